Source: an optimization exercise on an open RTL-to-GDS flow (aim: small area, a short achievable clock period and few clock cycles). Production flows keep margins and buffers that such runs may drop. In this exercise RTL edits were held to simulation tests only and were not proved equivalent to the original. Order is by start time. A run may have started before the one above it ended, and the first run may already hold edits. Some runs may be left out. An edit can pass the tests and still lose a function that they never use. Power is estimated from default activity; no workload was simulated.

<file path="design.v">
module alu(
    input [15:0] a,         
    input [15:0] b,         
    input [2:0] alu_op,     
    output reg [15:0] result,   
    output reg zero,        
    output reg negative,    
    output reg carry,       
    output reg overflow     
);
wire [16:0] add_result;   
wire [16:0] sub_result;   
wire [15:0] b_invert;     
assign add_result = {1'b0, a} + {1'b0, b};
assign b_invert = ~b;
assign sub_result = {1'b0, a} + {1'b0, b_invert} + 17'b1;
always @(*) begin
    carry = 0;
    overflow = 0;
    case(alu_op)
        3'b000: begin  
            result = add_result[15:0];
            carry = add_result[16];   
            overflow = (a[15] & b[15] & ~result[15]) | (~a[15] & ~b[15] & result[15]);
        end
        3'b001: begin  
            result = sub_result[15:0];
            carry = sub_result[16];
            overflow = (a[15] & ~b[15] & ~result[15]) | (~a[15] & b[15] & result[15]);
        end
        3'b010: begin  
            result = a & b;
        end
        3'b011: begin  
            result = a | b;
        end
        3'b100: begin  
            result = a ^ b;
        end
        3'b101: begin  
            result = ~a;   
        end
        3'b110: begin  
            result = a << 1;
            carry = a[15];   
        end
        3'b111: begin  
            result = a >> 1;
            carry = a[0];    
        end
        default: begin
            result = 16'h0000;
        end
    endcase
    zero = (result == 16'h0000);
    negative = result[15];
end
endmodule
module register_file(
    input clk,                   
    input rst,                   
    input [3:0] rs_addr,         
    input [3:0] rt_addr,         
    output [15:0] rs_data,       
    output [15:0] rt_data,       
    input wr_en,                 
    input [3:0] rd_addr,         
    input [15:0] rd_data,        
    output [15:0] pc_out,        
    output [15:0] sp_out,        
    output [15:0] flags_out,     
    input pc_wr,                 
    input sp_wr,                 
    input flags_wr,              
    input [15:0] pc_in,          
    input [15:0] sp_in,          
    input [15:0] flags_in        
);
reg [15:0] registers [0:10];
parameter R0 = 4'd0;
parameter R1 = 4'd1;
parameter R2 = 4'd2;
parameter R3 = 4'd3;
parameter R4 = 4'd4;
parameter R5 = 4'd5;
parameter R6 = 4'd6;
parameter R7 = 4'd7;
parameter SP = 4'd8;
parameter PC = 4'd9;
parameter FLAGS = 4'd10;
assign rs_data = (rs_addr == R0 || rs_addr > FLAGS) ? 16'h0000 : registers[rs_addr];
assign rt_data = (rt_addr == R0 || rt_addr > FLAGS) ? 16'h0000 : registers[rt_addr];
assign pc_out = registers[PC];
assign sp_out = registers[SP];
assign flags_out = registers[FLAGS];
always @(posedge clk or posedge rst) begin
    if (rst) begin
        registers[0] <= 16'h0000;
        registers[1] <= 16'h0000;
        registers[2] <= 16'h0000;
        registers[3] <= 16'h0000;
        registers[4] <= 16'h0000;
        registers[5] <= 16'h0000;
        registers[6] <= 16'h0000;
        registers[7] <= 16'h0000;
        registers[8] <= 16'h0FFF;   
        registers[9] <= 16'h0000;   
        registers[10] <= 16'h0000;  
    end
    else begin
        if (wr_en && rd_addr != R0 && rd_addr <= 4'd7) begin
            registers[rd_addr] <= rd_data;
        end
        if (pc_wr) begin
            registers[PC] <= pc_in;
        end
        if (sp_wr) begin
            registers[SP] <= sp_in;
        end
        if (flags_wr) begin
            registers[FLAGS] <= flags_in;
        end
    end
end
endmodule
module solix16_cpu(
    input         clk,           
    input         rst,           
    output [11:0] imem_addr,     
    input  [15:0] imem_data,     
    output [11:0] dmem_addr,     
    output [15:0] dmem_wdata,    
    output        dmem_we,       
    input  [15:0] dmem_rdata,    
    output        halted         
);
localparam OP_MOV = 4'b1000;
localparam OP_JMP = 4'b1001;
localparam OP_JZ  = 4'b1010;
localparam OP_JNZ = 4'b1011;
localparam OP_LD  = 4'b1100;
localparam OP_ST  = 4'b1101;
localparam OP_HLT = 4'b1111;
wire [15:0] instr  = imem_data;
wire [3:0]  opcode = instr[15:12];
wire [3:0]  rd     = instr[11:8];
wire [3:0]  rs     = instr[7:4];
wire [3:0]  rt     = instr[3:0];
wire [7:0]  imm8   = instr[7:0];
wire [11:0] target = instr[11:0];
wire is_alu = (opcode[3] == 1'b0);      
wire is_mov = (opcode == OP_MOV);
wire is_ld  = (opcode == OP_LD);
wire is_st  = (opcode == OP_ST);
wire is_jmp = (opcode == OP_JMP);
wire is_jz  = (opcode == OP_JZ);
wire is_jnz = (opcode == OP_JNZ);
wire is_hlt = (opcode == OP_HLT);
wire       reg_write  = is_alu | is_mov | is_ld;
wire       flags_write = is_alu;
wire [2:0] alu_op     = is_alu ? opcode[2:0] : 3'b000;
wire [15:0] rs_data;
wire [15:0] rt_data;
wire [15:0] wb_data;
wire [15:0] pc;
wire [15:0] sp;
wire [15:0] flags;
wire [15:0] pc_next;
wire [15:0] flags_next;
register_file u_regs (
    .clk       (clk),
    .rst       (rst),
    .rs_addr   (rs),
    .rt_addr   (rt),
    .rs_data   (rs_data),
    .rt_data   (rt_data),
    .wr_en     (reg_write),
    .rd_addr   (rd),
    .rd_data   (wb_data),
    .pc_out    (pc),
    .sp_out    (sp),
    .flags_out (flags),
    .pc_wr     (~is_hlt),
    .sp_wr     (1'b0),
    .flags_wr  (flags_write),
    .pc_in     (pc_next),
    .sp_in     (16'h0000),
    .flags_in  (flags_next)
);
wire [15:0] alu_result;
wire        alu_zero;
wire        alu_negative;
wire        alu_carry;
wire        alu_overflow;
alu u_alu (
    .a        (rs_data),
    .b        (rt_data),
    .alu_op   (alu_op),
    .result   (alu_result),
    .zero     (alu_zero),
    .negative (alu_negative),
    .carry    (alu_carry),
    .overflow (alu_overflow)
);
assign flags_next = {12'h000, alu_overflow, alu_carry, alu_negative, alu_zero};
assign wb_data = is_ld  ? dmem_rdata :
                 is_mov ? {8'h00, imm8} :
                          alu_result;
wire branch = is_jmp | (is_jz & flags[0]) | (is_jnz & ~flags[0]);
assign pc_next = branch ? {4'h0, target} : pc + 16'd1;
assign imem_addr  = pc[11:0];
assign dmem_addr  = rs_data[11:0];
assign dmem_wdata = rt_data;
assign dmem_we    = is_st;
assign halted     = is_hlt;
endmodule
</file>
<file path="run.sh">
#!/bin/bash
# synth_recipe.tcl (not shown) runs the flow's synth.tcl, then flattens the netlist and writes it again
# the make line also repeats each setting of config.mk as NAME=value (left out here)
make -C /OpenROAD-flow-scripts/flow DESIGN_CONFIG=/design/flow/config.mk WORK_HOME=/design/flow/orfs CLKGATE_MAP_FILE= SYNTH_SCRIPT=/design/flow/synth_recipe.tcl finish
</file>
<file path="config.mk">
export PLATFORM = sky130hd
export DESIGN_NAME = solix16_cpu
export DESIGN_NICKNAME = solix16_cpu
export VERILOG_FILES = /design/flow/design.v
export SDC_FILE = /design/flow/constraint.sdc
export NUM_CORES = 4
export LEC_CHECK = 0
export CAP_MARGIN = 20
export CORE_MARGIN = 2
export CORE_UTILIZATION = 40
export SLEW_MARGIN = 20
</file>
<file path="constraint.sdc">
create_clock -name core_clock -period 5.3 [get_ports {clk}]
set_input_delay 1.0600 -clock core_clock [delete_from_list [all_inputs] [get_ports {clk}]]
set_output_delay 1.0600 -clock core_clock [all_outputs]
set_load 0.01 [all_outputs]
</file>
==> results.yml, run 1 <==
run_status:
  status: "timing/DRC/antenna clean"
yosys:
  synth_ff_type: "dfrtp_1"
  ys_seq_area_share_pct: 33.29
  synthArstFlopShare_pct: 100.0
  yosysMostFrequentCell: "a21oi_1"
  syn_avg_cell_area_um2: 8.837
  synth_cell_types: 94
  ys_top_cells_by_count: "a21oi_1, nor2_1, dfrtp_1, a22oi_1, clkbuf_1"
  ys_ff_latch: 160
  synth_area_leaders: "dfrtp_1, a21oi_1, mux2_2"
  synth_warnings: 3
  yosysTopAreaCell: "dfrtp_1"
  syn_inst: 1366
  synth.net_count: 1447
  yosysTopAreaCellShare_pct: 30.68
  synth_area_um2: 12070
  synth-edff-count: 0
global_routing:
  grt_max_degree: 161
  antenna_found_initial: 0
  track_usage_pct: 31.71
  grt.overflow.total: 0
  grt_pass1_vias: 12225
  grt_pass1_wl_um: 74950
timing:
  slew_viol_final: 0
  skew_ps: 10.54
  fmax_mhz: 194.0
  maxSlewHeadroom_pct: 35.93
  fin_crit_sh_pct: 97.24
  fin_setup_tns_ps: 0
  fin_crit_ps: 5154
  hold_viol: 0
  setup_viol: 0
  tightestPinTransition_ps: 952.3
  rsz0062_at_grt: "no"
  hold_ws_ps: 375.4
clock_tree:
  clk_latency_ps: 440
  path_clk_slew_ps: 70
  clock_path_buffers: 2
  clockRootBuffer: "clkbuf_16"
  cts_htree_levels: 4
  cts_buffers: 17
  cts_tree: "done"
  cts.sinks: 160
floorplanning:
  die-area_um2: 31580
  rows: 63
  die_w_um: 177.7
  pin_count: 76
  start_util_pct: 40.62
  core_um2: 29720
  die_h_um: 177.7
setup_path:
  worst-path-max-fanout: 8
  crit_path_cell_trace: "dlygate4sd2_1 -> buf_6 -> nand2b_4 -> nor2_2 -> a22o_1 -> a221o_1 -> and4b_2 -> buf_4 -> ha_1 -> buf_4 -> o21a_1 -> o21a_1 -> and3_1 -> a22o_1 -> a221oi_2 -> buf_4 -> mux2i_1 -> a21oi_1 -> o311a_1 -> o21ai_4 -> mux2_2"
  path_buf_inv: 5
  slowest_delay_ps: 420
  cp.depth: 21
  slowest_stage: "nor2_2"
  path_class: "in -> reg"
  worst_path_most_repeated_cell: "buf_4"
  worstPathRequired_ps: 5630
  crit_arrival_ps: 5480
  crit_family: "compound AO/OA/AOI/OAI gates"
  reg2reg_depth: 18
  start_kind: "input port"
  cp-end-kind: "flop"
pwr:
  cellLeakagePower_uw: 0.006880
  ir_worst_vdd_v: 0.0002206
  power_density_nw_per_um2: 379.4
routing:
  wl_um: 49490
  first_iter_violations: 1394
  route.detailed.drc: 0
  vias: 12605
  wl_per_cell_um: 24.36
  drtPass1Iterations: 6
  via_per_inst: 6.203
  antenna_left: 0
cells_and_area:
  largest_register_ff_count: 160
  fin_util_pct: 52.77
  drive_above_1_share_pct: 28.08
  top_register: "u_regs.registers"
  area_delta_synth_final_pct: 29.90
  fin_cells: 2032
  antenna_cells: 0
  reg_top3: "u_regs.registers (160)"
  final_nets: 1710
  nFillCells: 2816
worst_hold_path:
  hp-class: "reg -> reg"
  holdPathStages: 0
run:
  cap_violations: 0
place:
  place_congestion: 1.015
  dpl.cell_count: 1997
  port_buffers: 75
  place_hpwl_um: 38240
-- kinds of logic (layout without fill, tap and decap cells) --
| kind of cell | Yosys count | after routing | share of synthesized area, % |
|---|---|---|---|
| AND/OR/NAND/NOR | 405 | 405 | 18.21 |
| adder cells (fa/ha/maj) | 47 | 47 | 4.996 |
| buffers and inverters | 178 | 454 | 7.038 |
| multiplexers | 94 | 94 | 8.427 |
| AO/OA/AOI/OAI | 463 | 463 | 26.66 |
| XOR/XNOR | 19 | 19 | 1.379 |
| flip-flops | 160 | 160 | 33.29 |
-- stage by stage --
| stage | power [µW] | setup WS [ps] | area (µm²) |
|---|---|---|---|
| 6_report | 5949 | 146.2 | 15680 |
| 5_1_grt | 6272 | 14.05 | 15680 |
| 2_1_floorplan | 3317 | 38.09 | 12080 |
| 3_5_place_dp | 4534 | -1027 | 14870 |
| 4_1_cts | 5891 | -3.598 | 15620 |
| 3_3_place_gp | 4508 | -989.9 | 14860 |
-- worst paths after layout --
kind                                   startpoint                       to  slack [ps]
max                                  imem_data[1]  u_regs.registers[6][14]         150
max in group asynchronous                     rst   u_regs.registers[1][2]        3400
min                        u_regs.registers[8][9]   u_regs.registers[8][9]         380
min reg2reg                u_regs.registers[8][9]   u_regs.registers[8][9]         380
min in group asynchronous                     rst  u_regs.registers[6][10]        1210
max reg2reg                u_regs.registers[9][0]  u_regs.registers[6][14]         770
-- placed cells by master (no fill, tap or decap), types with 21 or more instances in the layout --
cell,instances
buf_4,281
a21oi_1,150
dfrtp_1,148
nor2_1,142
a22oi_1,70
clkdlybuf4s50_1,67
mux2_2,58
inv_1,55
nand2_1,46
ha_1,44
o21ai_0,40
mux2i_1,33
nand3_1,31
nand3b_1,28
nor2b_1,21
-- what timing repair did --
item,CTS,global route
endpoints found under the setup margin,67,67
resized for setup,29,16
hold buffers,0,0
setup buffers,2,2
gates cloned,0,0
pin swaps,7,7
-- cell type report --
cell class	instances	area [µm²]	share of cell area [%]
clock inverters	15	214.0	1.364
clock buffers	17	425.4	2.713
repair buffers	363	2937	18.73
flip-flops and latches	160	4019	25.63
multi-input cells	1028	7373	47.02
inverters	59	225.2	1.436
well taps	390	488.0	3.112
-- where the power goes --
group          internal [µW]  switching (µW)
clock                    727             590
sequential              1560             433
combinational           1270            1360
-- routing by layer --
metal,global-route usage [%],wire [µm]
met1,42.61,21120
met2,51.10,22780
met4,12.64,1897
met3,4.841,3699
met5,0,0
Testbench counts, summed over its fixed seeds: cycles 135,911.
==> inputs of run 2 (changes only) <==
==> design.v (replaced) <==
module alu(
    input  [15:0] a,
    input  [15:0] b,
    input         op_arith,     
    input         op_sub,       
    input         op_and,
    input         op_or,        
    input         op_xor,
    input         op_not,
    input         op_shl,
    input         op_shr,
    output [15:0] result,
    output        zero,
    output        negative,
    output        carry,
    output        overflow
);
wire [15:0] bx  = b ^ {16{op_sub}};
wire [16:0] sum = {1'b0, a} + {1'b0, bx} + {16'b0, op_sub};
wire [15:0] r_and = a & b;
wire [15:0] r_or  = a | b;
wire [15:0] r_xor = a ^ b;
wire [15:0] r_not = ~a;
wire [15:0] r_shl = {a[14:0], 1'b0};
wire [15:0] r_shr = {1'b0, a[15:1]};
wire [15:0] r_logic = ({16{op_and}} & r_and) | ({16{op_or}}  & r_or)  |
                      ({16{op_xor}} & r_xor) | ({16{op_not}} & r_not) |
                      ({16{op_shl}} & r_shl) | ({16{op_shr}} & r_shr);
assign result = ({16{op_arith}} & sum[15:0]) | r_logic;
wire [15:0] p   = a ^ bx;
wire [15:0] cz  = {a[14:0] | bx[14:0], op_sub};
wire [15:0] ez  = op_arith ? (p ^ cz) : r_logic;
assign zero     = ~|ez;
assign negative = result[15];
assign carry    = (op_arith & sum[16]) | (op_shl & a[15]) | (op_shr & a[0]);
assign overflow = op_arith & (a[15] == bx[15]) & (sum[15] != a[15]);
endmodule
module register_file(
    input         clk,
    input         rst,
    input         wr_en,
    input  [2:0]  rd_addr,       
    input  [15:0] rd_data,
    output [111:0] regs          
);
reg [15:0] r [1:7];
reg [7:1]  valid;
always @(posedge clk or posedge rst) begin
    if (rst)
        valid <= 7'b0;
    else if (wr_en)
        valid <= valid | (7'b1 << (rd_addr - 3'd1));
end
genvar k;
generate
    for (k = 1; k <= 7; k = k + 1) begin : g_reg
        always @(posedge clk)
            if (wr_en && rd_addr == k)
                r[k] <= rd_data;
        assign regs[16*k-1 -: 16] = valid[k] ? r[k] : 16'h0000;
    end
endgenerate
endmodule
module solix16_cpu(
    input         clk,           
    input         rst,           
    output [11:0] imem_addr,     
    input  [15:0] imem_data,     
    output [11:0] dmem_addr,     
    output [15:0] dmem_wdata,    
    output        dmem_we,       
    input  [15:0] dmem_rdata,    
    output        halted         
);
localparam OP_MOV = 4'b1000;
localparam OP_JMP = 4'b1001;
localparam OP_JZ  = 4'b1010;
localparam OP_JNZ = 4'b1011;
localparam OP_LD  = 4'b1100;
localparam OP_ST  = 4'b1101;
localparam OP_HLT = 4'b1111;
reg  [15:0] pc;              
reg  [3:0]  flags;           
reg         halt_r;
reg  [15:0] ex_a, ex_b;
reg         ex_arith, ex_sub, ex_and, ex_or, ex_xor, ex_not, ex_shl, ex_shr, ex_ld;
reg         ex_wr;           
reg  [2:0]  ex_rd;
reg         ex_flagwr;       
reg         ex_st;
wire [15:0] alu_result;
wire        alu_zero, alu_negative, alu_carry, alu_overflow;
alu u_alu (
    .a        (ex_a),
    .b        (ex_b),
    .op_arith (ex_arith),
    .op_sub   (ex_sub),
    .op_and   (ex_and),
    .op_or    (ex_or),
    .op_xor   (ex_xor),
    .op_not   (ex_not),
    .op_shl   (ex_shl),
    .op_shr   (ex_shr),
    .result   (alu_result),
    .zero     (alu_zero),
    .negative (alu_negative),
    .carry    (alu_carry),
    .overflow (alu_overflow)
);
wire [15:0] ex_result = ex_ld ? dmem_rdata : alu_result;
wire [3:0]  flags_new = {alu_overflow, alu_carry, alu_negative, alu_zero};
wire [3:0]  flags_fwd = ex_flagwr ? flags_new : flags;
wire [111:0] regs;
register_file u_regs (
    .clk     (clk),
    .rst     (rst),
    .wr_en   (ex_wr),
    .rd_addr (ex_rd),
    .rd_data (ex_result),
    .regs    (regs)
);
always @(posedge clk or posedge rst)
    if (rst)
        flags <= 4'b0;
    else if (ex_flagwr)
        flags <= flags_new;
assign dmem_addr  = ex_a[11:0];
assign dmem_wdata = ex_b;
assign dmem_we    = ex_st;
assign halted     = halt_r;
wire [15:0] instr  = imem_data;
wire [3:0]  opcode = instr[15:12];
wire [3:0]  rd     = instr[11:8];
wire [3:0]  rs     = instr[7:4];
wire [3:0]  rt     = instr[3:0];
wire [7:0]  imm8   = instr[7:0];
wire [11:0] target = instr[11:0];
wire is_alu = (opcode[3] == 1'b0);
wire is_mov = (opcode == OP_MOV);
wire is_ld  = (opcode == OP_LD);
wire is_st  = (opcode == OP_ST);
wire is_jmp = (opcode == OP_JMP);
wire is_jz  = (opcode == OP_JZ);
wire is_jnz = (opcode == OP_JNZ);
wire is_hlt = (opcode == OP_HLT);
wire stop = halt_r | is_hlt;
function [15:0] read_reg;
    input [3:0]   addr;
    input [111:0] regs_v;
    input [15:0]  pc_v;
    input [3:0]   flags_v;
    input         ex_wr_v;
    input [2:0]   ex_rd_v;
    input [15:0]  ex_result_v;
    begin
        if (ex_wr_v && addr == {1'b0, ex_rd_v})
            read_reg = ex_result_v;
        else case (addr)
            4'd1:  read_reg = regs_v[15:0];
            4'd2:  read_reg = regs_v[31:16];
            4'd3:  read_reg = regs_v[47:32];
            4'd4:  read_reg = regs_v[63:48];
            4'd5:  read_reg = regs_v[79:64];
            4'd6:  read_reg = regs_v[95:80];
            4'd7:  read_reg = regs_v[111:96];
            4'd8:  read_reg = 16'h0FFF;
            4'd9:  read_reg = pc_v;
            4'd10: read_reg = {12'h000, flags_v};
            default: read_reg = 16'h0000;
        endcase
    end
endfunction
wire [15:0] rs_val = read_reg(rs, regs, pc, flags_fwd, ex_wr, ex_rd, ex_result);
wire [15:0] rt_val = read_reg(rt, regs, pc, flags_fwd, ex_wr, ex_rd, ex_result);
wire z_now  = flags_fwd[0];
wire taken  = is_jmp | (is_jz & z_now) | (is_jnz & ~z_now);
wire [15:0] pc_next = taken ? {4'h0, target} : pc + 16'd1;
always @(posedge clk or posedge rst)
    if (rst) begin
        pc     <= 16'h0000;
        halt_r <= 1'b0;
    end else if (!stop) begin
        pc     <= pc_next;
    end else begin
        halt_r <= 1'b1;
    end
always @(posedge clk or posedge rst)
    if (rst) begin
        ex_wr     <= 1'b0;
        ex_flagwr <= 1'b0;
        ex_st     <= 1'b0;
    end else begin
        ex_wr     <= ~stop & (is_alu | is_mov | is_ld) & (rd[3] == 1'b0) & (rd[2:0] != 3'd0);
        ex_flagwr <= ~stop & is_alu;
        ex_st     <= ~stop & is_st;
    end
always @(posedge clk) begin
    ex_rd    <= rd[2:0];
    ex_a     <= is_mov ? 16'h0000 : rs_val;
    ex_b     <= is_mov ? {8'h00, imm8} : rt_val;
    ex_arith <= is_alu & (opcode[2:1] == 2'b00);
    ex_sub   <= is_alu & (opcode[2:0] == 3'b001);
    ex_and   <= is_alu & (opcode[2:0] == 3'b010);
    ex_or    <= (is_alu & (opcode[2:0] == 3'b011)) | is_mov;
    ex_xor   <= is_alu & (opcode[2:0] == 3'b100);
    ex_not   <= is_alu & (opcode[2:0] == 3'b101);
    ex_shl   <= is_alu & (opcode[2:0] == 3'b110);
    ex_shr   <= is_alu & (opcode[2:0] == 3'b111);
    ex_ld    <= is_ld;
end
assign imem_addr = pc[11:0];
endmodule
==> results.yml, run 2 <==
yosys:
  yosysMostFrequentCell: "nand2_1"
  synth-edff-count: 112
  yosysTopAreaCellShare_pct: 29.70
  synth_compound_area_share_pct: 20.11
  synth_xor_area_share_pct: 4.873
  synthMuxAreaShare_pct: 1.801
  yosysTopAreaCell: "edfxtp_1"
  synth_ff_type: "edfxtp_1"
  synth_area_um2: 11320
  ys_seq_area_share_pct: 44.33
  synth_top_family_by_area: "compound AO/OA/AOI/OAI gates"
  yosys.area_share.simple_pct: 15.22
  synth_warnings: 3
  ys_ff_latch: 187
  syn_avg_cell_area_um2: 9.596
  synth_area_leaders: "edfxtp_1, dfxtp_1, ha_1"
  synth_cell_types: 71
  synth.net_count: 1279
  synth_fa_ha_area_share_pct: 7.249
  ys_top_cells_by_count: "nand2_1, edfxtp_1, nor2_1, inv_1, o22ai_1"
  syn_inst: 1180
  synthArstFlopShare_pct: 16.58
routing:
  via_per_inst: 6.211
  route.detailed.drc: 0
  first_iter_violations: 1178
  drtPass1Iterations: 8
  vias: 9993
  wl_per_cell_um: 25.24
  wl_um: 40610
  antenna_left: 0
place:
  place_hpwl_um: 28320
  placed_cell_area_um2: 12320
  place_congestion: 0.9903
  dpl.cell_count: 1577
  port_buffers: 75
global_routing:
  antenna_found_initial: 0
  gr-usage-met2_pct: 42.92
  grt_max_degree: 32
  track_usage_pct: 27.44
  grt_pass1_vias: 9573
  use_met3_pct: 5.974
  grt_pass1_wl_um: 59480
  grt.busiest_layer: "met2"
  grt.overflow.total: 0
  met1_usage_pct: 36.06
timing:
  slew_viol_final: 0
  setup_viol: 0
  fmax_mhz: 254.5
  fin_setup_tns_ps: 0
  hold_ws_ps: 581.3
  hold_viol: 0
  fin_crit_ps: 3929
  skew_ps: 17.17
  maxSlewHeadroom_pct: 21.22
  rsz0062_at_grt: "no"
  tightestPinTransition_ps: 1177
  fin_crit_sh_pct: 74.14
cells_and_area:
  fin_cells: 1609
  mostFrequentLayoutCells: "nand2_1, edfxtp_1, clkdlybuf4s50_1"
  final_nets: 1317
  stdcell_area_um2: 12910
  fin_util_pct: 46.35
  final_common_cell: "nand2_1"
  multi_input_area_um2: 5608
  top_register: "u_regs.r"
  largest_register_ff_count: 112
  regArea_um2: 5021
  nFillCells: 2663
  area_delta_synth_final_pct: 14.02
  drive_above_1_share_pct: 8.530
  antenna_cells: 0
clock_tree:
  cts.repair.resized: 0
  cts_tree: "done"
  clockRootBuffer: "clkbuf_16"
  clk_latency_ps: 440
  clock_path_buffers: 2
  cts.sinks: 187
  cts_hold_buf: 0
  cts_buffers: 17
  cts_htree_levels: 4
  path_clk_slew_ps: 70
  postCtsSetupRepairBufs: 0
setup_path:
  worstPathRequired_ps: 5620
  slowest_delay_ps: 720
  crit_arrival_ps: 4250
  crit_path_cell_trace: "xor2_1 -> inv_1 -> ha_1 -> xnor2_1 -> nor4_1 -> nand3_1 -> nor4_1 -> o22a_2 -> mux2_4 -> a21oi_4 -> mux2_2"
  crit_family: "simple AND/OR/NAND/NOR gates"
  start_kind: "flop"
  worst-path-max-fanout: 18
  cp-end-kind: "flop"
  slowest_stage: "dfxtp_2"
  worst_path_most_repeated_cell: "nor4_1"
  path_class: "reg -> reg"
  path_buf_inv: 1
run_status:
  status: "timing/DRC/antenna clean"
floorplanning:
  start_util_pct: 40.65
  die_h_um: 172.3
  die_w_um: 172.3
  rows: 61
  pin_count: 76
  core_um2: 27860
  die-area_um2: 29670
pwr:
  ir_worst_vdd_v: 0.0001903
  cellLeakagePower_uw: 0.004726
  power_density_nw_per_um2: 322.9
worst_hold_path:
  hp-class: "reg -> reg"
run:
  cap_violations: 0
-- run 2: cell types whose count changed in the layout (fill, tap and decap cells not counted), sizes merged, moves of 55 or more --
cell / change
buf: -262
a21oi: -116
nand2: +95
dfrtp: -117
edfxtp: +112
o22ai: +55
nor2: -80
-- run 2: cells by family (layout without fill, tap and decap cells) --
| family | after synthesis | count (layout) |
|---|---|---|
| xor gates and xnor gates | 63 | 63 |
| AOI/OAI and AO/OA | 323 | 323 |
| muxes | 16 | 16 |
| and+or+nand+nor | 372 | 372 |
| DFF | 187 | 187 |
| adders and majority gates | 65 | 65 |
| buffers and inverters | 154 | 205 |
-- run 2: per-stage QoR --
stage	worst slack, ps	total power [µW]
2_1_floorplan	1754	2498
3_3_place_gp	1029	2893
3_5_place_dp	975.5	2900
4_1_cts	962.9	4156
5_1_grt	1100	4312
6_report	1371	4169
-- run 2: area by class of cell --
cell class                      instances  share of cell area, %
Multi-Input combinational cell        839                  43.43
Sequential cell                       187                  38.89
Clock buffer                           18                  3.324
Clock inverter                         14                  1.153
Inverter                               68                  1.977
Timing Repair Buffer                  105                  7.559
Tap cell                              378                  3.663
-- run 2: path summary, 6_finish.rpt --
kind	from	to	slack [ps]	cells past startpoint
max	ex_sub	pc[10]	1370	11
min	flags[0]	flags[0]	580	1
max reg2reg	ex_sub	pc[10]	1370	11
min reg2reg	flags[0]	flags[0]	580	1
max in group asynchronous	rst	u_regs.valid[6]	3960	3
min in group asynchronous	rst	ex_st	1010	3
-- run 2: where the power goes --
part	internal (µW)	leakage (µW)	total [µW]	switching [µW]
Combinational	436	0.00267	969	533
Clock	669	0.000285	1270	600
Sequential	1650	0.00177	1930	279
Total	2760	0.00473	4170	1410
-- run 2: per-layer routing --
layer / wire length [µm] / share of wire, %
met5: 0 / 0
met4: 1982 / 4.9
met3: 3984 / 9.8
met2: 18190 / 45
met1: 16450 / 41
Testbench counts for the RTL of run 2, summed over its fixed seeds: cycles 136,711.
==> inputs of run 3 (changes only) <==
--- a/config.mk
+++ b/config.mk
@@ -8,4 +8,5 @@
 export CAP_MARGIN = 20
 export CORE_MARGIN = 2
 export CORE_UTILIZATION = 40
+export SETUP_SLACK_MARGIN = 2.2
 export SLEW_MARGIN = 20
==> results.yml, run 3 <==
setup_path:
  cp.depth: 13
  worst-path-max-fanout: 7
  crit_path_cell_trace: "buf_12 -> mux2_4 -> fa_2 -> a21o_1 -> a21o_1 -> a211oi_2 -> o31ai_1 -> a21oi_1 -> xnor2_1 -> a211o_1 -> o21ai_4 -> inv_2 -> buf_6"
  cp-end-kind: "flop"
  path_class: "reg -> reg"
  crit_arrival_ps: 3440
  start_kind: "flop"
  crit_family: "compound AO/OA/AOI/OAI gates"
  slowest_stage: "dfxtp_4"
  worst_path_most_repeated_cell: "a21o_1"
  path_buf_inv: 3
  slowest_delay_ps: 400
  worstPathRequired_ps: 5510
  reg2reg_depth: 13
floorplanning:
  start_util_pct: 40.65
  pin_count: 76
  die-area_um2: 29670
  die_h_um: 172.3
  die_w_um: 172.3
  core_um2: 27860
  rows: 61
cells_and_area:
  drive_above_1_share_pct: 19.19
  nFillCells: 2516
  multi_input_area_um2: 6231
  final_nets: 1347
  fin_util_pct: 49.85
  stdcell_area_um2: 13890
  regArea_um2: 5055
  antenna_cells: 0
  mostFrequentLayoutCells: "nand2_1, edfxtp_1, clkdlybuf4s50_1"
  final_common_cell: "nand2_1"
  largest_register_ff_count: 112
  area_delta_synth_final_pct: 22.65
  top_register: "u_regs.r"
yosys:
  ys_seq_area_share_pct: 44.33
  yosysTopAreaCell: "edfxtp_1"
  synth-edff-count: 112
  ys_top_cells_by_count: "nand2_1, edfxtp_1, nor2_1, inv_1, o22ai_1"
  yosysMostFrequentCell: "nand2_1"
  synth_warnings: 3
  synth_area_um2: 11320
  synth_ff_type: "edfxtp_1"
  synth_cell_types: 71
  synthArstFlopShare_pct: 16.58
  synth.net_count: 1279
  synth_area_leaders: "edfxtp_1, dfxtp_1, ha_1"
  yosysTopAreaCellShare_pct: 29.70
  ys_ff_latch: 187
  syn_avg_cell_area_um2: 9.596
  syn_inst: 1180
timing:
  fmax_mhz: 309.7
  fin_crit_ps: 3229
  fin_crit_sh_pct: 60.93
  maxSlewHeadroom_pct: 25.41
  tightestPinTransition_ps: 1119
  slew_viol_final: 0
  hold_viol: 0
  rsz0062_at_grt: "yes"
  fin_ws_ps: 2071
  skew_ps: 13.88
  fin_setup_tns_ps: 0
  setup_viol: 0
run_status:
  status: "timing/DRC/antenna clean"
pwr:
  ir_worst_vdd_v: 0.0002170
  power_density_nw_per_um2: 311.3
  p_total_uw: 4323
  cellLeakagePower_uw: 0.004994
clock_tree:
  cts_hold_buf: 0
  clock_path_buffers: 2
  cts_buffers: 17
  clk_latency_ps: 450
  path_clk_slew_ps: 80
  cts_tree: "done"
  cts_htree_levels: 4
  cts.sinks: 187
  clockRootBuffer: "clkbuf_16"
routing:
  drtPass1Iterations: 6
  first_iter_violations: 1352
  antenna_left: 0
  via_per_inst: 6.198
  route.detailed.drc: 0
  wl_um: 40620
  vias: 10159
  wl_per_cell_um: 24.78
worst_hold_path:
  hp-class: "reg -> reg"
  holdPathStages: 2
global_routing:
  met1_usage_pct: 35.57
  grt.overflow.total: 0
  track_usage_pct: 27.52
  grt_pass1_wl_um: 60260
  grt.busiest_layer: "met2"
  grt_max_degree: 32
  use_met3_pct: 5.722
  antenna_found_initial: 0
  grt_pass1_vias: 9968
  gr-usage-met2_pct: 43.55
run:
  cap_violations: 0
place:
  placed_cell_area_um2: 12310
  place_congestion: 0.9924
  port_buffers: 75
  dp_slack_ps: 1050
  place_hpwl_um: 27530
[run 3: cell count changes in the layout (fill, tap and decap cells not counted), sizes merged]
cell,before,now
clkbuf,18,22
bufinv,1,2
clkdlybuf4s15,0,1
buf,30,59
dlygate4sd2,0,3
dlymetal6s2s,0,2
inv,77,75
clkdlybuf4s50,75,67
[run 3: kinds of logic (layout without fill, tap and decap cells)]
logic type / count (synthesis) / count (layout) / share of synthesized area (%)
mux: 16 / 16 / 1.801
simple gates: 372 / 372 / 15.22
buf+inv: 154 / 235 / 6.420
fa+ha+maj: 65 / 65 / 7.249
xor+xnor: 63 / 63 / 4.873
compound gates: 323 / 323 / 20.11
flops: 187 / 187 / 44.33
[run 3: power by group]
part | internal (µW) | total, µW | switching (µW)
clock | 710 | 1300 | 588
combinational | 507 | 1060 | 550
sequential | 1650 | 1970 | 314
[run 3: path summary, 6_finish.rpt]
check	start	endpoint	slack [ps]
min in group asynchronous	rst	ex_st	1000
max reg2reg	ex_sub	u_regs.r[6][12]	2070
max	ex_sub	u_regs.r[6][12]	2070
max in group asynchronous	rst	pc[14]	3980
min	u_regs.r[2][11]	ex_a[11]	590
min reg2reg	u_regs.r[2][11]	ex_a[11]	590
[run 3: cell type report]
class / count / share of cell area [%]
Multi-Input combinational cell: 839 / 44.86
Clock buffer: 19 / 3.117
Timing Repair Buffer: 135 / 9.207
Clock inverter: 13 / 1.135
Inverter: 68 / 1.874
Sequential cell: 187 / 36.40
Tap cell: 378 / 3.405
[run 3: worst reg2reg max path: cells and delay by family, from the launching register on]
kind	cells	cell delay, ps
AO/OA/AOI/OAI	7	1480
buffers and inverters	3	360
multiplexers	1	280
flip-flops	1	400
XOR/XNOR	1	100
adder cells (fa/ha/maj)	1	360
[run 3: through the flow]
stage                     instances  hold slack, ps
after floorplan                1180           519.4
after global placement         1573           568.8
after detailed placement       1573           572.8
after CTS                      1621           595.5
after global routing           1639           621.9
final                          1639           594.6
[run 3: routing by layer]
metal | up-vias | share of wire, %
met1 | 4861 | 40
met3 | 146 | 9.7
li1 | 4506 | -
met5 | - | 0
met4 | 0 | 4.7
met2 | 646 | 46
[run 3: timing repair]
item / in CTS / in global routing
setup endpoints to repair: 143 / 124
resized for setup: 81 / 91
pin swaps: 21 / 40
setup buffers: 16 / 17
gates cloned: 0 / 1
==> inputs of run 4 (changes only) <==
--- a/design.v
+++ b/design.v
@@ -36,30 +36,31 @@
 assign overflow = op_arith & (a[15] == bx[15]) & (sum[15] != a[15]);
 endmodule
 module register_file(
-    input         clk,
-    input         rst,
-    input         wr_en,
-    input  [2:0]  rd_addr,       
-    input  [15:0] rd_data,
-    output [111:0] regs          
+    input          clk,
+    input          rst,
+    input          wr_en,
+    input  [2:0]   rd_addr,      
+    input  [15:0]  rd_data,
+    output [111:0] regs,         
+    output [7:1]   valid         
 );
 reg [15:0] r [1:7];
-reg [7:1]  valid;
-always @(posedge clk or posedge rst) begin
-    if (rst)
-        valid <= 7'b0;
-    else if (wr_en)
-        valid <= valid | (7'b1 << (rd_addr - 3'd1));
-end
+reg [7:1]  valid_r;
 genvar k;
 generate
     for (k = 1; k <= 7; k = k + 1) begin : g_reg
+        always @(posedge clk or posedge rst)
+            if (rst)
+                valid_r[k] <= 1'b0;
+            else if (wr_en && rd_addr == k)
+                valid_r[k] <= 1'b1;
         always @(posedge clk)
             if (wr_en && rd_addr == k)
                 r[k] <= rd_data;
-        assign regs[16*k-1 -: 16] = valid[k] ? r[k] : 16'h0000;
+        assign regs[16*k-1 -: 16] = r[k];
     end
 endgenerate
+assign valid = valid_r;
 endmodule
 module solix16_cpu(
     input         clk,           
@@ -111,13 +112,15 @@
 wire [3:0]  flags_new = {alu_overflow, alu_carry, alu_negative, alu_zero};
 wire [3:0]  flags_fwd = ex_flagwr ? flags_new : flags;
 wire [111:0] regs;
+wire [7:1]   valid;
 register_file u_regs (
     .clk     (clk),
     .rst     (rst),
     .wr_en   (ex_wr),
     .rd_addr (ex_rd),
     .rd_data (ex_result),
-    .regs    (regs)
+    .regs    (regs),
+    .valid   (valid)
 );
 always @(posedge clk or posedge rst)
     if (rst)
@@ -147,34 +150,31 @@
 function [15:0] read_reg;
     input [3:0]   addr;
     input [111:0] regs_v;
+    input [7:1]   valid_v;
     input [15:0]  pc_v;
     input [3:0]   flags_v;
     input         ex_wr_v;
     input [2:0]   ex_rd_v;
     input [15:0]  ex_result_v;
+    reg           fwd;
+    integer       k;
     begin
-        if (ex_wr_v && addr == {1'b0, ex_rd_v})
-            read_reg = ex_result_v;
-        else case (addr)
-            4'd1:  read_reg = regs_v[15:0];
-            4'd2:  read_reg = regs_v[31:16];
-            4'd3:  read_reg = regs_v[47:32];
-            4'd4:  read_reg = regs_v[63:48];
-            4'd5:  read_reg = regs_v[79:64];
-            4'd6:  read_reg = regs_v[95:80];
-            4'd7:  read_reg = regs_v[111:96];
-            4'd8:  read_reg = 16'h0FFF;
-            4'd9:  read_reg = pc_v;
-            4'd10: read_reg = {12'h000, flags_v};
-            default: read_reg = 16'h0000;
-        endcase
+        fwd = ex_wr_v && addr == {1'b0, ex_rd_v};
+        read_reg = {16{fwd}} & ex_result_v;
+        for (k = 1; k <= 7; k = k + 1)
+            read_reg = read_reg |
+                       ({16{!fwd && valid_v[k] && addr == k}} & regs_v[16*k-1 -: 16]);
+        read_reg = read_reg | ({16{addr == 4'd8}} & 16'h0FFF)
+                            | ({16{addr == 4'd9}} & pc_v)
+                            | ({16{addr == 4'd10}} & {12'h000, flags_v});
     end
 endfunction
-wire [15:0] rs_val = read_reg(rs, regs, pc, flags_fwd, ex_wr, ex_rd, ex_result);
-wire [15:0] rt_val = read_reg(rt, regs, pc, flags_fwd, ex_wr, ex_rd, ex_result);
-wire z_now  = flags_fwd[0];
-wire taken  = is_jmp | (is_jz & z_now) | (is_jnz & ~z_now);
-wire [15:0] pc_next = taken ? {4'h0, target} : pc + 16'd1;
+wire [15:0] rs_val = read_reg(rs, regs, valid, pc, flags_fwd, ex_wr, ex_rd, ex_result);
+wire [15:0] rt_val = read_reg(rt, regs, valid, pc, flags_fwd, ex_wr, ex_rd, ex_result);
+wire [15:0] pc_inc = pc + 16'd1;
+wire [15:0] pc_z1  = (is_jmp | is_jz)  ? {4'h0, target} : pc_inc;
+wire [15:0] pc_z0  = (is_jmp | is_jnz) ? {4'h0, target} : pc_inc;
+wire [15:0] pc_next = flags_fwd[0] ? pc_z1 : pc_z0;
 always @(posedge clk or posedge rst)
     if (rst) begin
         pc     <= 16'h0000;
==> results.yml, run 4 <==
yosys:
  syn_inst: 1082
  yosysTopAreaCellShare_pct: 30.71
  yosysMostFrequentCell: "edfxtp_1"
  ys_top_cells_by_count: "edfxtp_1, nand2_1, inv_1, ha_1, a22oi_1"
  synth.net_count: 1181
  synth_area_um2: 10950
  ys_ff_latch: 187
  synth_cell_types: 76
  synth_area_leaders: "edfxtp_1, dfxtp_1, ha_1"
  synthArstFlopShare_pct: 16.58
  ys_seq_area_share_pct: 45.84
  synth_warnings: 3
  synth-edff-count: 112
  yosysTopAreaCell: "edfxtp_1"
  synth_ff_type: "edfxtp_1"
  syn_avg_cell_area_um2: 10.12
floorplanning:
  start_util_pct: 40.64
  die-area_um2: 28720
  pin_count: 76
  rows: 60
  core_um2: 26950
  die_w_um: 169.5
  die_h_um: 169.5
clock_tree:
  cts_tree: "done"
  clock_path_buffers: 2
  cts_buffers: 17
  cts_htree_levels: 4
  cts.sinks: 187
  clk_latency_ps: 440
  cts_hold_buf: 0
  clockRootBuffer: "clkbuf_16"
  path_clk_slew_ps: 70
cells_and_area:
  drive_above_1_share_pct: 20.48
  mostFrequentLayoutCells: "edfxtp_1, nand2_1, inv_1"
  area_delta_synth_final_pct: 25.08
  nFillCells: 2372
  stdcell_area_um2: 13700
  final_common_cell: "edfxtp_1"
  fin_util_pct: 50.83
  antenna_cells: 0
  largest_register_ff_count: 112
  top_register: "u_regs.r"
  final_nets: 1258
global_routing:
  track_usage_pct: 26.31
  grt_pass1_wl_um: 56490
  grt_max_degree: 32
  grt.overflow.total: 0
  grt_pass1_vias: 9057
  antenna_found_initial: 0
routing:
  first_iter_violations: 1357
  wl_per_cell_um: 25.24
  route.detailed.drc: 0
  drtPass1Iterations: 7
  antenna_left: 0
  via_per_inst: 6.319
  vias: 9561
  wl_um: 38180
timing:
  fmax_mhz: 311.3
  skew_ps: 11.32
  fin_crit_sh_pct: 60.61
  maxSlewHeadroom_pct: 34.46
  fin_crit_ps: 3213
  setup_viol: 0
  tightestPinTransition_ps: 969.9
  slew_viol_final: 0
  hold_viol: 0
  rsz0062_at_grt: "yes"
  fin_setup_tns_ps: 0
pwr:
  power_density_nw_per_um2: 317.8
  ir_worst_vdd_v: 0.0002162
  cellLeakagePower_uw: 0.005076
worst_hold_path:
  hold_path_end: "ex_flagwr"
  holdPathStages: 1
  hp-start: "halt_r"
  hp-class: "reg -> reg"
setup_path:
  reg2reg_depth: 16
  path_class: "reg -> reg"
  worst-path-max-fanout: 7
  start_kind: "flop"
  r2r-end: "pc[14]"
  reg2reg_slack_ps: 2090
  worstPathRequired_ps: 5630
  cp-end-kind: "flop"
  crit_arrival_ps: 3540
  rr_startpoint: "ex_sub"
place:
  place_hpwl_um: 25330
  place_congestion: 0.9230
  placed_cell_area_um2: 11920
  port_buffers: 75
run:
  cap_violations: 0
run_status:
  status: "timing/DRC/antenna clean"
-- run 4: stage by stage --
stage / instances / hold WS [ps] / setup slack (ps) / power, µW
final: 1513 / 487.3 / 2087 / 4353
after global routing: 1513 / 517.7 / 1935 / 4539
after CTS: 1497 / 497.6 / 2056 / 4267
after detailed placement: 1435 / 480.7 / 1173 / 2879
after global placement: 1435 / 486.6 / 1262 / 2871
after floorplan: 1082 / 445.6 / 2214 / 2499
-- run 4: area by class of cell --
type | count | area (µm²) | share of cell area, %
flip-flops and latches | 187 | 5029 | 36.71
clock buffers | 20 | 479.2 | 3.498
clock inverters | 12 | 120.1 | 0.8769
multi-input cells | 730 | 5977 | 43.63
repair buffers | 145 | 1368 | 9.984
inverters | 78 | 299.0 | 2.183
well taps | 341 | 426.7 | 3.115
-- run 4: how the worst max path moves through the flow --
| stage | slack [ps] | cells after the start | to | startpoint |
|---|---|---|---|---|
| global route | 1940 | 15 | pc[1] | ex_sub |
| CTS | 2060 | 14 | pc[8] | ex_sub |
| detailed placement | 1170 | 10 | ex_a[12] | imem_data[5] |
| finish | 2090 | 16 | pc[14] | ex_sub |
| floorplan | 2210 | 15 | pc[2] | ex_sub |
| global placement | 1260 | 9 | ex_a[0] | imem_data[5] |
-- run 4: what timing repair did --
action	CTS	global route
resized for setup	107	70
pin swaps	43	31
setup endpoints to repair	135	120
setup buffers	26	15
gates cloned	4	1
-- run 4: routing by layer --
metal | routed length [µm] | share of wire, % | global-route usage, %
met3 | 3335 | 8.7 | 4.478
met5 | 0 | 0 | 0
met4 | 1515 | 4.0 | 11.00
met1 | 15510 | 41 | 34.59
met2 | 17820 | 47 | 43.09
-- run 4: cell families (layout without fill, tap and decap cells) --
logic type	Yosys count	in the layout	share of synthesized area (%)
adders and majority gates	65	65	7.495
and+or+nand+nor	293	297	13.40
DFF	187	187	45.84
xor gates and xnor gates	50	50	3.999
AOI/OAI and AO/OA	305	305	21.06
buffers and inverters	169	255	7.003
muxes	13	13	1.211
-- run 4: critical path, stage by stage, from the launching register on --
cell and delay, ps:
dfxtp_4 360, buf_12 130, buf_16 150, buf_8 120
xnor2_2 120, ha_1 330, xor2_2 210, nor4_2 150
nand3_1 120, nor4_2 260, a31oi_2 130, or3_4 440
buf_6 150, nand3_4 130, buf_6 130, a21oi_2 30
a21o_1 140
-- run 4: report_power, final --
| group | internal [µW] | total [µW] | switching [µW] |
|---|---|---|---|
| Sequential | 1670 | 1890 | 217 |
| Combinational | 556 | 1190 | 636 |
| Clock | 680 | 1270 | 594 |
| Total | 2910 | 4350 | 1450 |
Testbench counts for the RTL of run 4, summed over its fixed seeds: cycles 136,711.
==> inputs of run 5 (changes only) <==
--- a/design.v
+++ b/design.v
@@ -1,6 +1,6 @@
 module alu(
     input  [15:0] a,
-    input  [15:0] b,
+    input  [15:0] b,            
     input         op_arith,     
     input         op_sub,       
     input         op_and,
@@ -15,25 +15,57 @@
     output        carry,
     output        overflow
 );
-wire [15:0] bx  = b ^ {16{op_sub}};
-wire [16:0] sum = {1'b0, a} + {1'b0, bx} + {16'b0, op_sub};
-wire [15:0] r_and = a & b;
-wire [15:0] r_or  = a | b;
-wire [15:0] r_xor = a ^ b;
-wire [15:0] r_not = ~a;
-wire [15:0] r_shl = {a[14:0], 1'b0};
-wire [15:0] r_shr = {1'b0, a[15:1]};
-wire [15:0] r_logic = ({16{op_and}} & r_and) | ({16{op_or}}  & r_or)  |
-                      ({16{op_xor}} & r_xor) | ({16{op_not}} & r_not) |
-                      ({16{op_shl}} & r_shl) | ({16{op_shr}} & r_shr);
-assign result = ({16{op_arith}} & sum[15:0]) | r_logic;
-wire [15:0] p   = a ^ bx;
-wire [15:0] cz  = {a[14:0] | bx[14:0], op_sub};
+wire [15:0] p = a ^ b;
+wire [15:0] g = a & b;
+wire [15:0] G0 = {g[15:1], g[0] | (p[0] & op_sub)};
+wire [15:0] P0 = {p[15:1], 1'b0};
+wire [15:0] G1, P1, G2, P2, G3, P3, G4;
+genvar i;
+generate
+    for (i = 0; i < 16; i = i + 1) begin : pfx
+        if (i >= 1) begin : s1
+            assign G1[i] = G0[i] | (P0[i] & G0[i-1]);
+            assign P1[i] = P0[i] & P0[i-1];
+        end else begin : n1
+            assign G1[i] = G0[i];
+            assign P1[i] = P0[i];
+        end
+        if (i >= 2) begin : s2
+            assign G2[i] = G1[i] | (P1[i] & G1[i-2]);
+            assign P2[i] = P1[i] & P1[i-2];
+        end else begin : n2
+            assign G2[i] = G1[i];
+            assign P2[i] = P1[i];
+        end
+        if (i >= 4) begin : s3
+            assign G3[i] = G2[i] | (P2[i] & G2[i-4]);
+            assign P3[i] = P2[i] & P2[i-4];
+        end else begin : n3
+            assign G3[i] = G2[i];
+            assign P3[i] = P2[i];
+        end
+        if (i >= 8) begin : s4
+            assign G4[i] = G3[i] | (P3[i] & G3[i-8]);
+        end else begin : n4
+            assign G4[i] = G3[i];
+        end
+    end
+endgenerate
+wire [16:0] c   = {G4, op_sub};
+wire [15:0] sum = p ^ c[15:0];
+wire [15:0] r_logic = ({16{op_and}} & g)              |
+                      ({16{op_or}}  & (a | b))        |
+                      ({16{op_xor}} & p)              |
+                      ({16{op_not}} & ~a)             |
+                      ({16{op_shl}} & {a[14:0], 1'b0}) |
+                      ({16{op_shr}} & {1'b0, a[15:1]});
+assign result = ({16{op_arith}} & sum) | r_logic;
+wire [15:0] cz  = {a[14:0] | b[14:0], op_sub};
 wire [15:0] ez  = op_arith ? (p ^ cz) : r_logic;
 assign zero     = ~|ez;
 assign negative = result[15];
-assign carry    = (op_arith & sum[16]) | (op_shl & a[15]) | (op_shr & a[0]);
-assign overflow = op_arith & (a[15] == bx[15]) & (sum[15] != a[15]);
+assign carry    = (op_arith & c[16]) | (op_shl & a[15]) | (op_shr & a[0]);
+assign overflow = op_arith & (a[15] == b[15]) & (sum[15] != a[15]);
 endmodule
 module register_file(
     input          clk,
@@ -80,15 +112,20 @@
 localparam OP_LD  = 4'b1100;
 localparam OP_ST  = 4'b1101;
 localparam OP_HLT = 4'b1111;
-reg  [15:0] pc;              
+reg  [15:0] pc_seq;          
+reg  [11:0] pc_tgt;          
+reg         tgt_z1;          
+reg         tgt_z0;          
 reg  [3:0]  flags;           
 reg         halt_r;
-reg  [15:0] ex_a, ex_b;
+reg  [15:0] ex_a, ex_b;      
 reg         ex_arith, ex_sub, ex_and, ex_or, ex_xor, ex_not, ex_shl, ex_shr, ex_ld;
 reg         ex_wr;           
 reg  [2:0]  ex_rd;
 reg         ex_flagwr;       
 reg         ex_st;
+wire        use_tgt = flags[0] ? tgt_z1 : tgt_z0;
+wire [15:0] pc      = use_tgt ? {4'h0, pc_tgt} : pc_seq;
 wire [15:0] alu_result;
 wire        alu_zero, alu_negative, alu_carry, alu_overflow;
 alu u_alu (
@@ -110,7 +147,6 @@
 );
 wire [15:0] ex_result = ex_ld ? dmem_rdata : alu_result;
 wire [3:0]  flags_new = {alu_overflow, alu_carry, alu_negative, alu_zero};
-wire [3:0]  flags_fwd = ex_flagwr ? flags_new : flags;
 wire [111:0] regs;
 wire [7:1]   valid;
 register_file u_regs (
@@ -139,6 +175,7 @@
 wire [7:0]  imm8   = instr[7:0];
 wire [11:0] target = instr[11:0];
 wire is_alu = (opcode[3] == 1'b0);
+wire is_sub = (opcode == 4'b0001);
 wire is_mov = (opcode == OP_MOV);
 wire is_ld  = (opcode == OP_LD);
 wire is_st  = (opcode == OP_ST);
@@ -155,35 +192,46 @@
     input [3:0]   flags_v;
     input         ex_wr_v;
     input [2:0]   ex_rd_v;
-    input [15:0]  ex_result_v;
-    reg           fwd;
+    input         ex_flagwr_v;
+    reg   [15:0]  v;
     integer       k;
     begin
-        fwd = ex_wr_v && addr == {1'b0, ex_rd_v};
-        read_reg = {16{fwd}} & ex_result_v;
+        v = 16'h0000;
         for (k = 1; k <= 7; k = k + 1)
-            read_reg = read_reg |
-                       ({16{!fwd && valid_v[k] && addr == k}} & regs_v[16*k-1 -: 16]);
-        read_reg = read_reg | ({16{addr == 4'd8}} & 16'h0FFF)
-                            | ({16{addr == 4'd9}} & pc_v)
-                            | ({16{addr == 4'd10}} & {12'h000, flags_v});
+            v = v | ({16{valid_v[k] && addr == k}} & regs_v[16*k-1 -: 16]);
+        v = v | ({16{addr == 4'd8}} & 16'h0FFF)
+              | ({16{addr == 4'd9}} & pc_v)
+              | ({16{addr == 4'd10 && !ex_flagwr_v}} & {12'h000, flags_v});
+        read_reg = v;
     end
 endfunction
-wire [15:0] rs_val = read_reg(rs, regs, valid, pc, flags_fwd, ex_wr, ex_rd, ex_result);
-wire [15:0] rt_val = read_reg(rt, regs, valid, pc, flags_fwd, ex_wr, ex_rd, ex_result);
+wire [15:0] rs_reg = read_reg(rs, regs, valid, pc, flags, ex_wr, ex_rd, ex_flagwr);
+wire [15:0] rt_reg = read_reg(rt, regs, valid, pc, flags, ex_wr, ex_rd, ex_flagwr);
+wire rs_fwd  = ex_wr && rs == {1'b0, ex_rd};
+wire rt_fwd  = ex_wr && rt == {1'b0, ex_rd};
+wire rs_fwdf = ex_flagwr && rs == 4'd10;
+wire rt_fwdf = ex_flagwr && rt == 4'd10;
+wire [15:0] rs_val = rs_fwd ? ex_result : rs_fwdf ? {12'h000, flags_new} : rs_reg;
+wire [15:0] rt_val = rt_fwd ? ex_result : rt_fwdf ? {12'h000, flags_new} : rt_reg;
 wire [15:0] pc_inc = pc + 16'd1;
-wire [15:0] pc_z1  = (is_jmp | is_jz)  ? {4'h0, target} : pc_inc;
-wire [15:0] pc_z0  = (is_jmp | is_jnz) ? {4'h0, target} : pc_inc;
-wire [15:0] pc_next = flags_fwd[0] ? pc_z1 : pc_z0;
 always @(posedge clk or posedge rst)
     if (rst) begin
-        pc     <= 16'h0000;
+        pc_seq <= 16'h0000;
+        tgt_z1 <= 1'b0;
+        tgt_z0 <= 1'b0;
         halt_r <= 1'b0;
     end else if (!stop) begin
-        pc     <= pc_next;
+        pc_seq <= pc_inc;
+        tgt_z1 <= is_jmp | is_jz;
+        tgt_z0 <= is_jmp | is_jnz;
     end else begin
+        pc_seq <= pc;
+        tgt_z1 <= 1'b0;
+        tgt_z0 <= 1'b0;
         halt_r <= 1'b1;
     end
+always @(posedge clk)
+    pc_tgt <= target;
 always @(posedge clk or posedge rst)
     if (rst) begin
         ex_wr     <= 1'b0;
@@ -197,9 +245,9 @@
 always @(posedge clk) begin
     ex_rd    <= rd[2:0];
     ex_a     <= is_mov ? 16'h0000 : rs_val;
-    ex_b     <= is_mov ? {8'h00, imm8} : rt_val;
+    ex_b     <= is_mov ? {8'h00, imm8} : is_sub ? ~rt_val : rt_val;
     ex_arith <= is_alu & (opcode[2:1] == 2'b00);
-    ex_sub   <= is_alu & (opcode[2:0] == 3'b001);
+    ex_sub   <= is_sub;
     ex_and   <= is_alu & (opcode[2:0] == 3'b010);
     ex_or    <= (is_alu & (opcode[2:0] == 3'b011)) | is_mov;
     ex_xor   <= is_alu & (opcode[2:0] == 3'b100);
==> results.yml, run 5 <==
yosys:
  yosysMostFrequentCell: "a22oi_1"
  synth_compound_area_share_pct: 20.39
  ys_seq_area_share_pct: 48.37
  synth_cell_types: 78
  syn_avg_cell_area_um2: 10.08
  yosysTopAreaCell: "edfxtp_1"
  ys_top_cells_by_count: "a22oi_1, edfxtp_1, inv_1, nand2_1, nor2_1"
  synthMuxAreaShare_pct: 2.801
  ys_ff_latch: 198
  synth.net_count: 1146
  yosysTopAreaCellShare_pct: 30.99
  synth_area_leaders: "edfxtp_1, dfxtp_1, a22oi_1"
  synth_area_um2: 10850
  synth-edff-count: 112
  synth_xor_area_share_pct: 3.954
  synth_fa_ha_area_share_pct: 4.173
  yosys.area_share.simple_pct: 13.72
  synthArstFlopShare_pct: 16.67
  synth_ff_type: "edfxtp_1"
  synth_top_family_by_area: "compound AO/OA/AOI/OAI gates"
  synth_warnings: 3
  syn_inst: 1077
timing:
  fin_setup_tns_ps: 0
  fin_ws_ps: 2215
  skew_ps: 9.512
  rsz0062_at_grt: "yes"
  setup_viol: 0
  slew_viol_final: 0
  hold_viol: 0
  maxSlewHeadroom_pct: 30.94
  fmax_mhz: 324.2
  fin_crit_ps: 3085
  tightestPinTransition_ps: 1036
  fin_crit_sh_pct: 58.21
floorplanning:
  start_util_pct: 40.49
  rows: 60
  die_h_um: 168.7
  core_um2: 26800
  die_w_um: 168.7
  die-area_um2: 28470
  pin_count: 76
run_status:
  status: "timing/DRC/antenna clean"
cells_and_area:
  largest_register_ff_count: 112
  mostFrequentLayoutCells: "a22oi_1, edfxtp_1, inv_1"
  drive_above_1_share_pct: 18.14
  nFillCells: 2435
  final_nets: 1225
  area_delta_synth_final_pct: 21.22
  top_register: "u_regs.r"
  antenna_cells: 0
  final_common_cell: "a22oi_1"
  fin_cells: 1510
global_routing:
  grt_max_degree: 34
  grt_pass1_wl_um: 54850
  met1_usage_pct: 35.76
  gr-usage-met2_pct: 39.31
  use_met3_pct: 4.583
  grt.overflow.total: 0
  grt_pass1_vias: 8828
  grt.busiest_layer: "met2"
  track_usage_pct: 25.51
  antenna_found_initial: 0
routing:
  first_iter_violations: 1582
  route.detailed.drc: 0
  via_per_inst: 6.222
  vias: 9395
  antenna_left: 0
  wl_per_cell_um: 24.35
  wl_um: 36780
  drtPass1Iterations: 10
setup_path:
  crit_path_cell_trace: "inv_1 -> ha_1 -> a22oi_1 -> nand3_1 -> a221oi_2 -> nand3_1 -> nor4_4 -> o22ai_2 -> a21oi_1 -> mux2i_1 -> nand4b_1"
  rr_startpoint: "ex_a[12]"
  cp-end-kind: "flop"
  path_class: "reg -> reg"
  worst-path-max-fanout: 6
  start_kind: "flop"
  crit_family: "compound AO/OA/AOI/OAI gates"
  path_buf_inv: 1
  crit_arrival_ps: 3380
  startpoint: "ex_a[12]"
  slowest_delay_ps: 440
  slowest_stage: "dfxtp_1"
  worstPathRequired_ps: 5600
  worst_path_most_repeated_cell: "nand3_1"
pwr:
  power_density_nw_per_um2: 338.4
  ir_worst_vdd_v: 0.0002028
  cellLeakagePower_uw: 0.005024
  p_total_uw: 4452
clock_tree:
  cts_tree: "done"
  clk_latency_ps: 430
  cts.sinks: 198
  clock_path_buffers: 2
  cts_hold_buf: 0
  clockRootBuffer: "clkbuf_16"
  cts_htree_levels: 4
  path_clk_slew_ps: 70
  cts_buffers: 17
place:
  dpl.cell_count: 1440
  place_congestion: 0.9298
  dp_slack_ps: 1454
  place_hpwl_um: 24760
  port_buffers: 75
worst_hold_path:
  hp-start: "u_regs.valid_r[1]"
  hp-class: "reg -> reg"
run:
  cap_violations: 0
## run 5: cell type report
class	instances	area, µm²	share of cell area, %
inverters	82	310.3	2.359
clock inverters	12	98.84	0.7513
clock buffers	20	489.2	3.718
multi-input cells	715	5323	40.46
flip-flops and latches	198	5271	40.07
repair buffers	142	1237	9.406
well taps	341	426.7	3.243
## run 5: what timing repair did
item                       in CTS  in global routing
setup buffers                  22                 15
pin swaps                       6                 11
resized for setup              76                 63
setup endpoints to repair     102                 58
cloned                          1                  0
## run 5: final timing paths
| kind | depth (start not counted) | slack, ps | end |
|---|---|---|---|
| worst max-delay path | 11 | 2220 | ex_b[0] |
| worst min-delay path | 1 | 530 | u_regs.valid_r[1] |
| worst max register to register | 11 | 2220 | ex_b[0] |
| worst min register to register | 1 | 530 | u_regs.valid_r[1] |
| max in group asynchronous | 3 | 3950 | flags[0] |
| min in group asynchronous | 3 | 1020 | tgt_z1 |
## run 5: cell families after synthesis
kind of cell	count (synthesis)
compound gates	309
xor+xnor	49
fa+ha+maj	35
buf+inv	165
flops	198
mux	28
simple gates	293
## run 5: per-layer routing
| layer | part of all wire [%] | up-vias | routed length (µm) |
|---|---|---|---|
| li1 | - | 4143 | - |
| met1 | 42 | 4585 | 15540 |
| met2 | 44 | 579 | 16360 |
| met3 | 9.7 | 88 | 3576 |
| met4 | 3.5 | 0 | 1299 |
| met5 | 0 | - | 0 |
## run 5: power breakdown
part / internal [µW] / switching, µW
registers: 1770 / 126
clock network: 685 / 595
logic: 560 / 717
total: 3010 / 1440
## run 5: through the flow
stage,hold slack [ps],utilization [%],cell area (µm²)
floorplan,445.3,-,10850
global placement,477.1,44.30,11870
detailed placement,489.9,44.30,11870
CTS,506.3,48.05,12880
global route,550.5,49.09,13160
finish,534.7,49.09,13160
Testbench counts for the RTL of run 5, summed over its fixed seeds: cycles 136,711.
==> inputs of run 6 (changes only) <==
==> flow/run.sh (new file) <==
#!/bin/bash
# Layout flow: the standard ORFS flow (standard.sh, synthesis unchanged),
# with two changes to the layout steps:
#  - the ports are buffered with sky130_fd_sc_hd__buf_1 (still one buffer on
#    every input and output port) instead of the default delay-buffer cell;
#  - timing repair may resize a cell to any equivalent cell, not only to one
#    of the same footprint.
# The full output of the flow goes to flow_make.log in this folder; ORFS
# keeps each step's own log under orfs/logs/.
set -euo pipefail
export BUFFER_PORTS_ARGS="-buffer_cell sky130_fd_sc_hd__buf_1"
bash standard.sh MATCH_CELL_FOOTPRINT=0 finish > flow_make.log 2>&1
==> standard.sh (new file) <==
#!/bin/bash
# synth_recipe.tcl (not shown) runs the flow's synth.tcl, then flattens the netlist and writes it again
# the make line also repeats each setting of config.mk as NAME=value (left out here)
make -C /OpenROAD-flow-scripts/flow DESIGN_CONFIG=/design/flow/config.mk WORK_HOME=/design/flow/orfs CLKGATE_MAP_FILE= SYNTH_SCRIPT=/design/flow/synth_recipe.tcl "${@:-finish}"
removed: run.sh
==> results.yml, run 6 <==
run_status:
  status: "timing/DRC/antenna clean"
yosys:
  synth_area_leaders: "edfxtp_1, dfxtp_1, a22oi_1"
  yosysTopAreaCellShare_pct: 30.99
  syn_avg_cell_area_um2: 10.08
  synthArstFlopShare_pct: 16.67
  ys_ff_latch: 198
  synthMuxAreaShare_pct: 2.801
  synth_compound_area_share_pct: 20.39
  synth.net_count: 1146
  syn_inst: 1077
  yosysTopAreaCell: "edfxtp_1"
  synth-edff-count: 112
  ys_seq_area_share_pct: 48.37
  synth_area_um2: 10850
  synth_top_family_by_area: "compound AO/OA/AOI/OAI gates"
  synth_warnings: 3
  ys_top_cells_by_count: "a22oi_1, edfxtp_1, inv_1, nand2_1, nor2_1"
  synth_xor_area_share_pct: 3.954
  yosysMostFrequentCell: "a22oi_1"
  yosys.area_share.simple_pct: 13.72
  synth_cell_types: 78
  synth_ff_type: "edfxtp_1"
  synth_fa_ha_area_share_pct: 4.173
setup_path:
  path_class: "reg -> out"
  startpoint: "flags[0]"
  slowest_delay_ps: 500
  worstPathRequired_ps: 4240
  crit_arrival_ps: 2010
  path_buf_inv: 3
  cp-end-kind: "output port"
  slowest_stage: "dfrtp_2"
  crit_path_cell_trace: "mux2_4 -> buf_4 -> mux2i_4 -> inv_1 -> buf_1"
  rr_startpoint: "ex_a[1]"
  worst-path-max-fanout: 7
  start_kind: "flop"
  crit_family: "multiplexers"
timing:
  maxSlewHeadroom_pct: 36.92
  fmax_mhz: 325.8
  fin_crit_ps: 3069
  hold_viol: 0
  setup_viol: 0
  fin_crit_sh_pct: 57.91
  tightestPinTransition_ps: 944.9
  skew_ps: 13.10
  slew_viol_final: 0
  rsz0062_at_grt: "yes"
  fin_setup_tns_ps: 0
routing:
  wl_um: 36460
  first_iter_violations: 1526
  via_per_inst: 6.255
  vias: 9333
  wl_per_cell_um: 24.44
  drtPass1Iterations: 8
  route.detailed.drc: 0
  antenna_left: 0
cells_and_area:
  top_register: "u_regs.r"
  largest_register_ff_count: 112
  fin_cells: 1492
  antenna_cells: 0
  area_delta_synth_final_pct: 15.43
  fin_util_pct: 46.74
  nFillCells: 2476
  final_common_cell: "a22oi_1"
  final_nets: 1207
  drive_above_1_share_pct: 15.12
  mostFrequentLayoutCells: "a22oi_1, edfxtp_1, inv_1"
floorplanning:
  die_w_um: 168.7
  pin_count: 76
  rows: 60
  start_util_pct: 40.49
  die-area_um2: 28470
  core_um2: 26800
  die_h_um: 168.7
pwr:
  cellLeakagePower_uw: 0.004663
  ir_worst_vdd_v: 0.0002137
  power_density_nw_per_um2: 343.5
global_routing:
  antenna_found_initial: 0
  grt_max_degree: 34
  grt_pass1_wl_um: 54020
  grt_pass1_vias: 8765
  track_usage_pct: 25.13
  grt.overflow.total: 0
clock_tree:
  cts_tree: "done"
  cts_buffers: 17
  clock_path_buffers: 2
  clockRootBuffer: "clkbuf_16"
  cts_htree_levels: 4
  clk_latency_ps: 450
  path_clk_slew_ps: 70
  cts_hold_buf: 0
  cts.sinks: 198
place:
  place_congestion: 0.9115
  port_buffers: 75
  dpl.cell_count: 1433
  place_hpwl_um: 24660
run:
  cap_violations: 0
worst_hold_path:
  hp-start: "u_regs.valid_r[2]"
  hp-class: "reg -> reg"
## run 6: cell counts after synthesis
Identical to the previous run, type by type.
## run 6: area by class of cell
type / count / area, µm² / area share (%)
inverters: 82 / 307.8 / 2.457
repair buffers: 123 / 643.1 / 5.134
well taps: 341 / 426.7 / 3.406
clock buffers: 19 / 475.5 / 3.795
flip-flops and latches: 198 / 5268 / 42.05
multi-input cells: 716 / 5300 / 42.31
clock inverters: 13 / 106.4 / 0.8490
## run 6: kinds of logic (layout without fill, tap and decap cells)
kind of cell               Yosys count  after routing
AOI/OAI and AO/OA                  309            309
and+or+nand+nor                    293            294
DFF                                198            198
buffers and inverters              165            237
xor gates and xnor gates            49             49
adders and majority gates           35             35
muxes                               28             29
## run 6: power by group
part,switching [µW],total [µW],leakage [µW],internal (µW)
sequential,127,1900,0.00188,1770
clock,612,1280,0.000294,671
combinational,690,1120,0.00249,435
total,1430,4300,0.00466,2870
## run 6: timing repair
action | in CTS | in global routing
cloned | 1 | 1
resized for setup | 44 | 39
pin swaps | 4 | 10
setup endpoints to repair | 99 | 73
buffers inserted | 6 | 19
## run 6: layer usage
metal | global-route usage, % | part of all wire [%] | wire length (µm)
met1 | 33.27 | 41 | 14790
met2 | 41.11 | 47 | 16990
met3 | 4.209 | 8.8 | 3200
met4 | 10.23 | 4.1 | 1487
met5 | 0 | 0 | 0
## run 6: final timing paths
| check | endpoint | slack [ps] | cells past startpoint |
|---|---|---|---|
| max | imem_addr[5] | 2230 | 5 |
| max in group asynchronous | flags[0] | 4300 | 3 |
| min | u_regs.valid_r[2] | 510 | 1 |
| max reg2reg | ex_b[15] | 2290 | 11 |
| min reg2reg | u_regs.valid_r[2] | 510 | 1 |
| min in group asynchronous | ex_st | 670 | 3 |
## run 6: stage by stage
stage | total power [µW] | hold slack (ps) | cell area [µm²] | setup WS, ps
3_5_place_dp | 2867 | 477.8 | 11360 | 1495
6_report | 4303 | 507.9 | 12530 | 2231
3_3_place_gp | 2857 | 480.7 | 11350 | 1471
5_1_grt | 4476 | 528.9 | 12530 | 2168
2_1_floorplan | 2537 | 445.3 | 10850 | 2450
4_1_cts | 4199 | 508.4 | 12210 | 2137
==> inputs of run 7 (changes only) <==
==> run.sh (new file) <==
#!/bin/bash
# synth_recipe.tcl (not shown) runs the flow's synth.tcl, then flattens the netlist and writes it again
# the make line also repeats each setting of config.mk as NAME=value (left out here)
make -C /OpenROAD-flow-scripts/flow DESIGN_CONFIG=/design/flow/config.mk WORK_HOME=/design/flow/orfs CLKGATE_MAP_FILE= SYNTH_SCRIPT=/design/flow/synth_recipe.tcl finish
--- a/config.mk
+++ b/config.mk
@@ -7,6 +7,7 @@
 export LEC_CHECK = 0
 export CAP_MARGIN = 20
 export CORE_MARGIN = 2
-export CORE_UTILIZATION = 40
-export SETUP_SLACK_MARGIN = 2.2
+export CORE_UTILIZATION = 55
+export CTS_BUF_LIST = sky130_fd_sc_hd__clkbuf_4 sky130_fd_sc_hd__clkbuf_8
+export SETUP_SLACK_MARGIN = 2.5
 export SLEW_MARGIN = 20
removed: flow/run.sh
removed: standard.sh
==> results.yml, run 7 <==
yosys:
  ys_top_cells_by_count: "a22oi_1, edfxtp_1, inv_1, nand2_1, nor2_1"
  synthArstFlopShare_pct: 16.67
  syn_inst: 1077
  synth.net_count: 1146
  syn_avg_cell_area_um2: 10.08
  synth_cell_types: 78
  synth_warnings: 3
  synth_ff_type: "edfxtp_1"
  synth-edff-count: 112
  synth_area_um2: 10850
  synth_area_leaders: "edfxtp_1, dfxtp_1, a22oi_1"
  yosysMostFrequentCell: "a22oi_1"
  ys_seq_area_share_pct: 48.37
  yosysTopAreaCell: "edfxtp_1"
  ys_ff_latch: 198
  yosysTopAreaCellShare_pct: 30.99
floorplanning:
  die_w_um: 144.5
  pin_count: 76
  core_um2: 19400
  rows: 51
  die_h_um: 144.5
  start_util_pct: 55.95
  die-area_um2: 20870
global_routing:
  grt_pass1_vias: 8962
  grt_max_degree: 34
  track_usage_pct: 35.73
  grt.overflow.total: 0
  grt_pass1_wl_um: 54660
  antenna_found_initial: 0
cells_and_area:
  final_nets: 1271
  top_register: "u_regs.r"
  area_delta_synth_final_pct: 25.95
  stdcell_area_um2: 13670
  drive_above_1_share_pct: 27.24
  mostFrequentLayoutCells: "a22oi_1, edfxtp_1, buf_4"
  antenna_cells: 0
  final_common_cell: "a22oi_1"
  largest_register_ff_count: 112
worst_hold_path:
  hold_path_end: "u_regs.valid_r[3]"
  hp-class: "reg -> reg"
  hp-start: "u_regs.valid_r[3]"
  holdPathStages: 1
routing:
  drtPass1Iterations: 7
  wl_um: 37210
  wl_per_cell_um: 25.14
  first_iter_violations: 1210
  vias: 9637
  via_per_inst: 6.511
  route.detailed.drc: 0
  antenna_left: 0
clock_tree:
  cts.sinks: 198
  cts_buffers: 17
  clock_path_buffers: 2
  cts_htree_levels: 4
  cts_tree: "done"
  clockRootBuffer: "clkbuf_8"
  cts_hold_buf: 0
  clk_latency_ps: 480
  path_clk_slew_ps: 110
timing:
  fin_crit_ps: 3076
  tightestPinTransition_ps: 1045
  fmax_mhz: 325.1
  slew_viol_final: 0
  setup_viol: 0
  hold_viol: 0
  fin_crit_sh_pct: 58.05
  maxSlewHeadroom_pct: 30.22
  rsz0062_at_grt: "yes"
  skew_ps: 15.71
  fin_setup_tns_ps: 0
setup_path:
  slowest_stage: "dfrtp_2"
  worstPathRequired_ps: 4240
  rr_startpoint: "ex_b[0]"
  r2r-end: "ex_b[2]"
  crit_path_cell_trace: "mux2_4 -> buf_6 -> mux2i_4 -> inv_1 -> buf_2"
  cp-end-kind: "output port"
  crit_arrival_ps: 2020
  crit_family: "multiplexers"
  path_buf_inv: 3
  path_class: "reg -> out"
  slowest_delay_ps: 500
  reg2reg_depth: 11
  worst-path-max-fanout: 6
  reg2reg_slack_ps: 2410
  start_kind: "flop"
place:
  place_hpwl_um: 24040
  place_congestion: 0.9061
  placed_cell_area_um2: 11750
  port_buffers: 75
pwr:
  power_density_nw_per_um2: 318.4
  cellLeakagePower_uw: 0.005186
  ir_worst_vdd_v: 0.0002459
  p_total_uw: 4353
run_status:
  status: "timing/DRC/antenna clean"
run:
  cap_violations: 0
run 7: cell counts after synthesis:
Identical to the previous run, type by type.
run 7: through the flow:
step	util [%]	setup WS, ps	instances	hold WS, ps
after floorplan	-	2517	1077	445.3
after global routing	70.47	2192	1480	550.9
after global placement	60.59	1373	1359	500.9
after detailed placement	60.59	1385	1359	501.2
after CTS	67.41	2168	1448	534.6
final	70.47	2224	1480	543.1
run 7: cell families (layout without fill, tap and decap cells):
logic type	after synthesis	in the layout	share of synthesized area [%]
AO/OA/AOI/OAI	309	309	20.39
XOR/XNOR	49	49	3.954
adder cells (fa/ha/maj)	35	35	4.173
buffers and inverters	165	302	6.583
flip-flops	198	198	48.37
multiplexers	28	29	2.801
AND/OR/NAND/NOR	293	293	13.72
run 7: layout make-up:
class                   instances  area, µm²
clock buffers                  17      234.0
clock inverters                15      177.7
fillers                      1475       5729
inverters                      82      316.6
multi-input cells             715       5648
flip-flops and latches        198       5310
well taps                     265      331.6
repair buffers                188       1652
run 7: per-layer routing:
metal,vias to the layer above,track usage (%),routed length (µm)
met2,649,54.38,17040
met4,0,14.36,1350
met1,4668,51.06,15080
li1,4233,-,-
met5,-,0,0
met3,87,6.060,3747
run 7: worst max-delay path by stage:
stage / from / endpoint / slack, ps / depth (start not counted)
after floorplan: imem_data[0] / ex_b[0] / 2520 / 11
after global placement: imem_data[7] / ex_a[15] / 1370 / 9
after detailed placement: imem_data[7] / ex_a[15] / 1380 / 9
after CTS: flags[0] / imem_addr[11] / 2170 / 5
after global routing: flags[0] / imem_addr[11] / 2190 / 5
final: flags[0] / imem_addr[11] / 2220 / 5
run 7: report_power, final:
part           total, µW  internal [µW]  leakage (µW)  switching (µW)
combinational       1470            690       0.00309             781
sequential          1910           1770       0.00189             135
clock                975            361      0.000204             614
run 7: repair_timing:
item	in CTS	in global routing
gates resized for setup	190	114
gates cloned	1	0
setup buffers	56	32
endpoints found under the setup margin	129	101
pin swaps	26	39
==> inputs of run 8 (changes only) <==
--- a/design.v
+++ b/design.v
@@ -112,10 +112,8 @@
 localparam OP_LD  = 4'b1100;
 localparam OP_ST  = 4'b1101;
 localparam OP_HLT = 4'b1111;
-reg  [15:0] pc_seq;          
-reg  [11:0] pc_tgt;          
-reg         tgt_z1;          
-reg         tgt_z0;          
+reg  [15:0] pc_z1;           
+reg  [15:0] pc_z0;           
 reg  [3:0]  flags;           
 reg         halt_r;
 reg  [15:0] ex_a, ex_b;      
@@ -124,8 +122,7 @@
 reg  [2:0]  ex_rd;
 reg         ex_flagwr;       
 reg         ex_st;
-wire        use_tgt = flags[0] ? tgt_z1 : tgt_z0;
-wire [15:0] pc      = use_tgt ? {4'h0, pc_tgt} : pc_seq;
+wire [15:0] pc = flags[0] ? pc_z1 : pc_z0;
 wire [15:0] alu_result;
 wire        alu_zero, alu_negative, alu_carry, alu_overflow;
 alu u_alu (
@@ -216,22 +213,15 @@
 wire [15:0] pc_inc = pc + 16'd1;
 always @(posedge clk or posedge rst)
     if (rst) begin
-        pc_seq <= 16'h0000;
-        tgt_z1 <= 1'b0;
-        tgt_z0 <= 1'b0;
+        pc_z1  <= 16'h0000;
+        pc_z0  <= 16'h0000;
         halt_r <= 1'b0;
-    end else if (!stop) begin
-        pc_seq <= pc_inc;
-        tgt_z1 <= is_jmp | is_jz;
-        tgt_z0 <= is_jmp | is_jnz;
     end else begin
-        pc_seq <= pc;
-        tgt_z1 <= 1'b0;
-        tgt_z0 <= 1'b0;
-        halt_r <= 1'b1;
-    end
-always @(posedge clk)
-    pc_tgt <= target;
+        pc_z1  <= (is_jmp | is_jz)  ? {4'h0, target} : pc_inc;
+        pc_z0  <= (is_jmp | is_jnz) ? {4'h0, target} : pc_inc;
+        if (stop)
+            halt_r <= 1'b1;
+    end
 always @(posedge clk or posedge rst)
     if (rst) begin
         ex_wr     <= 1'b0;
==> flow/run.sh (new file) <==
#!/bin/bash
# Layout flow: the standard ORFS flow (standard.sh, synthesis unchanged),
# with two changes to the layout steps:
#  - the ports are buffered with sky130_fd_sc_hd__buf_1 (still one buffer on
#    every input and output port) instead of the default delay-buffer cell;
#  - timing repair may resize a cell to any equivalent cell, not only to one
#    of the same footprint.
# The full output of the flow goes to flow_make.log in this folder; ORFS
# keeps each step's own log under orfs/logs/.
set -euo pipefail
export BUFFER_PORTS_ARGS="-buffer_cell sky130_fd_sc_hd__buf_1"
bash standard.sh MATCH_CELL_FOOTPRINT=0 finish > flow_make.log 2>&1
==> standard.sh (new file) <==
#!/bin/bash
# synth_recipe.tcl (not shown) runs the flow's synth.tcl, then flattens the netlist and writes it again
# the make line also repeats each setting of config.mk as NAME=value (left out here)
make -C /OpenROAD-flow-scripts/flow DESIGN_CONFIG=/design/flow/config.mk WORK_HOME=/design/flow/orfs CLKGATE_MAP_FILE= SYNTH_SCRIPT=/design/flow/synth_recipe.tcl "${@:-finish}"
--- a/config.mk
+++ b/config.mk
@@ -7,7 +7,6 @@
 export LEC_CHECK = 0
 export CAP_MARGIN = 20
 export CORE_MARGIN = 2
-export CORE_UTILIZATION = 55
-export CTS_BUF_LIST = sky130_fd_sc_hd__clkbuf_4 sky130_fd_sc_hd__clkbuf_8
+export CORE_UTILIZATION = 40
 export SETUP_SLACK_MARGIN = 2.5
 export SLEW_MARGIN = 20
removed: run.sh
==> results.yml, run 8 <==
setup_path:
  cp-end-kind: "flop"
  crit_arrival_ps: 3210
  path_class: "reg -> reg"
  worstPathRequired_ps: 5660
  start_kind: "flop"
  worst-path-max-fanout: 4
cells_and_area:
  final_nets: 1301
  multi_input_area_um2: 5851
  area_delta_synth_final_pct: 18.64
  antenna_cells: 0
  largest_register_ff_count: 112
  top_register: "u_regs.r"
  drive_above_1_share_pct: 18.99
  mostFrequentLayoutCells: "nand2_1, edfxtp_1, nor2_1"
  nFillCells: 2626
  regArea_um2: 5461
  final_common_cell: "nand2_1"
clock_tree:
  cts_htree_levels: 1
  cts_tree: "done"
  path_clk_slew_ps: 60
  clockRootBuffer: "clkbuf_16"
  cts_hold_buf: 0
  clk_latency_ps: 510
  cts_buffers: 22
  cts.sinks: 203
  clock_path_buffers: 3
yosys:
  synth_area_leaders: "edfxtp_1, dfrtp_1, dfxtp_1"
  yosysTopAreaCellShare_pct: 29.50
  synth.net_count: 1237
  synth_warnings: 3
  synth_ff_type: "edfxtp_1"
  ys_seq_area_share_pct: 47.54
  syn_inst: 1168
  synthArstFlopShare_pct: 23.15
  syn_avg_cell_area_um2: 9.761
  synth-edff-count: 112
  yosysMostFrequentCell: "nand2_1"
  ys_ff_latch: 203
  ys_top_cells_by_count: "nand2_1, edfxtp_1, nor2_1, a22oi_1, clkbuf_1"
  synth_area_um2: 11400
  yosysTopAreaCell: "edfxtp_1"
  synth_cell_types: 80
floorplanning:
  pin_count: 76
  rows: 61
  die-area_um2: 29870
  core_um2: 27930
  die_h_um: 172.8
  die_w_um: 172.8
  start_util_pct: 40.81
run:
  cap_violations: 0
routing:
  wl_um: 39620
  first_iter_violations: 1180
  route.detailed.drc: 0
  wl_per_cell_um: 24.37
  via_per_inst: 6.214
  antenna_left: 0
  drtPass1Iterations: 6
  vias: 10104
timing:
  skew_ps: 13.64
  hold_viol: 0
  fin_crit_sh_pct: 53.65
  setup_viol: 0
  hold_ws_ps: 505.3
  rsz0062_at_grt: "yes"
  tightestPinTransition_ps: 952.8
  maxSlewHeadroom_pct: 36.48
  fin_crit_ps: 2844
  fin_setup_tns_ps: 0
  slew_viol_final: 0
  fmax_mhz: 351.7
pwr:
  swShare_pct: 32.87
  clockPowerShare_pct: 29.1
  cellLeakagePower_uw: 0.004993
  power_density_nw_per_um2: 378.9
  seq_power_share_pct: 39.3
  power_frac_comb_pct: 31.6
  ir_worst_vdd_v: 0.0001668
  switching_power_uw: 1685
  internal_power_uw: 3441
run_status:
  status: "timing/DRC/antenna clean"
global_routing:
  grt_max_degree: 48
  grt.overflow.total: 0
  track_usage_pct: 25.50
  grt_pass1_vias: 9893
  antenna_found_initial: 0
  grt_pass1_wl_um: 59110
place:
  port_buffers: 75
  place_congestion: 0.9574
  place_hpwl_um: 26200
worst_hold_path:
  hp-class: "reg -> reg"
run 8: changes by cell type after synthesis, sizes merged, moves of 14 or more:
cell    change
a221oi     +17
a22oi      -37
clkbuf     +22
dfrtp      +14
inv        -16
nand2      +48
nor2       +16
run 8: cell families (layout without fill, tap and decap cells):
group / after synthesis / in the layout / synth area share (%)
AND/OR/NAND/NOR: 361 / 361 / 15.34
AO/OA/AOI/OAI: 333 / 333 / 20.96
flip-flops: 203 / 203 / 47.54
buffers and inverters: 162 / 242 / 6.135
XOR/XNOR: 45 / 45 / 3.457
adder cells (fa/ha/maj): 35 / 35 / 3.973
multiplexers: 29 / 29 / 2.590
run 8: worst max-delay path, cell delays in order (launching register included):
cell and delay (ps):
dfxtp_4 350, fa_2 360, inv_2 60, fa_2 190, nor2b_2 60, o31a_1 280
o211ai_1 220, a21boi_1 120, or3_1 370, a31o_4 270, o21bai_4 200, buf_4 150
a21oi_2 40
run 8: final cells by class:
| type | instances | share of cell area, % |
|---|---|---|
| multi-input combinational | 803 | 43.26 |
| clock buffer | 30 | 4.598 |
| inverter | 68 | 1.924 |
| sequential | 203 | 40.38 |
| timing repair buffer | 134 | 5.754 |
| clock inverter | 10 | 0.5920 |
| tap | 378 | 3.497 |
run 8: repair_timing:
item / CTS / global route
gates resized for setup: 108 / 67
buffers inserted: 25 / 14
pin swaps: 15 / 20
setup endpoints to repair: 125 / 77
run 8: power by group through the flow:
stage / registers (µW) / clock network (µW) / logic (µW)
2_1_floorplan: 1950 / 0 / 869
3_3_place_gp: 2010 / 0 / 1210
3_5_place_dp: 2010 / 0 / 1220
4_1_cts: 2000 / 1510 / 1470
5_1_grt: 2030 / 1570 / 1740
6_report: 2010 / 1490 / 1620
run 8: per-layer routing:
metal  GRT usage (%)  vias to the layer above  part of all wire, %
li1                -                     4462                    -
met2           41.02                      556                   46
met5               0                        -                    0
met1           34.61                     4975                   42
met4           9.428                        0                  3.7
met3           4.332                      111                  8.3
run 8: stage by stage:
step / cells / instance area [µm²] / total power [µW] / worst slack, ps / utilization (%)
after floorplan: 1168 / 11430 / 2821 / 2527 / -
after global placement: 1547 / 11900 / 3219 / 1630 / 42.59
after detailed placement: 1547 / 11900 / 3230 / 1593 / 42.60
after CTS: 1612 / 13190 / 4988 / 2391 / 47.22
after global routing: 1626 / 13530 / 5336 / 2380 / 48.42
final: 1626 / 13530 / 5125 / 2456 / 48.42
run 8: path summary, 6_finish.rpt:
| kind | slack (ps) | from | endpoint | cells after the start |
|---|---|---|---|---|
| hold reg to reg | 510 | halt_r | ex_flagwr | 1 |
| min in group asynchronous | 650 | rst | ex_st | 2 |
| setup reg to reg | 2460 | ex_b[0] | ex_a[10] | 12 |
| max in group asynchronous | 4090 | rst | flags[0] | 2 |
| hold / removal | 510 | halt_r | ex_flagwr | 1 |
| setup / recovery | 2460 | ex_b[0] | ex_a[10] | 12 |
Testbench counts for the RTL of run 8, summed over its fixed seeds: cycles 136,711.
==> inputs of run 9 (changes only) <==
--- a/design.v
+++ b/design.v
@@ -122,7 +122,8 @@
 reg  [2:0]  ex_rd;
 reg         ex_flagwr;       
 reg         ex_st;
-wire [15:0] pc = flags[0] ? pc_z1 : pc_z0;
+reg         zsel;
+wire [15:0] pc = zsel ? pc_z1 : pc_z0;
 wire [15:0] alu_result;
 wire        alu_zero, alu_negative, alu_carry, alu_overflow;
 alu u_alu (
@@ -160,6 +161,8 @@
         flags <= 4'b0;
     else if (ex_flagwr)
         flags <= flags_new;
+always @(posedge clk)
+    zsel <= ex_flagwr ? alu_zero : flags[0];
 assign dmem_addr  = ex_a[11:0];
 assign dmem_wdata = ex_b;
 assign dmem_we    = ex_st;
--- a/config.mk
+++ b/config.mk
@@ -8,5 +8,5 @@
 export CAP_MARGIN = 20
 export CORE_MARGIN = 2
 export CORE_UTILIZATION = 40
-export SETUP_SLACK_MARGIN = 2.5
+export SETUP_SLACK_MARGIN = 2.3
 export SLEW_MARGIN = 20
==> results.yml, run 9 <==
run_status:
  status: "timing/DRC/antenna clean"
pwr:
  p_total_uw: 4915
  power_density_nw_per_um2: 377.5
  ir_worst_vdd_v: 0.0001917
  cellLeakagePower_uw: 0.004770
timing:
  setup_viol: 0
  fmax_mhz: 338.2
  fin_crit_sh_pct: 55.79
  hold_viol: 0
  fin_setup_tns_ps: 0
  fin_crit_ps: 2957
  skew_ps: 11.31
  rsz0062_at_grt: "yes"
  slew_viol_final: 0
  maxSlewHeadroom_pct: 30.20
  tightestPinTransition_ps: 1046
yosys:
  synth_area_um2: 11570
  synth_warnings: 3
  synth_area_leaders: "edfxtp_1, dfrtp_1, dfxtp_1"
  synth_ff_type: "edfxtp_1"
  synthArstFlopShare_pct: 23.04
  ys_top_cells_by_count: "nand2_1, edfxtp_1, nor2_1, a22oi_1, inv_1"
  yosysTopAreaCellShare_pct: 29.06
  yosys.area_share.simple_pct: 16.08
  yosysTopAreaCell: "edfxtp_1"
  yosysMostFrequentCell: "nand2_1"
  ys_ff_latch: 204
  synth_top_family_by_area: "compound AO/OA/AOI/OAI gates"
  synth-edff-count: 112
  synth_cell_types: 85
  synth_xor_area_share_pct: 3.708
  syn_inst: 1163
  synth_fa_ha_area_share_pct: 3.913
  synth.net_count: 1232
  ys_seq_area_share_pct: 47.00
  synthMuxAreaShare_pct: 2.335
  synth_compound_area_share_pct: 20.91
  syn_avg_cell_area_um2: 9.953
cells_and_area:
  final_nets: 1263
  nFillCells: 2656
  stdcell_area_um2: 13020
  drive_above_1_share_pct: 11.32
  regArea_um2: 5446
  area_delta_synth_final_pct: 12.49
  multi_input_area_um2: 5620
  final_common_cell: "nand2_1"
  mostFrequentLayoutCells: "nand2_1, edfxtp_1, nor2_1"
  top_register: "u_regs.r"
  antenna_cells: 0
  largest_register_ff_count: 112
setup_path:
  reg2reg_slack_ps: 2380
  start_kind: "flop"
  cp-end-kind: "output port"
  slowest_stage: "mux2i_2"
  slowest_delay_ps: 350
  path_class: "reg -> out"
  worst-path-max-fanout: 18
  crit_path_cell_trace: "buf_4 -> mux2i_2 -> inv_1 -> buf_1"
  crit_arrival_ps: 1900
  worstPathRequired_ps: 4240
routing:
  drtPass1Iterations: 10
  antenna_left: 0
  first_iter_violations: 1351
  wl_um: 38430
  wl_per_cell_um: 24.11
  route.detailed.drc: 0
  vias: 9996
  via_per_inst: 6.271
global_routing:
  grt_max_degree: 48
  antenna_found_initial: 1
  grt_pass1_vias: 9596
  track_usage_pct: 24.86
  grt.overflow.total: 0
  grt_pass1_wl_um: 58330
place:
  place_hpwl_um: 26360
  place_congestion: 0.8883
  placed_cell_area_um2: 12050
  port_buffers: 75
clock_tree:
  cts_tree: "done"
  cts.sinks: 204
  clockRootBuffer: "clkbuf_16"
  path_clk_slew_ps: 60
  clock_path_buffers: 3
  cts_htree_levels: 1
  clk_latency_ps: 500
  cts_buffers: 22
floorplanning:
  core_um2: 28630
  die_w_um: 174.1
  die_h_um: 174.1
  pin_count: 76
  rows: 62
  die-area_um2: 30310
  start_util_pct: 40.44
worst_hold_path:
  hp-class: "reg -> reg"
run:
  cap_violations: 0
run 9: area by class of cell:
cell class | count | area share, %
well taps | 384 | 3.690
clock buffers | 26 | 4.507
clock inverters | 14 | 1.345
multi-input cells | 805 | 43.17
inverters | 59 | 1.711
flip-flops and latches | 204 | 41.83
repair buffers | 102 | 3.748
run 9: worst paths after layout:
| path | start | endpoint | cells after the start |
|---|---|---|---|
| setup / recovery | zsel | imem_addr[7] | 4 |
| hold / removal | halt_r | ex_st | 1 |
| setup reg to reg | ex_a[6] | ex_a[15] | 10 |
| hold reg to reg | halt_r | ex_st | 1 |
| max in group asynchronous | rst | pc_z1[13] | 2 |
| min in group asynchronous | rst | pc_z0[0] | 2 |
run 9: per-layer routing:
| layer | vias to the layer above | global-route usage, % | share of wire [%] |
|---|---|---|---|
| li1 | 4383 | - | - |
| met1 | 4893 | 33.74 | 41 |
| met2 | 622 | 39.24 | 45 |
| met3 | 98 | 5.206 | 11 |
| met4 | 0 | 9.244 | 3.4 |
| met5 | - | 0 | 0 |
run 9: cells by family (layout without fill, tap and decap cells):
| kind of cell | Yosys count | after routing |
|---|---|---|
| simple gates | 370 | 370 |
| compound gates | 325 | 325 |
| flops | 204 | 204 |
| buf+inv | 154 | 201 |
| xor+xnor | 49 | 49 |
| fa+ha+maj | 35 | 35 |
| mux | 26 | 26 |
run 9: stage by stage:
| step | hold WS (ps) | instances | util [%] | setup slack, ps |
|---|---|---|---|---|
| global placement | 478.3 | 1550 | 42.09 | 1637 |
| global route | 501.7 | 1594 | 45.48 | 2243 |
| finish | 492.1 | 1594 | 45.48 | 2343 |
| detailed placement | 479.3 | 1550 | 42.09 | 1587 |
| floorplan | 444.5 | 1163 | - | 2563 |
| CTS | 490.1 | 1592 | 45.04 | 2301 |
run 9: worst max-delay path, delay by kind of cell (launching register included):
family,cells,cell delay (ps)
buf+inv,3,730
mux,1,350
flops,1,300
run 9: where the power goes:
part           total [µW]  switching, µW  internal, µW
Combinational        1330            854           481
Clock                1600            617           987
Sequential           1980            111          1870
run 9: timing repair:
item                       in CTS  in global routing
setup endpoints to repair      71                 77
pin swaps                       2                  4
cloned                          0                  0
resized for setup              17                 25
setup buffers                   2                  2
hold buffers                    0                  0
Testbench counts for the RTL of run 9, summed over its fixed seeds: cycles 136,711.
==> inputs of run 10 (changes only) <==
--- a/design.v
+++ b/design.v
@@ -112,8 +112,10 @@
 localparam OP_LD  = 4'b1100;
 localparam OP_ST  = 4'b1101;
 localparam OP_HLT = 4'b1111;
-reg  [15:0] pc_z1;           
-reg  [15:0] pc_z0;           
+reg  [15:0] pc_seq;          
+reg  [11:0] pc_tgt;          
+reg         tgt_z1;          
+reg         tgt_z0;          
 reg  [3:0]  flags;           
 reg         halt_r;
 reg  [15:0] ex_a, ex_b;      
@@ -122,8 +124,8 @@
 reg  [2:0]  ex_rd;
 reg         ex_flagwr;       
 reg         ex_st;
-reg         zsel;
-wire [15:0] pc = zsel ? pc_z1 : pc_z0;
+wire        use_tgt = flags[0] ? tgt_z1 : tgt_z0;
+wire [15:0] pc      = use_tgt ? {4'h0, pc_tgt} : pc_seq;
 wire [15:0] alu_result;
 wire        alu_zero, alu_negative, alu_carry, alu_overflow;
 alu u_alu (
@@ -161,8 +163,6 @@
         flags <= 4'b0;
     else if (ex_flagwr)
         flags <= flags_new;
-always @(posedge clk)
-    zsel <= ex_flagwr ? alu_zero : flags[0];
 assign dmem_addr  = ex_a[11:0];
 assign dmem_wdata = ex_b;
 assign dmem_we    = ex_st;
@@ -216,15 +216,22 @@
 wire [15:0] pc_inc = pc + 16'd1;
 always @(posedge clk or posedge rst)
     if (rst) begin
-        pc_z1  <= 16'h0000;
-        pc_z0  <= 16'h0000;
+        pc_seq <= 16'h0000;
+        tgt_z1 <= 1'b0;
+        tgt_z0 <= 1'b0;
         halt_r <= 1'b0;
+    end else if (!stop) begin
+        pc_seq <= pc_inc;
+        tgt_z1 <= is_jmp | is_jz;
+        tgt_z0 <= is_jmp | is_jnz;
     end else begin
-        pc_z1  <= (is_jmp | is_jz)  ? {4'h0, target} : pc_inc;
-        pc_z0  <= (is_jmp | is_jnz) ? {4'h0, target} : pc_inc;
-        if (stop)
-            halt_r <= 1'b1;
-    end
+        pc_seq <= pc;
+        tgt_z1 <= 1'b0;
+        tgt_z0 <= 1'b0;
+        halt_r <= 1'b1;
+    end
+always @(posedge clk)
+    pc_tgt <= target;
 always @(posedge clk or posedge rst)
     if (rst) begin
         ex_wr     <= 1'b0;
--- a/config.mk
+++ b/config.mk
@@ -8,5 +8,6 @@
 export CAP_MARGIN = 20
 export CORE_MARGIN = 2
 export CORE_UTILIZATION = 40
-export SETUP_SLACK_MARGIN = 2.3
+export CTS_BUF_LIST = sky130_fd_sc_hd__clkbuf_8
+export SETUP_SLACK_MARGIN = 2.2
 export SLEW_MARGIN = 20
==> results.yml, run 10 <==
yosys:
  syn_inst: 1077
  synth_ff_type: "edfxtp_1"
  synth_area_um2: 10850
  synth-edff-count: 112
  synth.net_count: 1146
  yosysTopAreaCellShare_pct: 30.99
  yosysMostFrequentCell: "a22oi_1"
  synth_area_leaders: "edfxtp_1, dfxtp_1, a22oi_1"
  synth_warnings: 3
  synth_cell_types: 78
  syn_avg_cell_area_um2: 10.08
  yosysTopAreaCell: "edfxtp_1"
  ys_ff_latch: 198
  ys_seq_area_share_pct: 48.37
  synthArstFlopShare_pct: 16.67
  ys_top_cells_by_count: "a22oi_1, edfxtp_1, inv_1, nand2_1, nor2_1"
setup_path:
  slowest_delay_ps: 1020
  crit_arrival_ps: 3510
  cp-end-kind: "flop"
  path_class: "in -> reg"
  worst_path_most_repeated_cell: "a221oi_1"
  worst-path-max-fanout: 16
  worstPathRequired_ps: 5720
  slowest_stage: "and4b_1"
  crit_path_cell_trace: "buf_1 -> and4b_1 -> a22o_1 -> a221oi_1 -> a221oi_1 -> a21oi_1 -> nor2_1"
  start_kind: "input port"
run:
  cap_violations: 0
routing:
  vias: 9299
  wl_per_cell_um: 24.50
  first_iter_violations: 1384
  route.detailed.drc: 0
  via_per_inst: 6.203
  drtPass1Iterations: 6
  antenna_left: 0
  wl_um: 36720
run_status:
  status: "timing/DRC/antenna clean"
global_routing:
  met1_usage_pct: 32.99
  grt_max_degree: 34
  gr-usage-met2_pct: 41.04
  use_met3_pct: 4.442
  track_usage_pct: 25.18
  antenna_found_initial: 0
  grt.overflow.total: 0
  grt.busiest_layer: "met2"
  grt_pass1_wl_um: 54140
  grt_pass1_vias: 8905
timing:
  setup_viol: 0
  skew_ps: 19.92
  fin_crit_ps: 3094
  tightestPinTransition_ps: 1047
  fin_setup_tns_ps: 0
  rsz0062_at_grt: "yes"
  slew_viol_final: 0
  fin_crit_sh_pct: 58.38
  fin_ws_ps: 2206
  maxSlewHeadroom_pct: 30.15
  fmax_mhz: 323.2
  hold_viol: 0
place:
  dp_slack_ps: 1495
  port_buffers: 75
  place_congestion: 0.9115
  place_hpwl_um: 24660
floorplanning:
  start_util_pct: 40.49
  rows: 60
  core_um2: 26800
  pin_count: 76
  die_w_um: 168.7
  die_h_um: 168.7
  die-area_um2: 28470
pwr:
  power_density_nw_per_um2: 325.7
  cellLeakagePower_uw: 0.004609
  ir_worst_vdd_v: 0.0001412
cells_and_area:
  final_common_cell: "a22oi_1"
  final_nets: 1214
  area_delta_synth_final_pct: 14.38
  multi_input_area_um2: 5315
  antenna_cells: 0
  mostFrequentLayoutCells: "a22oi_1, edfxtp_1, inv_1"
  top_register: "u_regs.r"
  nFillCells: 2496
  regArea_um2: 5268
  largest_register_ff_count: 112
  drive_above_1_share_pct: 15.63
clock_tree:
  clockRootBuffer: "clkbuf_8"
  cts.sinks: 198
  cts_tree: "done"
  cts_htree_levels: 4
  path_clk_slew_ps: 110
  cts_buffers: 17
  clk_latency_ps: 490
  clock_path_buffers: 2
worst_hold_path:
  hp-class: "reg -> reg"
==> run 10: worst paths after layout <==
check	start	to	slack [ps]	cells after the start
worst max-delay path	imem_data[5]	ex_a[0]	2210	7
worst min-delay path	u_regs.valid_r[2]	u_regs.valid_r[2]	520	1
worst max register to register	ex_b[0]	ex_b[15]	2320	11
worst min register to register	u_regs.valid_r[2]	u_regs.valid_r[2]	520	1
max in group asynchronous	rst	flags[0]	4360	3
min in group asynchronous	rst	pc_seq[3]	620	3
==> run 10: area by class of cell <==
| cell class | count | share of cell area (%) |
|---|---|---|
| inverter | 82 | 2.480 |
| sequential | 198 | 42.44 |
| clock buffer | 17 | 1.885 |
| tap | 341 | 3.437 |
| clock inverter | 15 | 1.341 |
| multi-input combinational | 716 | 42.82 |
| timing repair buffer | 130 | 5.604 |
==> run 10: cell families after synthesis <==
family | synth area share (%)
AO/OA/AOI/OAI | 20.39
AND/OR/NAND/NOR | 13.72
flip-flops | 48.37
buffers and inverters | 6.583
XOR/XNOR | 3.954
adder cells (fa/ha/maj) | 4.173
multiplexers | 2.801
==> run 10: timing repair <==
action	CTS	global route
cloned	1	1
hold buffers	0	0
pin swaps	5	10
resized for setup	46	37
setup buffers	12	20
endpoints found under the setup margin	100	64
==> run 10: report_power, final <==
group	leakage, µW	switching (µW)	internal, µW	total (µW)
Sequential	0.00188	127	1770	1890
Clock	0.000211	570	432	1000
Combinational	0.00252	698	450	1150
Total	0.00461	1390	2650	4040
==> run 10: per-stage QoR <==
stage	hold slack (ps)	std cells	cell area (µm²)	util, %	total power, µW
after floorplan	445.3	1077	10850	-	2537
after global placement	480.7	1433	11350	42.36	2857
after detailed placement	477.8	1433	11360	42.38	2867
after CTS	516.2	1478	12110	45.19	3950
after global routing	545.6	1499	12410	46.32	4212
final	515.0	1499	12410	46.32	4043
==> run 10: per-layer routing <==
layer  vias to the layer above  routed length, µm
li1                       4117                  -
met1                      4508              15050
met2                       585              17010
met3                        89               3163
met4                         0               1496
met5                         -                  0
==> run 10: critical path, delay by kind of cell <==
family	cells	cell delay (ps)
simple gates	2	1170
compound gates	4	740
buf+inv	1	530
Testbench counts for the RTL of run 10, summed over its fixed seeds: cycles 136,711.
==> inputs of run 11 (changes only) <==
--- a/design.v
+++ b/design.v
@@ -112,10 +112,7 @@
 localparam OP_LD  = 4'b1100;
 localparam OP_ST  = 4'b1101;
 localparam OP_HLT = 4'b1111;
-reg  [15:0] pc_seq;          
-reg  [11:0] pc_tgt;          
-reg         tgt_z1;          
-reg         tgt_z0;          
+reg  [15:0] pc;              
 reg  [3:0]  flags;           
 reg         halt_r;
 reg  [15:0] ex_a, ex_b;      
@@ -124,8 +121,6 @@
 reg  [2:0]  ex_rd;
 reg         ex_flagwr;       
 reg         ex_st;
-wire        use_tgt = flags[0] ? tgt_z1 : tgt_z0;
-wire [15:0] pc      = use_tgt ? {4'h0, pc_tgt} : pc_seq;
 wire [15:0] alu_result;
 wire        alu_zero, alu_negative, alu_carry, alu_overflow;
 alu u_alu (
@@ -158,6 +153,7 @@
     .regs    (regs),
     .valid   (valid)
 );
+wire        z_now = ex_flagwr ? alu_zero : flags[0];
 always @(posedge clk or posedge rst)
     if (rst)
         flags <= 4'b0;
@@ -214,24 +210,17 @@
 wire [15:0] rs_val = rs_fwd ? ex_result : rs_fwdf ? {12'h000, flags_new} : rs_reg;
 wire [15:0] rt_val = rt_fwd ? ex_result : rt_fwdf ? {12'h000, flags_new} : rt_reg;
 wire [15:0] pc_inc = pc + 16'd1;
+wire [15:0] pc_z1 = (is_jmp | is_jz)  ? {4'h0, target} : pc_inc;
+wire [15:0] pc_z0 = (is_jmp | is_jnz) ? {4'h0, target} : pc_inc;
 always @(posedge clk or posedge rst)
     if (rst) begin
-        pc_seq <= 16'h0000;
-        tgt_z1 <= 1'b0;
-        tgt_z0 <= 1'b0;
+        pc     <= 16'h0000;
         halt_r <= 1'b0;
-    end else if (!stop) begin
-        pc_seq <= pc_inc;
-        tgt_z1 <= is_jmp | is_jz;
-        tgt_z0 <= is_jmp | is_jnz;
     end else begin
-        pc_seq <= pc;
-        tgt_z1 <= 1'b0;
-        tgt_z0 <= 1'b0;
-        halt_r <= 1'b1;
-    end
-always @(posedge clk)
-    pc_tgt <= target;
+        pc     <= z_now ? pc_z1 : pc_z0;
+        if (stop)
+            halt_r <= 1'b1;
+    end
 always @(posedge clk or posedge rst)
     if (rst) begin
         ex_wr     <= 1'b0;
--- a/config.mk
+++ b/config.mk
@@ -8,6 +8,5 @@
 export CAP_MARGIN = 20
 export CORE_MARGIN = 2
 export CORE_UTILIZATION = 40
-export CTS_BUF_LIST = sky130_fd_sc_hd__clkbuf_8
-export SETUP_SLACK_MARGIN = 2.2
+export SETUP_SLACK_MARGIN = 2.3
 export SLEW_MARGIN = 20
==> results.yml, run 11 <==
clock_tree:
  clock_path_buffers: 2
  cts_htree_levels: 4
  cts_hold_buf: 0
  cts.sinks: 187
  cts_tree: "done"
  clockRootBuffer: "clkbuf_16"
  clk_latency_ps: 440
  cts_buffers: 17
  path_clk_slew_ps: 70
routing:
  wl_um: 36670
  vias: 9284
  wl_per_cell_um: 25.64
  first_iter_violations: 1608
  drtPass1Iterations: 9
  via_per_inst: 6.492
  route.detailed.drc: 0
  antenna_left: 0
yosys:
  synth_cell_types: 72
  synth_ff_type: "edfxtp_1"
  synth_warnings: 3
  yosysTopAreaCell: "edfxtp_1"
  syn_inst: 1048
  yosysTopAreaCellShare_pct: 31.39
  yosysMostFrequentCell: "edfxtp_1"
  ys_top_cells_by_count: "edfxtp_1, clkbuf_1, a22oi_1, nor2_1, nand2_1"
  syn_avg_cell_area_um2: 10.22
  synth-edff-count: 112
  ys_ff_latch: 187
  synthArstFlopShare_pct: 16.58
  synth.net_count: 1117
  synth_area_um2: 10710
  synth_area_leaders: "edfxtp_1, dfxtp_1, dfrtp_1"
  ys_seq_area_share_pct: 46.86
timing:
  fin_ws_ps: 2283
  slew_viol_final: 0
  fin_crit_ps: 3017
  fin_setup_tns_ps: 0
  fmax_mhz: 331.5
  hold_viol: 0
  fin_crit_sh_pct: 56.92
  skew_ps: 12.88
  rsz0062_at_grt: "yes"
  tightestPinTransition_ps: 1128
  setup_viol: 0
  maxSlewHeadroom_pct: 24.57
run_status:
  status: "timing/DRC/antenna clean"
run:
  cap_violations: 0
worst_hold_path:
  hp-class: "reg -> reg"
  hp-start: "halt_r"
setup_path:
  reg2reg_slack_ps: 2280
  rr_startpoint: "ex_a[9]"
  path_class: "reg -> reg"
  start_kind: "flop"
  cp-end-kind: "flop"
  worstPathRequired_ps: 5630
  worst-path-max-fanout: 10
  crit_arrival_ps: 3350
  startpoint: "ex_a[9]"
cells_and_area:
  final_common_cell: "edfxtp_1"
  mostFrequentLayoutCells: "edfxtp_1, buf_1, a22oi_1"
  top_register: "u_regs.r"
  drive_above_1_share_pct: 19.45
  final_nets: 1151
  antenna_cells: 0
  largest_register_ff_count: 112
  area_delta_synth_final_pct: 16.12
pwr:
  power_density_nw_per_um2: 337.7
  cellLeakagePower_uw: 0.004517
  ir_worst_vdd_v: 0.0001868
floorplanning:
  die_h_um: 167.7
  core_um2: 26210
  pin_count: 76
  die_w_um: 167.7
  die-area_um2: 28110
  start_util_pct: 40.88
  rows: 59
global_routing:
  antenna_found_initial: 0
  grt_max_degree: 32
  grt_pass1_wl_um: 54450
  grt_pass1_vias: 8878
  track_usage_pct: 25.56
  grt.overflow.total: 0
place:
  place_hpwl_um: 23850
  port_buffers: 75
  place_congestion: 0.9329
  dp_slack_ps: 1315
-- run 11: cell types whose count changed after synthesis, moves of 20 or more --
cell      previous run  this run
a221oi_1            14        46
inv_1               81        56
a22o_1               8        37
nand3_1             40        20
clkbuf_1            52        74
nand4_1              6        29
a22oi_1            118        69
-- run 11: critical path, cell delays in order, from the launching register on --
cell and delay (ps):
dfxtp_4 390, inv_1 90, ha_4 270, a22oi_1 180
o211ai_1 130, a221oi_2 260, nand4b_1 240, nor4_4 340
o22ai_4 130, nand4_1 230, o211a_4 290, mux2_2 350
-- run 11: kinds of logic (layout without fill, tap and decap cells) --
| family | count (synthesis) | count (layout) | synth area share, % |
|---|---|---|---|
| adders and majority gates | 35 | 35 | 4.228 |
| xor gates and xnor gates | 49 | 49 | 4.006 |
| AOI/OAI and AO/OA | 326 | 327 | 22.87 |
| buffers and inverters | 160 | 206 | 6.704 |
| muxes | 21 | 21 | 2.336 |
| DFF | 187 | 187 | 46.86 |
| and+or+nand+nor | 270 | 270 | 13.00 |
-- run 11: final cells by class --
| class | instances | area [µm²] |
|---|---|---|
| inverter | 57 | 225.2 |
| multi-input combinational | 702 | 5547 |
| fill | 2350 | 13770 |
| timing repair buffer | 117 | 606.8 |
| sequential | 187 | 5072 |
| clock inverter | 14 | 118.9 |
| clock buffer | 18 | 450.4 |
| tap | 335 | 419.2 |
-- run 11: stage by stage --
step | hold WS, ps | area [µm²] | cells | total power, µW | util [%]
after floorplan | 445.5 | 10710 | 1048 | 2528 | -
after global placement | 477.3 | 11020 | 1369 | 2767 | 42.05
after detailed placement | 463.1 | 11020 | 1369 | 2775 | 42.05
after CTS | 484.1 | 12060 | 1412 | 4092 | 46.00
after global routing | 516.8 | 12440 | 1430 | 4356 | 47.47
final | 480.8 | 12440 | 1430 | 4201 | 47.47
-- run 11: final timing paths --
path	end	depth (start not counted)
max	pc[3]	11
min	ex_flagwr	1
max reg2reg	pc[3]	11
min reg2reg	ex_flagwr	1
max in group asynchronous	flags[1]	3
min in group asynchronous	pc[9]	3
-- run 11: layer usage --
layer,vias to the layer above,global-route usage (%),part of all wire (%)
li1,4065,-,-
met1,4469,34.67,41
met2,629,40.10,45
met3,121,4.680,9.6
met4,0,11.27,4.3
met5,-,0,0
-- run 11: timing repair --
action,4_1_cts,5_1_grt
pin swaps,21,28
endpoints found under the setup margin,114,58
gates cloned,1,0
gates resized for setup,98,63
setup buffers,10,18
-- run 11: power by group --
| part | leakage [µW] | switching, µW | internal (µW) |
|---|---|---|---|
| registers | 0.00178 | 201 | 1680 |
| clock network | 0.000296 | 588 | 664 |
| logic | 0.00244 | 595 | 470 |
| total | 0.00452 | 1380 | 2820 |
Testbench counts for the RTL of run 11, summed over its fixed seeds: cycles 136,711.
==> inputs of run 12 (changes only) <==
--- a/config.mk
+++ b/config.mk
@@ -8,5 +8,6 @@
 export CAP_MARGIN = 20
 export CORE_MARGIN = 2
 export CORE_UTILIZATION = 40
+export CTS_BUF_LIST = sky130_fd_sc_hd__clkbuf_8
 export SETUP_SLACK_MARGIN = 2.3
 export SLEW_MARGIN = 20
==> results.yml, run 12 <==
clock_tree:
  clock_path_buffers: 2
  clockRootBuffer: "clkbuf_8"
  path_clk_slew_ps: 100
  clk_latency_ps: 490
  cts.sinks: 187
  cts_tree: "done"
  cts_hold_buf: 0
  cts_buffers: 17
  cts_htree_levels: 4
floorplanning:
  die_w_um: 167.7
  start_util_pct: 40.88
  rows: 59
  core_um2: 26210
  pin_count: 76
  die_h_um: 167.7
  die-area_um2: 28110
cells_and_area:
  antenna_cells: 0
  nFillCells: 2353
  area_delta_synth_final_pct: 15.37
  final_nets: 1162
  stdcell_area_um2: 12360
  final_common_cell: "edfxtp_1"
  drive_above_1_share_pct: 20.25
  top_register: "u_regs.r"
  largest_register_ff_count: 112
  mostFrequentLayoutCells: "edfxtp_1, buf_1, a22oi_1"
routing:
  wl_um: 36720
  wl_per_cell_um: 25.48
  via_per_inst: 6.505
  antenna_left: 0
  first_iter_violations: 1597
  vias: 9374
  drtPass1Iterations: 6
  route.detailed.drc: 0
yosys:
  yosysTopAreaCell: "edfxtp_1"
  synth_area_um2: 10710
  yosysTopAreaCellShare_pct: 31.39
  syn_inst: 1048
  synth_cell_types: 72
  synth_warnings: 3
  ys_seq_area_share_pct: 46.86
  synth_area_leaders: "edfxtp_1, dfxtp_1, dfrtp_1"
  syn_avg_cell_area_um2: 10.22
  synth_ff_type: "edfxtp_1"
  synth-edff-count: 112
  yosysMostFrequentCell: "edfxtp_1"
  synthArstFlopShare_pct: 16.58
  ys_top_cells_by_count: "edfxtp_1, clkbuf_1, a22oi_1, nor2_1, nand2_1"
  ys_ff_latch: 187
  synth.net_count: 1117
global_routing:
  grt_pass1_wl_um: 54810
  antenna_found_initial: 0
  grt_pass1_vias: 8891
  grt_max_degree: 32
  track_usage_pct: 25.76
  grt.overflow.total: 0
run:
  cap_violations: 0
setup_path:
  start_kind: "flop"
  worst-path-max-fanout: 16
  path_class: "reg -> reg"
  crit_arrival_ps: 3430
  cp-end-kind: "flop"
  worstPathRequired_ps: 5670
timing:
  maxSlewHeadroom_pct: 24.03
  tightestPinTransition_ps: 1136
  fin_ws_ps: 2240
  fin_crit_ps: 3060
  fin_crit_sh_pct: 57.73
  hold_viol: 0
  rsz0062_at_grt: "yes"
  fmax_mhz: 326.8
  fin_setup_tns_ps: 0
  setup_viol: 0
  skew_ps: 16.87
  slew_viol_final: 0
pwr:
  ir_worst_vdd_v: 0.0001358
  cellLeakagePower_uw: 0.004514
  power_density_nw_per_um2: 317.1
worst_hold_path:
  hp-class: "reg -> reg"
place:
  port_buffers: 75
  dp_slack_ps: 1315
  place_hpwl_um: 23850
  place_congestion: 0.9329
  placed_cell_area_um2: 11020
run_status:
  status: "timing/DRC/antenna clean"
-- run 12: changes by cell type in the layout (fill, tap and decap cells not counted), sizes merged --
cell	previous run	this run
buf	112	124
bufinv	1	2
clkbuf	23	21
clkinvlp	3	2
inv	64	65
-- run 12: routing by layer --
layer / routed length, µm / track usage [%]
met2: 16710 / 40.45
met1: 14720 / 34.77
met3: 3658 / 5.672
met5: 0 / 0
met4: 1624 / 10.21
-- run 12: worst paths after layout --
| kind | startpoint | to | slack, ps | depth (start not counted) |
|---|---|---|---|---|
| min reg2reg | halt_r | ex_flagwr | 490 | 1 |
| max in group asynchronous | rst | flags[1] | 4360 | 3 |
| max reg2reg | ex_xor | pc[9] | 2240 | 7 |
| min in group asynchronous | rst | pc[9] | 620 | 3 |
| min | halt_r | ex_flagwr | 490 | 1 |
| max | ex_xor | pc[9] | 2240 | 7 |
-- run 12: metrics by stage --
step	instances	power [µW]	hold slack (ps)	utilization (%)
after floorplan	1048	2528	445.5	-
after global placement	1369	2767	477.3	42.05
after detailed placement	1369	2775	463.1	42.05
after CTS	1416	3808	488.9	45.57
after global routing	1441	4082	524.9	47.16
final	1441	3919	485.3	47.16
-- run 12: what timing repair did --
item                       in CTS  in global routing
setup buffers                  14                 25
gates cloned                    1                  0
resized for setup             103                 66
pin swaps                      21                 30
setup endpoints to repair     114                 87
-- run 12: cell type report --
class	count	area (µm²)	share of cell area, %
inverters	57	221.5	1.792
flip-flops and latches	187	5076	41.07
clock buffers	17	234.0	1.893
repair buffers	128	695.7	5.629
clock inverters	15	148.9	1.205
well taps	335	419.2	3.391
multi-input cells	702	5564	45.02
-- run 12: power by group --
part	internal, µW	switching (µW)	total (µW)
clock network	407	549	955
logic	488	596	1080
registers	1680	197	1880
-- run 12: logic make-up (layout without fill, tap and decap cells) --
group	Yosys count	in the layout	synth area share, %
AOI/OAI and AO/OA	326	327	22.87
and+or+nand+nor	270	270	13.00
DFF	187	187	46.86
buffers and inverters	160	217	6.704
xor gates and xnor gates	49	49	4.006
adders and majority gates	35	35	4.228
muxes	21	21	2.336
-- run 12: critical path, cell delays in order (launching register included) --
cell	delay (ps)
dfxtp_1	590
a221o_1	500
or4_4	570
nor4_4	290
o22ai_4	130
nand4_1	240
o211a_4	310
mux2_4	320
==> inputs of run 13 (changes only) <==
--- a/config.mk
+++ b/config.mk
@@ -8,6 +8,5 @@
 export CAP_MARGIN = 20
 export CORE_MARGIN = 2
 export CORE_UTILIZATION = 40
-export CTS_BUF_LIST = sky130_fd_sc_hd__clkbuf_8
-export SETUP_SLACK_MARGIN = 2.3
+export SETUP_SLACK_MARGIN = 2.55
 export SLEW_MARGIN = 20
==> results.yml, run 13 <==
run_status:
  status: "timing/DRC/antenna clean"
place:
  port_buffers: 75
  dpl.cell_count: 1369
  place_hpwl_um: 24580
  place_congestion: 0.9351
  placed_cell_area_um2: 11190
yosys:
  syn_avg_cell_area_um2: 10.22
  ys_ff_latch: 187
  synth_warnings: 3
  yosysTopAreaCell: "edfxtp_1"
  yosysMostFrequentCell: "edfxtp_1"
  synthArstFlopShare_pct: 16.58
  synth_cell_types: 72
  synth.net_count: 1117
  ys_seq_area_share_pct: 46.86
  synth-edff-count: 112
  syn_inst: 1048
  synth_ff_type: "edfxtp_1"
  yosysTopAreaCellShare_pct: 31.39
  synth_area_um2: 10710
  synth_area_leaders: "edfxtp_1, dfxtp_1, dfrtp_1"
  ys_top_cells_by_count: "edfxtp_1, clkbuf_1, a22oi_1, nor2_1, nand2_1"
floorplanning:
  die_h_um: 167.7
  core_um2: 26210
  die-area_um2: 28110
  rows: 59
  pin_count: 76
  start_util_pct: 40.88
  die_w_um: 167.7
run:
  cap_violations: 0
clock_tree:
  cts_tree: "done"
  cts_hold_buf: 0
  clockRootBuffer: "clkbuf_16"
  cts_htree_levels: 4
  path_clk_slew_ps: 80
  cts_buffers: 17
  clk_latency_ps: 440
  clock_path_buffers: 2
  cts.sinks: 187
pwr:
  power_density_nw_per_um2: 333.7
  cellLeakagePower_uw: 0.004760
  p_total_uw: 4341
  ir_worst_vdd_v: 0.0002251
cells_and_area:
  top_register: "u_regs.r"
  largest_register_ff_count: 112
  fin_cells: 1460
  antenna_cells: 0
  stdcell_area_um2: 13010
  drive_above_1_share_pct: 25.51
  area_delta_synth_final_pct: 21.42
  final_common_cell: "edfxtp_1"
  mostFrequentLayoutCells: "edfxtp_1, a22oi_1, buf_1"
  final_nets: 1181
routing:
  vias: 9591
  wl_per_cell_um: 25.91
  first_iter_violations: 1613
  antenna_left: 0
  wl_um: 37830
  route.detailed.drc: 0
  drtPass1Iterations: 6
  via_per_inst: 6.569
timing:
  tightestPinTransition_ps: 906.0
  fin_setup_tns_ps: 0
  setup_viol: 0
  fin_crit_ps: 2894
  hold_viol: 0
  slew_viol_final: 0
  maxSlewHeadroom_pct: 39.60
  rsz0062_at_grt: "yes"
  skew_ps: 9.186
  fin_crit_sh_pct: 54.60
  fmax_mhz: 345.5
setup_path:
  cp-end-kind: "flop"
  crit_arrival_ps: 3220
  reg2reg_depth: 11
  worstPathRequired_ps: 5630
  path_class: "reg -> reg"
  start_kind: "flop"
  worst-path-max-fanout: 6
global_routing:
  grt_max_degree: 32
  track_usage_pct: 26.34
  grt_pass1_vias: 9030
  antenna_found_initial: 0
  grt_pass1_wl_um: 55770
  grt.overflow.total: 0
worst_hold_path:
  holdPathStages: 1
  hp-class: "reg -> reg"
[run 13: cell types whose count changed in the layout (fill, tap and decap cells not counted), sizes merged]
| cell | before | now |
|---|---|---|
| buf | 124 | 141 |
| bufinv | 2 | 0 |
| clkbuf | 21 | 26 |
| clkinvlp | 2 | 3 |
| inv | 65 | 63 |
[run 13: timing repair]
item	4_1_cts	5_1_grt
setup buffers	30	28
resized for setup	132	83
pin swaps	30	50
endpoints found under the setup margin	135	104
gates cloned	1	0
endpoints found under the hold margin	0	0
[run 13: final cells by class]
class	count	area, µm²
Fill cell	2313	13200
Multi-Input combinational cell	702	5776
Sequential cell	187	5106
Timing Repair Buffer	147	888.4
Clock buffer	20	478.0
Tap cell	335	419.2
Inverter	57	225.2
Clock inverter	12	115.1
[run 13: per-stage QoR]
stage	setup slack, ps	util, %	hold slack [ps]
floorplan	2555	-	445.5
global placement	1472	42.68	465.5
detailed placement	1440	42.68	474.7
CTS	2322	47.64	486.7
global route	2330	49.63	522.2
finish	2406	49.63	493.4
[run 13: critical path: stages, from the launching register on]
cell	delay, ps
dfxtp_4	370
inv_1	60
ha_4	260
a22oi_1	170
nand3_1	130
or4_4	570
nor4_4	240
o22ai_4	140
nand4_1	150
buf_4	150
o211a_4	220
mux2_4	310
[run 13: layer usage]
layer | part of all wire, % | GRT usage [%] | vias to the layer above
li1 | - | - | 4112
met1 | 41 | 34.82 | 4714
met2 | 45 | 41.04 | 624
met3 | 9.7 | 6.523 | 141
met4 | 4.1 | 11.80 | 0
met5 | 0 | 0 | -
[run 13: path summary, 6_finish.rpt]
| kind | startpoint | to | slack, ps |
|---|---|---|---|
| setup / recovery | ex_b[2] | pc[7] | 2410 |
| hold / removal | halt_r | ex_flagwr | 490 |
| setup reg to reg | ex_b[2] | pc[7] | 2410 |
| hold reg to reg | halt_r | ex_flagwr | 490 |
| max in group asynchronous | rst | flags[3] | 4310 |
| min in group asynchronous | rst | pc[9] | 670 |
[run 13: cells by family (layout without fill, tap and decap cells)]
group	after synthesis	in the layout	synth area share, %
compound gates	326	327	22.87
mux	21	21	2.336
flops	187	187	46.86
fa+ha+maj	35	35	4.228
simple gates	270	270	13.00
xor+xnor	49	49	4.006
buf+inv	160	236	6.704
[run 13: power by group]
group / total [µW] / switching [µW] / internal (µW) / leakage (µW)
combinational: 1160 / 627 / 531 / 0.00267
sequential: 1890 / 200 / 1690 / 0.00179
clock: 1300 / 620 / 677 / 0.000297
total: 4340 / 1450 / 2890 / 0.00476
==> inputs of run 14 (changes only) <==
--- a/design.v
+++ b/design.v
@@ -60,9 +60,16 @@
                       ({16{op_shl}} & {a[14:0], 1'b0}) |
                       ({16{op_shr}} & {1'b0, a[15:1]});
 assign result = ({16{op_arith}} & sum) | r_logic;
-wire [15:0] cz  = {a[14:0] | b[14:0], op_sub};
-wire [15:0] ez  = op_arith ? (p ^ cz) : r_logic;
-assign zero     = ~|ez;
+wire [15:0] cz      = {a[14:0] | b[14:0], op_sub};
+wire        z_arith = ~|(p ^ cz);
+wire        z_a_lo  = ~|a[14:1];
+assign zero = (op_arith & z_arith)                      |
+              (op_and   & ~|g)                          |
+              (op_or    & z_a_lo & ~a[0] & ~a[15] & ~|b) |
+              (op_xor   & ~|p)                          |
+              (op_not   & (&a))                         |
+              (op_shl   & z_a_lo & ~a[0])               |
+              (op_shr   & z_a_lo & ~a[15]);
 assign negative = result[15];
 assign carry    = (op_arith & c[16]) | (op_shl & a[15]) | (op_shr & a[0]);
 assign overflow = op_arith & (a[15] == b[15]) & (sum[15] != a[15]);
--- a/config.mk
+++ b/config.mk
@@ -8,5 +8,5 @@
 export CAP_MARGIN = 20
 export CORE_MARGIN = 2
 export CORE_UTILIZATION = 40
-export SETUP_SLACK_MARGIN = 2.55
+export SETUP_SLACK_MARGIN = 2.3
 export SLEW_MARGIN = 20
==> results.yml, run 14 <==
setup_path:
  r2r-end: "ex_b[14]"
  rr_startpoint: "ex_b[0]"
  crit_family: "compound AO/OA/AOI/OAI gates"
  path_class: "reg -> reg"
  worstPathRequired_ps: 5660
  cp-end-kind: "flop"
  crit_arrival_ps: 3430
  start_kind: "flop"
  cp.depth: 12
  worst-path-max-fanout: 3
  reg2reg_slack_ps: 2230
  slowest_delay_ps: 380
  path_buf_inv: 1
  slowest_stage: "fa_2"
  crit_path_cell_trace: "inv_2 -> fa_2 -> fa_2 -> nand2b_4 -> a21oi_4 -> o22ai_4 -> o31a_1 -> or3_4 -> a31oi_4 -> o22ai_4 -> a21oi_2 -> mux2i_1"
  reg2reg_depth: 12
floorplanning:
  start_util_pct: 40.99
  rows: 59
  die_w_um: 167.9
  pin_count: 76
  die_h_um: 167.9
  die-area_um2: 28180
  core_um2: 26210
clock_tree:
  path_clk_slew_ps: 80
  clock_path_buffers: 2
  cts_htree_levels: 4
  cts_buffers: 17
  clk_latency_ps: 450
  clockRootBuffer: "clkbuf_16"
  cts.sinks: 187
  cts_tree: "done"
place:
  place_hpwl_um: 25990
  placed_cell_area_um2: 11120
  dp_slack_ps: 1504
  dpl.cell_count: 1400
  port_buffers: 75
  place_congestion: 0.9513
yosys:
  ys_top_cells_by_count: "edfxtp_1, a22oi_1, nor2_1, inv_1"
  synth_warnings: 3
  synth.net_count: 1138
  synth_area_um2: 10740
  synth_cell_types: 87
  synth_ff_type: "edfxtp_1"
  yosysTopAreaCell: "edfxtp_1"
  synthArstFlopShare_pct: 16.58
  synth_area_leaders: "edfxtp_1, dfxtp_1, dfrtp_1"
  syn_inst: 1069
  ys_ff_latch: 187
  yosysMostFrequentCell: "edfxtp_1"
  synth-edff-count: 112
  ys_seq_area_share_pct: 46.73
  syn_avg_cell_area_um2: 10.05
  yosysTopAreaCellShare_pct: 31.31
pwr:
  cellLeakagePower_uw: 0.004220
  ir_worst_vdd_v: 0.0002794
  power_density_nw_per_um2: 349.6
routing:
  route.detailed.drc: 0
  drtPass1Iterations: 6
  first_iter_violations: 1678
  wl_per_cell_um: 26.45
  wl_um: 38330
  vias: 9559
  via_per_inst: 6.597
  antenna_left: 0
global_routing:
  grt_pass1_wl_um: 57340
  use_met3_pct: 6.018
  grt_max_degree: 32
  grt.overflow.total: 0
  track_usage_pct: 26.92
  grt.busiest_layer: "met2"
  grt_pass1_vias: 9169
  met1_usage_pct: 34.90
  antenna_found_initial: 0
  gr-usage-met2_pct: 43.05
cells_and_area:
  nFillCells: 2437
  antenna_cells: 0
  mostFrequentLayoutCells: "edfxtp_1, a22oi_1, buf_1"
  final_common_cell: "edfxtp_1"
  drive_above_1_share_pct: 17.86
  top_register: "u_regs.r"
  final_nets: 1170
  stdcell_area_um2: 12170
  area_delta_synth_final_pct: 13.26
  fin_cells: 1449
  fin_util_pct: 46.42
  largest_register_ff_count: 112
timing:
  fmax_mhz: 325.5
  setup_viol: 0
  fin_setup_tns_ps: 0
  skew_ps: 17.66
  tightestPinTransition_ps: 997.5
  fin_ws_ps: 2228
  hold_viol: 0
  slew_viol_final: 0
  fin_crit_sh_pct: 57.97
  rsz0062_at_grt: "yes"
  maxSlewHeadroom_pct: 33.50
  fin_crit_ps: 3072
worst_hold_path:
  hp-class: "reg -> reg"
  hold_path_end: "ex_flagwr"
  holdPathStages: 1
  hp-start: "halt_r"
run_status:
  status: "timing/DRC/antenna clean"
run:
  cap_violations: 0
run 14: per-stage QoR:
stage | power [µW] | hold WS, ps
after global placement | 2871 | 479.1
after CTS | 4187 | 487.8
final | 4253 | 492.1
after floorplan | 2583 | 445.3
after global routing | 4402 | 494.6
after detailed placement | 2877 | 472.0
run 14: what timing repair did:
item	4_1_cts	5_1_grt
endpoints found under the setup margin	126	87
gates cloned	1	0
setup buffers	9	7
pin swaps	12	15
hold endpoints to repair	0	0
hold buffers	0	0
resized for setup	59	43
run 14: report_power, final:
group | internal [µW] | switching (µW)
sequential | 1690 | 245
combinational | 429 | 623
clock | 667 | 604
total | 2780 | 1470
run 14: metal layers:
metal / vias up / share of wire [%]
met1: 4630 / 39
li1: 4117 / -
met2: 673 / 45
met3: 139 / 11
met5: - / 0
met4: 0 / 4.5
run 14: cell type report:
class	instances	area [µm²]	share of cell area (%)
repair buffers	110	549.3	4.515
clock inverters	15	161.4	1.327
inverters	65	247.7	2.036
multi-input cells	720	5300	43.57
flip-flops and latches	187	5062	41.61
clock buffers	17	425.4	3.497
well taps	335	419.2	3.445
run 14: kinds of logic after synthesis:
group,Yosys count,share of synthesized area [%]
adders and majority gates,35,4.217
xor gates and xnor gates,45,3.669
and+or+nand+nor,294,14.36
AOI/OAI and AO/OA,335,23.11
DFF,187,46.73
muxes,10,1.025
buffers and inverters,163,6.884
run 14: worst max-delay path by stage:
| stage | startpoint | endpoint |
|---|---|---|
| CTS | ex_b[0] | ex_b[14] |
| finish | ex_b[0] | ex_b[14] |
| detailed placement | imem_data[6] | ex_a[9] |
| floorplan | ex_a[0] | ex_b[14] |
| global placement | imem_data[0] | ex_b[10] |
| global route | ex_b[0] | ex_b[14] |
Testbench counts for the RTL of run 14, summed over its fixed seeds: cycles 136,711.
==> inputs of run 15 (changes only) <==
--- a/design.v
+++ b/design.v
@@ -60,16 +60,9 @@
                       ({16{op_shl}} & {a[14:0], 1'b0}) |
                       ({16{op_shr}} & {1'b0, a[15:1]});
 assign result = ({16{op_arith}} & sum) | r_logic;
-wire [15:0] cz      = {a[14:0] | b[14:0], op_sub};
-wire        z_arith = ~|(p ^ cz);
-wire        z_a_lo  = ~|a[14:1];
-assign zero = (op_arith & z_arith)                      |
-              (op_and   & ~|g)                          |
-              (op_or    & z_a_lo & ~a[0] & ~a[15] & ~|b) |
-              (op_xor   & ~|p)                          |
-              (op_not   & (&a))                         |
-              (op_shl   & z_a_lo & ~a[0])               |
-              (op_shr   & z_a_lo & ~a[15]);
+wire [15:0] cz  = {a[14:0] | b[14:0], op_sub};
+wire [15:0] ez  = op_arith ? (p ^ cz) : r_logic;
+assign zero     = ~|ez;
 assign negative = result[15];
 assign carry    = (op_arith & c[16]) | (op_shl & a[15]) | (op_shr & a[0]);
 assign overflow = op_arith & (a[15] == b[15]) & (sum[15] != a[15]);
--- a/config.mk
+++ b/config.mk
@@ -5,8 +5,9 @@
 export SDC_FILE = /design/flow/constraint.sdc
 export NUM_CORES = 4
 export LEC_CHECK = 0
+export ABC_AREA = 1
 export CAP_MARGIN = 20
 export CORE_MARGIN = 2
 export CORE_UTILIZATION = 40
-export SETUP_SLACK_MARGIN = 2.3
+export SETUP_SLACK_MARGIN = 2.5
 export SLEW_MARGIN = 20
==> results.yml, run 15 <==
run_status:
  status: "timing/DRC/antenna clean"
place:
  placed_cell_area_um2: 12250
  place_hpwl_um: 31060
  place_congestion: 1.016
  port_buffers: 75
  dpl.cell_count: 1955
setup_path:
  r2r-end: "ex_b[4]"
  rr_startpoint: "ex_a[0]"
  cp-end-kind: "flop"
  crit_arrival_ps: 3120
  path_class: "in -> reg"
  reg2reg_depth: 13
  worst-path-max-fanout: 9
  reg2reg_slack_ps: 2630
  worstPathRequired_ps: 5630
  start_kind: "input port"
pwr:
  power_density_nw_per_um2: 321.0
  internal_power_uw: 2714
  cellLeakagePower_uw: 0.005783
  seq_power_share_pct: 43.7
  ir_worst_vdd_v: 0.0002179
  swShare_pct: 35.94
  clockPowerShare_pct: 30.4
  switching_power_uw: 1523
  power_frac_comb_pct: 25.9
timing:
  tightestPinTransition_ps: 808.8
  fin_crit_ps: 2787
  hold_ws_ps: 512.1
  fin_setup_tns_ps: 0
  fin_crit_sh_pct: 52.59
  fmax_mhz: 358.8
  hold_viol: 0
  setup_viol: 0
  rsz0062_at_grt: "yes"
  skew_ps: 12.56
  slew_viol_final: 0
  maxSlewHeadroom_pct: 46.02
clock_tree:
  clock_path_buffers: 2
  cts_tree: "done"
  clk_latency_ps: 450
  clockRootBuffer: "clkbuf_16"
  cts_hold_buf: 0
  cts_buffers: 17
  cts.sinks: 187
  path_clk_slew_ps: 70
  cts_htree_levels: 4
cells_and_area:
  final_common_cell: "nand2_1"
  drive_above_1_share_pct: 10.80
  antenna_cells: 0
  fin_util_pct: 45.61
  fin_cells: 2004
  stdcell_area_um2: 13200
  area_delta_synth_final_pct: 11.47
  top_register: "u_regs.r"
  largest_register_ff_count: 112
  final_nets: 1676
  mostFrequentLayoutCells: "nand2_1, inv_1, nand3_1"
routing:
  via_per_inst: 5.628
  wl_um: 41990
  vias: 11279
  drtPass1Iterations: 6
  first_iter_violations: 1421
  wl_per_cell_um: 20.96
  antenna_left: 0
  route.detailed.drc: 0
floorplanning:
  pin_count: 76
  rows: 62
  core_um2: 28940
  start_util_pct: 40.91
  die_w_um: 176.0
  die_h_um: 176.0
  die-area_um2: 30990
yosys:
  synth_cell_types: 59
  synth_compound_area_share_pct: 12.50
  syn_inst: 1547
  synthMuxAreaShare_pct: 0.08455
  syn_avg_cell_area_um2: 7.653
  synthArstFlopShare_pct: 16.58
  synth_warnings: 3
  yosysTopAreaCellShare_pct: 28.41
  synth_area_leaders: "edfxtp_1, nand2_1, dfxtp_1"
  synth-edff-count: 112
  synth_ff_type: "edfxtp_1"
  ys_seq_area_share_pct: 42.40
  synth_top_family_by_area: "simple AND/OR/NAND/NOR gates"
  ys_ff_latch: 187
  synth_fa_ha_area_share_pct: 3.826
  synth_area_um2: 11840
  yosysMostFrequentCell: "nand2_1"
  yosys.area_share.simple_pct: 29.21
  synth.net_count: 1616
  synth_xor_area_share_pct: 1.332
  yosysTopAreaCell: "edfxtp_1"
  ys_top_cells_by_count: "nand2_1, inv_1, nand3_1, edfxtp_1, nor2_1"
global_routing:
  grt_max_degree: 32
  grt_pass1_wl_um: 63670
  grt.overflow.total: 0
  grt_pass1_vias: 10619
  antenna_found_initial: 0
  track_usage_pct: 27.10
run:
  cap_violations: 0
worst_hold_path:
  hp-class: "reg -> reg"
  holdPathStages: 2
  hold_path_end: "u_regs.valid_r[7]"
  hp-start: "u_regs.valid_r[7]"
==> run 15: cell types whose count changed after synthesis, sizes merged, moves of 18 or more <==
cell,previous run,this run
nor2,70,125
a221oi,32,3
inv,64,209
o22ai,12,34
o21ai,37,57
a22o,22,4
clkbuf,56,11
a22oi,78,5
xnor2,36,2
and3,19,0
nand3,26,135
nand2,55,461
==> run 15: layout make-up <==
cell class | instances | area (µm²)
repair buffers | 105 | 560.5
well taps | 384 | 480.5
repair inverters | 1 | 5.005
fillers | 2898 | 15740
clock inverters | 14 | 158.9
clock buffers | 18 | 429.2
multi-input cells | 1083 | 5707
inverters | 212 | 827.0
flip-flops and latches | 187 | 5029
==> run 15: worst max path at each step <==
stage	from	endpoint	slack, ps	cells after the start
2_1_floorplan	imem_data[1]	ex_b[15]	2830	9
3_3_place_gp	imem_data[2]	ex_b[1]	2020	14
3_5_place_dp	imem_data[2]	ex_b[1]	2000	14
4_1_cts	imem_data[2]	ex_b[1]	2520	14
5_1_grt	ex_a[0]	ex_b[4]	2490	13
6_report	imem_data[0]	ex_b[1]	2510	14
==> run 15: critical path, cell delays in order <==
cell and delay [ps]:
buf_1 290, nand2_1 160, inv_1 90, nand3_2 290, inv_2 370, nand2_1 90, o211ai_1 110, nor2_1 60
a21oi_1 190, nand2_1 130, nand2_1 80, nand2_1 40, nand3_1 80, nand2_1 60
==> run 15: repair_timing <==
action	in CTS	in global routing
buffers inserted	2	14
setup endpoints to repair	61	84
gates cloned	0	1
pin swaps	1	5
gates resized for setup	19	35
==> run 15: logic make-up (layout without fill, tap and decap cells) <==
kind of cell,Yosys count,in the layout
fa+ha+maj,35,35
compound gates,240,240
xor+xnor,18,18
mux,1,1
buf+inv,277,350
simple gates,789,789
flops,187,187
==> run 15: power groups by stage <==
stage	clock (µW)	combinational, µW	sequential (µW)
6_report	1290	1100	1850
5_1_grt	1360	1210	1870
4_1_cts	1300	1050	1850
3_5_place_dp	0	1030	1880
3_3_place_gp	0	1020	1880
2_1_floorplan	0	813	1800
==> run 15: stage by stage <==
| stage | total power, µW | setup slack (ps) |
|---|---|---|
| final | 4237 | 2513 |
| after global routing | 4438 | 2485 |
| after CTS | 4196 | 2523 |
| after detailed placement | 2906 | 2001 |
| after global placement | 2900 | 2015 |
| after floorplan | 2615 | 2833 |
==> run 15: per-layer routing <==
| layer | GRT usage [%] | part of all wire [%] | vias up |
|---|---|---|---|
| met1 | 36.00 | 41 | 5295 |
| li1 | - | - | 5227 |
| met3 | 5.383 | 9.6 | 124 |
| met2 | 43.07 | 45 | 633 |
| met4 | 11.67 | 4.2 | 0 |
| met5 | 0 | 0 | - |
Testbench counts for the RTL of run 15, summed over its fixed seeds: cycles 136,711.
==> inputs of run 16 (changes only) <==
--- a/design.v
+++ b/design.v
@@ -23,7 +23,10 @@
 genvar i;
 generate
     for (i = 0; i < 16; i = i + 1) begin : pfx
-        if (i >= 1) begin : s1
+        if (i == 1) begin : s1c
+            assign G1[i] = g[1] | (p[1] & g[0]) | (p[1] & p[0] & op_sub);
+            assign P1[i] = 1'b0;
+        end else if (i >= 2) begin : s1
             assign G1[i] = G0[i] | (P0[i] & G0[i-1]);
             assign P1[i] = P0[i] & P0[i-1];
         end else begin : n1
@@ -60,9 +63,16 @@
                       ({16{op_shl}} & {a[14:0], 1'b0}) |
                       ({16{op_shr}} & {1'b0, a[15:1]});
 assign result = ({16{op_arith}} & sum) | r_logic;
-wire [15:0] cz  = {a[14:0] | b[14:0], op_sub};
-wire [15:0] ez  = op_arith ? (p ^ cz) : r_logic;
-assign zero     = ~|ez;
+wire [15:0] cz      = {a[14:0] | b[14:0], op_sub};
+wire        z_arith = ~|(p ^ cz);
+wire        z_a_lo  = ~|a[14:1];
+assign zero = (op_arith & z_arith)                      |
+              (op_and   & ~|g)                          |
+              (op_or    & z_a_lo & ~a[0] & ~a[15] & ~|b) |
+              (op_xor   & ~|p)                          |
+              (op_not   & (&a))                         |
+              (op_shl   & z_a_lo & ~a[0])               |
+              (op_shr   & z_a_lo & ~a[15]);
 assign negative = result[15];
 assign carry    = (op_arith & c[16]) | (op_shl & a[15]) | (op_shr & a[0]);
 assign overflow = op_arith & (a[15] == b[15]) & (sum[15] != a[15]);
--- a/config.mk
+++ b/config.mk
@@ -5,9 +5,8 @@
 export SDC_FILE = /design/flow/constraint.sdc
 export NUM_CORES = 4
 export LEC_CHECK = 0
-export ABC_AREA = 1
 export CAP_MARGIN = 20
 export CORE_MARGIN = 2
 export CORE_UTILIZATION = 40
-export SETUP_SLACK_MARGIN = 2.5
+export SETUP_SLACK_MARGIN = 2.45
 export SLEW_MARGIN = 20
==> results.yml, run 16 <==
cells_and_area:
  nFillCells: 2502
  drive_above_1_share_pct: 20.63
  top_register: "u_regs.r"
  final_nets: 1204
  largest_register_ff_count: 112
  mostFrequentLayoutCells: "edfxtp_1, a22oi_1, nor2_1, buf_1, inv_1"
  multi_input_area_um2: 5749
  area_delta_synth_final_pct: 16.60
  regArea_um2: 5091
  antenna_cells: 0
  final_common_cell: "edfxtp_1"
timing:
  fin_setup_tns_ps: 0
  fin_crit_sh_pct: 53.03
  skew_ps: 12.45
  fin_ws_ps: 2489
  fmax_mhz: 355.8
  setup_viol: 0
  slew_viol_final: 0
  tightestPinTransition_ps: 1002
  rsz0062_at_grt: "yes"
  maxSlewHeadroom_pct: 32.52
  hold_viol: 0
  fin_crit_ps: 2811
yosys:
  syn_avg_cell_area_um2: 10.02
  synth-edff-count: 112
  yosysMostFrequentCell: "edfxtp_1"
  synth_ff_type: "edfxtp_1"
  synth_area_um2: 10990
  syn_inst: 1097
  ys_seq_area_share_pct: 45.68
  ys_ff_latch: 187
  yosysTopAreaCellShare_pct: 30.60
  synth.net_count: 1165
  ys_top_cells_by_count: "edfxtp_1, a22oi_1, nor2_1, inv_1, nand2_1"
  yosysTopAreaCell: "edfxtp_1"
  synth_warnings: 3
  synth_area_leaders: "edfxtp_1, dfxtp_1, dfrtp_1"
  synth_cell_types: 83
  synthArstFlopShare_pct: 16.58
floorplanning:
  start_util_pct: 40.78
  die-area_um2: 28820
  die_w_um: 169.8
  die_h_um: 169.8
  pin_count: 76
  rows: 60
  core_um2: 26950
pwr:
  switching_power_uw: 1504
  clockPowerShare_pct: 30.6
  internal_power_uw: 2891
  power_density_nw_per_um2: 343.0
  swShare_pct: 34.23
  power_frac_comb_pct: 25.5
  cellLeakagePower_uw: 0.004558
  seq_power_share_pct: 43.9
  ir_worst_vdd_v: 0.0002077
setup_path:
  cp-end-kind: "flop"
  worst-path-max-fanout: 14
  worstPathRequired_ps: 5410
  start_kind: "flop"
  path_class: "reg -> reg"
  crit_arrival_ps: 2920
routing:
  via_per_inst: 6.534
  first_iter_violations: 1545
  wl_um: 40100
  antenna_left: 0
  route.detailed.drc: 0
  vias: 9736
  wl_per_cell_um: 26.92
  drtPass1Iterations: 7
global_routing:
  grt_max_degree: 32
  antenna_found_initial: 0
  track_usage_pct: 27.49
  grt.overflow.total: 0
  grt_pass1_wl_um: 59090
  grt_pass1_vias: 9384
clock_tree:
  clk_latency_ps: 450
  cts_buffers: 17
  cts_htree_levels: 4
  cts_tree: "done"
  clockRootBuffer: "clkbuf_16"
  cts.sinks: 187
  clock_path_buffers: 2
  path_clk_slew_ps: 80
place:
  place_hpwl_um: 27510
  dp_slack_ps: 1371
  place_congestion: 0.9708
  port_buffers: 75
run:
  cap_violations: 0
run_status:
  status: "timing/DRC/antenna clean"
worst_hold_path:
  hp-class: "reg -> reg"
run 16: cell types whose count changed after synthesis, sizes merged, moves of 44 or more:
cell	previous run	this run
inv	209	67
clkbuf	11	55
a22oi	5	91
nor2	125	69
nand3	135	20
nand2	461	61
run 16: stage by stage:
step	hold slack [ps]	total power, µW	instance area [µm²]	utilization (%)	instances
after floorplan	445.3	2573	10990	-	1097
after global placement	481.8	2863	11370	42.18	1434
after detailed placement	490.0	2863	11370	42.18	1434
after CTS	495.8	4256	12320	45.72	1470
after global routing	514.4	4552	12810	47.54	1490
final	493.6	4395	12810	47.54	1490
run 16: layout make-up:
type / count / share of cell area (%)
clock buffers: 17 / 3.320
flip-flops and latches: 187 / 39.73
inverters: 67 / 2.021
well taps: 341 / 3.330
clock inverters: 15 / 1.543
repair buffers: 122 / 5.185
multi-input cells: 741 / 44.87
run 16: cells by family after synthesis:
family	synth area share [%]
compound gates	22.24
buf+inv	7.082
flops	45.68
fa+ha+maj	3.939
xor+xnor	3.586
simple gates	14.73
mux	2.744
run 16: timing repair:
item                       in CTS  in global routing
setup endpoints to repair     124                 98
pin swaps                       8                 15
cloned                          0                  0
setup buffers                   4                 20
gates resized for setup        89                 80
hold buffers                    0                  0
run 16: worst max-delay path, cell delays in order (launching register included):
cell     delay [ps]
dfxtp_1         960
inv_1           140
buf_4           250
o21ai_0         810
inv_1           290
run 16: final timing paths:
kind / start / endpoint / slack (ps) / depth (start not counted)
worst max-delay path: ex_ld / u_regs.r[2][0] / 2490 / 4
worst min-delay path: halt_r / ex_flagwr / 490 / 1
worst max register to register: ex_ld / u_regs.r[2][0] / 2490 / 4
worst min register to register: halt_r / ex_flagwr / 490 / 1
max in group asynchronous: rst / flags[3] / 4340 / 3
min in group asynchronous: rst / pc[3] / 660 / 3
run 16: metal layers:
| layer | vias up | part of all wire, % | GRT usage [%] |
|---|---|---|---|
| met5 | - | 0 | 0 |
| met4 | 0 | 4.5 | 12.11 |
| met3 | 126 | 10 | 6.623 |
| met2 | 662 | 45 | 43.34 |
| met1 | 4717 | 40 | 36.03 |
| li1 | 4231 | - | - |
run 16: power groups by stage:
stage / logic (µW) / registers (µW) / clock network [µW]
5_1_grt: 1200 / 1930 / 1430
3_5_place_dp: 929 / 1930 / 0
4_1_cts: 989 / 1910 / 1360
6_report: 1120 / 1930 / 1350
3_3_place_gp: 924 / 1940 / 0
2_1_floorplan: 746 / 1830 / 0
Testbench counts for the RTL of run 16, summed over its fixed seeds: cycles 136,711.
==> inputs of run 17 (changes only) <==
--- a/config.mk
+++ b/config.mk
@@ -5,8 +5,9 @@
 export SDC_FILE = /design/flow/constraint.sdc
 export NUM_CORES = 4
 export LEC_CHECK = 0
+export ABC_AREA = 1
 export CAP_MARGIN = 20
 export CORE_MARGIN = 2
 export CORE_UTILIZATION = 40
-export SETUP_SLACK_MARGIN = 2.45
+export SETUP_SLACK_MARGIN = 2.65
 export SLEW_MARGIN = 20
==> results.yml, run 17 <==
yosys:
  synth_warnings: 3
  ys_top_cells_by_count: "nand2_1, inv_1, nor2_1, edfxtp_1, nand3_1"
  synth_area_um2: 12080
  synth_ff_type: "edfxtp_1"
  synth_area_leaders: "edfxtp_1, nand2_1, dfxtp_1"
  syn_inst: 1638
  yosysMostFrequentCell: "nand2_1"
  synth-edff-count: 112
  syn_avg_cell_area_um2: 7.376
  yosysTopAreaCellShare_pct: 27.84
  synth.net_count: 1706
  synth_cell_types: 54
  ys_seq_area_share_pct: 41.55
  ys_ff_latch: 187
  yosysTopAreaCell: "edfxtp_1"
  synthArstFlopShare_pct: 16.58
timing:
  fin_crit_sh_pct: 49.76
  maxSlewHeadroom_pct: 44.25
  fin_setup_tns_ps: 0
  hold_viol: 0
  slew_viol_final: 0
  fmax_mhz: 379.2
  skew_ps: 10.92
  rsz0062_at_grt: "yes"
  fin_crit_ps: 2637
  setup_viol: 0
  tightestPinTransition_ps: 835.1
  hold_ws_ps: 521.8
worst_hold_path:
  hp-start: "halt_r"
  holdPathStages: 1
  hp-class: "reg -> reg"
global_routing:
  grt_max_degree: 32
  antenna_found_initial: 0
  track_usage_pct: 29.49
  grt_pass1_vias: 10988
  grt.overflow.total: 0
  grt_pass1_wl_um: 68570
setup_path:
  path_class: "in -> reg"
  cp-end-kind: "flop"
  worstPathRequired_ps: 5630
  start_kind: "input port"
  crit_arrival_ps: 2970
  startpoint: "imem_data[0]"
  reg2reg_depth: 11
  rr_startpoint: "ex_shl"
  worst-path-max-fanout: 9
routing:
  wl_per_cell_um: 22.53
  drtPass1Iterations: 6
  first_iter_violations: 1675
  vias: 11969
  antenna_left: 0
  via_per_inst: 5.691
  route.detailed.drc: 0
  wl_um: 47390
pwr:
  cellLeakagePower_uw: 0.005953
  ir_worst_vdd_v: 0.0002169
  p_total_uw: 4391
  power_density_nw_per_um2: 318.4
floorplanning:
  die_w_um: 177.8
  rows: 63
  pin_count: 76
  die_h_um: 177.8
  start_util_pct: 40.66
  core_um2: 29720
  die-area_um2: 31610
place:
  place_hpwl_um: 34650
  place_congestion: 0.9892
  port_buffers: 75
clock_tree:
  clock_path_buffers: 2
  clk_latency_ps: 450
  clockRootBuffer: "clkbuf_16"
  cts_hold_buf: 0
  cts_htree_levels: 4
  cts_buffers: 17
  path_clk_slew_ps: 70
  cts.sinks: 187
  cts_tree: "done"
cells_and_area:
  area_delta_synth_final_pct: 14.17
  drive_above_1_share_pct: 12.14
  top_register: "u_regs.r"
  largest_register_ff_count: 112
  final_nets: 1768
  antenna_cells: 0
  final_common_cell: "nand2_1"
  nFillCells: 3054
  mostFrequentLayoutCells: "nand2_1, inv_1, nor2_1"
run_status:
  status: "timing/DRC/antenna clean"
run:
  cap_violations: 0
-- run 17: cell types whose count changed after synthesis, sizes merged, moves of 24 or more --
cell / change
nor2: +105
inv: +175
nand3: +91
xnor2: -32
nand2: +372
a22oi: -83
o22ai: +31
clkbuf: -39
a21oi: +39
o21ai: +55
a221oi: -24
-- run 17: worst paths after layout --
check                      slack, ps           endpoint
setup / recovery                2660            ex_b[2]
hold / removal                   520              ex_st
setup reg to reg                2710            ex_b[2]
hold reg to reg                  520              ex_st
max in group asynchronous       4290  u_regs.valid_r[5]
min in group asynchronous        680              pc[6]
-- run 17: critical path, stage by stage --
cell and delay (ps):
buf_2 280, inv_2 120, nor2_4 200, nand3_4 250, inv_4 200, nand2_1 70, o21ai_0 80, nor2_1 60
nand3_1 190, nand3_1 140, nand2_1 90, nand2_1 50, nand3_1 80, nand2_1 70
-- run 17: final cells by class --
class                   count  area (µm²)  area share, %
repair inverters            5       32.53         0.2358
flip-flops and latches    187        5054          36.64
well taps                 390       488.0          3.538
inverters                 247       991.0          7.184
clock inverters            15       155.1          1.125
repair buffers            113       629.4          4.563
clock buffers              17       425.4          3.084
multi-input cells        1129        6018          43.63
-- run 17: power by group --
part	internal (µW)	total [µW]	switching, µW	leakage, µW
registers	1670	1890	219	0.00178
logic	422	1210	790	0.00388
clock network	666	1290	619	0.000285
-- run 17: what timing repair did --
item | in CTS | in global routing
gates cloned | 0 | 6
pin swaps | 5 | 12
endpoints found under the setup margin | 125 | 101
gates resized for setup | 65 | 71
buffers inserted | 4 | 18
-- run 17: metrics by stage --
stage          instances  area, µm²  util, %  setup WS, ps
2_1_floorplan       1638      12080        -          2845
6_report            2103      13790    46.41          2663
3_3_place_gp        2043      12520    42.13          1481
4_1_cts             2079      13330    44.87          2653
3_5_place_dp        2043      12520    42.13          1613
5_1_grt             2103      13790    46.41          2579
-- run 17: logic make-up after synthesis --
group / synth area share (%)
AND/OR/NAND/NOR: 28.13
buffers and inverters: 11.44
AO/OA/AOI/OAI: 14.14
flip-flops: 41.55
adder cells (fa/ha/maj): 3.583
XOR/XNOR: 1.160
-- run 17: layer usage --
metal / GRT usage, % / up-vias / wire (µm)
met1: 39.12 / 5650 / 19470
met3: 3.877 / 138 / 3584
li1: - / 5510 / -
met4: 12.98 / 0 / 1980
met5: 0 / - / 0
met2: 48.11 / 671 / 22360
==> inputs of run 18 (changes only) <==
==> flow/run.sh (replaced) <==
#!/bin/bash
# Layout flow: the standard ORFS flow (standard.sh, synthesis unchanged),
# with two changes to the layout steps:
#  - the ports are buffered with sky130_fd_sc_hd__buf_2 (still one buffer on
#    every input and output port) instead of the default delay-buffer cell;
#  - timing repair may resize a cell to any equivalent cell, not only to one
#    of the same footprint.
# The full output of the flow goes to flow_make.log in this folder; ORFS
# keeps each step's own log under orfs/logs/.
set -euo pipefail
export BUFFER_PORTS_ARGS="-buffer_cell sky130_fd_sc_hd__buf_2"
bash standard.sh MATCH_CELL_FOOTPRINT=0 finish > flow_make.log 2>&1
==> results.yml, run 18 <==
yosys:
  syn_inst: 1638
  synth_ff_type: "edfxtp_1"
  synth_area_leaders: "edfxtp_1, nand2_1, dfxtp_1"
  ys_seq_area_share_pct: 41.55
  synth_warnings: 3
  synthArstFlopShare_pct: 16.58
  yosysTopAreaCell: "edfxtp_1"
  synth-edff-count: 112
  synth.net_count: 1706
  ys_top_cells_by_count: "nand2_1, inv_1, nor2_1, edfxtp_1, nand3_1"
  yosysMostFrequentCell: "nand2_1"
  syn_avg_cell_area_um2: 7.376
  synth_area_um2: 12080
  yosysTopAreaCellShare_pct: 27.84
  ys_ff_latch: 187
  synth_cell_types: 54
setup_path:
  cp-end-kind: "flop"
  worstPathRequired_ps: 5630
  worst-path-max-fanout: 22
  reg2reg_depth: 7
  startpoint: "ex_ld"
  path_class: "reg -> reg"
  start_kind: "flop"
  crit_arrival_ps: 3010
  rr_startpoint: "ex_ld"
timing:
  skew_ps: 12.19
  maxSlewHeadroom_pct: 46.42
  hold_viol: 0
  slew_viol_final: 0
  fin_crit_ps: 2680
  fin_crit_sh_pct: 50.56
  fin_setup_tns_ps: 0
  rsz0062_at_grt: "yes"
  tightestPinTransition_ps: 802.7
  setup_viol: 0
  hold_ws_ps: 506.4
  fmax_mhz: 373.2
run:
  cap_violations: 0
global_routing:
  grt_max_degree: 32
  grt.overflow.total: 0
  track_usage_pct: 28.17
  antenna_found_initial: 0
  grt_pass1_wl_um: 66150
  grt_pass1_vias: 10920
run_status:
  status: "timing/DRC/antenna clean"
cells_and_area:
  top_register: "u_regs.r"
  area_delta_synth_final_pct: 13.18
  final_nets: 1748
  mostFrequentLayoutCells: "nand2_1, inv_1, nor2_1"
  drive_above_1_share_pct: 14.29
  antenna_cells: 0
  largest_register_ff_count: 112
  final_common_cell: "nand2_1"
pwr:
  cellLeakagePower_uw: 0.006202
  ir_worst_vdd_v: 0.0001797
  power_density_nw_per_um2: 322.0
routing:
  wl_um: 44380
  route.detailed.drc: 0
  wl_per_cell_um: 21.30
  vias: 11637
  via_per_inst: 5.587
  first_iter_violations: 1326
  antenna_left: 0
  drtPass1Iterations: 6
clock_tree:
  clock_path_buffers: 2
  cts_buffers: 17
  clk_latency_ps: 440
  path_clk_slew_ps: 70
  cts_htree_levels: 4
  cts_tree: "done"
  cts.sinks: 187
  clockRootBuffer: "clkbuf_16"
floorplanning:
  start_util_pct: 40.66
  die_h_um: 177.8
  die_w_um: 177.8
  rows: 63
  core_um2: 29720
  die-area_um2: 31610
  pin_count: 76
place:
  port_buffers: 75
  place_congestion: 1.030
  place_hpwl_um: 33600
worst_hold_path:
  hp-start: "u_regs.valid_r[7]"
  holdPathStages: 2
  hp-class: "reg -> reg"
run 18: what timing repair did:
item | CTS | global route
setup endpoints to repair | 121 | 86
hold buffers | 0 | 0
gates resized for setup | 47 | 49
hold endpoints to repair | 0 | 0
pin swaps | 4 | 5
gates cloned | 0 | 1
buffers inserted | 4 | 7
run 18: path summary, 6_finish.rpt:
kind / to / slack [ps]
max reg2reg: ex_b[2] / 2620
max: ex_b[2] / 2620
min in group asynchronous: pc[4] / 710
min: u_regs.valid_r[7] / 510
max in group asynchronous: u_regs.valid_r[2] / 4260
min reg2reg: u_regs.valid_r[7] / 510
run 18: power by group:
group	switching [µW]	internal, µW
registers	198	1680
clock network	609	716
logic	779	427
total	1590	2820
run 18: area by class of cell:
type	instances	area, µm²
inverter	247	943.4
timing repair buffer	98	614.3
sequential	187	5045
clock buffer	17	425.4
tap	390	488.0
multi-input combinational	1129	5974
clock inverter	15	183.9
fill	2948	16040
run 18: per-stage QoR:
stage	setup slack (ps)	total power (µW)	cells	util (%)	area (µm²)
2_1_floorplan	2845	2631	1638	-	12080
3_3_place_gp	1781	2969	2039	42.35	12580
3_5_place_dp	1844	2974	2039	42.35	12580
4_1_cts	2655	4331	2075	45.12	13410
5_1_grt	2584	4608	2083	46.01	13670
6_report	2620	4403	2083	46.01	13670
run 18: logic make-up (layout without fill, tap and decap cells):
logic type | count (synthesis) | count (layout) | synth area share [%]
AOI/OAI and AO/OA | 288 | 288 | 14.14
xor gates and xnor gates | 16 | 16 | 1.160
adders and majority gates | 34 | 34 | 3.583
buffers and inverters | 323 | 377 | 11.44
DFF | 187 | 187 | 41.55
and+or+nand+nor | 790 | 791 | 28.13
run 18: routing by layer:
metal	routed length, µm	up-vias	track usage, %
met5	0	-	0
met4	2679	0	15.27
met3	3584	156	4.434
met2	20160	650	45.77
met1	17950	5362	35.91
li1	-	5469	-
run 18: worst max-delay path, cell delays in order (launching register included):
cell	delay, ps
dfxtp_1	710
clkinvlp_4	570
o21ai_0	660
inv_2	230
nand2_1	140
nand3_1	70
nand3_1	110
nand2_1	70
==> inputs of run 19 (changes only) <==
==> flow/run.sh (replaced) <==
#!/bin/bash
# Layout flow: the standard ORFS flow (standard.sh, synthesis unchanged),
# with two changes to the layout steps:
#  - the ports are buffered with sky130_fd_sc_hd__buf_1 (still one buffer on
#    every input and output port) instead of the default delay-buffer cell;
#  - timing repair may resize a cell to any equivalent cell, not only to one
#    of the same footprint.
# The full output of the flow goes to flow_make.log in this folder; ORFS
# keeps each step's own log under orfs/logs/.
set -euo pipefail
export BUFFER_PORTS_ARGS="-buffer_cell sky130_fd_sc_hd__buf_1"
bash standard.sh MATCH_CELL_FOOTPRINT=0 finish > flow_make.log 2>&1
==> config.mk (replaced) <==
export PLATFORM = sky130hd
export DESIGN_NAME = solix16_cpu
export DESIGN_NICKNAME = solix16_cpu
export VERILOG_FILES = /design/flow/design.v
export SDC_FILE = /design/flow/constraint.sdc
export NUM_CORES = 4
export LEC_CHECK = 0
export CAP_MARGIN = 20
export CORE_MARGIN = 2
export CORE_UTILIZATION = 55
export PLACE_DENSITY = 0.7
export SETUP_SLACK_MARGIN = 2.45
export SLEW_MARGIN = 20
==> results.yml, run 19 <==
pwr:
  seq_power_share_pct: 44.4
  cellLeakagePower_uw: 0.004591
  power_frac_comb_pct: 26.9
  p_total_uw: 4318
  swShare_pct: 34.61
  switching_power_uw: 1494
  ir_worst_vdd_v: 0.0002509
  internal_power_uw: 2824
  clockPowerShare_pct: 28.8
  power_density_nw_per_um2: 336.9
yosys:
  synth_ff_type: "edfxtp_1"
  synth.net_count: 1165
  syn_avg_cell_area_um2: 10.02
  yosysMostFrequentCell: "edfxtp_1"
  synth_warnings: 3
  syn_inst: 1097
  ys_ff_latch: 187
  synth_cell_types: 83
  synthArstFlopShare_pct: 16.58
  yosysTopAreaCell: "edfxtp_1"
  ys_seq_area_share_pct: 45.68
  synth_area_leaders: "edfxtp_1, dfxtp_1, dfrtp_1"
  synth-edff-count: 112
  ys_top_cells_by_count: "edfxtp_1, a22oi_1, nor2_1, inv_1, nand2_1"
  synth_area_um2: 10990
  yosysTopAreaCellShare_pct: 30.60
cells_and_area:
  antenna_cells: 0
  fin_util_pct: 65.64
  area_delta_synth_final_pct: 16.62
  drive_above_1_share_pct: 21.15
  final_nets: 1218
  final_common_cell: "edfxtp_1"
  top_register: "u_regs.r"
  largest_register_ff_count: 112
  mostFrequentLayoutCells: "edfxtp_1, a22oi_1, buf_1"
  fin_cells: 1428
floorplanning:
  pin_count: 76
  core_um2: 19530
  die-area_um2: 21130
  rows: 51
  die_w_um: 145.4
  die_h_um: 145.4
  start_util_pct: 56.28
routing:
  route.detailed.drc: 0
  vias: 9927
  wl_per_cell_um: 26.87
  wl_um: 38370
  first_iter_violations: 1459
  antenna_left: 0
  via_per_inst: 6.952
  drtPass1Iterations: 8
clock_tree:
  cts_tree: "done"
  cts_htree_levels: 4
  cts_hold_buf: 0
  cts_buffers: 17
  cts.sinks: 187
  path_clk_slew_ps: 80
  clk_latency_ps: 450
  clockRootBuffer: "clkbuf_16"
  clock_path_buffers: 2
setup_path:
  rr_startpoint: "ex_a[0]"
  worstPathRequired_ps: 5600
  start_kind: "input port"
  reg2reg_slack_ps: 2430
  cp-end-kind: "flop"
  reg2reg_depth: 9
  worst-path-max-fanout: 16
  path_class: "in -> reg"
  r2r-end: "ex_b[2]"
  crit_arrival_ps: 3180
timing:
  rsz0062_at_grt: "yes"
  fin_setup_tns_ps: 0
  setup_viol: 0
  fmax_mhz: 347.0
  hold_viol: 0
  skew_ps: 12.97
  slew_viol_final: 0
  maxSlewHeadroom_pct: 31.51
  fin_crit_ps: 2881
  tightestPinTransition_ps: 1023
  fin_crit_sh_pct: 54.37
global_routing:
  antenna_found_initial: 0
  grt_pass1_vias: 9397
  grt_pass1_wl_um: 57240
  track_usage_pct: 35.24
  grt_max_degree: 32
  grt.overflow.total: 0
worst_hold_path:
  holdPathStages: 1
  hold_path_end: "ex_flagwr"
  hp-start: "halt_r"
  hp-class: "reg -> reg"
run:
  cap_violations: 0
place:
  port_buffers: 75
  place_hpwl_um: 25540
  place_congestion: 0.9698
  dpl.cell_count: 1357
run_status:
  status: "timing/DRC/antenna clean"
[run 19: changes by cell type in the layout (fill, tap and decap cells not counted), sizes merged, moves of 19 or more]
| cell | before | now |
|---|---|---|
| nand2 | 434 | 61 |
| inv | 245 | 71 |
| nor2 | 174 | 69 |
| nand3 | 111 | 20 |
| a22oi | 8 | 91 |
| o21ai | 88 | 33 |
| a21oi | 89 | 50 |
| buf | 98 | 131 |
| xnor2 | 2 | 34 |
| o22ai | 35 | 4 |
| a221oi | 4 | 28 |
| and3 | 2 | 25 |
| nand2b | 0 | 19 |
[run 19: how the worst max path moves through the flow]
stage,endpoint,cells after the start,from
floorplan,ex_b[3],10,imem_data[2]
global placement,ex_b[10],8,imem_data[1]
global route,ex_b[14],10,ex_a[8]
finish,ex_b[1],9,imem_data[2]
CTS,ex_b[15],10,ex_a[0]
detailed placement,ex_b[10],8,imem_data[1]
[run 19: layer usage]
| metal | part of all wire (%) | GRT usage (%) | wire length [µm] |
|---|---|---|---|
| met1 | 37 | 46.99 | 14360 |
| met2 | 46 | 55.14 | 17460 |
| met3 | 12 | 7.931 | 4553 |
| met4 | 5.2 | 16.27 | 1994 |
| met5 | 0 | 0 | 0 |
[run 19: area by class of cell]
class                           count  area, µm²
Fill cell                        1602       6710
Multi-Input combinational cell    741       5747
Sequential cell                   187       5090
Tap cell                          265      331.6
Clock buffer                       17      425.4
Inverter                           67      267.8
Clock inverter                     15      151.4
Timing Repair Buffer              136      803.3
[run 19: power groups by stage]
stage	logic, µW	clock network [µW]	registers [µW]
2_1_floorplan	746	0	1830
4_1_cts	1000	1240	1900
3_5_place_dp	923	0	1920
6_report	1160	1240	1920
3_3_place_gp	906	0	1930
5_1_grt	1230	1300	1920
[run 19: stage by stage]
| step | setup slack (ps) | hold WS (ps) | cell area, µm² |
|---|---|---|---|
| floorplan | 2532 | 445.3 | 10990 |
| global placement | 1404 | 475.5 | 11270 |
| detailed placement | 1347 | 473.7 | 11270 |
| CTS | 2450 | 493.3 | 12240 |
| global route | 2383 | 528.3 | 12820 |
| finish | 2419 | 499.0 | 12820 |
[run 19: repair_timing]
item                                    CTS  global route
pin swaps                                 6            26
setup buffers                             9            30
hold endpoints to repair                  0             0
endpoints found under the setup margin  128            94
gates resized for setup                  91            77
[run 19: worst max-delay path: stages]
cell and delay [ps]:
clkbuf_2 250, nor2b_1 240, and3_4 400, a22o_1 190, a221oi_1 40, a31oi_1 410, mux2_2 400, o41ai_2 60
a211oi_1 130
[run 19: logic make-up (layout without fill, tap and decap cells)]
family / count (synthesis) / count (layout) / share of synthesized area, %
compound gates: 328 / 328 / 22.24
simple gates: 307 / 307 / 14.73
flops: 187 / 187 / 45.68
buf+inv: 169 / 235 / 7.082
xor+xnor: 45 / 45 / 3.586
fa+ha+maj: 34 / 34 / 3.939
mux: 27 / 27 / 2.744
==> inputs of run 20 (changes only) <==
--- a/config.mk
+++ b/config.mk
@@ -7,7 +7,7 @@
 export LEC_CHECK = 0
 export CAP_MARGIN = 20
 export CORE_MARGIN = 2
-export CORE_UTILIZATION = 55
-export PLACE_DENSITY = 0.7
+export CORE_UTILIZATION = 40
+export CTS_CLUSTER_SIZE = 30
 export SETUP_SLACK_MARGIN = 2.45
 export SLEW_MARGIN = 20
==> results.yml, run 20 <==
cells_and_area:
  top_register: "u_regs.r"
  final_common_cell: "edfxtp_1"
  drive_above_1_share_pct: 20.63
  fin_cells: 1490
  antenna_cells: 0
  mostFrequentLayoutCells: "edfxtp_1, a22oi_1, nor2_1, buf_1, inv_1"
  stdcell_area_um2: 12810
  final_nets: 1204
  area_delta_synth_final_pct: 16.60
  largest_register_ff_count: 112
floorplanning:
  die-area_um2: 28820
  rows: 60
  die_h_um: 169.8
  core_um2: 26950
  start_util_pct: 40.78
  pin_count: 76
  die_w_um: 169.8
timing:
  hold_viol: 0
  tightestPinTransition_ps: 1002
  fin_crit_sh_pct: 53.03
  fin_setup_tns_ps: 0
  rsz0062_at_grt: "yes"
  fin_crit_ps: 2811
  setup_viol: 0
  skew_ps: 12.45
  maxSlewHeadroom_pct: 32.52
  fmax_mhz: 355.8
  slew_viol_final: 0
clock_tree:
  cts_htree_levels: 4
  cts.sinks: 187
  cts_buffers: 17
  clock_path_buffers: 2
  clockRootBuffer: "clkbuf_16"
  cts_hold_buf: 0
  cts_tree: "done"
  path_clk_slew_ps: 80
  clk_latency_ps: 450
routing:
  via_per_inst: 6.534
  drtPass1Iterations: 7
  vias: 9736
  route.detailed.drc: 0
  wl_per_cell_um: 26.92
  wl_um: 40100
  first_iter_violations: 1545
  antenna_left: 0
yosys:
  synth_warnings: 3
  syn_inst: 1097
  yosysMostFrequentCell: "edfxtp_1"
  synth-edff-count: 112
  synth_xor_area_share_pct: 3.586
  synthMuxAreaShare_pct: 2.744
  synth_area_um2: 10990
  synth_area_leaders: "edfxtp_1, dfxtp_1, dfrtp_1"
  yosysTopAreaCellShare_pct: 30.60
  synth_cell_types: 83
  synthArstFlopShare_pct: 16.58
  synth_compound_area_share_pct: 22.24
  synth_fa_ha_area_share_pct: 3.939
  ys_top_cells_by_count: "edfxtp_1, a22oi_1, nor2_1, inv_1, nand2_1"
  ys_seq_area_share_pct: 45.68
  synth_top_family_by_area: "compound AO/OA/AOI/OAI gates"
  syn_avg_cell_area_um2: 10.02
  yosysTopAreaCell: "edfxtp_1"
  yosys.area_share.simple_pct: 14.73
  ys_ff_latch: 187
  synth_ff_type: "edfxtp_1"
  synth.net_count: 1165
setup_path:
  slowest_delay_ps: 960
  slowest_stage: "dfxtp_1"
  worst_path_most_repeated_cell: "inv_1"
  worst-path-max-fanout: 14
  start_kind: "flop"
  reg2reg_depth: 4
  worstPathRequired_ps: 5410
  cp-end-kind: "flop"
  crit_arrival_ps: 2920
  path_class: "reg -> reg"
  crit_path_cell_trace: "inv_1 -> buf_4 -> o21ai_0 -> inv_1"
global_routing:
  track_usage_pct: 27.49
  grt.overflow.total: 0
  antenna_found_initial: 0
  grt_pass1_vias: 9384
  grt_max_degree: 32
  grt_pass1_wl_um: 59090
pwr:
  power_density_nw_per_um2: 343.0
  ir_worst_vdd_v: 0.0002077
  cellLeakagePower_uw: 0.004558
worst_hold_path:
  hp-class: "reg -> reg"
  holdPathStages: 1
place:
  place_congestion: 0.9708
  placed_cell_area_um2: 11370
  port_buffers: 75
  dpl.cell_count: 1434
  place_hpwl_um: 27510
run_status:
  status: "timing/DRC/antenna clean"
run:
  cap_violations: 0
-- run 20: cell counts after synthesis --
No cell type changed its count.
-- run 20: layout make-up --
class | instances | area [µm²]
Fill cell | 2502 | 14140
Multi-Input combinational cell | 741 | 5749
Sequential cell | 187 | 5091
Timing Repair Buffer | 122 | 664.4
Tap cell | 341 | 426.7
Clock buffer | 17 | 425.4
Inverter | 67 | 259.0
Clock inverter | 15 | 197.7
-- run 20: power breakdown --
part           leakage (µW)  internal (µW)  switching (µW)
Clock              0.000306            723             623
Sequential          0.00178           1690             241
Combinational       0.00247            481             641
Total               0.00456           2890            1500
-- run 20: repair_timing --
action	in CTS	in global routing
gates resized for setup	89	80
endpoints found under the setup margin	124	98
buffers inserted	4	20
pin swaps	8	15
hold endpoints to repair	0	0
-- run 20: path summary, 6_finish.rpt --
path,startpoint,endpoint,slack [ps]
worst max register to register,ex_ld,u_regs.r[2][0],2490
min in group asynchronous,rst,pc[3],660
worst min register to register,halt_r,ex_flagwr,490
worst max-delay path,ex_ld,u_regs.r[2][0],2490
worst min-delay path,halt_r,ex_flagwr,490
max in group asynchronous,rst,flags[3],4340
-- run 20: cell families (layout without fill, tap and decap cells) --
| kind of cell | after synthesis | count (layout) |
|---|---|---|
| xor+xnor | 45 | 45 |
| compound gates | 328 | 328 |
| fa+ha+maj | 34 | 34 |
| flops | 187 | 187 |
| buf+inv | 169 | 221 |
| simple gates | 307 | 307 |
| mux | 27 | 27 |
-- run 20: metrics by stage --
stage / hold WS (ps) / worst slack [ps] / power (µW) / util (%)
floorplan: 445.3 / 2532 / 2573 / -
global placement: 481.8 / 1474 / 2863 / 42.18
detailed placement: 490.0 / 1371 / 2863 / 42.18
CTS: 495.8 / 2428 / 4256 / 45.72
global route: 514.4 / 2385 / 4552 / 47.54
finish: 493.6 / 2489 / 4395 / 47.54
-- run 20: per-layer routing --
metal	track usage (%)	part of all wire (%)	vias to the layer above
li1	-	-	4231
met1	36.03	40	4717
met2	43.34	45	662
met3	6.623	10	126
met4	12.11	4.5	0
met5	0	0	-
-- run 20: critical path, delay by kind of cell, from the launching register on --
| kind | cells | cell delay [ps] |
|---|---|---|
| DFF | 1 | 960 |
| AOI/OAI and AO/OA | 1 | 810 |
| buffers and inverters | 3 | 680 |
==> inputs of run 21 (changes only) <==
--- a/config.mk
+++ b/config.mk
@@ -5,9 +5,10 @@
 export SDC_FILE = /design/flow/constraint.sdc
 export NUM_CORES = 4
 export LEC_CHECK = 0
+export ABC_AREA = 1
 export CAP_MARGIN = 20
 export CORE_MARGIN = 2
 export CORE_UTILIZATION = 40
 export CTS_CLUSTER_SIZE = 30
-export SETUP_SLACK_MARGIN = 2.45
+export SETUP_SLACK_MARGIN = 2.55
 export SLEW_MARGIN = 20
==> results.yml, run 21 <==
yosys:
  synth_fa_ha_area_share_pct: 3.583
  synthMuxAreaShare_pct: 0
  synth_compound_area_share_pct: 14.14
  synth_warnings: 3
  syn_inst: 1638
  synth.net_count: 1706
  yosysMostFrequentCell: "nand2_1"
  yosysTopAreaCell: "edfxtp_1"
  synthArstFlopShare_pct: 16.58
  synth_area_um2: 12080
  synth_ff_type: "edfxtp_1"
  yosys.area_share.simple_pct: 28.13
  yosysTopAreaCellShare_pct: 27.84
  ys_ff_latch: 187
  synth-edff-count: 112
  synth_xor_area_share_pct: 1.160
  ys_seq_area_share_pct: 41.55
  synth_area_leaders: "edfxtp_1, nand2_1, dfxtp_1"
  synth_top_family_by_area: "simple AND/OR/NAND/NOR gates"
  synth_cell_types: 54
  ys_top_cells_by_count: "nand2_1, inv_1, nor2_1, edfxtp_1, nand3_1"
  syn_avg_cell_area_um2: 7.376
routing:
  route.detailed.drc: 0
  wl_um: 46650
  wl_per_cell_um: 22.30
  via_per_inst: 5.657
  antenna_left: 0
  vias: 11834
  first_iter_violations: 1784
  drtPass1Iterations: 6
timing:
  skew_ps: 11.89
  fin_crit_ps: 2703
  fin_crit_sh_pct: 51.01
  maxSlewHeadroom_pct: 44.47
  rsz0062_at_grt: "yes"
  slew_viol_final: 0
  hold_viol: 0
  fin_ws_ps: 2597
  tightestPinTransition_ps: 831.8
  setup_viol: 0
  fmax_mhz: 369.9
  fin_setup_tns_ps: 0
place:
  place_congestion: 0.9892
  port_buffers: 75
  placed_cell_area_um2: 12520
  dp_slack_ps: 1613
  place_hpwl_um: 34650
worst_hold_path:
  hp-start: "halt_r"
  hp-class: "reg -> reg"
global_routing:
  grt_pass1_wl_um: 68630
  grt_max_degree: 32
  antenna_found_initial: 0
  grt_pass1_vias: 10985
  track_usage_pct: 29.55
  grt.overflow.total: 0
cells_and_area:
  largest_register_ff_count: 112
  fin_util_pct: 45.61
  top_register: "u_regs.r"
  area_delta_synth_final_pct: 12.19
  mostFrequentLayoutCells: "nand2_1, inv_1, nor2_1"
  final_nets: 1757
  drive_above_1_share_pct: 10.40
  antenna_cells: 0
  final_common_cell: "nand2_1"
  stdcell_area_um2: 13550
  nFillCells: 3063
clock_tree:
  clockRootBuffer: "clkbuf_16"
  path_clk_slew_ps: 80
  clk_latency_ps: 450
  cts_buffers: 17
  cts.sinks: 187
  clock_path_buffers: 2
  cts_htree_levels: 4
  cts_tree: "done"
setup_path:
  startpoint: "imem_data[6]"
  cp-endpoint: "ex_a[10]"
  path_class: "in -> reg"
  start_kind: "input port"
  rr_startpoint: "ex_ld"
  cp-end-kind: "flop"
  worstPathRequired_ps: 5670
  reg2reg_depth: 4
  reg2reg_slack_ps: 2690
  worst-path-max-fanout: 9
  r2r-end: "u_regs.r[5][12]"
  crit_arrival_ps: 3080
pwr:
  cellLeakagePower_uw: 0.005898
  ir_worst_vdd_v: 0.0002167
  power_density_nw_per_um2: 321.1
  p_total_uw: 4352
floorplanning:
  core_um2: 29720
  rows: 63
  pin_count: 76
  die-area_um2: 31610
  start_util_pct: 40.66
  die_w_um: 177.8
  die_h_um: 177.8
run:
  cap_violations: 0
run_status:
  status: "timing/DRC/antenna clean"
==> run 21: changes by cell type after synthesis, moves of 58 or more <==
cell,before,now
a22oi_1,91,8
inv_1,67,232
nand2_1,61,429
nand3_1,20,105
nor2_1,68,164
o21ai_0,28,86
==> run 21: layer usage <==
layer	part of all wire, %	vias to the layer above	wire, µm	track usage [%]
li1	-	5481	-	-
met1	41	5503	19160	39.22
met2	46	686	21320	47.97
met3	8.3	164	3870	4.177
met4	4.9	0	2288	13.01
met5	0	-	0	0
==> run 21: cell families after synthesis <==
group	Yosys count
buf+inv	323
compound gates	288
simple gates	790
flops	187
xor+xnor	16
fa+ha+maj	34
==> run 21: area by class of cell <==
| cell class | count | area (µm²) | area share, % |
|---|---|---|---|
| clock buffer | 17 | 425.4 | 3.139 |
| clock inverter | 15 | 155.1 | 1.145 |
| inverter | 247 | 970.9 | 7.163 |
| multi-input combinational | 1128 | 5932 | 43.76 |
| sequential | 187 | 5036 | 37.16 |
| tap | 390 | 488.0 | 3.600 |
| timing repair buffer | 105 | 529.3 | 3.905 |
| timing repair inverter | 3 | 17.52 | 0.1292 |
==> run 21: critical path, cell delays in order <==
cell       delay [ps]
buf_1             180
nor2_1            360
nand3_1           500
inv_2             370
nand2_1            80
nand2_1            80
nor2_1             50
o2111ai_1         120
nand2_1           110
a21oi_1           160
==> run 21: worst min-delay path by stage <==
stage,to,slack (ps),cells past startpoint
6_report,ex_st,520,1
5_1_grt,ex_flagwr,570,1
4_1_cts,ex_st,520,1
3_5_place_dp,u_regs.valid_r[7],500,2
3_3_place_gp,ex_st,500,1
2_1_floorplan,flags[1],450,2
==> run 21: repair_timing <==
item,in CTS,in global routing
endpoints found under the setup margin,103,100
gates cloned,0,3
pin swaps,1,9
hold buffers,0,0
resized for setup,40,59
setup buffers,1,13
==> run 21: through the flow <==
step           instances  hold WS [ps]
6_report            2092         521.2
5_1_grt             2092         565.6
4_1_cts             2076         520.1
3_5_place_dp        2043         497.1
3_3_place_gp        2043         499.0
2_1_floorplan       1638         452.6
==> run 21: power breakdown <==
group | total [µW] | internal (µW) | switching, µW
logic | 1180 | 400 | 780
registers | 1890 | 1670 | 212
clock network | 1290 | 667 | 619
total | 4350 | 2740 | 1610
==> inputs of run 22 (changes only) <==
--- a/design.v
+++ b/design.v
@@ -150,7 +150,7 @@
     .carry    (alu_carry),
     .overflow (alu_overflow)
 );
-wire [15:0] ex_result = ex_ld ? dmem_rdata : alu_result;
+wire [15:0] ex_result = ({16{ex_ld}} & dmem_rdata) | alu_result;
 wire [3:0]  flags_new = {alu_overflow, alu_carry, alu_negative, alu_zero};
 wire [111:0] regs;
 wire [7:1]   valid;
==> config.mk (replaced) <==
export PLATFORM = sky130hd
export DESIGN_NAME = solix16_cpu
export DESIGN_NICKNAME = solix16_cpu
export VERILOG_FILES = /design/flow/design.v
export SDC_FILE = /design/flow/constraint.sdc
export NUM_CORES = 4
export LEC_CHECK = 0
export CAP_MARGIN = 20
export CORE_MARGIN = 2
export CORE_UTILIZATION = 40
export SETUP_SLACK_MARGIN = 2.45
export SLEW_MARGIN = 20
==> results.yml, run 22 <==
floorplanning:
  die_h_um: 168.1
  rows: 60
  die_w_um: 168.1
  start_util_pct: 40.31
  core_um2: 26730
  pin_count: 76
  die-area_um2: 28260
yosys:
  synth_compound_area_share_pct: 22.41
  yosysTopAreaCell: "edfxtp_1"
  synth.net_count: 1130
  yosysTopAreaCellShare_pct: 31.22
  synth_area_leaders: "edfxtp_1, dfxtp_1, dfrtp_1"
  ys_ff_latch: 187
  synth_cell_types: 73
  ys_top_cells_by_count: "edfxtp_1, clkbuf_1, a22oi_1, nand2_1, inv_1"
  synth_fa_ha_area_share_pct: 4.018
  synth_area_um2: 10770
  synthMuxAreaShare_pct: 2.508
  synth_xor_area_share_pct: 3.496
  synth_warnings: 3
  ys_seq_area_share_pct: 46.59
  synthArstFlopShare_pct: 16.58
  yosys.area_share.simple_pct: 14.37
  syn_avg_cell_area_um2: 10.15
  syn_inst: 1062
  yosysMostFrequentCell: "edfxtp_1"
  synth_top_family_by_area: "compound AO/OA/AOI/OAI gates"
  synth-edff-count: 112
  synth_ff_type: "edfxtp_1"
timing:
  slew_viol_final: 0
  hold_ws_ps: 474.6
  rsz0062_at_grt: "yes"
  fmax_mhz: 333.7
  setup_viol: 0
  maxSlewHeadroom_pct: 39.73
  fin_setup_tns_ps: 0
  tightestPinTransition_ps: 900.1
  skew_ps: 16.33
  hold_viol: 0
  fin_crit_ps: 2996
  fin_crit_sh_pct: 56.53
routing:
  antenna_left: 0
  via_per_inst: 6.773
  wl_um: 40250
  first_iter_violations: 1818
  drtPass1Iterations: 6
  vias: 10017
  wl_per_cell_um: 27.22
  route.detailed.drc: 0
place:
  placed_cell_area_um2: 11260
  place_congestion: 0.9580
  port_buffers: 75
  dpl.cell_count: 1400
  place_hpwl_um: 26630
worst_hold_path:
  holdPathStages: 1
  hold_path_end: "ex_flagwr"
  hp-class: "reg -> reg"
  hp-start: "halt_r"
setup_path:
  crit_arrival_ps: 3320
  rr_startpoint: "ex_a[0]"
  reg2reg_depth: 11
  r2r-end: "pc[1]"
  start_kind: "flop"
  worst-path-max-fanout: 7
  worstPathRequired_ps: 5630
  slowest_stage: "fa_1"
  slowest_delay_ps: 580
  reg2reg_slack_ps: 2300
  path_class: "reg -> reg"
  crit_path_cell_trace: "inv_4 -> fa_1 -> nand2_1 -> or4_4 -> nor4_4 -> a2111oi_4 -> a211oi_2 -> xnor2_1 -> nor2_4 -> buf_12 -> mux2_2"
  cp-end-kind: "flop"
cells_and_area:
  final_common_cell: "edfxtp_1"
  final_nets: 1193
  top_register: "u_regs.r"
  antenna_cells: 0
  fin_util_pct: 48.84
  area_delta_synth_final_pct: 21.16
  largest_register_ff_count: 112
  fin_cells: 1479
  stdcell_area_um2: 13050
  mostFrequentLayoutCells: "edfxtp_1, buf_1, a22oi_1"
  drive_above_1_share_pct: 24.52
global_routing:
  track_usage_pct: 27.71
  grt_pass1_vias: 9501
  antenna_found_initial: 0
  grt_max_degree: 32
  grt_pass1_wl_um: 59250
  grt.overflow.total: 0
clock_tree:
  clock_path_buffers: 2
  cts_tree: "done"
  cts_hold_buf: 0
  cts.sinks: 187
  clk_latency_ps: 450
  cts_htree_levels: 4
  clockRootBuffer: "clkbuf_16"
  path_clk_slew_ps: 80
  cts_buffers: 17
pwr:
  power_density_nw_per_um2: 337.4
  cellLeakagePower_uw: 0.004620
  ir_worst_vdd_v: 0.0001950
run_status:
  status: "timing/DRC/antenna clean"
run:
  cap_violations: 0
[run 22: changes by cell type after synthesis, moves of 24 or more]
cell	change
nor2_1	-107
a22oi_1	+60
clkbuf_1	+58
nand3_1	-67
o22ai_1	-24
nand2_1	-368
a221oi_1	+48
inv_1	-174
buf_2	-25
a21oi_1	-53
o21ai_0	-58
[run 22: logic make-up after synthesis]
family,count (synthesis)
mux,25
buf+inv,161
flops,187
simple gates,294
fa+ha+maj,34
xor+xnor,43
compound gates,318
[run 22: critical path, delay by kind of cell (launching register included)]
| kind | cells | cell delay (ps) |
|---|---|---|
| xor+xnor | 1 | 130 |
| compound gates | 2 | 340 |
| fa+ha+maj | 1 | 580 |
| simple gates | 4 | 920 |
| flops | 1 | 360 |
| mux | 1 | 340 |
| buf+inv | 2 | 220 |
[run 22: where the power goes]
group | switching, µW | internal [µW] | leakage (µW)
Sequential | 245 | 1690 | 0.00179
Clock | 585 | 664 | 0.000272
Combinational | 682 | 537 | 0.00256
Total | 1510 | 2890 | 0.00462
[run 22: layer usage]
layer / track usage [%] / share of wire, % / up-vias
li1: - / - / 4209
met1: 37.32 / 40 / 4834
met2: 42.02 / 44 / 794
met3: 7.358 / 12 / 180
met4: 12.44 / 4.5 / 0
met5: 0 / 0 / -
[run 22: cell type report]
cell class / count / area (µm²)
clock buffers: 20 / 436.7
clock inverters: 12 / 131.4
fillers: 2422 / 13670
inverters: 59 / 227.7
multi-input cells: 714 / 5828
flip-flops and latches: 187 / 5115
well taps: 341 / 426.7
repair buffers: 146 / 888.4
[run 22: stage by stage]
step           setup WS [ps]  total power [µW]
6_report                2304              4404
5_1_grt                 2253              4550
4_1_cts                 2351              4244
3_5_place_dp            1482              2856
3_3_place_gp            1551              2848
2_1_floorplan           2455              2552
[run 22: worst max path at each step]
stage                            start  endpoint  slack (ps)
final                          ex_a[0]     pc[1]        2300
after global routing           ex_a[0]     pc[1]        2250
after CTS                      ex_a[0]     pc[1]        2350
after detailed placement  imem_data[1]   ex_b[2]        1480
after global placement    imem_data[1]   ex_b[2]        1550
after floorplan                ex_a[8]    pc[10]        2450
[run 22: what timing repair did]
action / CTS / global route
cloned: 1 / 1
pin swaps: 15 / 29
buffers inserted: 19 / 26
setup endpoints to repair: 125 / 102
gates resized for setup: 120 / 93
Testbench counts for the RTL of run 22, summed over its fixed seeds: cycles 136,711.
==> inputs of run 23 (changes only) <==
--- a/config.mk
+++ b/config.mk
@@ -5,8 +5,9 @@
 export SDC_FILE = /design/flow/constraint.sdc
 export NUM_CORES = 4
 export LEC_CHECK = 0
+export ABC_AREA = 1
 export CAP_MARGIN = 20
 export CORE_MARGIN = 2
 export CORE_UTILIZATION = 40
-export SETUP_SLACK_MARGIN = 2.45
+export SETUP_SLACK_MARGIN = 2.55
 export SLEW_MARGIN = 20
==> results.yml, run 23 <==
yosys:
  syn_inst: 1492
  ys_ff_latch: 187
  synth_area_leaders: "edfxtp_1, nand2_1, dfxtp_1"
  synth.net_count: 1560
  synth-edff-count: 112
  yosysMostFrequentCell: "nand2_1"
  synth_ff_type: "edfxtp_1"
  synthArstFlopShare_pct: 16.58
  yosysTopAreaCell: "edfxtp_1"
  ys_seq_area_share_pct: 43.44
  ys_top_cells_by_count: "nand2_1, inv_1, nor2_1, edfxtp_1, nand3_1"
  yosysTopAreaCellShare_pct: 29.11
  syn_avg_cell_area_um2: 7.745
  synth_area_um2: 11550
  synth_cell_types: 52
  synth_warnings: 3
setup_path:
  cp-end-kind: "flop"
  slowest_stage: "nor2_2"
  crit_arrival_ps: 3060
  worstPathRequired_ps: 5620
  r2r-end: "ex_b[4]"
  rr_startpoint: "ex_or"
  path_buf_inv: 5
  worst-path-max-fanout: 8
  reg2reg_slack_ps: 2640
  path_class: "in -> reg"
  crit_family: "buffers and inverters"
  worst_path_most_repeated_cell: "buf_4"
  crit_path_cell_trace: "buf_1 -> inv_1 -> nor2_2 -> nand2_1 -> o21ai_0 -> nand4_1 -> buf_4 -> nand2_2 -> clkinvlp_4 -> buf_4 -> o31ai_1 -> a21oi_1"
  startpoint: "imem_data[6]"
  slowest_delay_ps: 280
  cp-endpoint: "ex_a[9]"
  reg2reg_depth: 8
  start_kind: "input port"
  cp.depth: 12
pwr:
  cellLeakagePower_uw: 0.005329
  power_density_nw_per_um2: 330.1
  ir_worst_vdd_v: 0.0002228
  p_total_uw: 4300
routing:
  via_per_inst: 5.861
  drtPass1Iterations: 6
  wl_per_cell_um: 23.15
  antenna_left: 0
  wl_um: 44890
  first_iter_violations: 1693
  vias: 11364
  route.detailed.drc: 0
timing:
  rsz0062_at_grt: "yes"
  slew_viol_final: 0
  hold_viol: 0
  maxSlewHeadroom_pct: 33.95
  fin_ws_ps: 2559
  setup_viol: 0
  fin_setup_tns_ps: 0
  fmax_mhz: 364.8
  skew_ps: 15.47
  fin_crit_ps: 2741
  tightestPinTransition_ps: 989.3
  fin_crit_sh_pct: 51.72
floorplanning:
  start_util_pct: 40.48
  rows: 62
  pin_count: 76
  die-area_um2: 30260
  die_w_um: 174.0
  die_h_um: 174.0
  core_um2: 28550
clock_tree:
  cts_buffers: 17
  cts.sinks: 187
  clk_latency_ps: 460
  cts_htree_levels: 4
  clockRootBuffer: "clkbuf_16"
  cts_tree: "done"
  path_clk_slew_ps: 80
  clock_path_buffers: 2
run_status:
  status: "timing/DRC/antenna clean"
cells_and_area:
  multi_input_area_um2: 5573
  top_register: "u_regs.r"
  stdcell_area_um2: 13030
  largest_register_ff_count: 112
  nFillCells: 2935
  drive_above_1_share_pct: 10.74
  area_delta_synth_final_pct: 12.72
  regArea_um2: 5031
  antenna_cells: 0
  final_nets: 1610
  final_common_cell: "nand2_1"
  mostFrequentLayoutCells: "nand2_1, inv_1, nor2_1"
global_routing:
  grt_pass1_vias: 10791
  grt.overflow.total: 0
  grt_pass1_wl_um: 66380
  track_usage_pct: 29.12
  grt_max_degree: 32
  antenna_found_initial: 0
place:
  place_congestion: 0.9679
  port_buffers: 75
  placed_cell_area_um2: 11980
  place_hpwl_um: 32820
  dp_slack_ps: 1644
run:
  cap_violations: 0
worst_hold_path:
  hp-class: "reg -> reg"
## run 23: changes by cell type in the layout (fill, tap and decap cells not counted), moves of 21 or more
cell | before | now
nor2_1 | 46 | 126
nand3_1 | 38 | 81
nand2_1 | 58 | 352
xnor2_1 | 22 | 1
o22ai_1 | 8 | 53
dfxtp_1 | 10 | 35
a221oi_1 | 50 | 10
buf_4 | 59 | 27
inv_1 | 49 | 188
a21oi_1 | 34 | 64
o21ai_0 | 25 | 79
a22oi_1 | 67 | 8
dfxtp_4 | 21 | 0
## run 23: layer usage
| layer | up-vias | part of all wire [%] | global-route usage [%] |
|---|---|---|---|
| met5 | - | 0 | 0 |
| met4 | 0 | 5.5 | 14.88 |
| met3 | 175 | 9.4 | 4.965 |
| met2 | 786 | 45 | 46.98 |
| met1 | 5259 | 40 | 37.74 |
| li1 | 5144 | - | - |
## run 23: cells by family after synthesis
logic type      after synthesis  synth area share [%]
flops                       187                 43.44
simple gates                658                 24.22
buf+inv                     285                 10.67
fa+ha+maj                    34                 3.747
xor+xnor                     20                 1.516
compound gates              308                 16.40
## run 23: what timing repair did
| action | CTS | global route |
|---|---|---|
| gates cloned | 0 | 1 |
| setup endpoints to repair | 111 | 97 |
| buffers inserted | 9 | 8 |
| hold buffers | 0 | 0 |
| hold endpoints to repair | 0 | 0 |
| pin swaps | 3 | 4 |
| gates resized for setup | 44 | 44 |
## run 23: how the worst min path moves through the flow
stage	slack [ps]	cells past startpoint	from	endpoint
floorplan	460	2	u_regs.valid_r[1]	u_regs.valid_r[1]
global placement	490	1	halt_r	ex_st
detailed placement	510	1	halt_r	ex_flagwr
CTS	520	1	halt_r	ex_flagwr
global route	540	1	halt_r	ex_flagwr
finish	510	1	halt_r	ex_flagwr
## run 23: final cells by class
type / count / area share (%)
Clock buffer: 17 / 3.266
Clock inverter: 15 / 1.153
Inverter: 210 / 6.254
Multi-Input combinational cell: 1021 / 42.79
Sequential cell: 187 / 38.63
Tap cell: 384 / 3.689
Timing Repair Buffer: 105 / 4.227
## run 23: worst register-to-register path, delay by kind of cell (launching register included)
kind            cells  cell delay [ps]
compound gates      3             1050
simple gates        4              510
flops               1              380
buf+inv             1              540
## run 23: where the power goes
group,internal (µW),total [µW],switching [µW]
Combinational,377,1180,800
Sequential,1680,1850,174
Clock,626,1270,647
## run 23: metrics by stage
stage,std cells,utilization [%],hold slack (ps)
2_1_floorplan,1492,-,461.2
3_3_place_gp,1889,41.95,493.5
3_5_place_dp,1889,41.95,505.5
4_1_cts,1930,44.74,521.6
5_1_grt,1939,45.63,541.4
6_report,1939,45.63,514.4
==> inputs of run 24 (changes only) <==
--- a/design.v
+++ b/design.v
@@ -150,7 +150,7 @@
     .carry    (alu_carry),
     .overflow (alu_overflow)
 );
-wire [15:0] ex_result = ({16{ex_ld}} & dmem_rdata) | alu_result;
+wire [15:0] ex_result = ex_ld ? dmem_rdata : alu_result;
 wire [3:0]  flags_new = {alu_overflow, alu_carry, alu_negative, alu_zero};
 wire [111:0] regs;
 wire [7:1]   valid;
--- a/config.mk
+++ b/config.mk
@@ -5,7 +5,6 @@
 export SDC_FILE = /design/flow/constraint.sdc
 export NUM_CORES = 4
 export LEC_CHECK = 0
-export ABC_AREA = 1
 export CAP_MARGIN = 20
 export CORE_MARGIN = 2
 export CORE_UTILIZATION = 40
==> results.yml, run 24 <==
timing:
  hold_viol: 0
  setup_viol: 0
  rsz0062_at_grt: "yes"
  fin_crit_ps: 2789
  fin_setup_tns_ps: 0
  maxSlewHeadroom_pct: 27.86
  skew_ps: 23.55
  fmax_mhz: 358.5
  fin_crit_sh_pct: 52.63
  slew_viol_final: 0
  tightestPinTransition_ps: 1081
setup_path:
  startpoint: "imem_data[1]"
  slowest_delay_ps: 370
  worstPathRequired_ps: 5600
  crit_arrival_ps: 3090
  reg2reg_slack_ps: 2530
  slowest_stage: "mux2_2"
  path_class: "in -> reg"
  r2r-end: "ex_b[10]"
  crit_path_cell_trace: "buf_2 -> nor2b_1 -> and3_4 -> buf_12 -> a22oi_1 -> nand4_1 -> mux2_2 -> and3_1 -> a211oi_1 -> o311ai_1"
  start_kind: "input port"
  reg2reg_depth: 12
  rr_startpoint: "ex_a[1]"
  worst-path-max-fanout: 14
  cp-end-kind: "flop"
place:
  place_congestion: 0.9556
  place_hpwl_um: 27310
  port_buffers: 75
yosys:
  synth_area_um2: 10990
  yosysTopAreaCellShare_pct: 30.60
  yosysTopAreaCell: "edfxtp_1"
  ys_seq_area_share_pct: 45.68
  synth.net_count: 1165
  synth_area_leaders: "edfxtp_1, dfxtp_1, dfrtp_1"
  synth_cell_types: 83
  synthArstFlopShare_pct: 16.58
  yosysMostFrequentCell: "edfxtp_1"
  syn_avg_cell_area_um2: 10.02
  syn_inst: 1097
  ys_top_cells_by_count: "edfxtp_1, a22oi_1, nor2_1, inv_1, nand2_1"
  synth_ff_type: "edfxtp_1"
  ys_ff_latch: 187
  synth_warnings: 3
  synth-edff-count: 112
pwr:
  power_density_nw_per_um2: 333.9
  power_frac_comb_pct: 28.4
  switching_power_uw: 1526
  internal_power_uw: 2925
  ir_worst_vdd_v: 0.0001996
  cellLeakagePower_uw: 0.004803
  swShare_pct: 34.28
  seq_power_share_pct: 43.1
  clockPowerShare_pct: 28.6
  p_total_uw: 4451
routing:
  route.detailed.drc: 0
  vias: 9917
  drtPass1Iterations: 8
  via_per_inst: 6.511
  first_iter_violations: 1621
  wl_per_cell_um: 26.84
  antenna_left: 0
  wl_um: 40880
clock_tree:
  cts_buffers: 17
  cts_htree_levels: 4
  path_clk_slew_ps: 80
  cts_tree: "done"
  clockRootBuffer: "clkbuf_16"
  cts_hold_buf: 0
  clock_path_buffers: 2
  clk_latency_ps: 450
  cts.sinks: 187
floorplanning:
  die-area_um2: 28820
  start_util_pct: 40.78
  core_um2: 26950
  die_h_um: 169.8
  die_w_um: 169.8
  pin_count: 76
  rows: 60
cells_and_area:
  drive_above_1_share_pct: 25.38
  final_nets: 1237
  fin_util_pct: 49.46
  area_delta_synth_final_pct: 21.30
  antenna_cells: 0
  mostFrequentLayoutCells: "edfxtp_1, a22oi_1, buf_4"
  top_register: "u_regs.r"
  largest_register_ff_count: 112
  final_common_cell: "edfxtp_1"
run:
  cap_violations: 0
global_routing:
  grt_pass1_vias: 9290
  track_usage_pct: 27.55
  grt_max_degree: 32
  grt_pass1_wl_um: 59130
  antenna_found_initial: 0
  grt.overflow.total: 0
worst_hold_path:
  hold_path_end: "ex_flagwr"
  holdPathStages: 1
  hp-start: "halt_r"
  hp-class: "reg -> reg"
run_status:
  status: "timing/DRC/antenna clean"
-- run 24: cell types whose count changed after synthesis, moves of 49 or more --
cell     previous run  this run
o22ai_1            53         4
nand2_1           367        61
a22oi_1             8        91
nor2_1            132        68
o21ai_0            85        28
nand3_1            87        20
inv_1             191        67
-- run 24: cell families after synthesis --
| group | Yosys count | share of synthesized area (%) |
|---|---|---|
| and+or+nand+nor | 307 | 14.73 |
| adders and majority gates | 34 | 3.939 |
| buffers and inverters | 169 | 7.082 |
| AOI/OAI and AO/OA | 328 | 22.24 |
| DFF | 187 | 45.68 |
| muxes | 27 | 2.744 |
| xor gates and xnor gates | 45 | 3.586 |
-- run 24: layout make-up --
class	count	area, µm²
fillers	2403	13620
multi-input cells	741	5954
flip-flops and latches	187	5122
repair buffers	155	970.9
clock buffers	20	467.9
well taps	341	426.7
inverters	67	266.5
clock inverters	12	121.4
-- run 24: critical path, delay by kind of cell --
| kind | cells | cell delay [ps] |
|---|---|---|
| AOI/OAI and AO/OA | 3 | 500 |
| buffers and inverters | 2 | 330 |
| muxes | 1 | 370 |
| and+or+nand+nor | 4 | 820 |
-- run 24: worst max path at each step --
stage / end / slack, ps / cells after the start
finish: ex_b[3] / 2510 / 10
global route: ex_b[15] / 2420 / 10
CTS: ex_b[15] / 2520 / 10
detailed placement: ex_b[10] / 1330 / 8
global placement: ex_b[10] / 1440 / 8
floorplan: ex_b[3] / 2540 / 10
-- run 24: per-stage QoR --
| step | area (µm²) | setup WS, ps | hold WS (ps) | std cells |
|---|---|---|---|---|
| global placement | 11340 | 1445 | 465.5 | 1430 |
| finish | 13330 | 2511 | 484.5 | 1523 |
| detailed placement | 11340 | 1328 | 470.4 | 1430 |
| floorplan | 10990 | 2544 | 445.3 | 1097 |
| CTS | 12670 | 2517 | 491.1 | 1481 |
| global route | 13330 | 2423 | 524.1 | 1523 |
-- run 24: timing repair --
action                     CTS  global route
setup buffers               19            41
resized for setup          147            82
pin swaps                   12            34
setup endpoints to repair  135            73
gates cloned                 0             1
-- run 24: layer usage --
metal	global-route usage, %	up-vias	part of all wire [%]
met3	5.644	164	10
met1	36.75	4743	40
met5	0	-	0
li1	-	4304	-
met4	14.42	0	5.6
met2	42.34	706	44
-- run 24: power by group through the flow --
stage | sequential [µW] | combinational, µW | clock [µW]
2_1_floorplan | 1830 | 746 | 0
3_3_place_gp | 1940 | 917 | 0
3_5_place_dp | 1940 | 924 | 0
4_1_cts | 1910 | 1080 | 1280
5_1_grt | 1920 | 1340 | 1340
6_report | 1920 | 1260 | 1270
Testbench counts for the RTL of run 24, summed over its fixed seeds: cycles 136,711.
==> inputs of run 25 (changes only) <==
--- a/design.v
+++ b/design.v
@@ -150,7 +150,7 @@
     .carry    (alu_carry),
     .overflow (alu_overflow)
 );
-wire [15:0] ex_result = ex_ld ? dmem_rdata : alu_result;
+wire [15:0] ex_result = ({16{ex_ld}} & dmem_rdata) | alu_result;
 wire [3:0]  flags_new = {alu_overflow, alu_carry, alu_negative, alu_zero};
 wire [111:0] regs;
 wire [7:1]   valid;
--- a/config.mk
+++ b/config.mk
@@ -5,8 +5,9 @@
 export SDC_FILE = /design/flow/constraint.sdc
 export NUM_CORES = 4
 export LEC_CHECK = 0
+export ABC_AREA = 1
 export CAP_MARGIN = 20
 export CORE_MARGIN = 2
 export CORE_UTILIZATION = 40
-export SETUP_SLACK_MARGIN = 2.55
+export SETUP_SLACK_MARGIN = 2.65
 export SLEW_MARGIN = 20
==> results.yml, run 25 <==
run_status:
  status: "timing/DRC/antenna clean"
yosys:
  ys_ff_latch: 187
  synth_ff_type: "edfxtp_1"
  synth_area_leaders: "edfxtp_1, nand2_1, dfxtp_1"
  synth_warnings: 3
  syn_avg_cell_area_um2: 7.745
  synth_cell_types: 52
  synthArstFlopShare_pct: 16.58
  yosysTopAreaCellShare_pct: 29.11
  synth.net_count: 1560
  ys_seq_area_share_pct: 43.44
  yosysMostFrequentCell: "nand2_1"
  synth-edff-count: 112
  yosysTopAreaCell: "edfxtp_1"
  ys_top_cells_by_count: "nand2_1, inv_1, nor2_1, edfxtp_1, nand3_1"
  synth_area_um2: 11550
  syn_inst: 1492
timing:
  tightestPinTransition_ps: 981.3
  maxSlewHeadroom_pct: 34.49
  fin_setup_tns_ps: 0
  hold_viol: 0
  fmax_mhz: 379.7
  fin_crit_sh_pct: 49.69
  skew_ps: 15.02
  setup_viol: 0
  fin_crit_ps: 2633
  rsz0062_at_grt: "yes"
  slew_viol_final: 0
floorplanning:
  die-area_um2: 30260
  pin_count: 76
  rows: 62
  start_util_pct: 40.48
  die_w_um: 174.0
  core_um2: 28550
  die_h_um: 174.0
global_routing:
  track_usage_pct: 29.19
  grt_pass1_vias: 10821
  grt_max_degree: 32
  antenna_found_initial: 0
  grt.overflow.total: 0
  grt_pass1_wl_um: 66530
cells_and_area:
  antenna_cells: 0
  largest_register_ff_count: 112
  top_register: "u_regs.r"
  area_delta_synth_final_pct: 14.48
  final_common_cell: "nand2_1"
  final_nets: 1620
  drive_above_1_share_pct: 12.91
  mostFrequentLayoutCells: "nand2_1, inv_1, nor2_1"
worst_hold_path:
  hp-class: "reg -> reg"
routing:
  antenna_left: 0
  via_per_inst: 5.852
  first_iter_violations: 1737
  wl_per_cell_um: 23.04
  wl_um: 44900
  vias: 11406
  drtPass1Iterations: 7
  route.detailed.drc: 0
clock_tree:
  path_clk_slew_ps: 80
  cts.sinks: 187
  clk_latency_ps: 460
  cts_htree_levels: 4
  cts_tree: "done"
  clockRootBuffer: "clkbuf_16"
  cts_buffers: 17
  clock_path_buffers: 2
setup_path:
  reg2reg_slack_ps: 2740
  path_class: "in -> reg"
  crit_path_cell_trace: "clkbuf_2 -> inv_1 -> nor2_2 -> nand2_1 -> nor2_2 -> inv_1 -> nand2_2 -> clkinvlp_4 -> buf_4 -> o31ai_1 -> a21oi_1"
  worstPathRequired_ps: 5620
  crit_arrival_ps: 2960
  crit_family: "buffers and inverters"
  path_buf_inv: 5
  worst-path-max-fanout: 8
  start_kind: "input port"
  cp-end-kind: "flop"
  slowest_delay_ps: 250
  slowest_stage: "clkinvlp_4"
pwr:
  power_density_nw_per_um2: 328.6
  p_total_uw: 4346
  cellLeakagePower_uw: 0.005394
  ir_worst_vdd_v: 0.0002239
place:
  place_congestion: 0.9679
  place_hpwl_um: 32820
  port_buffers: 75
run:
  cap_violations: 0
## run 25: changes by cell type in the layout (fill, tap and decap cells not counted), moves of 20 or more
cell | before | now
nand2_1 | 59 | 351
inv_1 | 56 | 182
a22oi_1 | 91 | 8
nand3_1 | 18 | 80
nor2_1 | 66 | 123
o21ai_0 | 27 | 79
o22ai_1 | 4 | 53
buf_4 | 73 | 37
xnor2_1 | 30 | 1
dfxtp_1 | 8 | 33
dfxtp_4 | 23 | 2
a21oi_1 | 42 | 62
## run 25: metrics by stage
| stage | std cells | hold WS, ps | util (%) | setup slack, ps | cell area [µm²] |
|---|---|---|---|---|---|
| floorplan | 1492 | 461.2 | - | 2877 | 11550 |
| global placement | 1889 | 493.5 | 41.95 | 1570 | 11980 |
| detailed placement | 1889 | 505.5 | 41.95 | 1644 | 11980 |
| CTS | 1935 | 521.6 | 45.02 | 2630 | 12850 |
| global route | 1949 | 541.4 | 46.34 | 2570 | 13230 |
| finish | 1949 | 521.1 | 46.34 | 2667 | 13230 |
## run 25: cell type report
type,count,area [µm²]
Fill cell,2906,15320
Multi-Input combinational cell,1021,5690
Sequential cell,187,5039
Inverter,210,829.5
Timing Repair Buffer,114,608.1
Tap cell,384,480.5
Clock buffer,17,425.4
Clock inverter,15,150.1
Timing Repair inverter,1,5.005
## run 25: worst paths after layout
check                              from                end  depth (start not counted)
hold reg to reg                  halt_r          ex_flagwr                          1
hold / removal                   halt_r          ex_flagwr                          1
setup reg to reg                ex_a[0]              pc[0]                         14
max in group asynchronous           rst  u_regs.valid_r[4]                          3
min in group asynchronous           rst              pc[4]                          3
setup / recovery           imem_data[5]           ex_a[10]                         11
## run 25: logic make-up after synthesis
| group | share of synthesized area [%] |
|---|---|
| AND/OR/NAND/NOR | 24.22 |
| XOR/XNOR | 1.516 |
| AO/OA/AOI/OAI | 16.40 |
| adder cells (fa/ha/maj) | 3.747 |
| buffers and inverters | 10.67 |
| flip-flops | 43.44 |
## run 25: what timing repair did
item,4_1_cts,5_1_grt
setup endpoints to repair,126,77
hold buffers,0,0
pin swaps,4,5
cloned,0,2
resized for setup,61,67
buffers inserted,14,12
## run 25: report_power, final
group,switching (µW),internal (µW)
clock,648,626
sequential,176,1680
combinational,812,408
total,1640,2710
## run 25: per-layer routing
| layer | global-route usage (%) | wire length, µm | vias up |
|---|---|---|---|
| met1 | 38.00 | 17970 | 5329 |
| met3 | 4.615 | 4082 | 187 |
| met5 | 0 | 0 | - |
| met2 | 47.24 | 20350 | 732 |
| li1 | - | - | 5158 |
| met4 | 14.71 | 2497 | 0 |
Testbench counts for the RTL of run 25, summed over its fixed seeds: cycles 136,711.
==> inputs of run 26 (changes only) <==
--- a/config.mk
+++ b/config.mk
@@ -9,5 +9,5 @@
 export CAP_MARGIN = 20
 export CORE_MARGIN = 2
 export CORE_UTILIZATION = 40
-export SETUP_SLACK_MARGIN = 2.65
+export SETUP_SLACK_MARGIN = 2.45
 export SLEW_MARGIN = 20
==> results.yml, run 26 <==
yosys:
  synth_cell_types: 52
  synth-edff-count: 112
  yosysTopAreaCellShare_pct: 29.11
  yosysMostFrequentCell: "nand2_1"
  ys_seq_area_share_pct: 43.44
  synth.net_count: 1560
  synth_area_um2: 11550
  ys_top_cells_by_count: "nand2_1, inv_1, nor2_1, edfxtp_1, nand3_1"
  ys_ff_latch: 187
  synth_area_leaders: "edfxtp_1, nand2_1, dfxtp_1"
  yosysTopAreaCell: "edfxtp_1"
  synth_warnings: 3
  syn_avg_cell_area_um2: 7.745
  synthArstFlopShare_pct: 16.58
  syn_inst: 1492
  synth_ff_type: "edfxtp_1"
timing:
  tightestPinTransition_ps: 960.7
  hold_ws_ps: 511.8
  fmax_mhz: 347.8
  rsz0062_at_grt: "yes"
  hold_viol: 0
  slew_viol_final: 0
  fin_crit_ps: 2875
  skew_ps: 18.04
  setup_viol: 0
  fin_crit_sh_pct: 54.25
  fin_setup_tns_ps: 0
  maxSlewHeadroom_pct: 35.87
global_routing:
  grt_pass1_vias: 10784
  antenna_found_initial: 0
  track_usage_pct: 28.95
  grt.overflow.total: 0
  grt_max_degree: 32
  grt_pass1_wl_um: 65880
pwr:
  seq_power_share_pct: 43.3
  internal_power_uw: 2657
  swShare_pct: 37.73
  power_frac_comb_pct: 26.9
  ir_worst_vdd_v: 0.0002223
  power_density_nw_per_um2: 331.5
  clockPowerShare_pct: 29.8
  switching_power_uw: 1610
  cellLeakagePower_uw: 0.005281
cells_and_area:
  antenna_cells: 0
  mostFrequentLayoutCells: "nand2_1, inv_1, nor2_1"
  top_register: "u_regs.r"
  final_nets: 1607
  largest_register_ff_count: 112
  final_common_cell: "nand2_1"
  area_delta_synth_final_pct: 11.40
  nFillCells: 2958
  multi_input_area_um2: 5488
  drive_above_1_share_pct: 9.858
  regArea_um2: 5030
run_status:
  status: "timing/DRC/antenna clean"
setup_path:
  worst-path-max-fanout: 9
  crit_arrival_ps: 3180
  slowest_delay_ps: 450
  worstPathRequired_ps: 5600
  crit_path_cell_trace: "buf_1 -> inv_1 -> nor2_2 -> nand3_2 -> clkinvlp_4 -> a22oi_1 -> o221ai_1 -> o21ai_0 -> a21oi_1"
  slowest_stage: "o21ai_0"
  path_class: "in -> reg"
  cp-end-kind: "flop"
  start_kind: "input port"
place:
  place_congestion: 0.9679
  port_buffers: 75
  place_hpwl_um: 32820
routing:
  vias: 11289
  drtPass1Iterations: 6
  via_per_inst: 5.831
  route.detailed.drc: 0
  antenna_left: 0
  wl_per_cell_um: 23.04
  wl_um: 44610
  first_iter_violations: 1721
floorplanning:
  start_util_pct: 40.48
  die-area_um2: 30260
  rows: 62
  die_h_um: 174.0
  die_w_um: 174.0
  core_um2: 28550
  pin_count: 76
clock_tree:
  cts.sinks: 187
  path_clk_slew_ps: 80
  cts_htree_levels: 4
  cts_tree: "done"
  clk_latency_ps: 460
  cts_buffers: 17
  clock_path_buffers: 2
  clockRootBuffer: "clkbuf_16"
run:
  cap_violations: 0
worst_hold_path:
  hp-class: "reg -> reg"
-- run 26: cell counts after synthesis --
No cell type changed its count.
-- run 26: power by group through the flow --
stage	logic [µW]	clock network (µW)	registers, µW
after floorplan	813	0	1800
after global placement	1060	0	1870
after detailed placement	1070	0	1870
after CTS	1080	1280	1840
after global routing	1270	1330	1860
final	1150	1270	1850
-- run 26: worst max-delay path: cells and delay by family --
family,cells,cell delay [ps]
AO/OA/AOI/OAI,4,950
buffers and inverters,3,770
AND/OR/NAND/NOR,2,390
-- run 26: repair_timing --
action	CTS	global route
pin swaps	2	4
cloned	0	1
resized for setup	19	49
buffers inserted	4	10
hold buffers	0	0
setup endpoints to repair	56	104
-- run 26: final cells by class --
cell class,instances,share of cell area [%]
multi-input cells,1021,42.63
clock inverters,15,1.166
repair buffers,102,3.791
clock buffers,17,3.305
well taps,384,3.733
flip-flops and latches,187,39.07
inverters,210,6.299
-- run 26: metal layers --
metal / global-route usage, % / vias up / part of all wire [%]
met5: 0 / - / 0
met4: 14.36 / 0 / 4.9
met3: 5.009 / 164 / 9.6
met2: 46.85 / 731 / 46
met1: 37.52 / 5254 / 40
li1: - / 5140 / -
-- run 26: cell families (layout without fill, tap and decap cells) --
kind of cell / after synthesis / count (layout) / synth area share (%)
and+or+nand+nor: 658 / 659 / 24.22
AOI/OAI and AO/OA: 308 / 308 / 16.40
buffers and inverters: 285 / 344 / 10.67
adders and majority gates: 34 / 34 / 3.747
xor gates and xnor gates: 20 / 20 / 1.516
DFF: 187 / 187 / 43.44
-- run 26: path summary, 6_finish.rpt --
| kind | from | end | slack [ps] | cells past startpoint |
|---|---|---|---|---|
| setup / recovery | imem_data[5] | ex_a[6] | 2420 | 9 |
| min in group asynchronous | rst | pc[4] | 670 | 3 |
| hold reg to reg | halt_r | ex_flagwr | 510 | 1 |
| setup reg to reg | ex_a[0] | ex_a[15] | 2610 | 12 |
| max in group asynchronous | rst | flags[1] | 4310 | 3 |
| hold / removal | halt_r | ex_flagwr | 510 | 1 |
-- run 26: per-stage QoR --
stage	util (%)	instance area, µm²	total power (µW)	instances	setup WS (ps)
6_report	45.09	12870	4268	1936	2425
5_1_grt	45.09	12870	4454	1936	2428
2_1_floorplan	-	11550	2614	1492	2877
3_3_place_gp	41.95	11980	2927	1889	1570
4_1_cts	44.27	12640	4201	1925	2432
3_5_place_dp	41.95	11980	2939	1889	1644
==> inputs of run 27 (changes only) <==
--- a/config.mk
+++ b/config.mk
@@ -9,5 +9,5 @@
 export CAP_MARGIN = 20
 export CORE_MARGIN = 2
 export CORE_UTILIZATION = 40
-export SETUP_SLACK_MARGIN = 2.45
+export SETUP_SLACK_MARGIN = 2.75
 export SLEW_MARGIN = 20
==> results.yml, run 27 <==
floorplanning:
  start_util_pct: 40.48
  die_h_um: 174.0
  rows: 62
  die_w_um: 174.0
  die-area_um2: 30260
  pin_count: 76
  core_um2: 28550
yosys:
  synth_warnings: 3
  ys_top_cells_by_count: "nand2_1, inv_1, nor2_1, edfxtp_1, nand3_1"
  yosysMostFrequentCell: "nand2_1"
  ys_ff_latch: 187
  synth_ff_type: "edfxtp_1"
  synth-edff-count: 112
  synth_area_leaders: "edfxtp_1, nand2_1, dfxtp_1"
  synth.net_count: 1560
  syn_inst: 1492
  synth_cell_types: 52
  synthArstFlopShare_pct: 16.58
  syn_avg_cell_area_um2: 7.745
  yosysTopAreaCell: "edfxtp_1"
  ys_seq_area_share_pct: 43.44
  yosysTopAreaCellShare_pct: 29.11
  synth_area_um2: 11550
pwr:
  internal_power_uw: 2728
  power_frac_comb_pct: 28.6
  ir_worst_vdd_v: 0.0002189
  seq_power_share_pct: 42.4
  swShare_pct: 37.81
  switching_power_uw: 1658
  cellLeakagePower_uw: 0.005489
  clockPowerShare_pct: 29.0
  power_density_nw_per_um2: 323.4
setup_path:
  crit_arrival_ps: 2820
  worstPathRequired_ps: 5590
  path_class: "in -> reg"
  start_kind: "input port"
  worst-path-max-fanout: 6
  cp-end-kind: "flop"
worst_hold_path:
  hp-class: "reg -> reg"
clock_tree:
  cts_hold_buf: 0
  cts_buffers: 17
  clk_latency_ps: 460
  cts.sinks: 187
  path_clk_slew_ps: 80
  cts_tree: "done"
  cts_htree_levels: 4
  clockRootBuffer: "clkbuf_16"
  clock_path_buffers: 2
timing:
  tightestPinTransition_ps: 994.3
  fin_crit_sh_pct: 47.71
  rsz0062_at_grt: "yes"
  slew_viol_final: 0
  fin_setup_tns_ps: 0
  fmax_mhz: 395.5
  fin_ws_ps: 2771
  setup_viol: 0
  fin_crit_ps: 2529
  maxSlewHeadroom_pct: 33.62
  skew_ps: 20.40
  hold_viol: 0
run_status:
  status: "timing/DRC/antenna clean"
routing:
  wl_um: 45190
  vias: 11446
  wl_per_cell_um: 23.07
  first_iter_violations: 1473
  antenna_left: 0
  via_per_inst: 5.843
  drtPass1Iterations: 6
  route.detailed.drc: 0
global_routing:
  track_usage_pct: 29.36
  grt.overflow.total: 0
  grt_pass1_wl_um: 66920
  grt_pass1_vias: 10952
  grt_max_degree: 32
  antenna_found_initial: 0
cells_and_area:
  drive_above_1_share_pct: 15.75
  area_delta_synth_final_pct: 17.37
  top_register: "u_regs.r"
  final_nets: 1630
  largest_register_ff_count: 112
  final_common_cell: "nand2_1"
  mostFrequentLayoutCells: "nand2_1, inv_1, nor2_1"
  antenna_cells: 0
place:
  port_buffers: 75
  place_hpwl_um: 32820
  place_congestion: 0.9679
  dp_slack_ps: 1644
run:
  cap_violations: 0
==> run 27: stage by stage <==
step	instance area, µm²	hold slack [ps]	util [%]	cells	total power, µW
CTS	13030	521.6	45.64	1941	4281
global route	13560	541.2	47.51	1959	4569
finish	13560	520.6	47.51	1959	4386
global placement	11980	493.5	41.95	1889	2927
detailed placement	11980	505.5	41.95	1889	2939
floorplan	11550	461.2	-	1492	2614
==> run 27: layout make-up <==
type	instances	area, µm²
fillers	2883	14990
multi-input cells	1021	5867
flip-flops and latches	187	5056
inverters	210	850.8
repair buffers	122	711.9
well taps	384	480.5
clock buffers	17	425.4
clock inverters	15	150.1
repair inverters	3	20.02
==> run 27: timing repair <==
| action | CTS | global route |
|---|---|---|
| gates cloned | 1 | 3 |
| endpoints found under the setup margin | 135 | 107 |
| pin swaps | 7 | 9 |
| endpoints found under the hold margin | 0 | 0 |
| buffers inserted | 19 | 15 |
| gates resized for setup | 88 | 102 |
==> run 27: logic make-up after synthesis <==
family	Yosys count	share of synthesized area (%)
and+or+nand+nor	658	24.22
buffers and inverters	285	10.67
xor gates and xnor gates	20	1.516
AOI/OAI and AO/OA	308	16.40
DFF	187	43.44
adders and majority gates	34	3.747
==> run 27: power groups by stage <==
stage                     Combinational (µW)  Sequential (µW)  Clock (µW)
after floorplan                          813             1800           0
after global placement                  1060             1870           0
after detailed placement                1070             1870           0
after CTS                               1160             1840        1280
after global routing                    1370             1870        1330
final                                   1250             1860        1270
==> run 27: worst max-delay path: stages <==
cell      delay [ps]
clkbuf_2         220
inv_2             80
nor2_4           220
buf_4            220
buf_4            160
nand3_1           80
o21ai_0           90
nor2_1            70
nand3_1          180
nand3_1          100
nand3_1          150
o21ai_0          190
==> run 27: metal layers <==
| layer | vias up | GRT usage (%) | share of wire (%) |
|---|---|---|---|
| met5 | - | 0 | 0 |
| met4 | 0 | 15.30 | 5.3 |
| met3 | 168 | 4.856 | 8.6 |
| met2 | 702 | 47.46 | 46 |
| met1 | 5399 | 37.93 | 40 |
| li1 | 5177 | - | - |
==> run 27: worst paths after layout <==
check,from,cells after the start,slack (ps),endpoint
max in group asynchronous,rst,3,4310,flags[0]
hold / removal,halt_r,1,520,ex_flagwr
setup / recovery,imem_data[2],12,2770,ex_b[7]
setup reg to reg,ex_a[0],14,2820,pc[0]
hold reg to reg,halt_r,1,520,ex_flagwr
min in group asynchronous,rst,3,670,pc[4]
==> inputs of run 28 (changes only) <==
--- a/config.mk
+++ b/config.mk
@@ -9,5 +9,5 @@
 export CAP_MARGIN = 20
 export CORE_MARGIN = 2
 export CORE_UTILIZATION = 40
-export SETUP_SLACK_MARGIN = 2.75
+export SETUP_SLACK_MARGIN = 2.85
 export SLEW_MARGIN = 20
==> results.yml, run 28 <==
timing:
  maxSlewHeadroom_pct: 33.21
  skew_ps: 14.96
  slew_viol_final: 0
  tightestPinTransition_ps: 1000
  fmax_mhz: 409.7
  fin_crit_ps: 2441
  rsz0062_at_grt: "yes"
  fin_setup_tns_ps: 0
  fin_crit_sh_pct: 46.06
  hold_viol: 0
  setup_viol: 0
routing:
  first_iter_violations: 1997
  antenna_left: 0
  wl_per_cell_um: 23.25
  wl_um: 46390
  vias: 11682
  drtPass1Iterations: 6
  route.detailed.drc: 0
  via_per_inst: 5.856
clock_tree:
  clock_path_buffers: 2
  cts.sinks: 187
  clockRootBuffer: "clkbuf_16"
  cts_htree_levels: 4
  cts_buffers: 17
  clk_latency_ps: 460
  path_clk_slew_ps: 80
  cts_tree: "done"
  cts_hold_buf: 0
floorplanning:
  core_um2: 28550
  start_util_pct: 40.48
  die-area_um2: 30260
  pin_count: 76
  die_h_um: 174.0
  die_w_um: 174.0
  rows: 62
setup_path:
  slowest_delay_ps: 260
  worst-path-max-fanout: 8
  crit_path_cell_trace: "buf_4 -> inv_4 -> nor2_4 -> nand2_1 -> o21ai_0 -> nand4_1 -> nand2_2 -> clkinvlp_4 -> buf_6 -> o31ai_1 -> a21oi_1"
  slowest_stage: "clkinvlp_4"
  reg2reg_slack_ps: 2920
  path_class: "in -> reg"
  path_buf_inv: 4
  start_kind: "input port"
  crit_family: "buffers and inverters"
  crit_arrival_ps: 2760
  cp-end-kind: "flop"
  worstPathRequired_ps: 5620
cells_and_area:
  multi_input_area_um2: 6036
  mostFrequentLayoutCells: "nand2_1, inv_1, nor2_1"
  top_register: "u_regs.r"
  largest_register_ff_count: 112
  fin_util_pct: 49.34
  regArea_um2: 5065
  antenna_cells: 0
  final_common_cell: "nand2_1"
  drive_above_1_share_pct: 19.37
  nFillCells: 2847
  final_nets: 1666
  stdcell_area_um2: 14080
  area_delta_synth_final_pct: 21.90
  fin_cells: 1995
global_routing:
  grt_pass1_vias: 11046
  antenna_found_initial: 0
  grt.overflow.total: 0
  grt_max_degree: 32
  grt_pass1_wl_um: 67450
  track_usage_pct: 29.57
pwr:
  power_density_nw_per_um2: 317.6
  cellLeakagePower_uw: 0.005682
  p_total_uw: 4473
  ir_worst_vdd_v: 0.0002106
place:
  dpl.cell_count: 1889
  place_congestion: 0.9679
  place_hpwl_um: 32820
  port_buffers: 75
  placed_cell_area_um2: 11980
yosys:
  yosysMostFrequentCell: "nand2_1"
  synth.net_count: 1560
  synthArstFlopShare_pct: 16.58
  synth_area_um2: 11550
  synth_ff_type: "edfxtp_1"
  yosysTopAreaCellShare_pct: 29.11
  ys_seq_area_share_pct: 43.44
  synth-edff-count: 112
  synth_area_leaders: "edfxtp_1, nand2_1, dfxtp_1"
  syn_avg_cell_area_um2: 7.745
  synth_cell_types: 52
  syn_inst: 1492
  synth_warnings: 3
  ys_ff_latch: 187
  yosysTopAreaCell: "edfxtp_1"
  ys_top_cells_by_count: "nand2_1, inv_1, nor2_1, edfxtp_1, nand3_1"
run:
  cap_violations: 0
run_status:
  status: "timing/DRC/antenna clean"
worst_hold_path:
  hp-class: "reg -> reg"
## run 28: cell counts after synthesis
Identical to the previous run, type by type.
## run 28: per-stage QoR
step | hold slack (ps) | setup WS, ps
3_3_place_gp | 493.5 | 1570
6_report | 522.5 | 2859
3_5_place_dp | 505.5 | 1644
2_1_floorplan | 461.2 | 2877
5_1_grt | 541.5 | 2777
4_1_cts | 521.6 | 2834
## run 28: logic make-up (layout without fill, tap and decap cells)
logic type,after synthesis,in the layout,synth area share (%)
simple gates,658,660,24.22
compound gates,308,308,16.40
buf+inv,285,402,10.67
flops,187,187,43.44
fa+ha+maj,34,34,3.747
xor+xnor,20,20,1.516
## run 28: what timing repair did
action                                  CTS  global route
pin swaps                                10            31
buffers inserted                         24            46
gates resized for setup                 132           121
endpoints found under the setup margin  142           105
gates cloned                              1             3
## run 28: routing by layer
layer / part of all wire (%) / GRT usage (%)
met1: 39 / 38.14
met2: 46 / 48.01
met3: 9.4 / 4.856
met4: 5.5 / 15.23
met5: 0 / 0
## run 28: worst reg2reg max path: cells and delay by family, from the launching register on
kind,cells,cell delay [ps]
and+or+nand+nor,10,1020
adders and majority gates,1,550
DFF,1,370
buffers and inverters,2,250
AOI/OAI and AO/OA,1,50
## run 28: cell type report
| class | instances | share of cell area (%) |
|---|---|---|
| repair buffers | 158 | 7.373 |
| well taps | 384 | 3.411 |
| inverters | 210 | 6.209 |
| repair inverters | 2 | 0.1066 |
| clock buffers | 17 | 3.020 |
| multi-input cells | 1022 | 42.85 |
| flip-flops and latches | 187 | 35.96 |
| clock inverters | 15 | 1.066 |
## run 28: power by group
part	switching [µW]	internal [µW]
Sequential	184	1680
Clock	650	626
Combinational	866	469
Total	1700	2770
## run 28: worst paths after layout
check	to	from	cells past startpoint
min in group asynchronous	pc[4]	rst	3
worst min-delay path	ex_flagwr	halt_r	1
worst min register to register	ex_flagwr	halt_r	1
max in group asynchronous	flags[1]	rst	3
worst max register to register	pc[0]	ex_b[0]	14
worst max-delay path	ex_a[9]	imem_data[6]	11

[what the ideal ports hide]
The results above use ideal ports. As a check the final layouts listed here were re-extracted and re-timed, cells and wires unchanged.
Step 1 sets driving cells, clkbuf_16 on the clock port and buf_2 on the other inputs (assumed; they add their load-dependent delay and slew).
Step 2 adds t to the input delays and takes it off the output delays; t is the mean of the earliest and latest rising clock arrival at the registers after step 1. Input paths then give back, and output paths get back, about the clock's delay inside the block.
Slacks: no drivers / after step 1 / after step 2; pairs: no drivers / after step 1.
| run | t (ns) | setup slack, ns | clock arrival spread, ns |
|---|---|---|---|
| run 1 | 0.484 | 0.146 / 0.173 / -0.311 | 0.010 / 0.010 |
| run 2 | 0.484 | 1.371 / 1.371 / 1.128 | 0.017 / 0.018 |
| run 3 | 0.486 | 2.071 / 2.071 / 1.797 | 0.015 / 0.015 |
| run 4 | 0.482 | 2.087 / 2.087 / 1.694 | 0.012 / 0.011 |
| run 5 | 0.476 | 2.215 / 2.215 / 1.877 | 0.011 / 0.010 |
| run 6 | 0.489 | 2.231 / 2.181 / 1.849 | 0.013 / 0.014 |
| run 7 | 0.518 | 2.224 / 2.179 / 2.097 | 0.016 / 0.016 |
| run 8 | 0.551 | 2.456 / 2.456 / 2.043 | 0.014 / 0.014 |
| run 9 | 0.544 | 2.343 / 2.296 / 1.809 | 0.012 / 0.012 |
| run 10 | 0.527 | 2.206 / 2.207 / 1.700 | 0.020 / 0.020 |
| run 11 | 0.480 | 2.283 / 2.283 / 1.895 | 0.013 / 0.013 |
| run 12 | 0.520 | 2.240 / 2.240 / 1.802 | 0.017 / 0.017 |
| run 13 | 0.488 | 2.406 / 2.406 / 2.078 | 0.009 / 0.009 |
| run 14 | 0.486 | 2.228 / 2.228 / 1.884 | 0.018 / 0.017 |
| run 15 | 0.488 | 2.513 / 2.541 / 2.052 | 0.014 / 0.013 |
| run 16 | 0.483 | 2.489 / 2.489 / 2.064 | 0.012 / 0.012 |
| run 17 | 0.485 | 2.663 / 2.689 / 2.203 | 0.011 / 0.011 |
| run 18 | 0.482 | 2.620 / 2.620 / 2.190 | 0.012 / 0.012 |
| run 19 | 0.486 | 2.419 / 2.433 / 1.953 | 0.013 / 0.013 |
| run 20 | 0.483 | 2.489 / 2.489 / 2.064 | 0.012 / 0.012 |
| run 21 | 0.483 | 2.597 / 2.618 / 2.135 | 0.012 / 0.011 |
| run 22 | 0.485 | 2.304 / 2.304 / 1.973 | 0.016 / 0.016 |
| run 23 | 0.500 | 2.559 / 2.583 / 2.083 | 0.016 / 0.015 |
| run 24 | 0.488 | 2.511 / 2.527 / 2.055 | 0.023 / 0.024 |
| run 25 | 0.502 | 2.667 / 2.687 / 2.185 | 0.015 / 0.015 |
| run 26 | 0.500 | 2.425 / 2.453 / 1.952 | 0.018 / 0.019 |
| run 27 | 0.496 | 2.771 / 2.796 / 2.299 | 0.021 / 0.021 |
| run 28 | 0.502 | 2.859 / 2.880 / 2.379 | 0.015 / 0.015 |
With both steps, setup timing fails in run 1, where it was met with ideal ports. For run 9, which loses most, drivers alone change the setup slack by -0.047 ns; drivers and shift together by -0.534 ns.
